What follows belongs to an exercise in optimizing a design on an open flow for small area, a short achievable clock period and few clock cycles; a production flow would make more cautious choices.
RTL that was checked went through simulation tests only; none was proved equivalent to the original.
The runs stand in the order in which they began. Some may have run side by side, so a run need not build on the results above it, and the first need not be the original design.
Not every run is shown, and edits may drop behaviour that the tests do not exercise.
For runs 5 to 7, 16 and 17, only the layout was checked, not whether the RTL still works.
Power and IR drop assume default switching activity.

===== flow/config.mk =====
export PLATFORM = sky130hd
export DESIGN_NAME = Calculator_512bit
export DESIGN_NICKNAME = Calculator_512bit
export VERILOG_FILES = /design/flow/design.v
export SDC_FILE = /design/flow/constraint.sdc
export NUM_CORES = 4
export LEC_CHECK = 0
export CAP_MARGIN = 20
export CORE_AREA = 5 5 575 575
export DIE_AREA = 0 0 580 580
export SLEW_MARGIN = 20

===== flow/constraint.sdc =====
create_clock -name core_clock -period 8.0 [get_ports {iClk}]
set_input_delay 1.6000 -clock core_clock [delete_from_list [all_inputs] [get_ports {iClk}]]
set_output_delay 1.6000 -clock core_clock [all_outputs]
set_load 0.01 [all_outputs]

===== flow/design.v =====
`timescale 1ns / 1ps
module Calculator_512bit #(
      parameter OPERAND_WIDTH = 512,
      parameter ADDER_WIDTH   = 128,
      parameter N_ITERATIONS  = OPERAND_WIDTH / ADDER_WIDTH
    )
    (
    input  wire                       iClk,
    input  wire                       iRst,
    input  wire                       iStart,
    input  wire [1:0]                 iSel,
    input  wire [OPERAND_WIDTH-1:0]   iOpA,
    input  wire [OPERAND_WIDTH-1:0]   iOpB,
    output wire [OPERAND_WIDTH:0]     oRes,
    output wire                       oDone);
    localparam W   = OPERAND_WIDTH;
    localparam BLK = 4;              
    localparam NB  = W / BLK;        
    wire          wSub = iSel[1];
    wire [W-1:0]  wT   = iOpB ^ {W{wSub}};
    wire [W-1:0]  wG   = iOpA & wT;
    wire [W-1:0]  wP   = iOpA ^ wT;
    reg  [W-1:0]  wLG, wLP;
    reg  [NB-1:0] wBG, wBP;
    integer i, k, l, j;
    always @(*) begin
        for (k = 0; k < NB; k = k + 1) begin
            wLG[k*BLK] = 1'b0;
            wLP[k*BLK] = 1'b1;
            for (j = 1; j < BLK; j = j + 1) begin
                wLG[k*BLK+j] = wG[k*BLK+j-1] | (wP[k*BLK+j-1] & wLG[k*BLK+j-1]);
                wLP[k*BLK+j] = wP[k*BLK+j-1] & wLP[k*BLK+j-1];
            end
            wBG[k] = wG[k*BLK+BLK-1] | (wP[k*BLK+BLK-1] & wLG[k*BLK+BLK-1]);
            wBP[k] = wP[k*BLK+BLK-1] & wLP[k*BLK+BLK-1];
        end
    end
    reg [NB-1:0] wSG, wSP;
    always @(*) begin
        wSG = wBG;
        wSP = wBP;
        for (l = 0; (1 << l) < NB; l = l + 1)
            for (k = 0; k < NB; k = k + 1)
                if (k & (1 << l)) begin
                    j = (k & ~((2 << l) - 1)) + (1 << l) - 1;
                    wSG[k] = wSG[k] | (wSP[k] & wSG[j]);
                    wSP[k] = wSP[k] & wSP[j];
                end
    end
    wire wCout = wSG[NB-1];         
    wire wEq   = wSP[NB-1];         
    wire wEnd  = wSub & wCout;      
    wire [NB-1:0] wC = {wSG[NB-2:0] | (wSP[NB-2:0] & {(NB-1){wEnd}}), wEnd};
    reg [NB-1:0] rC;
    reg          rCout, rEq, rInv, rAdd, rCmp, rDone;
    always @(posedge iClk) begin
        rC    <= wC;
        rCout <= wCout;
        rEq   <= wEq;
        rInv  <= wSub & ~wCout;
        rAdd  <= (iSel == 2'b01);
        rCmp  <= (iSel == 2'b10);
        rDone <= iStart & ~iRst;
    end
    reg [W-1:0] wSum;
    always @(*)
        for (i = 0; i < W; i = i + 1)
            wSum[i] = wP[i] ^ (wLG[i] | (wLP[i] & rC[i / BLK])) ^ rInv;
    localparam [W:0] MSG_A  = {"iOpA is larger", 401'd0};
    localparam [W:0] MSG_B  = {"iOpB is larger", 401'd0};
    localparam [W:0] MSG_EQ = {"iOpA equals to iOpB", 361'd0};
    wire [W:0] wMsg = rCout ? MSG_A : (rEq ? MSG_EQ : MSG_B);
    assign oRes  = rCmp ? wMsg : {rAdd & rCout, wSum};
    assign oDone = rDone;
endmodule

===== flow/run.sh =====
#!/bin/bash
# synth_recipe.tcl (not shown) runs the flow's synth.tcl, then flattens the netlist and writes it again
# the make line also repeats each setting of config.mk as NAME=value (left out here)
make -C /OpenROAD-flow-scripts/flow DESIGN_CONFIG=/design/flow/config.mk WORK_HOME=/design/flow/orfs CLKGATE_MAP_FILE= SYNTH_SCRIPT=/design/flow/synth_recipe.tcl finish

==> results.tsv, run 1 <==
metric	value	unit
pwr_density_cell	201	mW/mm^2
hold_violations	0	
ys.flop_type	dfxtp_1	
period_share	0.930	
cts_tree	done	
area_growth	59.4	%
antenna_found_initial	182	
cp_cell_sequence	buf_8 > buf_12 > buf_12 > xor2_1 > ha_1 > nand4_1 > or3_1 > nor4_4 > buf_8 > o31ai_1 > buf_4 > a211oi_1 > o21bai_1 > nand4_4 > nand2_4 > inv_4 > nand4_1 > nand2_1 > buf_4 > a211oi_1 > buf_4 > o31ai_1	
cp-start-kind	input port	
grt_max_degree	174	
clockRootBuffer	clkbuf_16	
portBuffers	1542	
synth.largest_area_cell	xor2_1	
rsz0062_at_grt	no	
hold_start	iSel[1]	
grt_use_total	0.182	
async_reset_ff_frac	0	
synth_top_area_frac	0.181	
total_power	11.9	mW
fmax	0.134	GHz
drt_iter0_drc	2619	
synthCells	4720	
drv_slew	0	
postCtsSetupBuffers	0	
setup_viol	0	
gp_congestion	0.957	
max_stage_delay	0.94	ns
vdd_drop_max	0.103	mV
status	timing/DRC/antenna clean	
fin_util	0.182	
wl	320	mm
path_clk_slew	0.10	ns
dpl_cell_area	0.0582	sq mm
grt_pass1_vias	40600	
rows	209	
crit_type	input port to flip-flop	
hold_buffers	0	
ys_seq_elements	134	
arrival	7.90	ns
grt_pass1_wl	407	mm
critPathRequiredTime	8.46	ns
cts_buffer_depth	3	
dieWidth	580	um
die-area	0.336	sq mm
synth-edff-count	0	
synth_cell_type_count	77	
ys_seq_area_frac	0.0725	
vias	40600	
min_path_type	input port to flip-flop	
dp_cells	10500	
synth.most_common_cell	xor2_1	
die_h	580	um
syn_area	0.0370	sq mm
overflow	0	
vias_per_cell	3.84	
cts_htree_levels	4	
syn_nets	6389	
synth.area.top_cells	xor2_1 (18%), ha_1 (17%), xnor2_1 (15%), dfxtp_1 (7.3%), fa_1 (6.9%)	
post-route-drc-count	0	
ys_warn_count	1	
ctsResizeCount	0	
end_kind	flip-flop	
relSlewSlack	0.229	
clock_sinks	134	
critPathBufInv	8	
dpl.hpwl	292	mm
ios	1543	
leakagePower	25.0	nW
synth.avg_cell_area	7.84	sq um
nets	7873	
min_path_cells	2	
cp_max_fo	42	
cp_top_family	simple AND/OR/NAND/NOR gates	
synthTopCellsByCount	xor2_1 (764), xnor2_1 (644), nor2_1 (518), ha_1 (512), inv_1 (366)	
fin_setup_tns	0	ns
wl_per_cell	30.2	um
worstHoldEndpoint	rAdd	
first_pass_iters	5	
cap_violations	0	
worstMarginPinSlew	1.15	ns
crit_top_cell	buf_4	
fin_area	0.0589	sq mm
initial_core_util	0.114	
ant_nets	0	
numCtsBuffers	21	
finalNonFillerCells	10600	
core_area	0.324	sq mm
drive_gt1_frac	0.0325	
crit_slowest_cell	a211oi_1	
final.min_clock_period	7.44	ns
## worst max-delay path by stage
stage	start	to	slack, ns	cells past startpoint
floorplan	iSel[1]	rC[126]	1.76	18
global placement	iSel[1]	rC[93]	-2.04	21
detailed placement	iSel[1]	rC[91]	-0.22	22
CTS	iSel[1]	rC[91]	0.42	22
global route	iSel[1]	rC[91]	0.25	22
finish	iSel[1]	rC[91]	0.56	22
## logic make-up (layout without fill, tap and decap cells)
family,count (synthesis),after routing,share of synthesized area
AO/OA/AOI/OAI,967,967,0.167
XOR/XNOR,1408,1408,0.333
adder cells (fa/ha/maj),640,640,0.242
buffers and inverters,543,2035,0.0552
flip-flops,134,134,0.0725
multiplexers,1,1,0.000304
other,0,51,0
AND/OR/NAND/NOR,1027,1027,0.129
## placed cells by master (no fill, tap or decap), drive strengths merged, types with 5 or more instances in the layout
master | synthesis | final
a211oi | 20 | 20
and2 | 6 | 6
a21o | 297 | 297
diode | 0 | 51
o211ai | 8 | 8
buf | 95 | 106
fa | 128 | 128
a221oi | 22 | 22
nand2b | 40 | 40
a221o | 11 | 11
a21oi | 348 | 348
inv | 368 | 369
or4 | 10 | 10
nand2 | 155 | 155
nand3 | 50 | 50
nand4 | 118 | 118
or2 | 31 | 31
nor2 | 518 | 518
clkdlybuf4s50 | 0 | 1530
o21a | 20 | 20
and3 | 7 | 7
xnor2 | 644 | 644
nor4 | 21 | 21
nor3 | 22 | 22
a21boi | 8 | 8
xor2 | 764 | 764
dfxtp | 134 | 134
o31ai | 21 | 21
or3 | 5 | 5
o21bai | 23 | 23
clkbuf | 80 | 23
a31o | 6 | 6
ha | 512 | 512
o22ai | 5 | 5
nor2b | 12 | 12
o21ai | 148 | 148
and4 | 24 | 24
## layer usage
layer	vias up	global-route usage	share of wire
met3	455	0.0706	0.097
met1	19500	0.207	0.39
met2	1722	0.309	0.47
met5	-	0	0.0026
met4	122	0.0633	0.041
li1	18900	-	-
## flip-flops by register name, indices dropped and copies added (netlist names)
name	count
rAdd	1
rC	128
rCmp	1
rCout	1
rDone	1
rEq	1
rInv	1
## power breakdown
part	switching, mW	internal, mW
Sequential	0.138	0.800
Clock	0.518	0.526
Combinational	5.69	4.18
## area by class of cell
| cell class | instances | area (sq um) |
|---|---|---|
| Antenna cell | 51 | 128 |
| Multi-Input combinational cell | 4043 | 32300 |
| Inverter | 368 | 1380 |
| Timing Repair Buffer | 1636 | 16400 |
| Clock inverter | 8 | 80.1 |
| Tap cell | 4325 | 5410 |
| Fill cell | 36600 | 265000 |
| Clock buffer | 23 | 543 |
| Sequential cell | 134 | 2690 |
## per-stage QoR
step	hold WS [ns]	setup slack (ns)
3_3_place_gp	2.05	-2.04
2_1_floorplan	1.67	1.76
5_1_grt	1.39	0.245
4_1_cts	1.35	0.421
6_report	1.45	0.561
3_5_place_dp	2.05	-0.219
Testbench counts, summed over its fixed seeds: cycles 6,400.
==> inputs of run 2 (changes only) <==
--- a/flow/config.mk
+++ b/flow/config.mk
@@ -8,4 +8,5 @@
 export CAP_MARGIN = 20
 export CORE_AREA = 5 5 575 575
 export DIE_AREA = 0 0 580 580
+export SETUP_SLACK_MARGIN = 2.5
 export SLEW_MARGIN = 20
==> run 2 against run 1 <==
Effect of this change: hold slack better by 0.11 ns; sequential power is 1% lower; global-route usage is 0.64 points higher; largest cell class unchanged; cell count is 2.3% higher; synthesized area stayed put; fmax is 26% higher.
==> results.tsv, run 2 <==
metric	value	unit	change
status	timing/DRC/antenna clean		unchanged
clockRootBuffer	clkbuf_16		unchanged
core_area	0.324	sq mm	unchanged
cp_top_family	compound AO/OA/AOI/OAI gates		was simple AND/OR/NAND/NOR gates
cap_violations	0		unchanged
grt_use_total	0.188		was 0.182
synth.area.top_cells	xor2_1 (18%), ha_1 (17%), xnor2_1 (15%), dfxtp_1 (7.3%), fa_1 (6.9%)		unchanged
async_reset_ff_frac	0		unchanged
antenna_found_initial	229		was 182
cp_cell_sequence	buf_16 > buf_16 > buf_4 > xor2_1 > ha_1 > a21o_1 > a21o_1 > a221oi_2 > o221ai_4 > a31o_2 > a221o_2 > a211oi_4 > nand4_4 > nand2_8 > inv_12 > buf_12 > nand4_1 > nand2_4 > nor2_4 > inv_4 > a211o_1 > a221o_1		was buf_8 > buf_12 > buf_12 > xor2_1 > ha_1 > nand4_1 > or3_1 > nor4_4 > buf_8 > o31ai_1 > buf_4 > a211oi_1 > o21bai_1 > nand4_4 > nand2_4 > inv_4 > nand4_1 > nand2_1 > buf_4 > a211oi_1 > buf_4 > o31ai_1
fill_cells	36000		was 36600
largest_reg_flops	128		unchanged
dp_slack	0.490	ns	was -0.219 ns
die_h	580	um	unchanged
setup_viol	0		unchanged
regMostFlops	rC		unchanged
dpl_cell_area	0.0582	sq mm	about the same
relSlewSlack	0.295		was 0.229
end_kind	flip-flop		unchanged
synth.largest_area_cell	xor2_1		unchanged
grt_pass1_wl	422	mm	was 407 mm
cts_htree_levels	4		unchanged
final_cell_mix	clkdlybuf4s50_1 (1052), xor2_1 (598), xnor2_1 (522), nor2_1 (479), ha_1 (477)		was clkdlybuf4s50_1 (1530), xor2_1 (764), xnor2_1 (644), nor2_1 (518), ha_1 (512)
pwr_density_cell	184	mW/mm^2	was 201 mW/mm^2
synthCells	4720		unchanged
dpl.hpwl	294	mm	was 292 mm
syn_area	0.0370	sq mm	unchanged
ys_seq_elements	134		unchanged
wl_per_cell	30.9	um	was 30.2 um
ys.flop_type	dfxtp_1		unchanged
min_path_type	input port to flip-flop		unchanged
synthTopCellsByCount	xor2_1 (764), xnor2_1 (644), nor2_1 (518), ha_1 (512), inv_1 (366)		unchanged
mostFrequentLayoutCell	clkdlybuf4s50_1		unchanged
area_growth	78.2	%	was 59.4%
initial_core_util	0.114		unchanged
ys_warn_count	1		unchanged
period_share	0.738		was 0.930
drt_iter0_drc	2882		was 2619
timing.final.ws_setup	2.10	ns	was 0.561 ns
drive_gt1_frac	0.190		was 0.0325
fin_area	0.0659	sq mm	was 0.0589 sq mm
syn_nets	6389		unchanged
cp_max_fo	7		was 42
drv_slew	0		unchanged
synth_cell_type_count	77		unchanged
synth.avg_cell_area	7.84	sq um	unchanged
gp_congestion	0.964		was 0.957
synth.most_common_cell	xor2_1		unchanged
synth_top_area_frac	0.181		unchanged
post-route-drc-count	0		unchanged
rsz0062_at_grt	yes		was no
ant_nets	0		unchanged
path_clk_slew	0.09	ns	was 0.10 ns
crit_type	input port to flip-flop		unchanged
worstMarginPinSlew	1.06	ns	was 1.15 ns
first_pass_iters	5		unchanged
grt_max_degree	163		was 174
vias	42600		was 40600
critPathRequiredTime	8.47	ns	was 8.46 ns
clock_sinks	134		unchanged
ys_seq_area_frac	0.0725		unchanged
leakagePower	29.4	nW	was 25.0 nW
critPathBufInv	6		was 8
fmax	0.169	GHz	was 0.134 GHz
final.min_clock_period	5.90	ns	was 7.44 ns
grt_pass1_vias	42100		was 40600
cp-start-kind	input port		unchanged
wl	334	mm	was 320 mm
dieWidth	580	um	unchanged
fin_setup_tns	0	ns	unchanged
portBuffers	1542		unchanged
cts_tree	done		unchanged
vias_per_cell	3.94		was 3.84
ios	1543		unchanged
max_stage_delay	0.48	ns	was 0.94 ns
numCtsBuffers	21		unchanged
cts_buffer_depth	3		unchanged
rows	209		unchanged
arrival	6.37	ns	was 7.90 ns
nets	8087		was 7873
crit_slowest_cell	a221o_2		was a211oi_1
synth-edff-count	0		unchanged
vdd_drop_max	0.104	mV	was 0.103 mV
overflow	0		unchanged
hold_violations	0		unchanged
hold_buffers	0		unchanged
die-area	0.336	sq mm	unchanged
-- run 2: cell counts after synthesis --
Identical to the previous run, type by type.
-- run 2: power breakdown --
group	total [mW]	switching (mW)	internal [mW]	leakage, nW
Combinational	10.2	5.91	4.25	27.9
Clock	1.03	0.507	0.520	0.311
Sequential	0.927	0.127	0.800	1.13
-- run 2: worst paths after layout --
path / start / cells after the start / endpoint
worst min-delay path: iSel[0] / 2 / rCmp
worst max-delay path: iSel[1] / 22 / rC[75]
-- run 2: cell families after synthesis --
group                    count (synthesis)  share of synthesized area
AO/OA/AOI/OAI                          967                      0.167
XOR/XNOR                              1408                      0.333
adder cells (fa/ha/maj)                640                      0.242
buffers and inverters                  543                     0.0552
flip-flops                             134                     0.0725
multiplexers                             1                   0.000304
AND/OR/NAND/NOR                       1027                      0.129
-- run 2: metrics by stage --
| stage | util | hold slack [ns] | instances | total power [mW] |
|---|---|---|---|---|
| after floorplan | - | 1.67 | 4720 | 5.32 |
| after global placement | 0.180 | 2.13 | 10500 | 10.8 |
| after detailed placement | 0.180 | 2.15 | 10500 | 10.8 |
| after CTS | 0.194 | 1.47 | 10700 | 12.1 |
| after global routing | 0.203 | 1.51 | 10800 | 12.9 |
| final | 0.203 | 1.56 | 10800 | 12.1 |
-- run 2: cell type report --
| class | instances | area [sq um] | area share |
|---|---|---|---|
| Antenna cell | 74 | 185 | 0.00281 |
| Clock buffer | 28 | 592 | 0.00898 |
| Clock inverter | 5 | 25.0 | 0.000380 |
| Inverter | 368 | 1400 | 0.0212 |
| Multi-Input combinational cell | 4043 | 37000 | 0.561 |
| Sequential cell | 134 | 2690 | 0.0408 |
| Tap cell | 4325 | 5410 | 0.0821 |
| Timing Repair Buffer | 1850 | 18600 | 0.283 |
-- run 2: repair_timing --
item	4_1_cts	5_1_grt
hold endpoints to repair	0	0
pin swaps	122	167
setup buffers	89	95
endpoints found under the setup margin	641	475
gates cloned	16	5
gates resized for setup	1423	702
-- run 2: per-layer routing --
metal	wire length (um)	GRT usage	vias up
met5	1190	0	-
met4	14300	0.0643	178
met3	35600	0.0823	644
met2	158000	0.321	1955
met1	125000	0.208	20600
li1	-	-	19200
==> inputs of run 3 (changes only) <==
--- a/flow/config.mk
+++ b/flow/config.mk
@@ -8,5 +8,5 @@
 export CAP_MARGIN = 20
 export CORE_AREA = 5 5 575 575
 export DIE_AREA = 0 0 580 580
-export SETUP_SLACK_MARGIN = 2.5
+export SETUP_SLACK_MARGIN = 3.5
 export SLEW_MARGIN = 20
==> run 3 against run 2 <==
Effect of this change: still clean; sequential share of layout area decreased by 0.33 points; setup slack got worse by 0.23 ns; synthesized cell count unchanged; critical path type unchanged; largest cell class unchanged; highest routed layer unchanged.
==> results.tsv, run 3 <==
metric	value	unit	change
status	timing/DRC/antenna clean		unchanged
cp_cell_sequence	buf_16 > buf_12 > buf_16 > buf_16 > buf_12 > xor2_1 > ha_1 > nand4_1 > inv_1 > a221oi_2 > o221ai_2 > a31o_2 > a221o_2 > a211oi_4 > nand4_4 > nand2_8 > inv_8 > buf_6 > buf_6 > buf_6 > a31o_4 > a211o_1 > a21o_1 > a21o_1		was buf_16 > buf_16 > buf_4 > xor2_1 > ha_1 > a21o_1 > a21o_1 > a221oi_2 > o221ai_4 > a31o_2 > a221o_2 > a211oi_4 > nand4_4 > nand2_8 > inv_12 > buf_12 > nand4_1 > nand2_4 > nor2_4 > inv_4 > a211o_1 > a221o_1
synth.largest_area_cell	xor2_1		unchanged
dp_slack	0.153	ns	was 0.490 ns
syn_nets	6389		unchanged
drt_iter0_drc	2529		was 2882
total_power	13.6	mW	was 12.1 mW
fin_area	0.0718	sq mm	was 0.0659 sq mm
critPathRequiredTime	8.45	ns	was 8.47 ns
crit_slowest_cell	a221o_2		unchanged
fmax	0.163	GHz	was 0.169 GHz
arrival	6.58	ns	was 6.37 ns
grt_use_total	0.192		was 0.188
dpl_cell_area	0.0586	sq mm	was 0.0582 sq mm
wl	341	mm	was 334 mm
cts_buffer_depth	3		unchanged
pwr_density_cell	189	mW/mm^2	was 184 mW/mm^2
mostFrequentLayoutCell	clkdlybuf4s50_1		unchanged
synth-edff-count	0		unchanged
path_clk_slew	0.09	ns	about the same
portBuffers	1542		unchanged
hold_violations	0		unchanged
period_share	0.767		was 0.738
cp-start-kind	input port		unchanged
die-area	0.336	sq mm	unchanged
largest_reg_flops	128		unchanged
fin_setup_tns	0	ns	unchanged
clock_sinks	134		unchanged
nets	8267		was 8087
vdd_drop_max	0.160	mV	was 0.104 mV
finalNonFillerCells	11000		was 10800
timing.final.ws_setup	1.87	ns	was 2.10 ns
switching_share	0.525		was 0.540
worstMarginPinSlew	1.21	ns	was 1.06 ns
hold_start	iSel[0]		unchanged
intPower	6.44	mW	was 5.57 mW
drv_slew	0		unchanged
cap_violations	0		unchanged
ys_warn_count	1		unchanged
ys.flop_type	dfxtp_1		unchanged
p_seq_frac	0.068		was 0.076
max_stage_delay	0.45	ns	was 0.48 ns
numCtsBuffers	21		unchanged
die_h	580	um	unchanged
vias	43200		was 42600
setup_viol	0		unchanged
p_clk_frac	0.081		was 0.085
grt_max_degree	152		was 163
leakagePower	30.6	nW	was 29.4 nW
fin_util	0.222		was 0.203
ys_seq_area_frac	0.0725		unchanged
clockRootBuffer	clkbuf_16		unchanged
grt_pass1_wl	432	mm	was 422 mm
regMostFlops	rC		unchanged
synth.avg_cell_area	7.84	sq um	unchanged
crit_type	input port to flip-flop		unchanged
dp_cells	10500		about the same
synthCells	4720		unchanged
rsz0062_at_grt	yes		unchanged
drive_gt1_frac	0.316		was 0.190
antenna_found_initial	194		was 229
rows	209		unchanged
cts_htree_levels	4		unchanged
gp_congestion	0.994		was 0.964
cts_tree	done		unchanged
synth_top_area_frac	0.181		unchanged
min_path_type	input port to flip-flop		unchanged
synth_cell_type_count	77		unchanged
ios	1543		unchanged
dieWidth	580	um	unchanged
dpl.hpwl	294	mm	about the same
final.min_clock_period	6.13	ns	was 5.90 ns
initial_core_util	0.114		unchanged
vias_per_cell	3.93		was 3.94
worstHoldEndpoint	rCmp		unchanged
post-route-drc-count	0		unchanged
wl_per_cell	31.0	um	was 30.9 um
final_cell_mix	clkdlybuf4s50_1 (1050), xor2_1 (539), nor2_1 (463), ha_1 (414), xnor2_1 (394)		was clkdlybuf4s50_1 (1052), xor2_1 (598), xnor2_1 (522), nor2_1 (479), ha_1 (477)
synth.most_common_cell	xor2_1		unchanged
relSlewSlack	0.196		was 0.295
area_growth	94.1	%	was 78.2%
ant_nets	0		unchanged
core_area	0.324	sq mm	unchanged
hold_buffers	0		unchanged
combPwrFrac	0.850		was 0.839
cp_max_fo	7		unchanged
synthTopCellsByCount	xor2_1 (764), xnor2_1 (644), nor2_1 (518), ha_1 (512), inv_1 (366)		unchanged
ys_seq_elements	134		unchanged
holdWs	1.58	ns	was 1.56 ns
async_reset_ff_frac	0		unchanged
syn_area	0.0370	sq mm	unchanged
min_path_cells	2		unchanged
end_kind	flip-flop		unchanged
grt_pass1_vias	43600		was 42100
overflow	0		unchanged
synth.area.top_cells	xor2_1 (18%), ha_1 (17%), xnor2_1 (15%), dfxtp_1 (7.3%), fa_1 (6.9%)		unchanged
first_pass_iters	5		unchanged
power.switching	7.13	mW	was 6.55 mW
run 3: power by group through the flow:
stage	Sequential (mW)	Clock, mW	Combinational, mW
2_1_floorplan	0.871	0	4.53
3_3_place_gp	0.945	0	10.1
3_5_place_dp	0.941	0	10.1
4_1_cts	0.928	1.19	11.2
5_1_grt	0.941	1.18	12.3
6_report	0.927	1.10	11.5
run 3: cells by family (layout without fill, tap and decap cells):
kind of cell	count (synthesis)	after routing	synth area share
buf+inv	543	2429	0.0552
simple gates	1027	1027	0.129
other cells	0	65	0
compound gates	967	967	0.167
mux	1	1	0.000304
fa+ha+maj	640	640	0.242
xor+xnor	1408	1408	0.333
flops	134	134	0.0725
run 3: worst max path at each step:
| stage | slack (ns) | from | cells past startpoint | to |
|---|---|---|---|---|
| global placement | 0.21 | iSel[1] | 21 | rC[75] |
| CTS | 1.97 | iSel[1] | 24 | rC[79] |
| floorplan | 2.56 | iSel[1] | 21 | rC[75] |
| detailed placement | 0.15 | iSel[1] | 20 | rC[75] |
| global route | 1.81 | iSel[1] | 23 | rC[75] |
| finish | 1.87 | iSel[1] | 24 | rC[69] |
run 3: timing repair:
action,in CTS,in global routing
gates resized for setup,3267,499
setup buffers,245,119
pin swaps,555,431
gates cloned,40,0
setup endpoints to repair,643,643
run 3: worst max-delay path, delay by kind of cell:
kind / cells / cell delay (ns)
compound gates: 9 / 2.49
buf+inv: 10 / 1.31
simple gates: 3 / 0.56
fa+ha+maj: 1 / 0.33
xor+xnor: 1 / 0.16
run 3: cell type report:
type / count / area [sq um]
well taps: 4325 / 5410
multi-input cells: 4043 / 40800
clock inverters: 8 / 98.8
diodes: 65 / 163
fillers: 35300 / 252000
flip-flops and latches: 134 / 2690
repair buffers: 2030 / 20700
clock buffers: 23 / 553
inverters: 368 / 1390
run 3: metal layers:
layer | track usage | wire length [um]
met1 | 0.210 | 127000
met4 | 0.0743 | 16800
met5 | 0 | 742
met3 | 0.0697 | 30100
met2 | 0.339 | 167000
==> inputs of run 4 (changes only) <==
==> flow/flow/run.sh (new file) <==
#!/bin/bash
# The standard ORFS layout, with two changes to how it is made:
#  - port buffers use the smallest buffer cell (buf_1) instead of the default
#    choice; repair_design / repair_timing still resize them where needed;
#  - IO pins may sit on adjacent routing tracks, so a smaller die holds all 1543 pins.
set -euo pipefail
export BUFFER_PORTS_ARGS="-buffer_cell sky130_fd_sc_hd__buf_1"
export PLACE_PINS_ARGS="-min_distance 1 -min_distance_in_tracks"
bash standard.sh > standard.log 2>&1
==> flow/standard.sh (new file) <==
#!/bin/bash
# synth_recipe.tcl (not shown) runs the flow's synth.tcl, then flattens the netlist and writes it again
# the make line also repeats each setting of config.mk as NAME=value (left out here)
make -C /OpenROAD-flow-scripts/flow DESIGN_CONFIG=/design/flow/config.mk WORK_HOME=/design/flow/orfs CLKGATE_MAP_FILE= SYNTH_SCRIPT=/design/flow/synth_recipe.tcl "${@:-finish}"
--- a/flow/config.mk
+++ b/flow/config.mk
@@ -6,7 +6,7 @@
 export NUM_CORES = 4
 export LEC_CHECK = 0
 export CAP_MARGIN = 20
-export CORE_AREA = 5 5 575 575
-export DIE_AREA = 0 0 580 580
-export SETUP_SLACK_MARGIN = 3.5
+export CORE_AREA = 5 5 295 295
+export DIE_AREA = 0 0 300 300
+export SETUP_SLACK_MARGIN = 3
 export SLEW_MARGIN = 20
removed: flow/run.sh
==> run 4 against run 3 <==
Effect of this change: highest routed layer unchanged; global-route usage is 23 points higher; critical path depth is 2 lower; routed wire length is 40% lower; critical endpoint is now rC[110]; sequential share of layout area is 0.96 points higher; count of clock-buffer cells in the layout is 3 lower; combinational power is 23% lower; via count is 1.3% higher; hold slack worse by 0.36 ns; first-iteration DRC count is 38% higher; die area is 73% lower; power is 21% lower.
==> results.tsv, run 4 <==
metric	value	unit	change
synthTopCellsByCount	xor2_1 (764), xnor2_1 (644), nor2_1 (518), ha_1 (512), inv_1 (366)		unchanged
vias	43800		was 43200
met3_length	25.5	mm	was 30.1 mm
synthCells	4720		unchanged
mostFrequentLayoutCell	buf_1		was clkdlybuf4s50_1
async_reset_ff_frac	0		unchanged
largest_reg_flops	128		unchanged
dp_cells	7202		was 10500
synth.largest_area_cell	xor2_1		unchanged
ys_seq_area_frac	0.0725		unchanged
gp_congestion	1.14		was 0.994
fin_setup_tns	0	ns	unchanged
max_stage_delay	0.47	ns	was 0.45 ns
drive_gt1_frac	0.270		was 0.316
status	timing/DRC/antenna clean		unchanged
initial_core_util	0.443		was 0.114
cp_max_fo	10		was 7
wl	206	mm	was 341 mm
synth_top_area_frac	0.181		unchanged
ant_nets	0		unchanged
area_growth	54.7	%	was 94.1%
numCtsBuffers	17		was 21
clockRootBuffer	clkbuf_16		unchanged
die_h	300	um	was 580 um
first_pass_iters	26		was 5
fmax	0.180	GHz	was 0.163 GHz
vdd_drop_max	0.193	mV	was 0.160 mV
synth-adder-area-share	0.242		unchanged
period_share	0.696		was 0.767
grt_pass1_wl	279	mm	was 432 mm
cts_htree_levels	4		unchanged
cp-start-kind	input port		unchanged
regArea	0.00269	sq mm	unchanged
syn_nets	6389		unchanged
antenna_found_initial	136		was 194
synth.area.top_cells	xor2_1 (18%), ha_1 (17%), xnor2_1 (15%), dfxtp_1 (7.3%), fa_1 (6.9%)		unchanged
synth-simple-area-share	0.129		unchanged
synth_cell_type_count	77		unchanged
nets	8181		was 8267
wl_met1	72.3	mm	was 127 mm
wl_met2	86.6	mm	was 167 mm
synth.avg_cell_area	7.84	sq um	unchanged
crit_top_cell	buf_4		
overflow	0		unchanged
grt_pass1_vias	42300		was 43600
cap_violations	0		unchanged
finalNonFillerCells	7724		was 11000
rows	106		was 209
min_path_type	input port to flip-flop		unchanged
pwr_density_cell	187	mW/mm^2	was 189 mW/mm^2
dpl.hpwl	158	mm	was 294 mm
vias_per_cell	5.67		was 3.93
synth-edff-count	0		unchanged
final.min_clock_period	5.57	ns	was 6.13 ns
crit_slowest_cell	nor4_4		was a221o_2
wl_per_cell	26.7	um	was 31.0 um
path_clk_slew	0.07	ns	was 0.09 ns
setup_viol	0		unchanged
worstMarginPinSlew	1.15	ns	was 1.21 ns
synthXorXnorAreaFrac	0.333		unchanged
clock_sinks	134		unchanged
grt_use_total	0.419		was 0.192
final_cell_mix	buf_1 (1163), xor2_1 (575), xnor2_1 (505), nor2_1 (439), ha_1 (432)		was clkdlybuf4s50_1 (1050), xor2_1 (539), nor2_1 (463), ha_1 (414), xnor2_1 (394)
rsz0062_at_grt	yes		unchanged
portBuffers	1542		unchanged
cts_tree	done		unchanged
hold_violations	0		unchanged
muxShareOfSynthArea	0.000304		unchanged
regMostFlops	rC		unchanged
crit_type	input port to flip-flop		unchanged
die-area	0.0900	sq mm	was 0.336 sq mm
post-route-drc-count	0		unchanged
ios	1543		unchanged
relSlewSlack	0.229		was 0.196
synth_top_family_by_area	XOR/XNOR gates		unchanged
arrival	5.98	ns	was 6.58 ns
leakagePower	25.9	nW	was 30.6 nW
grt_max_degree	211		was 152
drt_iter0_drc	3494		was 2529
cts_buffer_depth	2		was 3
syn_area	0.0370	sq mm	unchanged
drv_slew	0		unchanged
end_kind	flip-flop		unchanged
total_power	10.7	mW	was 13.6 mW
fill_cells	7103		was 35300
multi_input_area	0.0387	sq mm	was 0.0408 sq mm
core_area	0.0836	sq mm	was 0.324 sq mm
ys.flop_type	dfxtp_1		unchanged
dieWidth	300	um	was 580 um
critPathRequiredTime	8.41	ns	was 8.45 ns
route.top_layer_used	met5		unchanged
ys_seq_elements	134		unchanged
ys_warn_count	1		unchanged
synth.most_common_cell	xor2_1		unchanged
synth_compound_area_frac	0.167		unchanged
cp_cell_sequence	clkbuf_16 > buf_16 > buf_4 > buf_16 > xor2_1 > ha_2 > nand4_1 > nor4_4 > nand4_1 > buf_6 > or2_4 > a311oi_2 > o211ai_1 > buf_4 > buf_4 > a41oi_4 > a211oi_4 > buf_12 > buf_12 > o211ai_4 > a21boi_4 > o31ai_2		was buf_16 > buf_12 > buf_16 > buf_16 > buf_12 > xor2_1 > ha_1 > nand4_1 > inv_1 > a221oi_2 > o221ai_2 > a31o_2 > a221o_2 > a211oi_4 > nand4_4 > nand2_8 > inv_8 > buf_6 > buf_6 > buf_6 > a31o_4 > a211o_1 > a21o_1 > a21o_1
==> run 4: final timing paths <==
path	from	endpoint	slack, ns	cells past startpoint
min	iRst	rDone	1.23	2
max	iSel[1]	rC[110]	2.43	22
==> run 4: critical path: cells and delay by family <==
kind | cells | cell delay (ns)
fa+ha+maj | 1 | 0.38
compound gates | 7 | 1.18
simple gates | 4 | 1.19
xor+xnor | 1 | 0.17
buf+inv | 9 | 1.44
==> run 4: layer usage <==
layer | vias to the layer above | track usage
li1 | 19400 | -
met5 | - | 0.00758
met2 | 2638 | 0.611
met3 | 885 | 0.186
met1 | 20800 | 0.462
met4 | 40 | 0.365
==> run 4: kinds of logic after synthesis <==
| kind of cell | after synthesis |
|---|---|
| AOI/OAI and AO/OA | 967 |
| xor gates and xnor gates | 1408 |
| muxes | 1 |
| and+or+nand+nor | 1027 |
| DFF | 134 |
| buffers and inverters | 543 |
| adders and majority gates | 640 |
==> run 4: area by class of cell <==
class | count | share of cell area
multi-input cells | 4043 | 0.676
clock buffers | 20 | 0.00798
flip-flops and latches | 134 | 0.0470
inverters | 368 | 0.0243
repair buffers | 1948 | 0.212
diodes | 119 | 0.00520
well taps | 1080 | 0.0236
clock inverters | 12 | 0.00348
==> run 4: per-stage QoR <==
stage / utilization / hold WS, ns / cell area [sq um] / setup WS (ns)
3_3_place_gp: 0.527 / 1.76 / 44000 / 0.927
2_1_floorplan: - / 1.67 / 37300 / 2.56
4_1_cts: 0.619 / 1.21 / 51700 / 2.64
5_1_grt: 0.684 / 1.25 / 57100 / 2.41
6_report: 0.685 / 1.23 / 57200 / 2.43
3_5_place_dp: 0.527 / 1.76 / 44000 / 0.851
==> run 4: power breakdown <==
| group | total (mW) | internal (mW) | switching, mW |
|---|---|---|---|
| clock | 0.944 | 0.568 | 0.376 |
| sequential | 0.927 | 0.800 | 0.127 |
| combinational | 8.80 | 3.85 | 4.95 |
==> run 4: repair_timing <==
item | in CTS | in global routing
endpoints found under the hold margin | 0 | 0
pin swaps | 429 | 558
gates resized for setup | 1066 | 840
endpoints found under the setup margin | 643 | 541
gates cloned | 50 | 7
setup buffers | 185 | 129
hold buffers | 0 | 0
==> inputs of run 5 (changes only) <==
==> flow/design.v (replaced) <==
`timescale 1ns / 1ps
module calc_c1_blk (
    input  wire [3:0] iA,
    input  wire [3:0] iB,
    input  wire       iSub,
    output wire [3:0] oX,        
    output wire       oG,
    output wire       oP);
    assign oX = iA ^ iB;
    wire wGA = oX[3] ? (oX[2] ? (oX[1] ? (~oX[0] & iA[0]) : iA[1]) : iA[2]) : iA[3];
    wire wGS = oX[3] ? iA[3] : (oX[2] ? iA[2] : (oX[1] ? iA[1] : (oX[0] & iA[0])));
    assign oG = iSub ? wGS : wGA;
    assign oP = iSub ? ~|oX : &oX;
endmodule
module calc_c1_tree #(parameter N = 128) (
    input  wire [N-1:0] iG,
    input  wire [N-1:0] iP,
    input  wire         iSub,
    output wire [N-1:0] oC,      
    output wire         oCout,   
    output wire         oEq);    
    reg [N-1:0] g, p;
    integer k, l, j;
    always @(*) begin
        g = iG;
        p = iP;
        for (l = 0; (1 << l) < N; l = l + 1)
            for (k = 0; k < N; k = k + 1)
                if (k & (1 << l)) begin
                    j = (k & ~((2 << l) - 1)) + (1 << l) - 1;
                    g[k] = g[k] | (p[k] & g[j]);
                    p[k] = p[k] & p[j];
                end
    end
    assign oCout = g[N-1];
    assign oEq   = p[N-1];
    wire e = iSub & g[N-1];
    assign oC = {g[N-2:0] | (p[N-2:0] & {(N-1){e}}), e};
endmodule
module calc_c2_blk (
    input  wire [3:0] iX,        
    input  wire [2:0] iA,
    input  wire       iC,        
    input  wire       iSub,      
    input  wire       iInv,      
    input  wire       iKill,     
    output wire [3:0] oR);
    wire [3:0] c;
    assign c[0] = iC;
    genvar j;
    generate for (j = 0; j < 3; j = j + 1) begin : g_c
        assign c[j+1] = (iX[j] ^ iSub) ? c[j] : iA[j];
    end endgenerate
    assign oR = (iX ^ c ^ {4{iInv}}) & {4{~iKill}};
endmodule
module calc_c2_blk_m (
    input  wire [3:0] iX,
    input  wire [2:0] iA,
    input  wire       iC,
    input  wire       iSub,
    input  wire       iInv,
    input  wire       iKill,
    input  wire [3:0] iM,        
    output wire [3:0] oR);
    wire [3:0] c;
    assign c[0] = iC;
    genvar j;
    generate for (j = 0; j < 3; j = j + 1) begin : g_c
        assign c[j+1] = (iX[j] ^ iSub) ? c[j] : iA[j];
    end endgenerate
    assign oR = iKill ? iM : (iX ^ c ^ {4{iInv}});
endmodule
module Calculator_512bit #(
      parameter OPERAND_WIDTH = 512,
      parameter ADDER_WIDTH   = 128,
      parameter N_ITERATIONS  = OPERAND_WIDTH / ADDER_WIDTH
    )
    (
    input  wire                       iClk,
    input  wire                       iRst,
    input  wire                       iStart,
    input  wire [1:0]                 iSel,
    input  wire [OPERAND_WIDTH-1:0]   iOpA,
    input  wire [OPERAND_WIDTH-1:0]   iOpB,
    output wire [OPERAND_WIDTH:0]     oRes,
    output wire                       oDone);
    localparam W  = OPERAND_WIDTH;
    localparam NB = W / 4;           
    localparam NM = 90;              
    wire [W-1:0]  wX;
    wire [NB-1:0] wBG, wBP;
    genvar k;
    generate for (k = 0; k < NB; k = k + 1) begin : g_c1
        calc_c1_blk u_c1 (
            .iA(iOpA[4*k +: 4]), .iB(iOpB[4*k +: 4]), .iSub(iSel[1]),
            .oX(wX[4*k +: 4]), .oG(wBG[k]), .oP(wBP[k]));
    end endgenerate
    wire [NB-1:0] wC;
    wire          wCout, wEq;
    calc_c1_tree #(.N(NB)) u_tree (
        .iG(wBG), .iP(wBP), .iSub(iSel[1]), .oC(wC), .oCout(wCout), .oEq(wEq));
    reg [NB-1:0] rC;
    reg          rCout, rEq, rSub, rInv, rAdd, rCmp, rDone;
    always @(posedge iClk) begin
        rC    <= wC;
        rCout <= wCout;
        rEq   <= wEq;
        rSub  <= iSel[1];
        rInv  <= iSel[1] & wCout;      
        rAdd  <= (iSel == 2'b01);
        rCmp  <= (iSel == 2'b10);
        rDone <= iStart & ~iRst;
    end
    localparam [W:0] MSG_A  = {"iOpA is larger", 401'd0};
    localparam [W:0] MSG_B  = {"iOpB is larger", 401'd0};
    localparam [W:0] MSG_EQ = {"iOpA equals to iOpB", 361'd0};
    wire [W:0] wMsg = rCout ? MSG_A : (rEq ? MSG_EQ : MSG_B);
    wire [W-1:0] wRes;
    generate for (k = 0; k < NB; k = k + 1) begin : g_c2
        if (k < NM) begin : g_z
            calc_c2_blk u_c2 (
                .iX(wX[4*k +: 4]), .iA(iOpA[4*k +: 3]), .iC(rC[k]), .iSub(rSub),
                .iInv(rInv), .iKill(rCmp), .oR(wRes[4*k +: 4]));
        end else begin : g_m
            calc_c2_blk_m u_c2 (
                .iX(wX[4*k +: 4]), .iA(iOpA[4*k +: 3]), .iC(rC[k]), .iSub(rSub),
                .iInv(rInv), .iKill(rCmp), .iM(wMsg[4*k +: 4]), .oR(wRes[4*k +: 4]));
        end
    end endgenerate
    assign oRes  = {rCmp ? wMsg[W] : (rAdd & rCout), wRes};
    assign oDone = rDone;
endmodule
==> run 5 against run 4 <==
Effect of this change: still clean; die area is the same; synthesized cell count grew 34%; hold slack gained 0.0069 ns; count of clock-buffer cells in the layout grew 6; synthesized area grew 27%.
==> results.tsv, run 5 <==
metric	value	unit	change
synthCells	6319		was 4720
ys_seq_area_frac	0.0572		was 0.0725
fin_util	0.808		was 0.685
syn_area	0.0469	sq mm	was 0.0370 sq mm
core_area	0.0836	sq mm	unchanged
area_growth	44.1	%	was 54.7%
max_stage_delay	0.43	ns	was 0.47 ns
rsz0062_at_grt	yes		unchanged
portBuffers	1542		unchanged
crit_start	iOpA[468]		was iSel[1]
rows	106		unchanged
regMostFlops	rC		unchanged
worstMarginPinSlew	1.12	ns	was 1.15 ns
synth_top_area_frac	0.180		was 0.181
finalNonFillerCells	9367		was 7724
cts_htree_levels	4		unchanged
vias	58500		was 43800
regArea	0.00269	sq mm	about the same
path_clk_slew	0.07	ns	about the same
min_path_cells	2		unchanged
dpl_cell_area	0.0538	sq mm	was 0.0440 sq mm
synth_cell_type_count	98		was 77
grt_pass1_vias	53100		was 42300
hold_buffers	0		unchanged
ant_nets	0		unchanged
hold_violations	0		unchanged
gp_congestion	1.08		was 1.14
multi_input_area	0.0481	sq mm	was 0.0387 sq mm
relSlewSlack	0.256		was 0.229
vdd_drop_max	0.205	mV	was 0.193 mV
ys_seq_elements	134		unchanged
async_reset_ff_frac	0		unchanged
pwr_density_cell	135	mW/mm^2	was 187 mW/mm^2
antenna_found_initial	175		was 136
grt_use_total	0.469		was 0.419
fill_cells	5616		was 7103
cts_tree	done		unchanged
mostFrequentLayoutCell	buf_1		unchanged
wl	240	mm	was 206 mm
cts_buffer_depth	2		unchanged
ios	1543		unchanged
critPathRequiredTime	6.40	ns	was 8.41 ns
initial_core_util	0.561		was 0.443
period_share	0.675		was 0.696
dpl.hpwl	171	mm	was 158 mm
ys.flop_type	dfxtp_1		unchanged
drv_slew	0		unchanged
cp_max_fo	2		was 10
final.min_clock_period	5.40	ns	was 5.57 ns
synthTopCellsByCount	xor2_1 (962), xnor2_1 (824), nor2_1 (722), inv_1 (474), maj3_1 (418)		was xor2_1 (764), xnor2_1 (644), nor2_1 (518), ha_1 (512), inv_1 (366)
overflow	0		unchanged
cap_violations	0		unchanged
cp_cell_sequence	buf_12 > ha_4 > xor2_2 > mux2_4 > maj3_2 > buf_4 > xnor2_2 > nand2_1 > buf_2		was clkbuf_16 > buf_16 > buf_4 > buf_16 > xor2_1 > ha_2 > nand4_1 > nor4_4 > nand4_1 > buf_6 > or2_4 > a311oi_2 > o211ai_1 > buf_4 > buf_4 > a41oi_4 > a211oi_4 > buf_12 > buf_12 > o211ai_4 > a21boi_4 > o31ai_2
vias_per_cell	6.25		was 5.67
wl_per_cell	25.6	um	was 26.7 um
leakagePower	27.5	nW	was 25.9 nW
cp-start-kind	input port		unchanged
synth.most_common_cell	xor2_1		unchanged
drt_iter0_drc	6973		was 3494
dieWidth	300	um	unchanged
min_path_type	input port to flip-flop		unchanged
clock_sinks	134		unchanged
synth-edff-count	0		unchanged
crit_type	input port to primary output		was input port to flip-flop
synth.largest_area_cell	xor2_1		unchanged
end_kind	primary output		was flip-flop
synth.area.top_cells	xor2_1 (18%), xnor2_1 (15%), maj3_1 (8.9%), ha_1 (6.8%), nor2_1 (5.8%)		was xor2_1 (18%), ha_1 (17%), xnor2_1 (15%), dfxtp_1 (7.3%), fa_1 (6.9%)
die_h	300	um	unchanged
fmax	0.185	GHz	was 0.180 GHz
post-route-drc-count	0		unchanged
drive_gt1_frac	0.256		was 0.270
grt_pass1_wl	326	mm	was 279 mm
nets	9419		was 8181
synth.avg_cell_area	7.42	sq um	was 7.84 sq um
die-area	0.0900	sq mm	unchanged
syn_nets	7604		was 6389
endpoint	oRes[470]		was rC[110]
setup_viol	0		unchanged
first_pass_iters	10		was 26
crit_slowest_cell	nand2_1		was nor4_4
status	timing/DRC/antenna clean		unchanged
grt_max_degree	181		was 211
ys_warn_count	2		was 1
fin_setup_tns	0	ns	unchanged
arrival	3.80	ns	was 5.98 ns
largest_reg_flops	128		unchanged
final_cell_mix	buf_1 (1130), xnor2_1 (790), xor2_1 (772), nor2_1 (677), buf_4 (444)		was buf_1 (1163), xor2_1 (575), xnor2_1 (505), nor2_1 (439), ha_1 (432)
clockRootBuffer	clkbuf_16		unchanged
numCtsBuffers	17		unchanged
fin_area	0.0675	sq mm	was 0.0572 sq mm
dp_cells	8751		was 7202
==> run 5: cell count changes after synthesis, moves of 59 or more <==
| cell | change |
|---|---|
| xnor2_1 | +180 |
| maj3_1 | +418 |
| nand2_1 | +232 |
| a21o_1 | -259 |
| nor2_1 | +204 |
| mux2_2 | +128 |
| ha_1 | -256 |
| xor2_1 | +198 |
| inv_1 | +108 |
| fa_1 | -128 |
| o22ai_1 | +68 |
| a21boi_0 | +59 |
| a21oi_1 | -174 |
| mux2i_1 | +116 |
==> run 5: worst min-delay path by stage <==
| stage | from | slack [ns] | to |
|---|---|---|---|
| 6_report | iRst | 1.23 | rDone |
| 2_1_floorplan | iSel[1] | 1.63 | rSub |
| 3_3_place_gp | iRst | 1.75 | rDone |
| 4_1_cts | iRst | 1.21 | rDone |
| 3_5_place_dp | iRst | 1.76 | rDone |
| 5_1_grt | iRst | 1.25 | rDone |
==> run 5: what timing repair did <==
action	4_1_cts	5_1_grt
pin swaps	301	454
gates resized for setup	1269	1088
cloned	4	4
endpoints found under the setup margin	360	344
setup buffers	248	188
==> run 5: worst max-delay path: cells and delay by family <==
family / cells / cell delay [ns]
and+or+nand+nor: 1 / 0.43
buffers and inverters: 3 / 0.60
xor gates and xnor gates: 2 / 0.25
adders and majority gates: 2 / 0.59
muxes: 1 / 0.32
==> run 5: routing by layer <==
metal	global-route usage	wire, um	vias up
met4	0.387	24000	104
met2	0.676	99400	3956
li1	-	-	25500
met1	0.506	80400	27700
met5	0.0465	933	-
met3	0.242	34900	1220
==> run 5: report_power, final <==
part / switching, mW / internal, mW
Combinational: 4.17 / 3.20
Clock: 0.365 / 0.519
Sequential: 0.114 / 0.762
==> run 5: per-stage QoR <==
step	setup slack (ns)	hold slack [ns]	total power, mW
global route	2.58	1.25	9.51
global placement	1.42	1.75	6.49
CTS	2.81	1.21	8.20
floorplan	2.90	1.63	4.64
detailed placement	1.32	1.76	6.55
finish	2.60	1.23	9.12
==> run 5: final cells by class <==
cell class,instances,area share
clock buffers,26,0.00740
repair inverters,2,0.000334
flip-flops and latches,134,0.0399
clock inverters,4,0.00141
inverters,476,0.0299
well taps,1080,0.0200
diodes,142,0.00526
multi-input cells,5471,0.713
repair buffers,2032,0.183
==> run 5: cell families (layout without fill, tap and decap cells) <==
logic type                 count (synthesis)  after routing  synth area share
muxes                                    245            245            0.0558
adders and majority gates                687            687             0.161
buffers and inverters                    714           2540            0.0599
xor gates and xnor gates                1787           1787             0.334
AOI/OAI and AO/OA                       1093           1093             0.169
other                                      0            142                 0
and+or+nand+nor                         1659           1659             0.163
DFF                                      134            134            0.0572
==> inputs of run 6 (changes only) <==
==> flow/design.v (replaced) <==
`timescale 1ns / 1ps
module Calculator_512bit #(
      parameter OPERAND_WIDTH = 512,
      parameter ADDER_WIDTH   = 128,
      parameter N_ITERATIONS  = OPERAND_WIDTH / ADDER_WIDTH
    )
    (
    input  wire                       iClk,
    input  wire                       iRst,
    input  wire                       iStart,
    input  wire [1:0]                 iSel,
    input  wire [OPERAND_WIDTH-1:0]   iOpA,
    input  wire [OPERAND_WIDTH-1:0]   iOpB,
    output wire [OPERAND_WIDTH:0]     oRes,
    output wire                       oDone);
    localparam W   = OPERAND_WIDTH;
    localparam BLK = 4;              
    localparam NB  = W / BLK;        
    integer i, k, l, j;
    wire          wSub = iSel[1];
    wire [W-1:0]  wX   = iOpA ^ iOpB;
    wire [W-1:0]  wP   = wX ^ {W{wSub}};
    wire [W-1:0]  wG   = iOpA & ~wP;
    reg  [NB-1:0] wBG, wBP;
    always @(*)
        for (k = 0; k < NB; k = k + 1) begin
            wBG[k] = 1'b0;
            wBP[k] = 1'b1;
            for (j = 0; j < BLK; j = j + 1) begin
                wBG[k] = wG[k*BLK+j] | (wP[k*BLK+j] & wBG[k]);
                wBP[k] = wP[k*BLK+j] & wBP[k];
            end
        end
    reg [NB-1:0] wSG, wSP;
    always @(*) begin
        wSG = wBG;
        wSP = wBP;
        for (l = 0; (1 << l) < NB; l = l + 1)
            for (k = 0; k < NB; k = k + 1)
                if (k & (1 << l)) begin
                    j = (k & ~((2 << l) - 1)) + (1 << l) - 1;
                    wSG[k] = wSG[k] | (wSP[k] & wSG[j]);
                    wSP[k] = wSP[k] & wSP[j];
                end
    end
    wire wCout = wSG[NB-1];         
    wire wEq   = wSP[NB-1];         
    reg [NB-1:1] rG, rP;            
    reg          rCout, rEq, rSub, rEnd, rAdd, rCmp, rDone;
    always @(posedge iClk) begin
        rG    <= wSG[NB-2:0];
        rP    <= wSP[NB-2:0];
        rCout <= wCout;
        rEq   <= wEq;
        rSub  <= wSub;
        rEnd  <= wSub & wCout;      
        rAdd  <= (iSel == 2'b01);
        rCmp  <= (iSel == 2'b10);
        rDone <= iStart & ~iRst;
    end
    wire [NB-1:0] wC = {rG | (rP & {(NB-1){rEnd}}), rEnd};
    reg [W-1:0] wCy;
    always @(*)
        for (k = 0; k < NB; k = k + 1) begin
            wCy[k*BLK] = wC[k];
            for (j = 1; j < BLK; j = j + 1)
                wCy[k*BLK+j] = (wX[k*BLK+j-1] ^ rSub) ? wCy[k*BLK+j-1] : iOpA[k*BLK+j-1];
        end
    wire [W-1:0] wSum = wX ^ wCy ^ {W{rEnd}};
    localparam [W:0] MSG_A  = {"iOpA is larger", 401'd0};
    localparam [W:0] MSG_B  = {"iOpB is larger", 401'd0};
    localparam [W:0] MSG_EQ = {"iOpA equals to iOpB", 361'd0};
    wire [W:0] wMsg = rCout ? MSG_A : (rEq ? MSG_EQ : MSG_B);
    assign oRes  = rCmp ? wMsg : {rAdd & rCout, wSum};
    assign oDone = rDone;
endmodule
==> run 6 against run 5 <==
Effect of this change: sequential cell count rose by 127; count of clock-buffer cells in the layout rose by 20; critical path depth fell by 5; clock power rose by 100%; largest power group unchanged; largest cell class unchanged; setup slack improved by 0.24 ns; critical path type is now flip-flop to primary output.
==> results.tsv, run 6 <==
metric	value	unit	change
syn_nets	8233		was 7604
post-route-drc-count	0		unchanged
cts_buffer_depth	3		was 2
synthTopCellsByCount	xor2_1 (1115), xnor2_1 (1041), nor2_1 (798), a21oi_1 (436), nand2_1 (386)		was xor2_1 (962), xnor2_1 (824), nor2_1 (722), inv_1 (474), maj3_1 (418)
first_pass_iters	9		was 10
overflow	0		unchanged
setup_viol	0		unchanged
drt_iter0_drc	6966		was 6973
initial_core_util	0.630		was 0.561
end_kind	primary output		unchanged
clockRootBuffer	clkbuf_16		unchanged
synth.most_common_cell	xor2_1		unchanged
nets	9519		was 9419
cp_cell_sequence	inv_4 > buf_4 > a21boi_0 > buf_1		was buf_12 > ha_4 > xor2_2 > mux2_4 > maj3_2 > buf_4 > xnor2_2 > nand2_1 > buf_2
relSlewSlack	0.272		was 0.256
antenna_found_initial	245		was 175
cap_violations	0		unchanged
ios	1543		unchanged
vias_per_cell	6.39		was 6.25
ys_seq_elements	261		was 134
total_power	10.2	mW	was 9.12 mW
holdWs	1.20	ns	was 1.23 ns
vias	62600		was 58500
ys_warn_count	1		was 2
cts_htree_levels	2		was 4
dpl.hpwl	178	mm	was 171 mm
arrival	3.57	ns	was 3.80 ns
portBuffers	1542		unchanged
pwr_density_cell	161	mW/mm^2	was 135 mW/mm^2
clock_sinks	261		was 134
fin_area	0.0632	sq mm	was 0.0675 sq mm
core_area	0.0836	sq mm	unchanged
synth.avg_cell_area	7.30	sq um	was 7.42 sq um
final.min_clock_period	5.17	ns	was 5.40 ns
cp_max_fo	67		was 2
wl_per_cell	24.7	um	was 25.6 um
grt_pass1_wl	347	mm	was 326 mm
worstMarginPinSlew	1.08	ns	was 1.12 ns
syn_area	0.0526	sq mm	was 0.0469 sq mm
critPathBufInv	3		unchanged
die_h	300	um	unchanged
synth_top_area_frac	0.186		was 0.180
rows	106		unchanged
drv_slew	0		unchanged
grt_max_degree	198		was 181
ant_nets	0		unchanged
max_stage_delay	0.88	ns	was 0.43 ns
dieWidth	300	um	unchanged
dpl_cell_area	0.0582	sq mm	was 0.0538 sq mm
status	timing/DRC/antenna clean		unchanged
vdd_drop_max	0.135	mV	was 0.205 mV
mostFrequentLayoutCell	buf_1		unchanged
period_share	0.646		was 0.675
synth.largest_area_cell	xor2_1		unchanged
cp_top_family	buffers and inverters		unchanged
ys_seq_area_frac	0.0993		was 0.0572
grt_use_total	0.495		was 0.469
fmax	0.194	GHz	was 0.185 GHz
largestRegisters	rG x127, rP x127		
ys.flop_type	dfxtp_1		unchanged
path_clk_slew	0.07	ns	about the same
synth-edff-count	0		unchanged
crit_slowest_cell	dfxtp_4		was nand2_1
rsz0062_at_grt	yes		unchanged
hold_violations	0		unchanged
area_growth	20.2	%	was 44.1%
cts_tree	done		unchanged
die-area	0.0900	sq mm	unchanged
min_path_type	input port to flip-flop		unchanged
numCtsBuffers	34		was 17
final_cell_mix	buf_1 (1268), xor2_1 (1099), xnor2_1 (999), nor2_1 (770), a21oi_1 (434)		was buf_1 (1130), xnor2_1 (790), xor2_1 (772), nor2_1 (677), buf_4 (444)
leakagePower	24.7	nW	was 27.5 nW
synth_cell_type_count	104		was 98
cp-start-kind	flip-flop		was input port
hold_buffers	0		unchanged
wl	242	mm	was 240 mm
drive_gt1_frac	0.115		was 0.256
crit_type	flip-flop to primary output		was input port to primary output
gp_congestion	1.09		was 1.08
critPathRequiredTime	6.40	ns	about the same
async_reset_ff_frac	0		unchanged
synthCells	7204		was 6319
synth.area.top_cells	xor2_1 (19%), xnor2_1 (17%), dfxtp_1 (9.9%), maj3_1 (7.3%), nor2_1 (5.7%)		was xor2_1 (18%), xnor2_1 (15%), maj3_1 (8.9%), ha_1 (6.8%), nor2_1 (5.8%)
grt_pass1_vias	56700		was 53100
fin_setup_tns	0	ns	unchanged
[run 6: changes by cell type after synthesis, sizes merged, moves of 78 or more]
cell / before / now
mux2: 129 / 4
o21ai: 180 / 288
a211oi: 24 / 102
dfxtp: 134 / 261
nor2: 722 / 803
nor3: 50 / 219
ha: 256 / 0
a21oi: 174 / 437
clkbuf: 122 / 276
inv: 475 / 164
a21o: 38 / 165
xnor2: 824 / 1041
xor2: 962 / 1115
[run 6: stage by stage]
step / util / worst slack, ns / instances
2_1_floorplan: - / 3.05 / 7204
3_3_place_gp: 0.697 / 1.43 / 9417
3_5_place_dp: 0.697 / 1.22 / 9417
4_1_cts: 0.729 / 2.88 / 9521
5_1_grt: 0.755 / 2.85 / 9725
6_report: 0.757 / 2.83 / 9799
[run 6: kinds of logic (layout without fill, tap and decap cells)]
group	after synthesis	after routing	synth area share
xor gates and xnor gates	2156	2156	0.359
and+or+nand+nor	2070	2070	0.192
muxes	46	46	0.00892
other	0	204	0
DFF	261	261	0.0993
buffers and inverters	628	1939	0.0535
AOI/OAI and AO/OA	1659	1659	0.214
adders and majority gates	384	384	0.0731
[run 6: layout make-up]
type | instances | area [sq um]
inverters | 166 | 658
fillers | 6835 | 20300
clock buffers | 46 | 1020
flip-flops and latches | 261 | 5240
multi-input cells | 6315 | 45900
clock inverters | 15 | 248
diodes | 204 | 510
well taps | 1080 | 1350
repair buffers | 1712 | 8350
[run 6: worst paths after layout]
kind | startpoint | end | slack, ns | depth (start not counted)
max | rCmp | oRes[388] | 2.83 | 4
min | iRst | rDone | 1.20 | 2
[run 6: report_power, final]
part	total (mW)	internal [mW]	switching, mW
Sequential	1.52	1.42	0.107
Combinational	6.88	2.75	4.13
Clock	1.79	1.09	0.700
Total	10.2	5.26	4.94
[run 6: per-layer routing]
layer | up-vias | share of wire | global-route usage
met5 | - | 0.0034 | 0.0687
met3 | 1253 | 0.15 | 0.268
met2 | 4321 | 0.41 | 0.709
li1 | 28000 | - | -
met4 | 110 | 0.10 | 0.420
met1 | 29000 | 0.33 | 0.526
[run 6: what timing repair did]
item,4_1_cts,5_1_grt
hold endpoints to repair,0,0
setup buffers,34,66
endpoints found under the setup margin,609,294
gates resized for setup,443,409
cloned,9,8
pin swaps,89,195
==> inputs of run 7 (changes only) <==
--- a/flow/config.mk
+++ b/flow/config.mk
@@ -8,5 +8,6 @@
 export CAP_MARGIN = 20
 export CORE_AREA = 5 5 295 295
 export DIE_AREA = 0 0 300 300
-export SETUP_SLACK_MARGIN = 3
+export SETUP_SLACK_MARGIN = 3.5
 export SLEW_MARGIN = 20
+export TNS_END_PERCENT = 0
==> run 7 against run 6 <==
Effect of this change: via count shrank 0.31%; synthesized area is the same; non-clock buffer count shrank 15; critical endpoint is now oRes[378].
==> results.tsv, run 7 <==
metric	value	unit	change
intPower	5.11	mW	was 5.26 mW
power.switching	4.88	mW	was 4.94 mW
hold_buffers	0		unchanged
synth-edff-count	0		unchanged
synth.area.top_cells	xor2_1 (19%), xnor2_1 (17%), dfxtp_1 (9.9%), maj3_1 (7.3%), nor2_1 (5.7%)		unchanged
vias_per_cell	6.38		was 6.39
arrival	3.51	ns	was 3.57 ns
synth_cell_type_count	104		unchanged
post-route-drc-count	0		unchanged
min_path_cells	2		unchanged
status	timing/DRC/antenna clean		unchanged
vdd_drop_max	0.124	mV	was 0.135 mV
rsz0062_at_grt	yes		unchanged
grt_pass1_vias	56400		was 56700
final.min_clock_period	5.11	ns	was 5.17 ns
min_path_type	input port to flip-flop		unchanged
vias	62400		was 62600
core_area	0.0836	sq mm	unchanged
cts_buffer_depth	3		unchanged
clock_sinks	261		unchanged
cp_top_family	adder cells		was buffers and inverters
drive_gt1_frac	0.102		was 0.115
p_clk_frac	0.169		was 0.176
drt_iter0_drc	7377		was 6966
worstHoldEndpoint	rDone		unchanged
dpl.hpwl	176	mm	was 178 mm
critPathRequiredTime	6.40	ns	about the same
synth.avg_cell_area	7.30	sq um	unchanged
cp_max_fo	2		was 67
dieWidth	300	um	unchanged
syn_area	0.0526	sq mm	unchanged
largestRegisters	rG x127, rP x127		unchanged
cts_tree	done		unchanged
path_clk_slew	0.06	ns	was 0.07 ns
first_pass_iters	7		was 9
grt_use_total	0.498		was 0.495
synthTopCellsByCount	xor2_1 (1115), xnor2_1 (1041), nor2_1 (798), a21oi_1 (436), nand2_1 (386)		unchanged
overflow	0		unchanged
hold_start	iRst		unchanged
gp_congestion	1.07		was 1.09
switching_share	0.488		was 0.485
final_cell_mix	buf_1 (1290), xor2_1 (1106), xnor2_1 (1020), nor2_1 (776), a21oi_1 (433)		was buf_1 (1268), xor2_1 (1099), xnor2_1 (999), nor2_1 (770), a21oi_1 (434)
holdWs	1.19	ns	was 1.20 ns
wl_per_cell	24.5	um	was 24.7 um
initial_core_util	0.630		unchanged
ys_warn_count	1		unchanged
combPwrFrac	0.679		was 0.675
rows	106		unchanged
drv_slew	0		unchanged
critPathBufInv	3		unchanged
ys_seq_area_frac	0.0993		unchanged
period_share	0.638		was 0.646
leakagePower	24.4	nW	was 24.7 nW
ys.flop_type	dfxtp_1		unchanged
finalNonFillerCells	9784		was 9799
synth_top_area_frac	0.186		unchanged
ios	1543		unchanged
synth.largest_area_cell	xor2_1		unchanged
grt_pass1_wl	348	mm	was 347 mm
cp-start-kind	input port		was flip-flop
mostFrequentLayoutCell	buf_1		unchanged
fmax	0.196	GHz	was 0.194 GHz
hold_violations	0		unchanged
dp_cells	9408		was 9417
pwr_density_cell	159	mW/mm^2	was 161 mW/mm^2
synth.most_common_cell	xor2_1		unchanged
crit_slowest_cell	a21boi_0		was dfxtp_4
p_seq_frac	0.152		was 0.150
numCtsBuffers	36		was 34
portBuffers	1542		unchanged
crit_type	input port to primary output		was flip-flop to primary output
end_kind	primary output		unchanged
cts_htree_levels	2		unchanged
async_reset_ff_frac	0		unchanged
setup_viol	0		unchanged
ant_nets	0		unchanged
max_stage_delay	0.50	ns	was 0.88 ns
wl	240	mm	was 242 mm
ys_seq_elements	261		unchanged
crit_top_cell	maj3_2		
clockRootBuffer	clkbuf_16		unchanged
fin_setup_tns	0	ns	unchanged
grt_max_degree	204		was 198
syn_nets	8233		unchanged
worstMarginPinSlew	1.15	ns	was 1.08 ns
synthCells	7204		unchanged
antenna_found_initial	237		was 245
die-area	0.0900	sq mm	unchanged
relSlewSlack	0.232		was 0.272
area_growth	19.6	%	was 20.2%
cp_cell_sequence	buf_8 > xor2_1 > maj3_2 > maj3_2 > buf_4 > xnor2_1 > a21boi_0 > buf_1		was inv_4 > buf_4 > a21boi_0 > buf_1
cap_violations	0		unchanged
die_h	300	um	unchanged
nets	9507		was 9519
## run 7: logic make-up after synthesis
logic type               share of synthesized area
adder cells (fa/ha/maj)                     0.0731
XOR/XNOR                                     0.359
multiplexers                               0.00892
AO/OA/AOI/OAI                                0.214
AND/OR/NAND/NOR                              0.192
flip-flops                                  0.0993
buffers and inverters                       0.0535
## run 7: cell type report
class                           count  area [sq um]
Fill cell                        6964         20600
Tap cell                         1080          1350
Antenna cell                      201           503
Clock buffer                       52          1070
Sequential cell                   261          5240
Inverter                          166           656
Timing Repair Buffer             1697          8320
Multi-Input combinational cell   6315         45600
Timing Repair inverter              1          11.3
Clock inverter                     11           130
## run 7: how the worst max path moves through the flow
stage | slack, ns | depth (start not counted) | endpoint | from
4_1_cts | 3.03 | 8 | oRes[227] | iOpB[224]
3_5_place_dp | 1.44 | 15 | rG[126] | iSel[1]
5_1_grt | 2.89 | 14 | rG[123] | iOpB[289]
3_3_place_gp | 1.59 | 15 | rG[126] | iSel[1]
6_report | 2.89 | 8 | oRes[378] | iOpB[376]
2_1_floorplan | 3.22 | 16 | rEq | iOpB[27]
## run 7: routing by layer
metal / vias to the layer above / global-route usage / share of wire / routed length, um
met5: - / 0.0644 / 0.0036 / 861
met4: 106 / 0.404 / 0.096 / 23000
met3: 1172 / 0.281 / 0.15 / 36100
met2: 4115 / 0.694 / 0.41 / 98200
met1: 29100 / 0.543 / 0.34 / 81700
li1: 28000 / - / - / -
## run 7: stage by stage
stage / utilization / area (sq um) / power (mW) / setup slack (ns)
final: 0.753 / 62900 / 9.99 / 2.89
after global routing: 0.750 / 62700 / 10.4 / 2.89
after CTS: 0.736 / 61500 / 9.64 / 3.03
after detailed placement: 0.698 / 58300 / 7.66 / 1.44
after global placement: 0.698 / 58300 / 7.56 / 1.59
after floorplan: - / 52800 / 5.68 / 3.22
## run 7: repair_timing
action                                  4_1_cts  5_1_grt
buffers inserted                             49       39
resized for setup                           555      120
pin swaps                                   116       57
endpoints found under the hold margin         0        0
gates cloned                                 15        9
endpoints found under the setup margin      712      672
## run 7: power groups by stage
stage	Combinational, mW	Clock [mW]	Sequential (mW)
after global placement	6.01	0	1.55
after CTS	6.44	1.68	1.52
after global routing	7.16	1.73	1.53
final	6.79	1.69	1.52
after floorplan	4.17	0	1.51
after detailed placement	6.11	0	1.55
==> inputs of run 8 (changes only) <==
==> flow/design.v: back to that of run 1 <==
==> run 8 against run 7 <==
Effect of this change: global-route usage fell by 11 points; sequential cell count fell by 127; non-clock buffer count fell by 27; critical path type is now input port to flip-flop; largest cell class unchanged.
==> results.tsv, run 8 <==
metric	value	unit	change
grt_pass1_wl	260	mm	was 348 mm
ys_warn_count	1		unchanged
vias	40900		was 62400
critPathRequiredTime	8.38	ns	was 6.40 ns
regMostFlops	rC		
cp_max_fo	14		was 2
area_growth	26.3	%	was 19.6%
syn_nets	6389		was 8233
portBuffers	1542		unchanged
cp-start-kind	input port		unchanged
rsz0062_at_grt	yes		unchanged
cts_tree	done		unchanged
vias_per_cell	5.49		was 6.38
synth_cell_type_count	77		was 104
vdd_drop_max	0.229	mV	was 0.124 mV
synthCells	4720		was 7204
fin_setup_tns	0	ns	unchanged
ys_seq_area_frac	0.0725		was 0.0993
final.min_clock_period	5.53	ns	was 5.11 ns
die_h	300	um	unchanged
fmax	0.181	GHz	was 0.196 GHz
core_area	0.0836	sq mm	unchanged
hold_violations	0		unchanged
numCtsBuffers	17		was 36
post-route-drc-count	0		unchanged
drt_iter0_drc	2998		was 7377
hold_start	iRst		unchanged
cts_buffer_depth	2		was 3
largest_reg_flops	128		
synth-edff-count	0		unchanged
dpl.hpwl	155	mm	was 176 mm
arrival	5.91	ns	was 3.51 ns
ios	1543		unchanged
worstHoldEndpoint	rDone		unchanged
nets	7903		was 9507
synthTopCellsByCount	xor2_1 (764), xnor2_1 (644), nor2_1 (518), ha_1 (512), inv_1 (366)		was xor2_1 (1115), xnor2_1 (1041), nor2_1 (798), a21oi_1 (436), nand2_1 (386)
synth.avg_cell_area	7.84	sq um	was 7.30 sq um
drv_slew	0		unchanged
syn_area	0.0370	sq mm	was 0.0526 sq mm
async_reset_ff_frac	0		unchanged
dp_slack	0.582	ns	was 1.44 ns
initial_core_util	0.443		was 0.630
wl_per_cell	24.9	um	was 24.5 um
cts_htree_levels	4		was 2
final_cell_mix	buf_1 (1523), xor2_1 (743), xnor2_1 (639), ha_1 (512), nor2_1 (510)		was buf_1 (1290), xor2_1 (1106), xnor2_1 (1020), nor2_1 (776), a21oi_1 (433)
end_kind	flip-flop		was primary output
min_path_cells	2		unchanged
ys_seq_elements	134		was 261
overflow	0		unchanged
grt_use_total	0.389		was 0.498
grt_max_degree	177		was 204
die-area	0.0900	sq mm	unchanged
grt_pass1_vias	40100		was 56400
first_pass_iters	8		was 7
timing.final.ws_setup	2.47	ns	was 2.89 ns
rows	106		unchanged
clockRootBuffer	clkbuf_16		unchanged
drive_gt1_frac	0.0549		was 0.102
dieWidth	300	um	unchanged
clock_sinks	134		was 261
ys.flop_type	dfxtp_1		unchanged
pwr_density_cell	189	mW/mm^2	was 159 mW/mm^2
antenna_found_initial	148		was 237
leakagePower	21.4	nW	was 24.4 nW
synth.area.top_cells	xor2_1 (18%), ha_1 (17%), xnor2_1 (15%), dfxtp_1 (7.3%), fa_1 (6.9%)		was xor2_1 (19%), xnor2_1 (17%), dfxtp_1 (9.9%), maj3_1 (7.3%), nor2_1 (5.7%)
synth.largest_area_cell	xor2_1		unchanged
synth_top_area_frac	0.181		was 0.186
period_share	0.692		was 0.638
synth.most_common_cell	xor2_1		unchanged
worstMarginPinSlew	1.09	ns	was 1.15 ns
relSlewSlack	0.271		was 0.232
crit_type	input port to flip-flop		was input port to primary output
cap_violations	0		unchanged
gp_congestion	1.08		was 1.07
path_clk_slew	0.07	ns	was 0.06 ns
min_path_type	input port to flip-flop		unchanged
total_power	8.81	mW	was 9.99 mW
mostFrequentLayoutCell	buf_1		unchanged
wl	185	mm	was 240 mm
ant_nets	0		unchanged
status	timing/DRC/antenna clean		unchanged
setup_viol	0		unchanged
[run 8: worst max path at each step]
stage,depth (start not counted),to,slack [ns],start
global route,21,rC[75],2.37,iSel[1]
finish,18,rC[126],2.47,iSel[1]
floorplan,21,rC[75],2.55,iSel[1]
CTS,10,oRes[115],2.61,iSel[1]
detailed placement,19,rC[94],0.58,iSel[1]
global placement,19,rC[94],0.65,iSel[1]
[run 8: what timing repair did]
action / CTS / global route
pin swaps: 60 / 27
endpoints found under the hold margin: 0 / 0
buffers inserted: 50 / 18
resized for setup: 159 / 29
endpoints found under the setup margin: 643 / 642
cloned: 11 / 0
hold buffers: 0 / 0
[run 8: logic make-up (layout without fill, tap and decap cells)]
family,after synthesis,after routing,synth area share
XOR/XNOR,1408,1408,0.333
AND/OR/NAND/NOR,1027,1027,0.129
AO/OA/AOI/OAI,967,967,0.167
flip-flops,134,134,0.0725
multiplexers,1,1,0.000304
adder cells (fa/ha/maj),640,640,0.242
buffers and inverters,543,2068,0.0552
other,0,116,0
[run 8: layer usage]
metal / track usage / share of wire
met4: 0.360 / 0.10
met3: 0.173 / 0.12
met2: 0.573 / 0.42
met5: 0.00703 / 0.0023
met1: 0.415 / 0.36
[run 8: stage by stage]
step                utilization  std cells  area [sq um]  hold slack (ns)
floorplan                     -       4720         37300             1.67
global placement          0.527       7215         44100             1.75
detailed placement        0.528       7216         44100             1.76
CTS                       0.552       7307         46200             1.21
global route              0.558       7419         46600             1.23
finish                    0.559       7441         46700             1.25
[run 8: critical path: stages]
cell	delay, ns
clkbuf_16	0.19
buf_16	0.19
xor2_1	0.17
ha_1	0.35
a21oi_1	0.20
o21ai_0	0.19
a221oi_1	0.48
a31oi_1	0.27
o22ai_1	0.33
o221ai_2	0.25
o21bai_2	0.24
buf_4	0.15
a41oi_2	0.15
a211oi_4	0.28
buf_12	0.17
nor2_2	0.06
or2_1	0.29
a221o_1	0.31
[run 8: power breakdown]
part / internal, mW / switching (mW) / leakage, nW
Clock: 0.469 / 0.377 / 0.275
Combinational: 2.75 / 4.29 / 20.0
Sequential: 0.800 / 0.123 / 1.13
[run 8: cell type report]
cell class / count / area [sq um]
Antenna cell: 116 / 290
Clock buffer: 21 / 460
Clock inverter: 9 / 104
Fill cell: 8484 / 36900
Inverter: 368 / 1390
Multi-Input combinational cell: 4043 / 33100
Sequential cell: 134 / 2690
Tap cell: 1080 / 1350
Timing Repair Buffer: 1670 / 7330
Testbench counts for the RTL of run 8, summed over its fixed seeds: cycles 6,400.
==> inputs of run 9 (changes only) <==
--- a/flow/config.mk
+++ b/flow/config.mk
@@ -6,8 +6,8 @@
 export NUM_CORES = 4
 export LEC_CHECK = 0
 export CAP_MARGIN = 20
-export CORE_AREA = 5 5 295 295
-export DIE_AREA = 0 0 300 300
+export CORE_AREA = 5 5 270 270
+export DIE_AREA = 0 0 275 275
 export SETUP_SLACK_MARGIN = 3.5
 export SLEW_MARGIN = 20
 export TNS_END_PERCENT = 0
==> run 9 against run 8 <==
Effect of this change: the run now fails in global routing (5_1_grt); synthesized area did not move; synthesized cell count did not move.
==> results.tsv, run 9 <==
metric	value	unit	change
stop_stage	global routing (5_1_grt)		
synth.most_common_cell	xor2_1		unchanged
grt_pass1_wl	259	mm	
cts_buffer_depth	2		unchanged
ys_seq_elements	134		unchanged
initial_core_util	0.530		was 0.443
synth.largest_area_cell	xor2_1		unchanged
overflow	1		
synth-edff-count	0		unchanged
syn_nets	6389		unchanged
synth.avg_cell_area	7.84	sq um	unchanged
numCtsBuffers	17		unchanged
ios	1543		unchanged
cts_htree_levels	4		unchanged
dieWidth	275	um	was 300 um
syn_area	0.0370	sq mm	unchanged
hold_buffers	0		unchanged
clockRootBuffer	clkbuf_16		unchanged
synth_cell_type_count	77		unchanged
synth.area.top_cells	xor2_1 (18%), ha_1 (17%), xnor2_1 (15%), dfxtp_1 (7.3%), fa_1 (6.9%)		unchanged
async_reset_ff_frac	0		unchanged
ys.flop_type	dfxtp_1		unchanged
synthTopCellsByCount	xor2_1 (764), xnor2_1 (644), nor2_1 (518), ha_1 (512), inv_1 (366)		unchanged
tool.error	[ERROR GRT-0116] Global routing finished with congestion. Check the congestion regions in the DRC Viewer.		
dpl.hpwl	150	mm	was 155 mm
die_h	275	um	was 300 um
synth_top_area_frac	0.181		unchanged
ys_seq_area_frac	0.0725		unchanged
grt_max_degree	212		
status	aborted with a tool error		was timing/DRC/antenna clean
portBuffers	1542		unchanged
grt_pass1_vias	41300		
ys_warn_count	1		unchanged
rows	97		was 106
synthCells	4720		unchanged
clock_sinks	134		unchanged
grt_use_total	0.463		
gp_congestion	1.10		was 1.08
run 9: cell counts after synthesis:
Identical to the previous run, type by type.
run 9: kinds of logic after synthesis:
logic type,share of synthesized area
AO/OA/AOI/OAI,0.167
XOR/XNOR,0.333
adder cells (fa/ha/maj),0.242
buffers and inverters,0.0552
flip-flops,0.0725
multiplexers,0.000304
AND/OR/NAND/NOR,0.129
run 9: what timing repair did:
| item | 4_1_cts |
|---|---|
| pin swaps | 20 |
| setup endpoints to repair | 643 |
| cloned | 10 |
| resized for setup | 94 |
| buffers inserted | 23 |
run 9: power by group through the flow:
| stage | logic (mW) | clock network [mW] | registers (mW) |
|---|---|---|---|
| detailed placement | 6.60 | 0 | 0.948 |
| global placement | 6.55 | 0 | 0.953 |
| CTS | 6.72 | 0.852 | 0.936 |
| floorplan | 4.45 | 0 | 0.870 |
run 9: worst max-delay path by stage:
stage	start	to	slack (ns)	cells past startpoint
CTS	iSel[1]	rC[126]	2.46	16
detailed placement	iSel[1]	rC[94]	0.74	19
global placement	iSel[1]	rC[94]	0.84	19
floorplan	iSel[1]	rC[75]	2.55	21
run 9: metrics by stage:
step | instance area [sq um] | power [mW] | instances | hold WS [ns] | setup WS, ns
detailed placement | 43700 | 7.55 | 7053 | 1.76 | 0.738
floorplan | 37300 | 5.32 | 4720 | 1.67 | 2.55
global placement | 43700 | 7.50 | 7053 | 1.75 | 0.841
CTS | 45300 | 8.51 | 7115 | 1.22 | 2.46
run 9: metal layers:
| layer | GRT usage | GRT overflow |
|---|---|---|
| met2 | 0.687 | 1 |
| met4 | 0.394 | 0 |
| met5 | 0.0334 | 0 |
| met1 | 0.488 | 0 |
| met3 | 0.228 | 0 |
==> inputs of run 10 (changes only) <==
==> flow/flow/run.sh (replaced) <==
#!/bin/bash
# The standard ORFS layout, with three changes to how it is made:
#  - synthesis maps the logic with a single-pass ABC script (flow/abc.script:
#    one choice computation and one delay-oriented mapping) in place of the
#    standard five-pass speed script; everything else in synthesis, the
#    registers included, is as synth_recipe.tcl makes it;
#  - port buffers use the smallest buffer cell (buf_1); repair_design and
#    repair_timing still resize them where needed;
#  - IO pins may sit on adjacent routing tracks, so a smaller die holds all pins.
# Each tool's output goes to standard.log here and to the ORFS logs under orfs/logs.
set -euo pipefail
W=$(pwd)
export BUFFER_PORTS_ARGS="-buffer_cell sky130_fd_sc_hd__buf_1"
export PLACE_PINS_ARGS="-min_distance 1 -min_distance_in_tracks"
export FLOW_ABC_SCRIPT="$W/flow/abc.script"
{
  head -n 1 synth_recipe.tcl
  cat <<'TCL'
proc abc {args} {
  set i [lsearch -exact $args -script]
  if {$i >= 0} { lset args [expr {$i + 1}] $::env(FLOW_ABC_SCRIPT) }
  yosys abc {*}$args
}
TCL
  tail -n +2 synth_recipe.tcl
} > flow_synth.tcl
sed "s#SYNTH_SCRIPT=[^ ]*#SYNTH_SCRIPT=$W/flow_synth.tcl#" standard.sh > flow_standard.sh
grep -q "SYNTH_SCRIPT=$W/flow_synth.tcl" flow_standard.sh
bash flow_standard.sh > standard.log 2>&1
==> flow/flow/abc.script (new file) <==
&get -n
&st
&dch
&nf
&put
buffer -c
topo
stime -c
upsize -c
dnsize -c
--- a/flow/config.mk
+++ b/flow/config.mk
@@ -6,8 +6,8 @@
 export NUM_CORES = 4
 export LEC_CHECK = 0
 export CAP_MARGIN = 20
-export CORE_AREA = 5 5 270 270
-export DIE_AREA = 0 0 275 275
+export CORE_AREA = 5 5 315 315
+export DIE_AREA = 0 0 320 320
 export SETUP_SLACK_MARGIN = 3.5
 export SLEW_MARGIN = 20
 export TNS_END_PERCENT = 0
==> run 10 against run 9 <==
Effect of this change: the run now finishes clean; synthesized area rose by 1.7%; synthesized cell count is 5.8% higher.
==> results.tsv, run 10 <==
metric	value	unit	change
critPathRequiredTime	6.40	ns	
fin_util	0.498		
syn_area	0.0376	sq mm	was 0.0370 sq mm
post-route-drc-count	0		
holdWs	1.27	ns	
pwr_density_cell	184	mW/mm^2	
end_kind	primary output		
synth_top_family_by_area	XOR/XNOR gates		unchanged
ant_nets	0		
crit_type	input port to primary output		
rsz0062_at_grt	yes		
overflow	0		
status	timing/DRC/antenna clean		was aborted with a tool error
cp_max_fo	20		
dpl.hpwl	156	mm	was 150 mm
largest_reg_flops	128		
ys_seq_area_frac	0.0713		was 0.0725
portBuffers	1542		unchanged
syn_nets	6662		was 6389
final.min_clock_period	5.33	ns	
vias_per_cell	5.40		
synth-adder-area-share	0.238		was 0.242
regMostFlops	rC		
vdd_drop_max	0.164	mV	
drive_gt1_frac	0.0590		
first_pass_iters	6		
multi_input_area	0.0334	sq mm	
final_cell_mix	buf_1 (1487), xor2_1 (722), xnor2_1 (642), nor2_1 (549), ha_1 (510)		
wl	191	mm	
synth-edff-count	0		unchanged
synth.area.top_cells	xor2_1 (17%), ha_1 (17%), xnor2_1 (15%), dfxtp_1 (7.1%), fa_1 (6.8%)		was xor2_1 (18%), ha_1 (17%), xnor2_1 (15%), dfxtp_1 (7.3%), fa_1 (6.9%)
drt_iter0_drc	3056		
cp-start-kind	input port		
finalNonFillerCells	7882		
cts_tree	done		
ios	1543		unchanged
gp_congestion	1.07		was 1.10
muxShareOfSynthArea	0		was 0.000304
grt_use_total	0.347		
async_reset_ff_frac	0		unchanged
cts_buffer_depth	2		unchanged
synthCells	4993		was 4720
hold_violations	0		
die_h	320	um	was 275 um
synth.avg_cell_area	7.53	sq um	was 7.84 sq um
synthTopCellsByCount	xor2_1 (737), xnor2_1 (646), nor2_1 (563), ha_1 (512), a21oi_1 (446)		was xor2_1 (764), xnor2_1 (644), nor2_1 (518), ha_1 (512), inv_1 (366)
fill_cells	9962		
area_growth	25.9	%	
synth.largest_area_cell	xor2_1		unchanged
clockRootBuffer	clkbuf_16		unchanged
min_path_type	input port to flip-flop		
cts_htree_levels	4		unchanged
regArea	0.00269	sq mm	
grt_pass1_vias	41900		
nets	8133		
ys_warn_count	1		unchanged
cap_violations	0		
antenna_found_initial	167		
fin_setup_tns	0	ns	
core_area	0.0952	sq mm	
vias	42500		
path_clk_slew	0.06	ns	
synth_compound_area_frac	0.158		was 0.167
synth-simple-area-share	0.153		was 0.129
setup_viol	0		
drv_slew	0		
synth_cell_type_count	77		unchanged
synth.most_common_cell	xor2_1		unchanged
clock_sinks	134		unchanged
mostFrequentLayoutCell	buf_1		
ys_seq_elements	134		unchanged
fmax	0.188	GHz	
ys.flop_type	dfxtp_1		unchanged
dieWidth	320	um	was 275 um
leakagePower	20.0	nW	
relSlewSlack	0.278		
dp_cells	7652		was 7053
initial_core_util	0.395		was 0.530
die-area	0.102	sq mm	
synth_top_area_frac	0.172		was 0.181
worstMarginPinSlew	1.08	ns	
rows	113		was 97
wl_per_cell	24.2	um	
grt_pass1_wl	269	mm	
arrival	3.73	ns	
synthXorXnorAreaFrac	0.322		was 0.333
period_share	0.666		
grt_max_degree	94		
numCtsBuffers	17		unchanged
-- run 10: changes by cell type after synthesis, sizes merged, moves of 27 or more --
cell / change
o21ai: +132
nand3: +74
nand2: +200
nand4: -61
a21o: -265
nor2: +51
xor2: -27
a21oi: +100
o31ai: +32
-- run 10: kinds of logic after synthesis --
kind of cell               Yosys count
DFF                                134
xor gates and xnor gates          1383
adders and majority gates          640
AOI/OAI and AO/OA                 1000
buffers and inverters              562
and+or+nand+nor                   1274
-- run 10: per-layer routing --
metal | routed length (um) | vias to the layer above | GRT usage | part of all wire
met5 | 337 | - | 0 | 0.0018
met4 | 20600 | 58 | 0.320 | 0.11
met3 | 17500 | 740 | 0.118 | 0.092
met2 | 82300 | 2184 | 0.527 | 0.43
met1 | 70100 | 19700 | 0.380 | 0.37
li1 | - | 19800 | - | -
-- run 10: area by class of cell --
cell class	count	area share
clock buffer	20	0.0101
multi-input combinational	4298	0.705
tap	1265	0.0334
timing repair buffer	1654	0.157
clock inverter	12	0.00196
sequential	134	0.0568
antenna	140	0.00740
inverter	359	0.0286
-- run 10: report_power, final --
| group | total, mW | leakage (nW) | switching, mW | internal [mW] |
|---|---|---|---|---|
| Combinational | 6.97 | 18.6 | 4.30 | 2.67 |
| Sequential | 0.912 | 1.13 | 0.112 | 0.799 |
| Clock | 0.826 | 0.271 | 0.393 | 0.433 |
-- run 10: critical path, cell delays in order --
cell	delay (ns)
clkbuf_16	0.16
buf_12	0.18
buf_16	0.18
xor2_1	0.16
ha_1	0.34
a21oi_1	0.22
o21ai_1	0.14
xor2_1	0.17
xnor2_1	0.14
nor2_2	0.21
buf_2	0.19
-- run 10: path summary, 6_finish.rpt --
| check | end | slack [ns] | cells after the start | startpoint |
|---|---|---|---|---|
| setup / recovery | oRes[174] | 2.67 | 11 | iSel[1] |
| hold / removal | rCmp | 1.27 | 2 | iSel[0] |
-- run 10: timing repair --
item | CTS | global route
cloned | 12 | 5
pin swaps | 26 | 30
hold buffers | 0 | 0
buffers inserted | 27 | 14
hold endpoints to repair | 0 | 0
gates resized for setup | 133 | 119
setup endpoints to repair | 643 | 643
-- run 10: per-stage QoR --
step / area, sq um / setup WS, ns / power, mW
floorplan: 37800 / 2.93 / 5.28
global placement: 44800 / 0.422 / 7.54
finish: 47400 / 2.67 / 8.71
CTS: 46300 / 2.71 / 8.57
global route: 47300 / 2.61 / 9.30
detailed placement: 44800 / 0.536 / 7.57
==> inputs of run 11 (changes only) <==
--- a/flow/config.mk
+++ b/flow/config.mk
@@ -8,6 +8,6 @@
 export CAP_MARGIN = 20
 export CORE_AREA = 5 5 315 315
 export DIE_AREA = 0 0 320 320
-export SETUP_SLACK_MARGIN = 3.5
+export SETUP_SLACK_MARGIN = 5
 export SLEW_MARGIN = 20
 export TNS_END_PERCENT = 0
==> run 11 against run 10 <==
Effect of this change: routed wire length unchanged; hold slack unchanged; core utilization unchanged; combinational power barely moved; die area stayed put; largest cell class unchanged; count of clock-buffer cells in the layout did not move; sequential cell count unchanged.
==> results.tsv, run 11 <==
metric	value	unit	change
die-area	0.102	sq mm	unchanged
synth.largest_area_cell	xor2_1		unchanged
hold_violations	0		unchanged
ys_seq_elements	134		unchanged
worstMarginPinSlew	1.08	ns	unchanged
regMostFlops	rC		unchanged
die_h	320	um	unchanged
syn_area	0.0376	sq mm	unchanged
cp_max_fo	20		unchanged
drive_gt1_frac	0.0590		unchanged
grt_max_degree	94		unchanged
drv_slew	0		unchanged
clockRootBuffer	clkbuf_16		unchanged
nets	8133		unchanged
crit_start	iSel[1]		unchanged
cts_tree	done		unchanged
synth-edff-count	0		unchanged
final.min_clock_period	5.33	ns	unchanged
dp_slack	0.536	ns	unchanged
async_reset_ff_frac	0		unchanged
mostFrequentLayoutCell	buf_1		unchanged
pwr_density_cell	184	mW/mm^2	unchanged
fin_area	0.0474	sq mm	unchanged
ys_warn_count	1		unchanged
critPathBufInv	4		unchanged
synthCells	4993		unchanged
synth.area.top_cells	xor2_1 (17%), ha_1 (17%), xnor2_1 (15%), dfxtp_1 (7.1%), fa_1 (6.8%)		unchanged
fin_util	0.498		unchanged
first_pass_iters	6		unchanged
ys_seq_area_frac	0.0713		unchanged
period_share	0.666		unchanged
cts_htree_levels	4		unchanged
drt_iter0_drc	3056		unchanged
post-route-drc-count	0		unchanged
cap_violations	0		unchanged
final_cell_mix	buf_1 (1487), xor2_1 (722), xnor2_1 (642), nor2_1 (549), ha_1 (510)		unchanged
end_kind	primary output		unchanged
synth.avg_cell_area	7.53	sq um	unchanged
overflow	0		unchanged
largest_reg_flops	128		unchanged
crit_slowest_cell	ha_1		unchanged
crit_top_cell	xor2_1		unchanged
cp_top_family	buffers and inverters		unchanged
relSlewSlack	0.278		unchanged
synth.most_common_cell	xor2_1		unchanged
clock_sinks	134		unchanged
leakagePower	20.0	nW	unchanged
rows	113		unchanged
timing.final.ws_setup	2.67	ns	unchanged
core_area	0.0952	sq mm	unchanged
ios	1543		unchanged
grt_pass1_vias	41900		unchanged
ant_nets	0		unchanged
crit_type	input port to primary output		unchanged
antenna_found_initial	167		unchanged
rsz0062_at_grt	yes		unchanged
vias_per_cell	5.40		unchanged
numCtsBuffers	17		unchanged
portBuffers	1542		unchanged
initial_core_util	0.395		unchanged
max_stage_delay	0.34	ns	about the same
fin_setup_tns	0	ns	unchanged
status	timing/DRC/antenna clean		unchanged
setup_viol	0		unchanged
cts_buffer_depth	2		unchanged
synth_top_area_frac	0.172		unchanged
cp-start-kind	input port		unchanged
critPathRequiredTime	6.40	ns	about the same
min_path_type	input port to flip-flop		unchanged
endpoint	oRes[174]		unchanged
vias	42500		unchanged
arrival	3.73	ns	about the same
wl_per_cell	24.2	um	unchanged
dpl_cell_area	0.0448	sq mm	unchanged
path_clk_slew	0.06	ns	about the same
synthTopCellsByCount	xor2_1 (737), xnor2_1 (646), nor2_1 (563), ha_1 (512), a21oi_1 (446)		unchanged
wl	191	mm	unchanged
gp_congestion	1.07		unchanged
holdWs	1.27	ns	unchanged
cp.depth	11		unchanged
dpl.hpwl	156	mm	unchanged
vdd_drop_max	0.164	mV	unchanged
grt_use_total	0.347		unchanged
synth_cell_type_count	77		unchanged
cp_cell_sequence	clkbuf_16 > buf_12 > buf_16 > xor2_1 > ha_1 > a21oi_1 > o21ai_1 > xor2_1 > xnor2_1 > nor2_2 > buf_2		unchanged
grt_pass1_wl	269	mm	unchanged
fmax	0.188	GHz	unchanged
ys.flop_type	dfxtp_1		unchanged
syn_nets	6662		unchanged
area_growth	25.9	%	unchanged
dieWidth	320	um	unchanged
-- run 11: cell counts in the layout (fill, tap and decap cells not counted) --
Identical to the previous run, type by type.
-- run 11: cells by family (layout without fill, tap and decap cells) --
family	count (synthesis)	count (layout)	synth area share
XOR/XNOR	1383	1383	0.322
AND/OR/NAND/NOR	1274	1275	0.153
AO/OA/AOI/OAI	1000	1000	0.158
adder cells (fa/ha/maj)	640	640	0.238
buffers and inverters	562	2045	0.0572
flip-flops	134	134	0.0713
other	0	140	0
-- run 11: layer usage --
metal,up-vias,GRT usage,share of wire
li1,19800,-,-
met1,19700,0.380,0.37
met2,2184,0.527,0.43
met3,740,0.118,0.092
met4,58,0.320,0.11
met5,-,0,0.0018
-- run 11: timing repair --
item                                    CTS  global route
setup buffers                            27            14
hold endpoints to repair                  0             0
cloned                                   12             5
gates resized for setup                 133           119
endpoints found under the setup margin  644           644
hold buffers                              0             0
pin swaps                                26            30
-- run 11: area by class of cell --
class | count | area, sq um
repair buffers | 1654 | 7430
fillers | 9962 | 47800
flip-flops and latches | 134 | 2690
diodes | 140 | 350
inverters | 359 | 1360
multi-input cells | 4298 | 33400
clock inverters | 12 | 92.6
well taps | 1265 | 1580
clock buffers | 20 | 478
-- run 11: per-stage QoR --
step                cells  total power [mW]
finish               7882              8.71
global route         7858              9.30
CTS                  7723              8.57
detailed placement   7652              7.57
global placement     7652              7.54
floorplan            4993              5.28
-- run 11: where the power goes --
part / total [mW] / internal, mW / switching (mW)
clock network: 0.826 / 0.433 / 0.393
logic: 6.97 / 2.67 / 4.30
registers: 0.912 / 0.799 / 0.112
-- run 11: how the worst min path moves through the flow --
stage	from	to	slack (ns)	cells after the start
2_1_floorplan	iSel[0]	rCmp	1.67	1
3_3_place_gp	iSel[0]	rCmp	1.78	2
3_5_place_dp	iSel[0]	rCmp	1.77	2
4_1_cts	iSel[0]	rCmp	1.23	2
5_1_grt	iRst	rDone	1.26	2
6_report	iSel[0]	rCmp	1.27	2
==> inputs of run 12 (changes only) <==
--- a/flow/config.mk
+++ b/flow/config.mk
@@ -6,8 +6,8 @@
 export NUM_CORES = 4
 export LEC_CHECK = 0
 export CAP_MARGIN = 20
-export CORE_AREA = 5 5 315 315
-export DIE_AREA = 0 0 320 320
-export SETUP_SLACK_MARGIN = 5
+export CORE_AREA = 5 5 305 305
+export DIE_AREA = 0 0 310 310
+export SETUP_SLACK_MARGIN = 3.5
 export SLEW_MARGIN = 20
 export TNS_END_PERCENT = 0
==> run 12 against run 11 <==
Effect of this change: clock power is 3.6% higher; sequential cell count stayed put; hold slack got worse by 0.016 ns; largest power group unchanged; highest routed layer unchanged.
==> results.tsv, run 12 <==
metric	value	unit	change
status	timing/DRC/antenna clean		unchanged
period_share	0.658		was 0.666
grt_max_degree	219		was 94
cp_max_fo	7		was 20
crit_slowest_cell	ha_1		unchanged
synth.most_common_cell	xor2_1		unchanged
drv_slew	0		unchanged
wl_per_cell	24.5	um	was 24.2 um
cp-start-kind	input port		unchanged
synth-edff-count	0		unchanged
path_clk_slew	0.07	ns	was 0.06 ns
vias_per_cell	5.47		was 5.40
area_growth	26.7	%	was 25.9%
numCtsBuffers	17		unchanged
wl	191	mm	about the same
clock_sinks	134		unchanged
rsz0062_at_grt	yes		unchanged
vdd_drop_max	0.181	mV	was 0.164 mV
cts_buffer_depth	2		unchanged
post-route-drc-count	0		unchanged
synthTopCellsByCount	xor2_1 (737), xnor2_1 (646), nor2_1 (563), ha_1 (512), a21oi_1 (446)		unchanged
synth_top_area_frac	0.172		unchanged
syn_nets	6662		unchanged
dieWidth	310	um	was 320 um
drt_iter0_drc	3333		was 3056
multi_input_area	0.0335	sq mm	was 0.0334 sq mm
syn_area	0.0376	sq mm	unchanged
cap_violations	0		unchanged
nets	8154		was 8133
synth.largest_area_cell	xor2_1		unchanged
grt_pass1_vias	41200		was 41900
die_h	310	um	was 320 um
end_kind	primary output		unchanged
first_pass_iters	6		unchanged
hold_buffers	0		unchanged
die-area	0.0961	sq mm	was 0.102 sq mm
antenna_found_initial	145		was 167
drive_gt1_frac	0.0706		was 0.0590
portBuffers	1542		unchanged
ios	1543		unchanged
ant_nets	0		unchanged
synthCells	4993		unchanged
synth_cell_type_count	77		unchanged
relSlewSlack	0.141		was 0.278
synth.avg_cell_area	7.53	sq um	unchanged
cts_htree_levels	4		unchanged
synth.area.top_cells	xor2_1 (17%), ha_1 (17%), xnor2_1 (15%), dfxtp_1 (7.1%), fa_1 (6.8%)		unchanged
core_area	0.0897	sq mm	was 0.0952 sq mm
leakagePower	20.3	nW	was 20.0 nW
regArea	0.00269	sq mm	unchanged
grt_pass1_wl	266	mm	was 269 mm
ys.flop_type	dfxtp_1		unchanged
final.min_clock_period	5.26	ns	was 5.33 ns
worstMarginPinSlew	1.29	ns	was 1.08 ns
cp_cell_sequence	clkbuf_16 > buf_12 > buf_16 > buf_16 > xor2_1 > ha_1 > buf_4 > nand3_2 > nand2_2 > xor2_2 > xnor2_1 > nor2_1 > buf_2		was clkbuf_16 > buf_12 > buf_16 > xor2_1 > ha_1 > a21oi_1 > o21ai_1 > xor2_1 > xnor2_1 > nor2_2 > buf_2
max_stage_delay	0.36	ns	was 0.34 ns
async_reset_ff_frac	0		unchanged
rows	110		was 113
vias	42700		was 42500
gp_congestion	1.07		about the same
grt_use_total	0.372		was 0.347
initial_core_util	0.419		was 0.395
overflow	0		unchanged
final_cell_mix	buf_1 (1458), xor2_1 (716), xnor2_1 (640), nor2_1 (542), ha_1 (510)		was buf_1 (1487), xor2_1 (722), xnor2_1 (642), nor2_1 (549), ha_1 (510)
min_path_type	input port to flip-flop		unchanged
crit_type	input port to primary output		unchanged
largest_reg_flops	128		unchanged
crit_top_cell	buf_16		was xor2_1
hold_violations	0		unchanged
cts_tree	done		unchanged
fmax	0.190	GHz	was 0.188 GHz
ys_seq_elements	134		unchanged
critPathRequiredTime	6.40	ns	about the same
arrival	3.66	ns	was 3.73 ns
clockRootBuffer	clkbuf_16		unchanged
mostFrequentLayoutCell	buf_1		unchanged
ys_seq_area_frac	0.0713		unchanged
dpl.hpwl	154	mm	was 156 mm
total_power	8.80	mW	was 8.71 mW
fin_setup_tns	0	ns	unchanged
pwr_density_cell	185	mW/mm^2	was 184 mW/mm^2
fill_cells	9346		was 9962
setup_viol	0		unchanged
regMostFlops	rC		unchanged
ys_warn_count	1		unchanged
-- run 12: changes by cell type in the layout (fill, tap and decap cells not counted), sizes merged, moves of 3 or more --
| cell | change |
|---|---|
| nand2 | +3 |
| diode | -6 |
| clkinvlp | -3 |
| clkbuf | +3 |
| buf | +19 |
-- run 12: worst paths after layout --
check                    from   endpoint  slack [ns]  cells past startpoint
worst max-delay path  iSel[1]  oRes[506]        2.74                     13
worst min-delay path     iRst      rDone        1.26                      2
-- run 12: critical path: cells and delay by family --
kind                       cells  cell delay (ns)
buffers and inverters          6             0.98
xor gates and xnor gates       3             0.51
adders and majority gates      1             0.36
and+or+nand+nor                3             0.21
-- run 12: final cells by class --
cell class | count | share of cell area
flip-flops and latches | 134 | 0.0564
clock buffers | 23 | 0.0100
well taps | 1176 | 0.0309
inverters | 359 | 0.0286
clock inverters | 8 | 0.00205
multi-input cells | 4300 | 0.703
diodes | 134 | 0.00703
repair buffers | 1673 | 0.162
-- run 12: kinds of logic (layout without fill, tap and decap cells) --
group	Yosys count	after routing	share of synthesized area
other cells	0	134	0
flops	134	134	0.0713
fa+ha+maj	640	640	0.238
buf+inv	562	2063	0.0572
compound gates	1000	1000	0.158
simple gates	1274	1277	0.153
xor+xnor	1383	1383	0.322
-- run 12: power breakdown --
| group | total (mW) | internal, mW | leakage (nW) | switching (mW) |
|---|---|---|---|---|
| logic | 7.03 | 2.72 | 18.8 | 4.31 |
| clock network | 0.856 | 0.480 | 0.284 | 0.376 |
| registers | 0.916 | 0.800 | 1.13 | 0.116 |
| total | 8.80 | 4.00 | 20.3 | 4.80 |
-- run 12: timing repair --
action / in CTS / in global routing
pin swaps: 40 / 26
setup buffers: 37 / 21
endpoints found under the setup margin: 643 / 643
cloned: 17 / 5
gates resized for setup: 197 / 139
-- run 12: metal layers --
layer  global-route usage  vias up  wire, um
met5               0.0114        -       352
met4                0.333       54     20600
met3                0.122      775     17100
met2                0.562     2228     82500
met1                0.416    19800     70700
li1                     -    19900         -
-- run 12: stage by stage --
step	instance area (sq um)	hold slack, ns	instances	worst slack (ns)	utilization
final	47700	1.26	7807	2.74	0.531
after global routing	47600	1.24	7767	2.62	0.530
after CTS	46600	1.22	7647	2.80	0.520
after detailed placement	44700	1.77	7562	0.901	0.498
after global placement	44700	1.76	7562	1.02	0.498
after floorplan	37800	1.67	4993	2.93	-
==> inputs of run 13 (changes only) <==
--- a/flow/config.mk
+++ b/flow/config.mk
@@ -6,8 +6,9 @@
 export NUM_CORES = 4
 export LEC_CHECK = 0
 export CAP_MARGIN = 20
-export CORE_AREA = 5 5 305 305
-export DIE_AREA = 0 0 310 310
+export CORE_AREA = 5 5 315 315
+export DIE_AREA = 0 0 320 320
+export GPL_ROUTABILITY_DRIVEN = 0
 export SETUP_SLACK_MARGIN = 3.5
 export SLEW_MARGIN = 20
 export TNS_END_PERCENT = 0
==> run 13 against run 12 <==
Effect of this change: sequential share of layout area barely moved; routed wire length fell by 2.4%; critical path type unchanged; synthesized cell count did not move; count of clock-buffer cells in the layout fell by 4; clock power fell by 3.5%; sequential cell count did not move; sequential power fell by 0.8%; global-route usage fell by 3.0 points; critical path depth fell by 2.
==> results.tsv, run 13 <==
metric	value	unit	change
setup_viol	0		unchanged
rows	113		was 110
power.switching	4.76	mW	was 4.80 mW
grt_use_total	0.342		was 0.372
dpl.hpwl	149	mm	was 154 mm
p_seq_frac	0.105		was 0.104
hold_buffers	0		unchanged
max_stage_delay	0.35	ns	was 0.36 ns
fin_setup_tns	0	ns	unchanged
synth.most_common_cell	xor2_1		unchanged
ys_seq_elements	134		unchanged
synth_cell_type_count	77		unchanged
numCtsBuffers	17		unchanged
cap_violations	0		unchanged
synth_top_area_frac	0.172		unchanged
synthXorXnorAreaFrac	0.322		unchanged
ys_seq_area_frac	0.0713		unchanged
min_path_type	input port to flip-flop		unchanged
drv_slew	0		unchanged
rsz0062_at_grt	yes		unchanged
die_h	320	um	was 310 um
hold_violations	0		unchanged
grtUsageMet1	0.374		was 0.416
syn_nets	6662		unchanged
cp_max_fo	12		was 7
regMostFlops	rC		unchanged
cts_htree_levels	4		unchanged
relSlewSlack	0.277		was 0.141
status	timing/DRC/antenna clean		unchanged
nets	8120		was 8154
largest_reg_flops	128		unchanged
synthTopCellsByCount	xor2_1 (737), xnor2_1 (646), nor2_1 (563), ha_1 (512), a21oi_1 (446)		unchanged
ios	1543		unchanged
vias	42800		was 42700
cp-start-kind	input port		unchanged
core_area	0.0952	sq mm	was 0.0897 sq mm
switching_share	0.550		was 0.545
pwr_density_cell	183	mW/mm^2	was 185 mW/mm^2
antenna_found_initial	139		was 145
synth_compound_area_frac	0.158		unchanged
gr-usage-met3	0.118		was 0.122
worstMarginPinSlew	1.08	ns	was 1.29 ns
final_cell_mix	buf_1 (1490), xor2_1 (722), xnor2_1 (642), nor2_1 (547), ha_1 (511)		was buf_1 (1458), xor2_1 (716), xnor2_1 (640), nor2_1 (542), ha_1 (510)
cts_buffer_depth	2		unchanged
ant_nets	0		unchanged
timing.final.ws_setup	2.69	ns	was 2.74 ns
grt_pass1_wl	266	mm	about the same
area_growth	25.6	%	was 26.7%
path_clk_slew	0.08	ns	was 0.07 ns
drt_iter0_drc	3294		was 3333
cts_tree	done		unchanged
mostFrequentLayoutCell	buf_1		unchanged
synth-simple-area-share	0.153		unchanged
grt_pass1_vias	42000		was 41200
clock_sinks	134		unchanged
use_met2	0.517		was 0.562
syn_area	0.0376	sq mm	unchanged
overflow	0		unchanged
cp_cell_sequence	clkbuf_16 > buf_16 > buf_16 > xor2_1 > ha_1 > a21oi_2 > nand2_1 > xnor2_1 > xnor2_1 > o21ai_0 > buf_1		was clkbuf_16 > buf_12 > buf_16 > buf_16 > xor2_1 > ha_1 > buf_4 > nand3_2 > nand2_2 > xor2_2 > xnor2_1 > nor2_1 > buf_2
wl	187	mm	was 191 mm
fmax	0.188	GHz	was 0.190 GHz
end_kind	primary output		unchanged
synthCells	4993		unchanged
dieWidth	320	um	was 310 um
first_pass_iters	6		unchanged
period_share	0.664		was 0.658
critPathRequiredTime	6.40	ns	about the same
busiest_layer	met2		unchanged
intPower	3.90	mW	was 4.00 mW
synth.largest_area_cell	xor2_1		unchanged
synth-edff-count	0		unchanged
leakagePower	19.9	nW	was 20.3 nW
post-route-drc-count	0		unchanged
wl_per_cell	23.8	um	was 24.5 um
synth.area.top_cells	xor2_1 (17%), ha_1 (17%), xnor2_1 (15%), dfxtp_1 (7.1%), fa_1 (6.8%)		unchanged
ys_warn_count	1		unchanged
p_clk_frac	0.095		was 0.097
async_reset_ff_frac	0		unchanged
initial_core_util	0.395		was 0.419
crit_slowest_cell	ha_1		unchanged
final.min_clock_period	5.31	ns	was 5.26 ns
portBuffers	1542		unchanged
ys.flop_type	dfxtp_1		unchanged
synth-adder-area-share	0.238		unchanged
clockRootBuffer	clkbuf_16		unchanged
crit_type	input port to primary output		unchanged
fill_cells	9940		was 9346
combPwrFrac	0.800		was 0.799
synth.avg_cell_area	7.53	sq um	unchanged
arrival	3.71	ns	was 3.66 ns
vdd_drop_max	0.152	mV	was 0.181 mV
synth_top_family_by_area	XOR/XNOR gates		unchanged
vias_per_cell	5.46		was 5.47
drive_gt1_frac	0.0558		was 0.0706
dp_slack	0.924	ns	was 0.901 ns
die-area	0.102	sq mm	was 0.0961 sq mm
muxShareOfSynthArea	0		unchanged
grt_max_degree	198		was 219
==> run 13: routing by layer <==
metal	vias up	share of wire
li1	19800	-
met1	19700	0.36
met2	2463	0.43
met3	851	0.099
met4	60	0.11
met5	-	0.0024
==> run 13: worst paths after layout <==
check,start,endpoint,slack (ns),cells past startpoint
min,iRst,rDone,1.27,2
max,iSel[1],oRes[374],2.69,11
==> run 13: power groups by stage <==
stage / sequential (mW) / clock (mW) / combinational, mW
2_1_floorplan: 0.861 / 0 / 4.42
3_3_place_gp: 0.924 / 0 / 6.55
3_5_place_dp: 0.919 / 0 / 6.58
4_1_cts: 0.907 / 0.838 / 6.78
5_1_grt: 0.920 / 0.857 / 7.48
6_report: 0.909 / 0.826 / 6.93
==> run 13: worst max-delay path, delay by kind of cell <==
family / cells / cell delay, ns
buffers and inverters: 4 / 0.74
XOR/XNOR: 3 / 0.45
AO/OA/AOI/OAI: 2 / 0.42
adder cells (fa/ha/maj): 1 / 0.35
AND/OR/NAND/NOR: 1 / 0.11
==> run 13: final cells by class <==
type / count / area, sq um / share of cell area
Antenna cell: 119 / 298 / 0.00630
Clock buffer: 19 / 433 / 0.00916
Clock inverter: 13 / 124 / 0.00262
Inverter: 359 / 1360 / 0.0287
Multi-Input combinational cell: 4297 / 33300 / 0.705
Sequential cell: 134 / 2690 / 0.0569
Tap cell: 1265 / 1580 / 0.0335
Timing Repair Buffer: 1642 / 7470 / 0.158
==> run 13: logic make-up after synthesis <==
kind of cell | after synthesis
xor gates and xnor gates | 1383
DFF | 134
and+or+nand+nor | 1274
buffers and inverters | 562
AOI/OAI and AO/OA | 1000
adders and majority gates | 640
==> run 13: repair_timing <==
action                                  CTS  global route
gates resized for setup                 174            70
pin swaps                                25            14
endpoints found under the setup margin  643           643
setup buffers                            22            13
hold endpoints to repair                  0             0
gates cloned                             17             4
==> run 13: stage by stage <==
step	hold WS (ns)	instances	util	total power [mW]	instance area, sq um
6_report	1.27	7848	0.497	8.67	47300
5_1_grt	1.26	7824	0.496	9.25	47200
4_1_cts	1.24	7712	0.489	8.52	46500
3_5_place_dp	1.79	7641	0.470	7.50	44700
3_3_place_gp	1.78	7641	0.470	7.47	44700
2_1_floorplan	1.67	4993	-	5.28	37800
==> inputs of run 14 (changes only) <==
--- a/flow/config.mk
+++ b/flow/config.mk
@@ -6,9 +6,8 @@
 export NUM_CORES = 4
 export LEC_CHECK = 0
 export CAP_MARGIN = 20
-export CORE_AREA = 5 5 315 315
-export DIE_AREA = 0 0 320 320
-export GPL_ROUTABILITY_DRIVEN = 0
+export CORE_AREA = 5 5 300 300
+export DIE_AREA = 0 0 305 305
 export SETUP_SLACK_MARGIN = 3.5
 export SLEW_MARGIN = 20
 export TNS_END_PERCENT = 0
==> run 14 against run 13 <==
Effect of this change: still clean; via count is 1.1% higher; hold slack worse by 0.046 ns; global-route usage is 4.4 points higher; largest cell class unchanged.
==> results.tsv, run 14 <==
metric	value	unit	change
drive_gt1_frac	0.0765		was 0.0558
synth_top_area_frac	0.172		unchanged
synth-edff-count	0		unchanged
synth_compound_area_frac	0.158		unchanged
final_cell_mix	buf_1 (1463), xor2_1 (713), xnor2_1 (633), nor2_1 (532), ha_1 (504)		was buf_1 (1490), xor2_1 (722), xnor2_1 (642), nor2_1 (547), ha_1 (511)
antenna_found_initial	155		was 139
ys_seq_elements	134		unchanged
ys_warn_count	1		unchanged
rsz0062_at_grt	yes		unchanged
status	timing/DRC/antenna clean		unchanged
initial_core_util	0.434		was 0.395
muxShareOfSynthArea	0		unchanged
fill_cells	8912		was 9940
regMostFlops	rC		unchanged
cp_max_fo	7		was 12
synth-simple-area-share	0.153		unchanged
synth.largest_area_cell	xor2_1		unchanged
crit_type	input port to primary output		unchanged
hold_violations	0		unchanged
fin_setup_tns	0	ns	unchanged
min_path_type	input port to flip-flop		unchanged
grt_pass1_vias	41700		was 42000
wl_per_cell	25.0	um	was 23.8 um
wl	194	mm	was 187 mm
cts_buffer_depth	2		unchanged
clockRootBuffer	clkbuf_16		unchanged
fmax	0.180	GHz	was 0.188 GHz
synth.area.top_cells	xor2_1 (17%), ha_1 (17%), xnor2_1 (15%), dfxtp_1 (7.1%), fa_1 (6.8%)		unchanged
vias_per_cell	5.57		was 5.46
regArea	0.00269	sq mm	unchanged
cts_htree_levels	4		unchanged
worstMarginPinSlew	1.38	ns	was 1.08 ns
ys_seq_area_frac	0.0713		unchanged
synth-adder-area-share	0.238		unchanged
grt_use_total	0.386		was 0.342
vias	43300		was 42800
ys.flop_type	dfxtp_1		unchanged
cp-start-kind	input port		unchanged
relSlewSlack	0.0825		was 0.277
dpl.hpwl	155	mm	was 149 mm
nets	8144		was 8120
post-route-drc-count	0		unchanged
die_h	305	um	was 320 um
clock_sinks	134		unchanged
end_kind	primary output		unchanged
first_pass_iters	7		was 6
dp_cells	7531		was 7641
synthTopCellsByCount	xor2_1 (737), xnor2_1 (646), nor2_1 (563), ha_1 (512), a21oi_1 (446)		unchanged
async_reset_ff_frac	0		unchanged
area_growth	27.6	%	was 25.6%
dieWidth	305	um	was 320 um
core_area	0.0866	sq mm	was 0.0952 sq mm
numCtsBuffers	17		unchanged
final.min_clock_period	5.56	ns	was 5.31 ns
overflow	0		unchanged
synth.avg_cell_area	7.53	sq um	unchanged
vdd_drop_max	0.158	mV	was 0.152 mV
synth.most_common_cell	xor2_1		unchanged
total_power	8.97	mW	was 8.67 mW
synthCells	4993		unchanged
finalNonFillerCells	7773		was 7848
drv_slew	0		unchanged
leakagePower	20.3	nW	was 19.9 nW
holdWs	1.23	ns	was 1.27 ns
rows	108		was 113
synth_top_family_by_area	XOR/XNOR gates		unchanged
multi_input_area	0.0338	sq mm	was 0.0333 sq mm
ant_nets	0		unchanged
arrival	3.96	ns	was 3.71 ns
synthXorXnorAreaFrac	0.322		unchanged
portBuffers	1542		unchanged
syn_area	0.0376	sq mm	unchanged
setup_viol	0		unchanged
grt_max_degree	213		was 198
period_share	0.695		was 0.664
synth_cell_type_count	77		unchanged
path_clk_slew	0.07	ns	was 0.08 ns
drt_iter0_drc	3564		was 3294
die-area	0.0930	sq mm	was 0.102 sq mm
largest_reg_flops	128		unchanged
ios	1543		unchanged
cts_tree	done		unchanged
cap_violations	0		unchanged
gp_congestion	1.09		
pwr_density_cell	187	mW/mm^2	was 183 mW/mm^2
critPathRequiredTime	6.40	ns	about the same
mostFrequentLayoutCell	buf_1		unchanged
syn_nets	6662		unchanged
grt_pass1_wl	271	mm	was 266 mm
## run 14: cell counts after synthesis
Identical to the previous run, type by type.
## run 14: routing by layer
| layer | vias to the layer above | track usage | part of all wire |
|---|---|---|---|
| met3 | 831 | 0.142 | 0.096 |
| met1 | 20100 | 0.419 | 0.36 |
| li1 | 19900 | - | - |
| met4 | 58 | 0.369 | 0.11 |
| met5 | - | 0.0155 | 0.0021 |
| met2 | 2416 | 0.574 | 0.43 |
## run 14: final cells by class
type / instances / area share
Timing Repair Buffer: 1665 / 0.162
Clock inverter: 12 / 0.00427
Multi-Input combinational cell: 4298 / 0.704
Sequential cell: 134 / 0.0560
Antenna cell: 132 / 0.00688
Inverter: 359 / 0.0283
Clock buffer: 18 / 0.00894
Tap cell: 1155 / 0.0301
## run 14: where the power goes
part / switching [mW] / internal (mW)
combinational: 4.37 / 2.74
clock: 0.385 / 0.549
sequential: 0.121 / 0.800
total: 4.88 / 4.09
## run 14: kinds of logic (layout without fill, tap and decap cells)
family          after synthesis  count (layout)
compound gates             1000            1000
xor+xnor                   1383            1383
simple gates               1274            1275
fa+ha+maj                   640             640
buf+inv                     562            2054
flops                       134             134
other cells                   0             132
## run 14: worst paths after layout
check     from         to  slack, ns  cells after the start
max    iSel[1]  oRes[140]       2.44                      9
min       iRst      rDone       1.23                      2
## run 14: per-stage QoR
step           area, sq um  worst slack, ns   util
6_report             48000             2.44  0.554
5_1_grt              47900             2.41  0.553
4_1_cts              46100             2.72  0.532
3_5_place_dp         44600             1.10  0.515
3_3_place_gp         44600             1.12  0.515
2_1_floorplan        37800             2.93      -
## run 14: worst max-delay path, stage by stage
cell and delay (ns):
clkbuf_16 0.16, clkbuf_16 0.20, buf_12 0.16, xor2_1 0.20, inv_1 0.08, fa_1 0.45
xor2_1 0.15, nor2_1 0.68, buf_1 0.24
## run 14: timing repair
item / CTS / global route
gates cloned: 12 / 14
pin swaps: 15 / 68
endpoints found under the setup margin: 643 / 643
gates resized for setup: 102 / 274
buffers inserted: 21 / 33
hold buffers: 0 / 0
==> inputs of run 15 (changes only) <==
--- a/flow/config.mk
+++ b/flow/config.mk
@@ -6,8 +6,8 @@
 export NUM_CORES = 4
 export LEC_CHECK = 0
 export CAP_MARGIN = 20
-export CORE_AREA = 5 5 300 300
-export DIE_AREA = 0 0 305 305
+export CORE_AREA = 5 5 310 310
+export DIE_AREA = 0 0 315 315
 export SETUP_SLACK_MARGIN = 3.5
 export SLEW_MARGIN = 20
 export TNS_END_PERCENT = 0
==> run 15 against run 14 <==
Effect of this change: still clean; combinational power about the same; sequential power barely moved; die area increased by 6.7%; cell count is 0.71% higher; first-iteration DRC count fell by 1.7%; count of clock-buffer cells in the layout up 3; routed wire length rose by 0.65%; clock power shrank 2%; synthesized area stayed put; hold slack gained 0.017 ns; critical path type unchanged.
==> results.tsv, run 15 <==
metric	value	unit	change
grt_max_degree	194		was 213
pwr_density_cell	187	mW/mm^2	about the same
portBuffers	1542		unchanged
max_stage_delay	0.36	ns	was 0.68 ns
crit_start	iSel[1]		unchanged
numCtsBuffers	17		unchanged
timing.final.ws_setup	2.71	ns	was 2.44 ns
wl	196	mm	was 194 mm
relSlewSlack	0.287		was 0.0825
dp_slack	0.694	ns	was 1.10 ns
syn_nets	6662		unchanged
final_cell_mix	buf_1 (1475), xor2_1 (715), xnor2_1 (635), nor2_1 (538), ha_1 (511)		was buf_1 (1463), xor2_1 (713), xnor2_1 (633), nor2_1 (532), ha_1 (504)
synth.area.top_cells	xor2_1 (17%), ha_1 (17%), xnor2_1 (15%), dfxtp_1 (7.1%), fa_1 (6.8%)		unchanged
worstMarginPinSlew	1.07	ns	was 1.38 ns
area_growth	26.9	%	was 27.6%
rsz0062_at_grt	yes		unchanged
synth_cell_type_count	77		unchanged
min_path_type	input port to flip-flop		unchanged
synthCells	4993		unchanged
core_area	0.0919	sq mm	was 0.0866 sq mm
status	timing/DRC/antenna clean		unchanged
first_pass_iters	6		was 7
crit_type	input port to primary output		unchanged
dpl.hpwl	156	mm	was 155 mm
wl_per_cell	25.0	um	about the same
cp_max_fo	8		was 7
critPathRequiredTime	6.40	ns	about the same
grtUsageMet1	0.405		was 0.419
cts_htree_levels	4		unchanged
ios	1543		unchanged
hold_start	iRst		unchanged
ys.flop_type	dfxtp_1		unchanged
vias_per_cell	5.46		was 5.57
async_reset_ff_frac	0		unchanged
cp-start-kind	input port		unchanged
synth-edff-count	0		unchanged
grt_use_total	0.372		was 0.386
setup_viol	0		unchanged
use_met2	0.566		was 0.574
synth.largest_area_cell	xor2_1		unchanged
drive_gt1_frac	0.0665		was 0.0765
mostFrequentLayoutCell	buf_1		unchanged
cp_cell_sequence	clkbuf_16 > buf_16 > buf_12 > buf_6 > buf_4 > xor2_1 > ha_1 > xnor2_2 > xnor2_2 > nor2_1 > buf_4		was clkbuf_16 > clkbuf_16 > buf_12 > xor2_1 > inv_1 > fa_1 > xor2_1 > nor2_1 > buf_1
arrival	3.69	ns	was 3.96 ns
end_kind	primary output		unchanged
path_clk_slew	0.08	ns	was 0.07 ns
vdd_drop_max	0.180	mV	was 0.158 mV
grt_pass1_wl	276	mm	was 271 mm
antenna_found_initial	136		was 155
ant_nets	0		unchanged
synthTopCellsByCount	xor2_1 (737), xnor2_1 (646), nor2_1 (563), ha_1 (512), a21oi_1 (446)		unchanged
post-route-drc-count	0		unchanged
clock_sinks	134		unchanged
endpoint	oRes[55]		was oRes[140]
period_share	0.662		was 0.695
final.min_clock_period	5.29	ns	was 5.56 ns
dieWidth	315	um	was 305 um
fin_setup_tns	0	ns	unchanged
busiest_layer	met2		unchanged
drt_iter0_drc	3503		was 3564
clockRootBuffer	clkbuf_16		unchanged
rows	111		was 108
largest_reg_flops	128		unchanged
drv_slew	0		unchanged
crit_slowest_cell	ha_1		was nor2_1
regMostFlops	rC		unchanged
gp_congestion	1.04		was 1.09
fill_cells	9483		was 8912
hold_buffers	0		unchanged
synth.avg_cell_area	7.53	sq um	unchanged
cts_tree	done		unchanged
gr-usage-met3	0.128		was 0.142
initial_core_util	0.409		was 0.434
synth.most_common_cell	xor2_1		unchanged
synth_top_area_frac	0.172		unchanged
syn_area	0.0376	sq mm	unchanged
overflow	0		unchanged
vias	42800		was 43300
ys_seq_area_frac	0.0713		unchanged
leakagePower	20.2	nW	was 20.3 nW
cap_violations	0		unchanged
die_h	315	um	was 305 um
hold_violations	0		unchanged
cts_buffer_depth	2		unchanged
ys_warn_count	1		unchanged
ys_seq_elements	134		unchanged
die-area	0.0992	sq mm	was 0.0930 sq mm
nets	8127		was 8144
grt_pass1_vias	42500		was 41700
fmax	0.189	GHz	was 0.180 GHz
run 15: cells by family after synthesis:
family / Yosys count / share of synthesized area
xor gates and xnor gates: 1383 / 0.322
and+or+nand+nor: 1274 / 0.153
AOI/OAI and AO/OA: 1000 / 0.158
DFF: 134 / 0.0713
buffers and inverters: 562 / 0.0572
adders and majority gates: 640 / 0.238
run 15: what timing repair did:
item,in CTS,in global routing
setup endpoints to repair,643,643
setup buffers,24,21
gates resized for setup,217,122
gates cloned,26,2
pin swaps,40,34
run 15: worst min path at each step:
| stage | endpoint | slack [ns] | depth (start not counted) |
|---|---|---|---|
| 2_1_floorplan | rCmp | 1.67 | 1 |
| 3_3_place_gp | rDone | 1.76 | 2 |
| 3_5_place_dp | rDone | 1.76 | 2 |
| 4_1_cts | rDone | 1.21 | 2 |
| 5_1_grt | rDone | 1.24 | 2 |
| 6_report | rDone | 1.25 | 2 |
run 15: report_power, final:
group          total [mW]  switching (mW)  internal, mW  leakage, nW
Clock               0.916           0.377         0.539        0.308
Sequential          0.921           0.122         0.800         1.13
Combinational        7.10            4.38          2.72         18.8
run 15: through the flow:
step                      hold WS, ns   util  cells  instance area (sq um)  power [mW]
after floorplan                  1.67      -   4993                  37800        5.28
after global placement           1.76  0.485   7609                  44600        7.56
after detailed placement         1.76  0.485   7609                  44600        7.57
after CTS                        1.21  0.510   7691                  46900        8.74
after global routing             1.24  0.519   7805                  47700        9.53
final                            1.25  0.519   7828                  47700        8.94
run 15: layer usage:
| metal | share of wire | wire length [um] | up-vias |
|---|---|---|---|
| li1 | - | - | 19800 |
| met2 | 0.43 | 84500 | 2282 |
| met1 | 0.36 | 70700 | 19800 |
| met5 | 0.0019 | 368 | - |
| met4 | 0.11 | 21500 | 56 |
| met3 | 0.095 | 18500 | 856 |
run 15: layout make-up:
type | count | area [sq um] | share of cell area
clock buffers | 21 | 460 | 0.00964
diodes | 114 | 285 | 0.00597
repair buffers | 1646 | 7560 | 0.158
inverters | 359 | 1360 | 0.0285
clock inverters | 11 | 173 | 0.00362
flip-flops and latches | 134 | 2690 | 0.0563
well taps | 1243 | 1560 | 0.0326
multi-input cells | 4300 | 33700 | 0.705
run 15: worst max-delay path: cells and delay by family:
kind	cells	cell delay [ns]
xor gates and xnor gates	3	0.58
adders and majority gates	1	0.36
buffers and inverters	6	1.04
and+or+nand+nor	1	0.08
==> inputs of run 16 (changes only) <==
--- a/flow/design.v
+++ b/flow/design.v
@@ -54,7 +54,7 @@
     reg [NB-1:0] rC;
     reg          rCout, rEq, rInv, rAdd, rCmp, rDone;
     always @(posedge iClk) begin
-        rC    <= wC;
+        rC    <= wC ^ {NB{wSub & ~wCout}};    
         rCout <= wCout;
         rEq   <= wEq;
         rInv  <= wSub & ~wCout;
@@ -62,10 +62,16 @@
         rCmp  <= (iSel == 2'b10);
         rDone <= iStart & ~iRst;
     end
-    reg [W-1:0] wSum;
+    reg [W-1:0] wCy, wSum;
+    always @(*)
+        for (k = 0; k < NB; k = k + 1) begin
+            wCy[k*BLK] = rC[k];
+            for (j = 1; j < BLK; j = j + 1)
+                wCy[k*BLK+j] = wP[k*BLK+j-1] ? wCy[k*BLK+j-1] : (iOpA[k*BLK+j-1] ^ rInv);
+        end
     always @(*)
         for (i = 0; i < W; i = i + 1)
-            wSum[i] = wP[i] ^ (wLG[i] | (wLP[i] & rC[i / BLK])) ^ rInv;
+            wSum[i] = wP[i] ^ wCy[i];
     localparam [W:0] MSG_A  = {"iOpA is larger", 401'd0};
     localparam [W:0] MSG_B  = {"iOpB is larger", 401'd0};
     localparam [W:0] MSG_EQ = {"iOpA equals to iOpB", 361'd0};
--- a/flow/config.mk
+++ b/flow/config.mk
@@ -6,8 +6,8 @@
 export NUM_CORES = 4
 export LEC_CHECK = 0
 export CAP_MARGIN = 20
-export CORE_AREA = 5 5 310 310
-export DIE_AREA = 0 0 315 315
+export CORE_AREA = 5 5 305 305
+export DIE_AREA = 0 0 310 310
 export SETUP_SLACK_MARGIN = 3.5
 export SLEW_MARGIN = 20
 export TNS_END_PERCENT = 0
==> run 16 against run 15 <==
Effect of this change: via count is 7.1% higher; setup slack worse by 0.26 ns; count of clock-buffer cells in the layout rose by 3; largest cell class unchanged; highest routed layer unchanged; first-iteration DRC count grew 14%; cell count is 3.6% higher.
==> results.tsv, run 16 <==
metric	value	unit	change
status	timing/DRC/antenna clean		unchanged
post-route-drc-count	0		unchanged
dieWidth	310	um	was 315 um
die-area	0.0961	sq mm	was 0.0992 sq mm
synth_top_family_by_area	XOR/XNOR gates		unchanged
cts_tree	done		unchanged
numCtsBuffers	17		unchanged
initial_core_util	0.415		was 0.409
portBuffers	1542		unchanged
drv_slew	0		unchanged
synth-edff-count	0		unchanged
muxShareOfSynthArea	0.0140		was 0
fmax	0.180	GHz	was 0.189 GHz
min_path_type	input port to flip-flop		unchanged
crit_type	input port to flip-flop		was input port to primary output
cts_buffer_depth	2		unchanged
vias	45800		was 42800
drive_gt1_frac	0.0857		was 0.0665
ys_warn_count	1		unchanged
synthTopCellsByCount	xnor2_1 (746), nor2_1 (721), xor2_1 (675), ha_1 (512), o21ai_0 (486)		was xor2_1 (737), xnor2_1 (646), nor2_1 (563), ha_1 (512), a21oi_1 (446)
clock_sinks	134		unchanged
overflow	0		unchanged
clockRootBuffer	clkbuf_16		unchanged
synth_cell_type_count	85		was 77
wl_met2	89.2	mm	was 84.5 mm
die_h	310	um	was 315 um
async_reset_ff_frac	0		unchanged
largest_reg_flops	128		unchanged
synth.avg_cell_area	7.14	sq um	was 7.53 sq um
regMostFlops	rC		unchanged
nets	8345		was 8127
wl	204	mm	was 196 mm
ys.flop_type	dfxtp_1		unchanged
final_cell_mix	buf_1 (1493), xnor2_1 (746), nor2_1 (704), xor2_1 (666), ha_1 (503)		was buf_1 (1475), xor2_1 (715), xnor2_1 (635), nor2_1 (538), ha_1 (511)
grt_max_degree	165		was 194
area_growth	30.9	%	was 26.9%
rsz0062_at_grt	yes		unchanged
fin_setup_tns	0	ns	unchanged
synth.most_common_cell	xnor2_1		was xor2_1
vias_per_cell	5.65		was 5.46
rows	110		was 111
ys_seq_elements	134		unchanged
critPathRequiredTime	8.38	ns	was 6.40 ns
gp_congestion	1.06		was 1.04
synth_top_area_frac	0.176		was 0.172
cp_max_fo	8		unchanged
ios	1543		unchanged
syn_area	0.0372	sq mm	was 0.0376 sq mm
synth.largest_area_cell	xnor2_1		was xor2_1
path_clk_slew	0.08	ns	about the same
ant_nets	0		unchanged
fin_area	0.0487	sq mm	was 0.0477 sq mm
grt_pass1_wl	283	mm	was 276 mm
dpl_cell_area	0.0444	sq mm	was 0.0446 sq mm
hold_violations	0		unchanged
worstMarginPinSlew	0.963	ns	was 1.07 ns
mostFrequentLayoutCell	buf_1		unchanged
met3_length	19.3	mm	was 18.5 mm
synth-adder-area-share	0.172		was 0.238
drt_iter0_drc	4006		was 3503
core_area	0.0897	sq mm	was 0.0919 sq mm
wl_met1	74.4	mm	was 70.7 mm
wl_per_cell	25.2	um	was 25.0 um
cap_violations	0		unchanged
synth.area.top_cells	xnor2_1 (18%), ha_1 (17%), xor2_1 (16%), nor2_1 (7.3%), dfxtp_1 (7.2%)		was xor2_1 (17%), ha_1 (17%), xnor2_1 (15%), dfxtp_1 (7.1%), fa_1 (6.8%)
first_pass_iters	6		unchanged
end_kind	flip-flop		was primary output
period_share	0.694		was 0.662
grt_use_total	0.393		was 0.372
min_path_cells	2		unchanged
pwr_density_cell	185	mW/mm^2	was 187 mW/mm^2
syn_nets	6748		was 6662
setup_viol	0		unchanged
ys_seq_area_frac	0.0721		was 0.0713
antenna_found_initial	132		was 136
vdd_drop_max	0.197	mV	was 0.180 mV
leakagePower	19.5	nW	was 20.2 nW
grt_pass1_vias	43200		was 42500
route.top_layer_used	met5		unchanged
dpl.hpwl	162	mm	was 156 mm
synth_compound_area_frac	0.189		was 0.158
final.min_clock_period	5.55	ns	was 5.29 ns
synth-simple-area-share	0.188		was 0.153
cts_htree_levels	4		unchanged
cp-start-kind	input port		unchanged
synthCells	5207		was 4993
synthXorXnorAreaFrac	0.335		was 0.322
arrival	5.93	ns	was 3.69 ns
relSlewSlack	0.358		was 0.287
==> run 16: metal layers <==
layer	up-vias	global-route usage
met4	50	0.346
met3	802	0.131
met1	21100	0.430
li1	21500	-
met5	-	0.00594
met2	2436	0.608
==> run 16: timing repair <==
action                     4_1_cts  5_1_grt
resized for setup              293      162
pin swaps                       83      116
cloned                          25        7
setup buffers                   82       70
hold buffers                     0        0
setup endpoints to repair      642      641
==> run 16: per-stage QoR <==
step                hold WS [ns]  instances   util  total power [mW]  setup WS, ns
finish                      1.24       8108  0.543              9.01          2.45
global route                1.25       8079  0.542              9.56          2.41
CTS                         1.22       7916  0.526              8.72          2.55
detailed placement          1.78       7777  0.495              7.52         0.525
global placement            1.76       7777  0.495              7.53         0.596
floorplan                   1.67       5207      -              5.20          2.30
==> run 16: final cells by class <==
class                           instances  area, sq um
Fill cell                            9290        41000
Multi-Input combinational cell       4791        34500
Timing Repair Buffer                 1793         8860
Sequential cell                       134         2690
Tap cell                             1176         1470
Clock buffer                           24          482
Antenna cell                          115          288
Inverter                               64          254
Clock inverter                          8         97.6
Timing Repair inverter                  3         26.3
==> run 16: kinds of logic after synthesis <==
| kind of cell | after synthesis |
|---|---|
| adders and majority gates | 512 |
| and+or+nand+nor | 1587 |
| AOI/OAI and AO/OA | 1219 |
| buffers and inverters | 284 |
| DFF | 134 |
| xor gates and xnor gates | 1421 |
| muxes | 50 |
==> run 16: report_power, final <==
part           internal (mW)  total, mW  switching (mW)
combinational           2.74       7.07            4.33
clock                  0.481      0.848           0.367
sequential             0.855       1.09           0.236
==> run 16: worst paths after layout <==
check	start	end
setup / recovery	iSel[1]	rC[51]
hold / removal	iRst	rDone
==> run 16: critical path, stage by stage <==
cell	delay [ns]
clkbuf_16	0.19
buf_16	0.19
bufbuf_16	0.28
xor2_1	0.16
ha_1	0.35
a21o_1	0.20
a21o_1	0.16
a21oi_1	0.21
o21ai_0	0.28
a21oi_1	0.20
o21ai_1	0.16
a21oi_2	0.27
o21ai_4	0.14
a21o_4	0.27
a311o_2	0.55
buf_12	0.21
clkbuf_16	0.18
mux2_2	0.27
==> inputs of run 17 (changes only) <==
--- a/flow/design.v
+++ b/flow/design.v
@@ -62,16 +62,17 @@
         rCmp  <= (iSel == 2'b10);
         rDone <= iStart & ~iRst;
     end
-    reg [W-1:0] wCy, wSum;
-    always @(*)
+    reg [W-1:0] wGe, wEG, wSum;
+    always @(*) begin
+        wGe = ~wP & (iOpA ^ {W{rInv}});
         for (k = 0; k < NB; k = k + 1) begin
-            wCy[k*BLK] = rC[k];
+            wEG[k*BLK] = 1'b0;
             for (j = 1; j < BLK; j = j + 1)
-                wCy[k*BLK+j] = wP[k*BLK+j-1] ? wCy[k*BLK+j-1] : (iOpA[k*BLK+j-1] ^ rInv);
+                wEG[k*BLK+j] = wGe[k*BLK+j-1] | (wP[k*BLK+j-1] & wEG[k*BLK+j-1]);
         end
-    always @(*)
         for (i = 0; i < W; i = i + 1)
-            wSum[i] = wP[i] ^ wCy[i];
+            wSum[i] = wP[i] ^ (wEG[i] | (wLP[i] & rC[i / BLK]));
+    end
     localparam [W:0] MSG_A  = {"iOpA is larger", 401'd0};
     localparam [W:0] MSG_B  = {"iOpB is larger", 401'd0};
     localparam [W:0] MSG_EQ = {"iOpA equals to iOpB", 361'd0};
==> run 17 against run 16 <==
Effect of this change: still clean on timing, DRC and antenna; global-route usage up 1.2 points; via count increased by 5.8%; cell count is 0.96% higher; largest cell class unchanged; largest power group unchanged.
==> results.tsv, run 17 <==
metric	value	unit	change
status	timing/DRC/antenna clean		unchanged
syn_area	0.0377	sq mm	was 0.0372 sq mm
synth-adder-area-share	0.170		was 0.172
vdd_drop_max	0.193	mV	was 0.197 mV
synthCells	5382		was 5207
cts_htree_levels	4		unchanged
fin_setup_tns	0	ns	unchanged
drive_gt1_frac	0.0725		was 0.0857
die-area	0.0961	sq mm	unchanged
numCtsBuffers	17		unchanged
die_h	310	um	unchanged
grt_pass1_vias	44500		was 43200
dp_slack	0.685	ns	was 0.525 ns
dpl.hpwl	163	mm	was 162 mm
synth_cell_type_count	86		was 85
synth_top_family_by_area	simple AND/OR/NAND/NOR gates		was XOR/XNOR gates
antenna_found_initial	130		was 132
worstMarginPinSlew	1.27	ns	was 0.963 ns
hold_buffers	0		unchanged
mostFrequentLayoutCell	buf_1		unchanged
path_clk_slew	0.07	ns	was 0.08 ns
end_kind	primary output		was flip-flop
relSlewSlack	0.151		was 0.358
pwr_density_cell	175	mW/mm^2	was 185 mW/mm^2
ys_seq_elements	134		unchanged
overflow	0		unchanged
final.min_clock_period	5.53	ns	was 5.55 ns
fill_cells	9385		was 9290
synth_top_area_frac	0.170		was 0.176
grt_max_degree	203		was 165
core_area	0.0897	sq mm	unchanged
largest_reg_flops	128		unchanged
ys_warn_count	1		unchanged
synth-simple-area-share	0.269		was 0.188
ys.flop_type	dfxtp_1		unchanged
synthTopCellsByCount	nor2_1 (800), xor2_1 (663), nor3_1 (525), ha_1 (512), a21oi_1 (391)		was xnor2_1 (746), nor2_1 (721), xor2_1 (675), ha_1 (512), o21ai_0 (486)
gp_congestion	1.11		was 1.06
first_pass_iters	6		unchanged
crit_slowest_cell	nor3_2		was a311o_2
arrival	3.93	ns	was 5.93 ns
grt_pass1_wl	291	mm	was 283 mm
synth-edff-count	0		unchanged
nets	8432		was 8345
vias	48400		was 45800
wl_per_cell	25.6	um	was 25.2 um
synth.most_common_cell	nor2_1		was xnor2_1
clockRootBuffer	clkbuf_16		unchanged
ios	1543		unchanged
synthXorXnorAreaFrac	0.243		was 0.335
critPathBufInv	7		was 5
synth.avg_cell_area	7.00	sq um	was 7.14 sq um
drv_slew	0		unchanged
rsz0062_at_grt	yes		unchanged
grt_use_total	0.405		was 0.393
cp-start-kind	input port		unchanged
final_cell_mix	buf_1 (1495), nor2_1 (782), xor2_1 (651), nor3_1 (509), ha_1 (503)		was buf_1 (1493), xnor2_1 (746), nor2_1 (704), xor2_1 (666), ha_1 (503)
regMostFlops	rC		unchanged
rows	110		unchanged
cp_cell_sequence	clkbuf_16 > buf_12 > buf_16 > buf_8 > xor2_1 > ha_1 > buf_6 > nor2_2 > o21a_1 > buf_4 > nor3_2 > buf_1		was clkbuf_16 > buf_16 > bufbuf_16 > xor2_1 > ha_1 > a21o_1 > a21o_1 > a21oi_1 > o21ai_0 > a21oi_1 > o21ai_1 > a21oi_2 > o21ai_4 > a21o_4 > a311o_2 > buf_12 > clkbuf_16 > mux2_2
crit_type	input port to primary output		was input port to flip-flop
async_reset_ff_frac	0		unchanged
portBuffers	1542		unchanged
holdWs	1.25	ns	was 1.24 ns
drt_iter0_drc	5028		was 4006
vias_per_cell	5.92		was 5.65
synth.largest_area_cell	ha_1		was xnor2_1
area_growth	28.4	%	was 30.9%
wl	210	mm	was 204 mm
leakagePower	19.2	nW	was 19.5 nW
post-route-drc-count	0		unchanged
max_stage_delay	0.37	ns	was 0.55 ns
fin_util	0.539		was 0.543
dieWidth	310	um	unchanged
period_share	0.692		was 0.694
synth_compound_area_frac	0.210		was 0.189
cap_violations	0		unchanged
syn_nets	6923		was 6748
min_path_type	input port to flip-flop		unchanged
hold_violations	0		unchanged
timing.final.ws_setup	2.47	ns	was 2.45 ns
synth.area.top_cells	ha_1 (17%), xor2_1 (15%), xnor2_1 (8.9%), nor2_1 (8.0%), dfxtp_1 (7.1%)		was xnor2_1 (18%), ha_1 (17%), xor2_1 (16%), nor2_1 (7.3%), dfxtp_1 (7.2%)
critPathRequiredTime	6.40	ns	was 8.38 ns
cp_max_fo	6		was 8
dpl_cell_area	0.0447	sq mm	was 0.0444 sq mm
ys_seq_area_frac	0.0712		was 0.0721
cts_buffer_depth	2		unchanged
clock_sinks	134		unchanged
setup_viol	0		unchanged
fin_area	0.0484	sq mm	was 0.0487 sq mm
cp_top_family	buffers and inverters		was compound AO/OA/AOI/OAI gates
cts_tree	done		unchanged
initial_core_util	0.420		was 0.415
fmax	0.181	GHz	was 0.180 GHz
ant_nets	0		unchanged
muxShareOfSynthArea	0.00840		was 0.0140
[run 17: changes by cell type after synthesis, moves of 31 or more]
cell,before,now
o21a_1,24,211
nor2_1,721,800
o21ai_0,486,268
and2_1,11,111
nand3_1,88,57
nor3_1,77,525
nand2_1,425,358
xnor2_1,746,383
[run 17: what timing repair did]
action,in CTS,in global routing
setup buffers,47,41
gates cloned,24,5
resized for setup,209,115
endpoints found under the setup margin,642,642
pin swaps,70,64
[run 17: layer usage]
metal / GRT usage / wire, um / vias up / part of all wire
li1: - / - / 22400 / -
met1: 0.448 / 76700 / 22200 / 0.37
met2: 0.607 / 88700 / 2820 / 0.42
met3: 0.149 / 21400 / 952 / 0.10
met4: 0.360 / 22400 / 60 / 0.11
met5: 0.0119 / 422 / - / 0.0020
[run 17: final cells by class]
| cell class | instances | area (sq um) | share of cell area |
|---|---|---|---|
| repair inverters | 1 | 8.76 | 0.000181 |
| flip-flops and latches | 134 | 2690 | 0.0556 |
| clock buffers | 20 | 457 | 0.00944 |
| clock inverters | 9 | 104 | 0.00215 |
| multi-input cells | 4987 | 35000 | 0.723 |
| well taps | 1176 | 1470 | 0.0304 |
| repair buffers | 1711 | 8210 | 0.170 |
| diodes | 109 | 273 | 0.00564 |
| inverters | 39 | 163 | 0.00336 |
[run 17: cells by family (layout without fill, tap and decap cells)]
group	after synthesis	after routing
adders and majority gates	512	512
buffers and inverters	262	1780
and+or+nand+nor	2160	2160
muxes	31	31
AOI/OAI and AO/OA	1237	1238
xor gates and xnor gates	1046	1046
DFF	134	134
other	0	109
[run 17: worst paths after layout]
check    start       end  slack (ns)  cells after the start
max    iSel[1]  oRes[65]        2.47                     12
min       iRst     rDone        1.25                      2
[run 17: power by group]
part	switching [mW]	leakage (nW)	total, mW	internal [mW]
Sequential	0.199	1.13	1.07	0.869
Combinational	4.10	17.8	6.57	2.47
Clock	0.367	0.271	0.834	0.467
[run 17: through the flow]
step / cells / total power, mW
floorplan: 5382 / 4.93
global placement: 7931 / 7.08
detailed placement: 7931 / 7.10
CTS: 8031 / 8.21
global route: 8151 / 8.97
finish: 8186 / 8.47
==> inputs of run 18 (changes only) <==
--- a/flow/design.v
+++ b/flow/design.v
@@ -54,7 +54,7 @@
     reg [NB-1:0] rC;
     reg          rCout, rEq, rInv, rAdd, rCmp, rDone;
     always @(posedge iClk) begin
-        rC    <= wC ^ {NB{wSub & ~wCout}};    
+        rC    <= wC;
         rCout <= wCout;
         rEq   <= wEq;
         rInv  <= wSub & ~wCout;
@@ -62,17 +62,10 @@
         rCmp  <= (iSel == 2'b10);
         rDone <= iStart & ~iRst;
     end
-    reg [W-1:0] wGe, wEG, wSum;
-    always @(*) begin
-        wGe = ~wP & (iOpA ^ {W{rInv}});
-        for (k = 0; k < NB; k = k + 1) begin
-            wEG[k*BLK] = 1'b0;
-            for (j = 1; j < BLK; j = j + 1)
-                wEG[k*BLK+j] = wGe[k*BLK+j-1] | (wP[k*BLK+j-1] & wEG[k*BLK+j-1]);
-        end
+    reg [W-1:0] wSum;
+    always @(*)
         for (i = 0; i < W; i = i + 1)
-            wSum[i] = wP[i] ^ (wEG[i] | (wLP[i] & rC[i / BLK]));
-    end
+            wSum[i] = wP[i] ^ (wLG[i] | (wLP[i] & rC[i / BLK])) ^ rInv;
     localparam [W:0] MSG_A  = {"iOpA is larger", 401'd0};
     localparam [W:0] MSG_B  = {"iOpB is larger", 401'd0};
     localparam [W:0] MSG_EQ = {"iOpA equals to iOpB", 361'd0};
--- a/flow/config.mk
+++ b/flow/config.mk
@@ -10,4 +10,4 @@
 export DIE_AREA = 0 0 310 310
 export SETUP_SLACK_MARGIN = 3.5
 export SLEW_MARGIN = 20
-export TNS_END_PERCENT = 0
+export TNS_END_PERCENT = 2
==> run 18 against run 17 <==
Effect of this change: power rose by 5.3%; die area did not move; critical path depth fell by 1; combinational power rose by 8.4%; sequential share of layout area rose by 0.066 points; count of clock-buffer cells in the layout fell by 1; routed wire length fell by 5.8%; fmax rose by 3.6%; synthesized cell count fell by 7.2%; non-clock buffer count fell by 31; critical path type unchanged.
==> results.tsv, run 18 <==
metric	value	unit	change
status	timing/DRC/antenna clean		unchanged
dpl.hpwl	160	mm	was 163 mm
period_share	0.668		was 0.692
total_power	8.92	mW	was 8.47 mW
cts_tree	done		unchanged
antenna_found_initial	123		was 130
hold_violations	0		unchanged
synthCells	4993		was 5382
fin_area	0.0478	sq mm	was 0.0484 sq mm
dpl_cell_area	0.0447	sq mm	about the same
relSlewSlack	0.286		was 0.151
ys_seq_area_frac	0.0713		was 0.0712
portBuffers	1542		unchanged
numCtsBuffers	17		unchanged
ios	1543		unchanged
synth.area.top_cells	xor2_1 (17%), ha_1 (17%), xnor2_1 (15%), dfxtp_1 (7.1%), fa_1 (6.8%)		was ha_1 (17%), xor2_1 (15%), xnor2_1 (8.9%), nor2_1 (8.0%), dfxtp_1 (7.1%)
cp_max_fo	8		was 6
cts_htree_levels	4		unchanged
synth-simple-area-share	0.153		was 0.269
crit_start	iSel[1]		unchanged
mostFrequentLayoutCell	buf_1		unchanged
syn_area	0.0376	sq mm	was 0.0377 sq mm
regMostFlops	rC		unchanged
synth.largest_area_cell	xor2_1		was ha_1
clockRootBuffer	clkbuf_16		unchanged
die-area	0.0961	sq mm	unchanged
ys_warn_count	1		unchanged
core_area	0.0897	sq mm	unchanged
arrival	3.74	ns	was 3.93 ns
synthTopCellsByCount	xor2_1 (737), xnor2_1 (646), nor2_1 (563), ha_1 (512), a21oi_1 (446)		was nor2_1 (800), xor2_1 (663), nor3_1 (525), ha_1 (512), a21oi_1 (391)
end_kind	primary output		unchanged
synth-edff-count	0		unchanged
p_clk_frac	0.099		was 0.098
area_growth	27.1	%	was 28.4%
intPower	4.02	mW	was 3.80 mW
synth-adder-area-share	0.238		was 0.170
worstHoldEndpoint	rDone		unchanged
synth_compound_area_frac	0.158		was 0.210
rows	110		unchanged
cts_buffer_depth	2		unchanged
muxShareOfSynthArea	0		was 0.00840
grt_pass1_vias	41900		was 44500
overflow	0		unchanged
hold_start	iRst		unchanged
gp_congestion	1.06		was 1.11
crit_type	input port to primary output		unchanged
fmax	0.187	GHz	was 0.181 GHz
ys.flop_type	dfxtp_1		unchanged
clock_sinks	134		unchanged
power.switching	4.90	mW	was 4.67 mW
critPathRequiredTime	6.40	ns	about the same
drt_iter0_drc	3912		was 5028
die_h	310	um	unchanged
path_clk_slew	0.07	ns	about the same
vias_per_cell	5.52		was 5.92
p_seq_frac	0.103		was 0.126
drv_slew	0		unchanged
grt_max_degree	160		was 203
initial_core_util	0.419		was 0.420
rsz0062_at_grt	yes		unchanged
min_path_type	input port to flip-flop		unchanged
final.min_clock_period	5.34	ns	was 5.53 ns
worstMarginPinSlew	1.07	ns	was 1.27 ns
fin_setup_tns	0	ns	unchanged
switching_share	0.549		was 0.551
first_pass_iters	8		was 6
dieWidth	310	um	unchanged
synthXorXnorAreaFrac	0.322		was 0.243
wl	197	mm	was 210 mm
synth.avg_cell_area	7.53	sq um	was 7.00 sq um
fill_cells	9272		was 9385
pwr_density_cell	187	mW/mm^2	was 175 mW/mm^2
synth_top_area_frac	0.172		was 0.170
synth.most_common_cell	xor2_1		was nor2_1
grt_use_total	0.385		was 0.405
nets	8163		was 8432
vdd_drop_max	0.184	mV	was 0.193 mV
leakagePower	20.2	nW	was 19.2 nW
wl_per_cell	25.4	um	was 25.6 um
vias	42900		was 48400
synth_cell_type_count	77		was 86
largest_reg_flops	128		unchanged
min_path_cells	2		unchanged
combPwrFrac	0.798		was 0.775
post-route-drc-count	0		unchanged
final_cell_mix	buf_1 (1486), xor2_1 (716), xnor2_1 (641), nor2_1 (523), ha_1 (508)		was buf_1 (1495), nor2_1 (782), xor2_1 (651), nor3_1 (509), ha_1 (503)
grt_pass1_wl	275	mm	was 291 mm
ant_nets	0		unchanged
drive_gt1_frac	0.0727		was 0.0725
async_reset_ff_frac	0		unchanged
setup_viol	0		unchanged
ys_seq_elements	134		unchanged
syn_nets	6662		was 6923
synth_top_family_by_area	XOR/XNOR gates		was simple AND/OR/NAND/NOR gates
cp-start-kind	input port		unchanged
cap_violations	0		unchanged
-- run 18: worst max-delay path by stage --
stage | depth (start not counted) | endpoint | slack (ns)
global route | 11 | oRes[297] | 2.57
global placement | 18 | rC[61] | 1.14
CTS | 12 | oRes[110] | 2.71
detailed placement | 18 | rC[61] | 1.06
floorplan | 17 | rC[127] | 2.95
finish | 11 | oRes[297] | 2.66
-- run 18: what timing repair did --
item	CTS	global route
setup endpoints to repair	643	643
resized for setup	239	101
gates cloned	21	5
hold buffers	0	0
setup buffers	46	23
pin swaps	48	43
-- run 18: through the flow --
step | hold WS (ns) | utilization | cells | setup slack (ns)
2_1_floorplan | 1.67 | - | 4993 | 2.95
3_5_place_dp | 1.76 | 0.498 | 7556 | 1.06
4_1_cts | 1.22 | 0.523 | 7653 | 2.71
3_3_place_gp | 1.76 | 0.498 | 7556 | 1.14
6_report | 1.25 | 0.533 | 7776 | 2.66
5_1_grt | 1.26 | 0.532 | 7753 | 2.57
-- run 18: cell families (layout without fill, tap and decap cells) --
group,count (synthesis),after routing
AOI/OAI and AO/OA,1000,1000
xor gates and xnor gates,1383,1383
adders and majority gates,640,640
buffers and inverters,562,2071
DFF,134,134
other,0,95
and+or+nand+nor,1274,1277
-- run 18: layout make-up --
class	count	area, sq um	area share
multi-input combinational	4300	33600	0.704
inverter	359	1370	0.0286
clock inverter	11	150	0.00314
clock buffer	19	453	0.00947
sequential	134	2690	0.0563
timing repair buffer	1680	7760	0.162
antenna	95	238	0.00497
timing repair inverter	2	20.0	0.000419
tap	1176	1470	0.0308
-- run 18: critical path: stages --
cell,delay [ns]
clkbuf_16,0.17
buf_12,0.15
buf_16,0.16
buf_8,0.13
xor2_1,0.22
inv_1,0.10
fa_1,0.42
xnor2_1,0.17
xnor2_1,0.17
nor2_1,0.23
buf_1,0.20
-- run 18: routing by layer --
layer / vias to the layer above / global-route usage / share of wire
li1: 19800 / - / -
met4: 62 / 0.348 / 0.11
met5: - / 0.00594 / 0.0020
met3: 823 / 0.131 / 0.093
met1: 19900 / 0.417 / 0.36
met2: 2279 / 0.597 / 0.44
-- run 18: power groups by stage --
stage	clock network, mW	registers (mW)	logic (mW)
detailed placement	0	0.925	6.67
global route	0.913	0.923	7.64
floorplan	0	0.861	4.42
finish	0.884	0.914	7.12
CTS	0.893	0.913	6.93
global placement	0	0.929	6.66
Testbench counts for the RTL of run 18, summed over its fixed seeds: cycles 6,400.
==> inputs of run 19 (changes only) <==
--- a/flow/config.mk
+++ b/flow/config.mk
@@ -8,6 +8,6 @@
 export CAP_MARGIN = 20
 export CORE_AREA = 5 5 305 305
 export DIE_AREA = 0 0 310 310
-export SETUP_SLACK_MARGIN = 3.5
+export SETUP_SLACK_MARGIN = 3.0
 export SLEW_MARGIN = 20
-export TNS_END_PERCENT = 2
+export TNS_END_PERCENT = 0
==> run 19 against run 18 <==
Effect of this change: core utilization is 0.14 points lower; largest power group unchanged; first-iteration DRC count is 15% lower; critical path type unchanged; sequential share of layout area hardly changed; non-clock buffer count is 7 lower; critical path depth is 2 higher; still clean on timing, DRC and antenna; sequential power hardly changed; setup slack better by 0.081 ns; cell area is 0.26% lower; global-route usage is 1.4 points lower; power is 1.3% lower; largest cell class unchanged; sequential cell count stayed put; synthesized cell count stayed put.
==> results.tsv, run 19 <==
metric	value	unit	change
async_reset_ff_frac	0		unchanged
wl_per_cell	24.5	um	was 25.4 um
cp_max_fo	7		was 8
post-route-drc-count	0		unchanged
setup_viol	0		unchanged
core_area	0.0897	sq mm	unchanged
grt_max_degree	219		was 160
final.min_clock_period	5.26	ns	was 5.34 ns
relSlewSlack	0.141		was 0.286
synth.largest_area_cell	xor2_1		unchanged
synthCells	4993		unchanged
drt_iter0_drc	3333		was 3912
clock_sinks	134		unchanged
synth.avg_cell_area	7.53	sq um	unchanged
period_share	0.658		was 0.668
dieWidth	310	um	unchanged
crit_type	input port to primary output		unchanged
hold_violations	0		unchanged
drive_gt1_frac	0.0706		was 0.0727
total_power	8.80	mW	was 8.92 mW
mostFrequentLayoutCell	buf_1		unchanged
grt_use_total	0.372		was 0.385
dp_cells	7562		was 7556
vias_per_cell	5.47		was 5.52
numCtsBuffers	17		unchanged
overflow	0		unchanged
rows	110		unchanged
critPathRequiredTime	6.40	ns	about the same
nets	8154		was 8163
ys_seq_elements	134		unchanged
ys_warn_count	1		unchanged
die_h	310	um	unchanged
rsz0062_at_grt	yes		unchanged
drv_slew	0		unchanged
crit_start	iSel[1]		unchanged
synth.most_common_cell	xor2_1		unchanged
leakagePower	20.3	nW	was 20.2 nW
synth_cell_type_count	77		unchanged
cts_tree	done		unchanged
largest_reg_flops	128		unchanged
finalNonFillerCells	7807		was 7776
ys_seq_area_frac	0.0713		unchanged
ant_nets	0		unchanged
vias	42700		was 42900
regMostFlops	rC		unchanged
vdd_drop_max	0.181	mV	was 0.184 mV
initial_core_util	0.419		unchanged
end_kind	primary output		unchanged
syn_area	0.0376	sq mm	unchanged
min_path_type	input port to flip-flop		unchanged
antenna_found_initial	145		was 123
wl	191	mm	was 197 mm
pwr_density_cell	185	mW/mm^2	was 187 mW/mm^2
ios	1543		unchanged
status	timing/DRC/antenna clean		unchanged
fin_util	0.531		was 0.533
arrival	3.66	ns	was 3.74 ns
cap_violations	0		unchanged
final_cell_mix	buf_1 (1458), xor2_1 (716), xnor2_1 (640), nor2_1 (542), ha_1 (510)		was buf_1 (1486), xor2_1 (716), xnor2_1 (641), nor2_1 (523), ha_1 (508)
syn_nets	6662		unchanged
grt_pass1_vias	41200		was 41900
worstMarginPinSlew	1.29	ns	was 1.07 ns
area_growth	26.7	%	was 27.1%
cts_htree_levels	4		unchanged
synth.area.top_cells	xor2_1 (17%), ha_1 (17%), xnor2_1 (15%), dfxtp_1 (7.1%), fa_1 (6.8%)		unchanged
fin_setup_tns	0	ns	unchanged
synthTopCellsByCount	xor2_1 (737), xnor2_1 (646), nor2_1 (563), ha_1 (512), a21oi_1 (446)		unchanged
path_clk_slew	0.07	ns	about the same
dpl.hpwl	154	mm	was 160 mm
holdWs	1.26	ns	was 1.25 ns
endpoint	oRes[506]		was oRes[297]
cp-start-kind	input port		unchanged
hold_buffers	0		unchanged
fmax	0.190	GHz	was 0.187 GHz
ys.flop_type	dfxtp_1		unchanged
gp_congestion	1.07		was 1.06
first_pass_iters	6		was 8
grt_pass1_wl	266	mm	was 275 mm
cts_buffer_depth	2		unchanged
portBuffers	1542		unchanged
synth-edff-count	0		unchanged
die-area	0.0961	sq mm	unchanged
clockRootBuffer	clkbuf_16		unchanged
synth_top_area_frac	0.172		unchanged
## run 19: cell count changes in the layout (fill, tap and decap cells not counted), sizes merged
cell / change
buf: -16
bufbuf: +1
bufinv: -1
clkbuf: +12
clkinv: +1
clkinvlp: -2
diode: +39
inv: -3
## run 19: per-stage QoR
stage	setup slack, ns	area [sq um]
floorplan	2.93	37800
global placement	1.02	44700
detailed placement	0.901	44700
CTS	2.80	46600
global route	2.62	47600
finish	2.74	47700
## run 19: area by class of cell
| class | instances | area [sq um] |
|---|---|---|
| Timing Repair Buffer | 1673 | 7710 |
| Antenna cell | 134 | 335 |
| Multi-Input combinational cell | 4300 | 33500 |
| Sequential cell | 134 | 2690 |
| Clock inverter | 8 | 97.6 |
| Tap cell | 1176 | 1470 |
| Clock buffer | 23 | 478 |
| Inverter | 359 | 1360 |
| Fill cell | 9346 | 42100 |
## run 19: critical path: stages
cell       delay [ns]
clkbuf_16        0.18
buf_12           0.15
buf_16           0.15
buf_16           0.15
xor2_1           0.16
ha_1             0.36
buf_4            0.17
nand3_2          0.07
nand2_2          0.08
xor2_2           0.16
xnor2_1          0.19
nor2_1           0.06
buf_2            0.18
## run 19: worst min-delay path by stage
stage                 start  cells after the start     to
floorplan           iSel[0]                      1   rCmp
global placement       iRst                      2  rDone
detailed placement     iRst                      2  rDone
CTS                    iRst                      2  rDone
global route           iRst                      2  rDone
finish                 iRst                      2  rDone
## run 19: metal layers
metal | vias to the layer above | GRT usage | part of all wire
met4 | 54 | 0.333 | 0.11
met1 | 19800 | 0.416 | 0.37
met3 | 775 | 0.122 | 0.089
met5 | - | 0.0114 | 0.0018
met2 | 2228 | 0.562 | 0.43
li1 | 19900 | - | -
## run 19: repair_timing
action	4_1_cts	5_1_grt
gates cloned	17	5
buffers inserted	37	21
endpoints found under the setup margin	643	583
resized for setup	197	139
pin swaps	40	26
## run 19: logic make-up (layout without fill, tap and decap cells)
kind of cell | after synthesis | count (layout) | synth area share
simple gates | 1274 | 1277 | 0.153
buf+inv | 562 | 2063 | 0.0572
compound gates | 1000 | 1000 | 0.158
other cells | 0 | 134 | 0
xor+xnor | 1383 | 1383 | 0.322
fa+ha+maj | 640 | 640 | 0.238
flops | 134 | 134 | 0.0713
## run 19: power breakdown
part	leakage [nW]	total, mW	internal [mW]	switching [mW]
sequential	1.13	0.916	0.800	0.116
combinational	18.8	7.03	2.72	4.31
clock	0.284	0.856	0.480	0.376
total	20.3	8.80	4.00	4.80

==> port drivers added, routing unchanged <==
No port has a modelled driver above. Below, the same layouts with a new extraction and two added sets of constraints. Step 1 (the two cells are an assumption about what drives the block):
set clk [get_ports {iClk}]
set_driving_cell -lib_cell sky130_fd_sc_hd__clkbuf_16 $clk
set_driving_cell -lib_cell sky130_fd_sc_hd__buf_2 [delete_from_list [all_inputs] $clk]
Step 2 times the ports against the registers' clock, not the clock port: input delays grow and output delays shrink by t, the midpoint of the rising clock arrivals with the driver on. Slacks: no drivers / after step 1 / after step 2; pairs: no drivers / after step 1.
run | shift t [ns] | slack for setup (ns) | worst register clock-pin slew, ns
run 1 | 0.641 | 0.561 / 0.576 / -0.065 | 0.11 / 0.11
run 2 | 0.643 | 2.100 / 1.797 / 1.202 | 0.10 / 0.10
run 3 | 0.639 | 1.867 / 1.698 / 1.060 | 0.10 / 0.10
run 4 | 0.567 | 2.434 / 2.239 / 1.684 | 0.07 / 0.07
run 5 | 0.575 | 2.599 / 2.445 / 2.166 | 0.07 / 0.07
run 6 | 0.633 | 2.835 / 2.758 / 2.201 | 0.07 / 0.07
run 7 | 0.639 | 2.895 / 2.741 / 2.102 | 0.06 / 0.06
run 8 | 0.562 | 2.467 / 2.281 / 1.743 | 0.07 / 0.07
run 10 | 0.561 | 2.674 / 2.469 / 2.062 | 0.08 / 0.08
run 11 | 0.561 | 2.674 / 2.469 / 2.062 | 0.08 / 0.08
run 12 | 0.558 | 2.737 / 2.455 / 2.040 | 0.07 / 0.07
run 13 | 0.557 | 2.691 / 2.435 / 1.975 | 0.08 / 0.08
run 14 | 0.575 | 2.441 / 2.189 / 2.029 | 0.07 / 0.07
run 15 | 0.560 | 2.707 / 2.415 / 1.976 | 0.08 / 0.08
run 16 | 0.564 | 2.451 / 2.224 / 1.736 | 0.08 / 0.08
run 17 | 0.559 | 2.466 / 2.199 / 1.742 | 0.07 / 0.07
run 18 | 0.567 | 2.656 / 2.387 / 1.990 | 0.07 / 0.07
run 19 | 0.558 | 2.737 / 2.455 / 2.040 | 0.07 / 0.07
Met with ideal ports but missed after step 2: setup timing in run 1. The setup slack of run 2, which loses most, moves by -0.303 ns with the drivers and by -0.898 ns with both steps.
